Background: an optimization exercise with open tools, aiming at small area. Do not read the settings as production practice. RTL that was checked went through simulation tests only; none was proved equivalent to the original. Runs are listed by start time; runs that overlapped did not see each other's results, and the first one shown may already differ from the original design. Not every run is shown, and edits may drop behaviour that the tests do not exercise. The RTL of runs 8 to 14 was laid out without a check of its function. Power figures rest on the tool's default switching activity, not on a simulated workload.

===== flow/run.sh =====
#!/bin/bash
# synth_recipe.tcl (not shown) runs the flow's synth.tcl, then flattens the netlist and writes it again
# the make line also repeats each setting of config.mk as NAME=value (left out here)
make -C /OpenROAD-flow-scripts/flow DESIGN_CONFIG=/design/flow/config.mk WORK_HOME=/design/flow/orfs CLKGATE_MAP_FILE= SYNTH_SCRIPT=/design/flow/synth_recipe.tcl finish

===== flow/config.mk =====
export PLATFORM = sky130hd
export DESIGN_NAME = uart_top
export DESIGN_NICKNAME = uart_top
export VERILOG_FILES = /design/flow/design.v
export SDC_FILE = /design/flow/constraint.sdc
export NUM_CORES = 4
export LEC_CHECK = 0
export CAP_MARGIN = 20
export CORE_MARGIN = 2
export CORE_UTILIZATION = 40
export SLEW_MARGIN = 20

===== flow/constraint.sdc =====
create_clock -name core_clock -period 8.0 [get_ports {iClk}]
set_input_delay 1.6000 -clock core_clock [delete_from_list [all_inputs] [get_ports {iClk}]]
set_output_delay 1.6000 -clock core_clock [all_outputs]
set_load 0.01 [all_outputs]

===== flow/design.v =====
`timescale 1ns / 1ps
module uart_top (
    input  wire iClk,
    input  wire iRst,
    input  wire iRx,
    output wire oTx
  );
  localparam P_CMD  = 3'd0;
  localparam P_A    = 3'd1;
  localparam P_B    = 3'd2;
  localparam P_WAIT = 3'd3;
  localparam P_TXF  = 3'd4;    
  localparam P_TX   = 3'd5;
  localparam P_TXL  = 3'd6;    
  reg  [511:0] rRing;
  reg  [5:0]   rS;        
  reg  [5:0]   rK;        
  reg  [2:0]   rPh;
  reg          rBusy;     
  reg  [3:0]   rC;        
  reg  [3:0]   rB;        
  reg  [7:0]   rD;
  reg          rX7;
  reg          rReady;    
  reg          rSub;
  reg          rCout;
  reg          rPend;     
  reg          rTx;
  wire [7:0] wHead  = rRing[7:0];
  wire       wHit   = (rS == rK);
  wire       wRxPh  = (rPh == P_CMD) | (rPh == P_A) | (rPh == P_B);
  wire       wTxPh  = rPh[2];
  wire       wWr    = rReady & wHit & ((rPh == P_A) | (rPh == P_B));
  wire       wWrA   = wWr & (rPh == P_A);
  wire       wWrB   = wWr & (rPh == P_B);
  wire       wInv   = wWrB & rSub;
  wire [7:0] wOpR   = wWrA ? 8'd0 : wHead;
  wire [7:0] wOpX   = (wWr ? rD : 8'd0) ^ {8{wInv}};
  wire       wCin   = rPend | (wInv & (rK == 6'd0));
  wire [8:0] wSum   = {1'b0, wOpR} + {1'b0, wOpX} + {8'd0, wCin};
  wire       wTop   = (rS == 6'd63);
  wire       wSample = rBusy & wRxPh & (((rB == 4'd1) & (rC == 4'd15)) |
                                        ((rB >= 4'd2) & (rB <= 4'd8) & (rC == 4'd0)));
  wire       wRxEnd  = rBusy & wRxPh & (rB == 4'd8) & (rC == 4'd15);
  wire       wBitEnd = (rC == 4'd15);
  wire       wLdWin  = (rB >= 4'd7) | ((rB == 4'd6) & wBitEnd) | ((rB == 4'd0) & ~wBitEnd);
  wire       wLoad   = wTxPh & wLdWin & wHit;
  wire       wFrEnd  = (rB == 4'd9) & wBitEnd;
  wire       wKDec   = ((rPh == P_TX) | (rPh == P_TXL)) & (rB == 4'd0) & wBitEnd;
  wire       wTxGo   = (rPh == P_WAIT) & ~rPend & rB[3] & rB[2];
  always @(posedge iClk) begin
    rRing <= {wSum[7:0], rRing[511:8]};
  end
  always @(posedge iClk) begin
    if (wSample) rD <= {iRx, rD[7:1]};
    else if (wLoad) rD[6:0] <= wHead[6:0];
    if (wKDec) rD[7] <= rX7;
    if (wLoad) rX7 <= wHead[7];
  end
  always @(posedge iClk) begin
    if (iRst) begin
      rS     <= 6'd0;
      rK     <= 6'd63;
      rPh    <= P_CMD;
      rBusy  <= 1'b0;
      rC     <= 4'd0;
      rB     <= 4'd0;
      rReady <= 1'b0;
      rSub   <= 1'b0;
      rCout  <= 1'b0;
      rPend  <= 1'b0;
      rTx    <= 1'b1;
    end else begin
      rS    <= rS + 6'd1;
      rPend <= wSum[8] & ~wTop;
      if (wSum[8] & wTop) rCout <= 1'b1;
      if (rBusy) begin
        rC <= rC + 4'd1;
        if (wBitEnd) rB <= rB + 4'd1;
      end
      if (wRxPh) begin
        if (!rBusy) begin
          if (!iRx) begin
            rBusy <= 1'b1;
            rC    <= 4'd1;
            rB    <= 4'd0;
          end
        end else if (wRxEnd) begin
          rBusy <= 1'b0;
        end
        if (wSample && rB == 4'd8) rReady <= 1'b1;
        if (rPh == P_CMD) begin
          if (rReady) begin
            rReady <= 1'b0;
            rSub   <= rD[0];
            rCout  <= 1'b0;
            rPh    <= P_A;
          end
        end else if (wWr) begin
          rReady <= 1'b0;
          rK     <= rK - 6'd1;
          if (rK == 6'd0) begin
            rPh <= (rPh == P_A) ? P_B : P_WAIT;
            if (rPh == P_B) rBusy <= 1'b1;
          end
        end
      end
      if (wTxGo) begin
        rPh   <= P_TXF;
        rBusy <= 1'b1;
        rC    <= 4'd0;
        rB    <= 4'd0;
      end
      if (wKDec) rK <= rK - 6'd1;
      if ((rPh == P_TXL) && (rB == 4'd9) && (rC == 4'd14)) begin
        rPh   <= P_CMD;
        rBusy <= 1'b0;
      end
      if (wTxPh && wFrEnd) begin
        rB <= 4'd0;
        if (rPh == P_TXF) begin
          rPh <= P_TX;
        end else if (rK == 6'd0) begin
          rPh <= P_TXL;
        end
      end
      if (wTxGo)
        rTx <= 1'b0;
      else if (wTxPh && wBitEnd) begin
        case (rB)
          4'd0:    rTx <= (rPh == P_TXF) ? (rCout & ~rSub) : rD[0];
          4'd1:    rTx <= (rPh == P_TXF) ? 1'b0 : rD[1];
          4'd2:    rTx <= (rPh == P_TXF) ? 1'b0 : rD[2];
          4'd3:    rTx <= (rPh == P_TXF) ? 1'b0 : rD[3];
          4'd4:    rTx <= (rPh == P_TXF) ? 1'b0 : rD[4];
          4'd5:    rTx <= (rPh == P_TXF) ? 1'b0 : rD[5];
          4'd6:    rTx <= (rPh == P_TXF) ? 1'b0 : rD[6];
          4'd7:    rTx <= (rPh == P_TXF) ? 1'b0 : rD[7];
          4'd8:    rTx <= 1'b1;
          default: rTx <= (rPh == P_TXL) ? 1'b1 : 1'b0;
        endcase
      end
    end
  end
  assign oTx = rTx;
endmodule

==> results of run 1 <==
## power groups by stage
stage / clock (mW) / combinational (mW) / sequential (mW)
after detailed placement: 0 / 0.0127 / 2.81
after floorplan: 0 / 0.00976 / 2.81
after CTS: 2.43 / 0.0128 / 2.75
after global routing: 2.54 / 0.0145 / 2.75
after global placement: 0 / 0.0126 / 2.81
final: 2.35 / 0.0125 / 2.75
## how the worst max path moves through the flow
stage | end | slack (ns) | depth (start not counted)
after floorplan | rCout$_SDFF_PP0_ | 4.92 | 12
after global placement | rCout$_SDFF_PP0_ | 4.64 | 11
after detailed placement | rCout$_SDFF_PP0_ | 4.56 | 12
after CTS | rCout$_SDFF_PP0_ | 4.57 | 12
after global routing | rCout$_SDFF_PP0_ | 4.16 | 12
final | rRing[510]$_DFF_P_ | 4.56 | 12
## synth_stat cells, drive strengths merged, types with 4 or more instances
library cell  instances  area (um^2)
nand4                 5        37.53
o21ai                13        65.06
xor2                 15        131.4
a21o                  4        30.03
buf                   7        52.54
dfxtp               541        10830
nand3                13        65.06
a21oi                17        96.35
xnor2                15        131.4
nor2b                 5        31.28
and3                  6        37.54
nor4                  7        50.05
nor3                  6        35.03
nor2                 25        96.35
and2b                 7        52.55
edfxtp                9        270.3
ha                   16        200.2
nand2b                5        38.78
nand2                22        85.09
mux2                  8        90.09
inv                  12        45.04
a31oi                 4        25.02
## registers in the layout, summed over array words and instances, names as in the netlist
name	count
rRing	512
rReady	1
rPh	3
rBusy	1
rTx	1
rK	6
rS	6
rD	8
rPend	1
rC	4
rX7	1
rCout	1
rB	4
rSub	1
## routing by layer
| metal | part of all wire, % | global-route usage (%) |
|---|---|---|
| met1 | 55 | 14.04 |
| met2 | 38 | 12.44 |
| met5 | 0 | 0 |
| met4 | 2.6 | 4.544 |
| met3 | 4.9 | 2.899 |
## cell type report
cell class | instances | area, um^2
well taps | 402 | 503.0
clock inverters | 24 | 284.0
fillers | 2689 | 16630
inverters | 12 | 45.04
repair buffers | 3 | 30.03
flip-flops and latches | 550 | 11100
clock buffers | 64 | 1394
multi-input cells | 232 | 1650
## cell families after synthesis
kind of cell / synth area share [%]
adder cells (fa/ha/maj): 1.869
XOR/XNOR: 2.044
AO/OA/AOI/OAI: 2.988
buffers and inverters: 0.8174
AND/OR/NAND/NOR: 5.080
flip-flops: 86.35
multiplexers: 0.8565
## critical path, delay by kind of cell (launching register included)
kind,cells,cell delay (ns)
fa+ha+maj,2,0.85
compound gates,4,0.70
simple gates,3,0.65
flops,1,0.62
xor+xnor,3,0.56
==> impl_metrics.ini, run 1 <==
[critical_path]
cp.arrival_ns = 3.91
cp-start-kind = flop
critPathLaunch = rPh[1]$_SDFF_PP0_
critPathRequiredTime_ns = 8.48
crit_path_end_kind = flop
crit_type = reg -> reg
ff2ff_path_depth = 12
cpPeakStageDelay_ns = 0.62
timing.rr.end = rRing[510]$_DFF_P_
cpMaxStageDelayCell = dfxtp_1
path_max_fanout = 14
crit_chain = xor2_1, nand4_1, nor2_2, nand2_1, xor2_1, fa_1, fa_1, a21o_1, a21oi_1, o21bai_1, a21oi_1, xnor2_1
reg2reg_from = rPh[1]$_SDFF_PP0_
ff2ff_setup_slack_ns = 4.56

[power_and_ir_drop]
p_sw_share_pct = 18.79
intPower_mw = 4.150
ir_drop_uv = 205.9
pwr-share-comb_pct = 0.2
clockPowerShare_pct = 45.9
p_leak_nw = 6.024
total_power_mw = 5.110
power_switching_mw = 0.9603
p_seq_share_pct = 53.8
p_per_area_nw_per_um2 = 340.5

[cts]
cts.sinks = 550
cts_resized = 0
clock_path_buffers = 3
htreeDepth = 2
clk_latency_ns = 0.55
cts_tree = built
cts_made_buffers = 49
clkTransAtPathRegs_ns = 0.06
cts_hold_buf = 0
cts-root-buf = clkbuf_16
postCtsSetupRepairBufs = 0

[grt]
grt_pass1_wl_um = 25870
antenna_found_initial = 0
grt_usage_pct = 9.480
grt_pass1_vias = 5215
grt.overflow.total = 0
grt_max_degree = 17

[timing]
worstMarginPinSlew_ns = 0.7006
fin_skew_ns = 0.02447
tns_ns = 0
rsz0062_at_grt = false
fin_crit_ns = 3.436
setup_viol = 0
finalCritPeriodShare_pct = 42.95
timing.hold.ws_ns = 0.3149
worst_slack_ns = 4.564
fmax_mhz = 291.0
slew_headroom_pct = 52.98
hold_violations = 0
drv_slew = 0

[floorplanning]
die_h_um = 183.3
dieArea_um2 = 33590
die_w_um = 183.3
start_util_pct = 40.64
core_um2 = 31640
num_rows = 65
num_io_pins = 4

[layout]
diodes = 0
fin_area_um2 = 15010
final_common_cell = dfxtp_1
final_nets = 869
drive_gt1_share_pct = 10.96
final_cell_mix = 541 x dfxtp_1, 50 x clkbuf_16, 24 x nor2_1
fin_util_pct = 47.44
final_cells = 1287
area_growth_pct = 16.73

[synthesis]
async_reset_ff_share_pct = 0
seq_area_frac_synth_pct = 86.35
synth_nets = 824
syn_inst = 803
synth_edf_count = 9
synthesis.area_um2 = 12860
ys_ff_latch = 550
ys_types = 63
syn_avg_cell_area_um2 = 16.01
ys_warn_count = 1
synth_ff_type = dfxtp_1

[placement]
hpwl_um = 8060
port_buffers = 3
place_inst = 1199
gp_congestion = 0.8090
post-place-ws_ns = 4.556
placed_area_um2 = 13330

[route]
ant_nets = 0
drt_first_iter_violations = 267
dr.pass1.iters = 5
num_vias = 5317
drcViolationCount = 0
wire_per_inst_um = 11.76
drt_wl_total_um = 15130
vias_per_cell = 4.131

[hold_path]
hold_path_class = reg -> reg
hold_depth = 0
holdPathEnd = rRing[467]$_DFF_P_
hold_path_startpoint = rRing[475]$_DFF_P_

[outcome]
status = complete, no violations

[flow_run]
cap_violations = 0
==> inputs of run 2 (changes only) <==
--- a/flow/config.mk
+++ b/flow/config.mk
@@ -5,7 +5,9 @@
 export SDC_FILE = /design/flow/constraint.sdc
 export NUM_CORES = 4
 export LEC_CHECK = 0
+export ABC_AREA = 1
 export CAP_MARGIN = 20
 export CORE_MARGIN = 2
 export CORE_UTILIZATION = 40
+export CTS_BUF_LIST = sky130_fd_sc_hd__clkbuf_4
 export SLEW_MARGIN = 20
==> impl_metrics.ini, run 2 <==
[timing]
rsz0062_at_grt = false
slew_headroom_pct = 29.18
finalCritPeriodShare_pct = 40.93
drv_slew = 0
fin_crit_ns = 3.274
setup_viol = 0
tns_ns = 0
worst_slack_ns = 4.726
fin_skew_ns = 0.03590
fmax_mhz = 305.4
hold_violations = 0
worstMarginPinSlew_ns = 1.051

[power_and_ir_drop]
p_per_area_nw_per_um2 = 326.3
p_sw_share_pct = 19.68
pwr-share-comb_pct = 0.3
p_seq_share_pct = 55.0
clockPowerShare_pct = 44.7
power_switching_mw = 0.9839
ir_drop_uv = 121.1
intPower_mw = 4.016
p_leak_nw = 6.406

[cts]
clock_path_buffers = 3
clkTransAtPathRegs_ns = 0.06
postCtsSetupRepairBufs = 0
cts.sinks = 550
cts-root-buf = clkbuf_4
cts_tree = built
clk_latency_ns = 0.74
htreeDepth = 4
cts_resized = 0
cts_hold_buf = 0
cts_made_buffers = 130

[critical_path]
critPathLaunch = rTx$_SDFFE_PP1P_
cp.arrival_ns = 1.67
reg2reg_from = rS[0]$_SDFF_PP0_
critical_path_cell_count = 1
critPathRequiredTime_ns = 6.40
cpPeakStageDelay_ns = 0.57
cp-start-kind = flop
crit_chain = clkdlybuf4s50_1
crit_path_end_kind = output pin
path_buf_inv = 1
path_max_fanout = 2
ff2ff_path_depth = 17
path_delay_family = buffers and inverters
crit_type = reg -> out
cpMaxStageDelayCell = clkdlybuf4s50_1

[synthesis]
synth_edf_count = 9
ys_ff_latch = 550
synth_top_family_by_area = simple AND/OR/NAND/NOR gates
syn_avg_cell_area_um2 = 14.26
yosysMostFrequentCell = dfxtp_1
async_reset_ff_share_pct = 0
synth_nets = 936
ys_types = 37
synth_fa_ha_area_share_pct = 1.841
synth-compound-area-share_pct = 2.494
synthesis.area_um2 = 13050
synth_top_area_share_pct = 83.02
synth_top_area_cell = dfxtp_1
synth-simple-area-share_pct = 6.857
ys_warn_count = 1
synth_ff_type = dfxtp_1
synthXorXnorAreaFrac_pct = 1.544
seq_area_frac_synth_pct = 85.09
synthTopCellsByArea = dfxtp_1 83%, nand2_1 2.3%, edfxtp_1 2.1%
synthTopCellsByCount = 541 x dfxtp_1, 81 x nand2_1, 62 x inv_1, 60 x nor2_1, 21 x a21oi_1
muxShareOfSynthArea_pct = 0
syn_inst = 915

[route]
num_vias = 6179
ant_nets = 0
dr.pass1.iters = 4
vias_per_cell = 3.901
wire_per_inst_um = 10.24
drt_first_iter_violations = 220
drt_wl_total_um = 16220
drcViolationCount = 0

[floorplanning]
start_util_pct = 40.41
num_io_pins = 4
dieArea_um2 = 34080
core_um2 = 32290
die_w_um = 184.6
die_h_um = 184.6
num_rows = 66

[placement]
port_buffers = 3
post-place-ws_ns = 4.852
hpwl_um = 8659
gp_congestion = 0.7913
placed_area_um2 = 13600
place_inst = 1355

[layout]
drive_gt1_share_pct = 20.86
final_nets = 1066
fin_area_um2 = 15320
final_cells = 1584
final_common_cell = dfxtp_1
area_growth_pct = 17.45
final_cell_mix = 541 x dfxtp_1, 199 x clkbuf_4, 81 x nand2_1
regMostFlops = rRing
largestRegisters = rRing (512), rD (8)
largest_reg_flops = 512

[hold_path]
hold_depth = 0
hold_path_startpoint = rRing[39]$_DFF_P_
hold_path_class = reg -> reg

[grt]
antenna_found_initial = 1
grt_pass1_vias = 6334
grt_usage_pct = 10.42
grt_pass1_wl_um = 28480
grt_max_degree = 18
grt.overflow.total = 0

[flow_run]
cap_violations = 0

[outcome]
status = complete, no violations
run 2: cell count changes after synthesis, moves of 6 or more:
| cell | before | now |
|---|---|---|
| o21ai_0 | 11 | 19 |
| nand2_1 | 21 | 81 |
| inv_1 | 12 | 62 |
| nor4_1 | 6 | 0 |
| inv_2 | 0 | 6 |
| nor2_1 | 24 | 60 |
| and2b_1 | 7 | 0 |
| mux2_2 | 7 | 0 |
run 2: path summary, 6_finish.rpt:
path                        end  slack, ns
max                         oTx       4.73
min           rRing[31]$_DFF_P_       0.30
max reg2reg  rRing[510]$_DFF_P_       4.82
min reg2reg   rRing[31]$_DFF_P_       0.30
run 2: metrics by stage:
step	util (%)	power (mW)	hold WS [ns]
finish	47.46	5.000	0.2991
global route	47.46	5.260	0.2972
CTS	47.45	5.104	0.2964
detailed placement	42.12	2.827	0.3121
global placement	42.12	2.827	0.3100
floorplan	-	2.822	0.3096
run 2: logic make-up (layout without fill, tap and decap cells):
kind of cell / after synthesis / count (layout)
AO/OA/AOI/OAI: 58 / 58
XOR/XNOR: 23 / 23
adder cells (fa/ha/maj): 18 / 18
buffers and inverters: 73 / 299
flip-flops: 550 / 550
other: 0 / 1
AND/OR/NAND/NOR: 193 / 193
run 2: layout make-up:
| cell class | count | area [um^2] |
|---|---|---|
| Fill cell | 2854 | 16970 |
| Clock inverter | 29 | 226.5 |
| Tap cell | 442 | 553.0 |
| Multi-Input combinational cell | 292 | 1662 |
| Timing Repair Buffer | 3 | 30.03 |
| Antenna cell | 1 | 2.502 |
| Inverter | 68 | 255.2 |
| Clock buffer | 199 | 1494 |
| Sequential cell | 550 | 11100 |
run 2: power by group through the flow:
stage / clock [mW] / combinational, mW / sequential, mW
after floorplan: 0 / 0.0122 / 2.81
after global placement: 0 / 0.0160 / 2.81
after detailed placement: 0 / 0.0165 / 2.81
after CTS: 2.34 / 0.0164 / 2.75
after global routing: 2.49 / 0.0191 / 2.75
final: 2.23 / 0.0163 / 2.75
run 2: per-layer routing:
layer  part of all wire, %  track usage, %  wire length [um]  vias up
li1                      -               -                 -     3212
met1                    53           13.82              8576     2807
met2                    40           13.65              6424      123
met3                   5.2           4.782               837       37
met4                   2.3           6.400               380        0
met5                     0               0                 0        -
==> inputs of run 3 (changes only) <==
--- a/flow/design.v
+++ b/flow/design.v
@@ -33,11 +33,9 @@
   wire       wWr    = rReady & wHit & ((rPh == P_A) | (rPh == P_B));
   wire       wWrA   = wWr & (rPh == P_A);
   wire       wWrB   = wWr & (rPh == P_B);
-  wire       wInv   = wWrB & rSub;
   wire [7:0] wOpR   = wWrA ? 8'd0 : wHead;
-  wire [7:0] wOpX   = (wWr ? rD : 8'd0) ^ {8{wInv}};
-  wire       wCin   = rPend | (wInv & (rK == 6'd0));
-  wire [8:0] wSum   = {1'b0, wOpR} + {1'b0, wOpX} + {8'd0, wCin};
+  wire [7:0] wOpX   = wWr ? rD : 8'd0;
+  wire [8:0] wSum   = {1'b0, wOpR} + {1'b0, wOpX} + {8'd0, rPend};
   wire       wTop   = (rS == 6'd63);
   wire       wSample = rBusy & wRxPh & (((rB == 4'd1) & (rC == 4'd15)) |
                                         ((rB >= 4'd2) & (rB <= 4'd8) & (rC == 4'd0)));
@@ -52,7 +50,7 @@
     rRing <= {wSum[7:0], rRing[511:8]};
   end
   always @(posedge iClk) begin
-    if (wSample) rD <= {iRx, rD[7:1]};
+    if (wSample) rD <= {iRx ^ (rSub & (rPh == P_A)), rD[7:1]};
     else if (wLoad) rD[6:0] <= wHead[6:0];
     if (wKDec) rD[7] <= rX7;
     if (wLoad) rX7 <= wHead[7];
@@ -63,17 +61,13 @@
       rK     <= 6'd63;
       rPh    <= P_CMD;
       rBusy  <= 1'b0;
-      rC     <= 4'd0;
-      rB     <= 4'd0;
       rReady <= 1'b0;
-      rSub   <= 1'b0;
-      rCout  <= 1'b0;
       rPend  <= 1'b0;
       rTx    <= 1'b1;
     end else begin
       rS    <= rS + 6'd1;
       rPend <= wSum[8] & ~wTop;
-      if (wSum[8] & wTop) rCout <= 1'b1;
+      if (wSum[8] & wTop & ~rSub) rCout <= 1'b1;
       if (rBusy) begin
         rC <= rC + 4'd1;
         if (wBitEnd) rB <= rB + 4'd1;
@@ -128,14 +122,14 @@
         rTx <= 1'b0;
       else if (wTxPh && wBitEnd) begin
         case (rB)
-          4'd0:    rTx <= (rPh == P_TXF) ? (rCout & ~rSub) : rD[0];
-          4'd1:    rTx <= (rPh == P_TXF) ? 1'b0 : rD[1];
-          4'd2:    rTx <= (rPh == P_TXF) ? 1'b0 : rD[2];
-          4'd3:    rTx <= (rPh == P_TXF) ? 1'b0 : rD[3];
-          4'd4:    rTx <= (rPh == P_TXF) ? 1'b0 : rD[4];
-          4'd5:    rTx <= (rPh == P_TXF) ? 1'b0 : rD[5];
-          4'd6:    rTx <= (rPh == P_TXF) ? 1'b0 : rD[6];
-          4'd7:    rTx <= (rPh == P_TXF) ? 1'b0 : rD[7];
+          4'd0:    rTx <= (rPh == P_TXF) ? rCout : rD[0] ^ rSub;
+          4'd1:    rTx <= (rPh == P_TXF) ? 1'b0 : rD[1] ^ rSub;
+          4'd2:    rTx <= (rPh == P_TXF) ? 1'b0 : rD[2] ^ rSub;
+          4'd3:    rTx <= (rPh == P_TXF) ? 1'b0 : rD[3] ^ rSub;
+          4'd4:    rTx <= (rPh == P_TXF) ? 1'b0 : rD[4] ^ rSub;
+          4'd5:    rTx <= (rPh == P_TXF) ? 1'b0 : rD[5] ^ rSub;
+          4'd6:    rTx <= (rPh == P_TXF) ? 1'b0 : rD[6] ^ rSub;
+          4'd7:    rTx <= (rPh == P_TXF) ? 1'b0 : rD[7] ^ rSub;
           4'd8:    rTx <= 1'b1;
           default: rTx <= (rPh == P_TXL) ? 1'b1 : 1'b0;
         endcase
==> flow/config.mk (replaced) <==
export PLATFORM = sky130hd
export DESIGN_NAME = uart_top
export DESIGN_NICKNAME = uart_top
export VERILOG_FILES = /design/flow/design.v
export SDC_FILE = /design/flow/constraint.sdc
export NUM_CORES = 4
export LEC_CHECK = 0
export CAP_MARGIN = 20
export CORE_MARGIN = 2
export CORE_UTILIZATION = 65
export CTS_BUF_LIST = sky130_fd_sc_hd__clkbuf_8
export CTS_CLUSTER_DIAMETER = 50
export CTS_CLUSTER_SIZE = 16
export SLEW_MARGIN = 20
==> impl_metrics.ini, run 3 <==
[outcome]
status = complete, no violations

[timing]
slew_headroom_pct = 39.13
hold_violations = 0
rsz0062_at_grt = false
drv_slew = 0
finalCritPeriodShare_pct = 45.20
fmax_mhz = 276.6
worstMarginPinSlew_ns = 0.9081
fin_skew_ns = 0.02470
tns_ns = 0
setup_viol = 0
fin_crit_ns = 3.616

[synthesis]
synth_edf_count = 19
synth_top_area_cell = dfxtp_1
synth_top_area_share_pct = 81.68
synthesis.area_um2 = 13010
synth_ff_type = dfxtp_1
ys_types = 56
syn_inst = 831
synthTopCellsByCount = 531 x dfxtp_1, 46 x nor2_1, 21 x nand2_1, 19 x edfxtp_1, 18 x xnor2_1
ys_ff_latch = 550
synthTopCellsByArea = dfxtp_1 82%, edfxtp_1 4.4%, ha_1 1.5%
seq_area_frac_synth_pct = 86.06
syn_avg_cell_area_um2 = 15.66
async_reset_ff_share_pct = 0
synth_nets = 852
yosysMostFrequentCell = dfxtp_1
ys_warn_count = 1

[floorplanning]
num_io_pins = 4
num_rows = 51
die_h_um = 145.5
dieArea_um2 = 21170
die_w_um = 145.5
core_um2 = 19530
start_util_pct = 66.65

[layout]
diodes = 0
largest_reg_flops = 512
final_cells = 1139
largestRegisters = rRing (512), rD (8)
regMostFlops = rRing
fillerInstances = 1262
drive_gt1_share_pct = 6.865
area_growth_pct = 7.528
final_common_cell = dfxtp_1
final_cell_mix = 531 x dfxtp_1, 46 x nor2_1, 43 x clkbuf_8
fin_util_pct = 71.67
final_nets = 887

[cts]
cts_made_buffers = 41
postCtsSetupRepairBufs = 0
clk_latency_ns = 0.56
cts_resized = 0
htreeDepth = 2
cts.sinks = 550
clock_path_buffers = 3
clkTransAtPathRegs_ns = 0.10
cts-root-buf = clkbuf_8
cts_tree = built
cts_hold_buf = 0

[grt]
grt_max_degree = 25
grt_pass1_vias = 5470
grt_usage_pct = 15.53
grt_pass1_wl_um = 26780
grt.overflow.total = 0
antenna_found_initial = 0

[placement]
hpwl_um = 9150
port_buffers = 3
place_inst = 1088
gp_congestion = 0.7904

[power_and_ir_drop]
total_power_mw = 4.111
p_per_area_nw_per_um2 = 293.7
ir_drop_uv = 204.2
p_leak_nw = 5.549

[route]
ant_nets = 0
num_vias = 5421
drcViolationCount = 0
drt_first_iter_violations = 275
dr.pass1.iters = 4
vias_per_cell = 4.759
wire_per_inst_um = 13.76
drt_wl_total_um = 15670

[critical_path]
cp-start-kind = flop
critPathRequiredTime_ns = 8.44
crit_type = reg -> reg
crit_path_end_kind = flop
path_max_fanout = 13
cp.arrival_ns = 4.06

[flow_run]
cap_violations = 0

[hold_path]
hold_path_class = reg -> reg
run 3: final timing paths:
path | cells past startpoint | end | slack [ns] | from
setup / recovery | 11 | rPend$_SDFF_PP0_ | 4.38 | rPh[1]$_SDFF_PP0_
hold / removal | 0 | rRing[499]$_DFF_P_ | 0.31 | rRing[507]$_DFF_P_
setup reg to reg | 11 | rPend$_SDFF_PP0_ | 4.38 | rPh[1]$_SDFF_PP0_
hold reg to reg | 0 | rRing[499]$_DFF_P_ | 0.31 | rRing[507]$_DFF_P_
run 3: cell type report:
| cell class | instances | area, um^2 | area share (%) |
|---|---|---|---|
| Inverter | 18 | 67.56 | 0.4828 |
| Tap cell | 265 | 331.6 | 2.369 |
| Clock inverter | 8 | 82.58 | 0.5901 |
| Multi-Input combinational cell | 252 | 1690 | 12.08 |
| Sequential cell | 550 | 11200 | 80.04 |
| Clock buffer | 43 | 591.8 | 4.229 |
| Timing Repair Buffer | 3 | 30.03 | 0.2146 |
run 3: power breakdown:
part           internal [mW]  leakage, nW  switching [mW]
registers               2.76         4.46          0.0154
logic                 0.0200        0.735          0.0238
clock network          0.529        0.355           0.763
run 3: kinds of logic after synthesis:
kind of cell | count (synthesis) | share of synthesized area, %
AOI/OAI and AO/OA | 45 | 2.375
xor gates and xnor gates | 25 | 1.682
adders and majority gates | 18 | 1.846
buffers and inverters | 29 | 0.9517
DFF | 550 | 86.06
muxes | 14 | 1.144
and+or+nand+nor | 150 | 5.941
run 3: critical path, stage by stage, from the launching register on:
cell and delay (ns):
dfxtp_1 0.56, xor2_1 0.22, nand3b_1 0.19, nor3_2 0.73, nand2_1 0.16, fa_1 0.43
fa_1 0.41, nor2b_1 0.12, o21ai_0 0.11, a21oi_1 0.21, o41ai_1 0.11, a311oi_1 0.24
run 3: per-stage QoR:
stage / instance area, um^2 / worst slack, ns / hold WS (ns)
6_report: 13990 / 4.384 / 0.3130
5_1_grt: 13990 / 4.093 / 0.3081
4_1_cts: 13990 / 4.360 / 0.3011
3_5_place_dp: 13320 / 3.877 / 0.3121
3_3_place_gp: 13320 / 4.061 / 0.3113
2_1_floorplan: 13020 / 5.192 / 0.3096
run 3: layer usage:
metal  part of all wire, %  routed length [um]  global-route usage, %  vias to the layer above
met1                    52                8201                  22.73                     2531
met5                     0                   0                      0                        -
li1                      -                   -                      -                     2759
met4                   2.9                 450                  6.716                        0
met2                    41                6446                  22.37                       93
met3                   3.7                 574                  3.699                       38
==> inputs of run 4 (changes only) <==
--- a/flow/config.mk
+++ b/flow/config.mk
@@ -8,7 +8,7 @@
 export CAP_MARGIN = 20
 export CORE_MARGIN = 2
 export CORE_UTILIZATION = 65
-export CTS_BUF_LIST = sky130_fd_sc_hd__clkbuf_8
-export CTS_CLUSTER_DIAMETER = 50
-export CTS_CLUSTER_SIZE = 16
+export CTS_BUF_LIST = sky130_fd_sc_hd__clkbuf_4 sky130_fd_sc_hd__clkbuf_8
+export CTS_CLUSTER_DIAMETER = 30
+export CTS_CLUSTER_SIZE = 10
 export SLEW_MARGIN = 20
==> impl_metrics.ini, run 4 <==
[grt]
grt_pass1_vias = 6073
use_met1_pct = 24.04
grt.busiest_layer = met2
antenna_found_initial = 0
grt_pass1_wl_um = 29680
grt_usage_pct = 17.36
gr-usage-met3_pct = 4.451
met2_usage_pct = 26.26
grt_max_degree = 25
grt.overflow.total = 0

[floorplanning]
start_util_pct = 66.65
die_h_um = 145.5
dieArea_um2 = 21170
core_um2 = 19530
num_io_pins = 4
num_rows = 51
die_w_um = 145.5

[outcome]
status = complete, no violations

[timing]
hold_violations = 0
finalCritPeriodShare_pct = 44.98
fin_crit_ns = 3.598
fin_skew_ns = 0.02872
worstMarginPinSlew_ns = 0.9135
tns_ns = 0
drv_slew = 0
fmax_mhz = 277.9
rsz0062_at_grt = false
setup_viol = 0
slew_headroom_pct = 38.77

[synthesis]
synth_fa_ha_area_share_pct = 1.846
synth_edf_count = 19
syn_avg_cell_area_um2 = 15.66
ys_warn_count = 1
yosysMostFrequentCell = dfxtp_1
synthXorXnorAreaFrac_pct = 1.682
synth_top_area_share_pct = 81.68
synthTopCellsByArea = dfxtp_1 82%, edfxtp_1 4.4%, ha_1 1.5%
synth_ff_type = dfxtp_1
synthesis.area_um2 = 13010
synth_nets = 852
seq_area_frac_synth_pct = 86.06
synth-compound-area-share_pct = 2.375
synthTopCellsByCount = 531 x dfxtp_1, 46 x nor2_1, 21 x nand2_1, 19 x edfxtp_1, 18 x xnor2_1
synth_top_family_by_area = simple AND/OR/NAND/NOR gates
muxShareOfSynthArea_pct = 1.144
synth-simple-area-share_pct = 5.941
ys_ff_latch = 550
ys_types = 56
syn_inst = 831
synth_top_area_cell = dfxtp_1
async_reset_ff_share_pct = 0

[layout]
final_nets = 919
diodes = 0
regMostFlops = rRing
final_common_cell = dfxtp_1
area_growth_pct = 12.78
final_cell_mix = 531 x dfxtp_1, 79 x clkbuf_8, 46 x nor2_1
fin_area_um2 = 14680
largestRegisters = rRing (512), rD (8)
largest_reg_flops = 512
drive_gt1_share_pct = 12.41

[cts]
htreeDepth = 3
cts_resized = 0
clkTransAtPathRegs_ns = 0.07
cts.sinks = 550
clk_latency_ns = 0.57
postCtsSetupRepairBufs = 0
cts_made_buffers = 73
clock_path_buffers = 3
cts-root-buf = clkbuf_8
cts_hold_buf = 0
cts_tree = built

[placement]
port_buffers = 3
placed_area_um2 = 13320
gp_congestion = 0.7904
hpwl_um = 9150

[route]
num_vias = 5628
drcViolationCount = 0
dr.pass1.iters = 4
wire_per_inst_um = 14.36
ant_nets = 0
drt_first_iter_violations = 316
drt_wl_total_um = 17120
vias_per_cell = 4.721

[critical_path]
timing.rr.end = rPend$_SDFF_PP0_
path_buf_inv = 0
cpMaxStageDelayCell = nor3_2
crit_type = reg -> reg
critPathRequiredTime_ns = 8.46
cp.arrival_ns = 4.05
crit_chain = xor2_1, nand3b_1, nor3_2, nand2_1, fa_1, fa_1, nor2b_1, o21ai_0, a21oi_1, o41ai_1, a311oi_1
reg2reg_from = rPh[0]$_SDFF_PP0_
cp_common_cell = fa_1
path_delay_family = simple AND/OR/NAND/NOR gates
path_max_fanout = 13
ff2ff_setup_slack_ns = 4.40
cp-start-kind = flop
cpPeakStageDelay_ns = 0.73
crit_path_end_kind = flop
ff2ff_path_depth = 11

[power_and_ir_drop]
ir_drop_uv = 250.0
p_per_area_nw_per_um2 = 326.2
p_leak_nw = 5.879

[hold_path]
hold_depth = 0
hold_path_class = reg -> reg
holdPathEnd = rRing[14]$_DFF_P_
hold_path_startpoint = rRing[22]$_DFF_P_

[flow_run]
cap_violations = 0
run 4: cell counts after synthesis:
No cell type changed its count.
run 4: area by class of cell:
cell class | instances | area, um^2
Tap cell | 265 | 331.6
Sequential cell | 550 | 11200
Multi-Input combinational cell | 252 | 1690
Fill cell | 1138 | 4848
Inverter | 18 | 67.56
Clock inverter | 18 | 217.7
Clock buffer | 86 | 1140
Timing Repair Buffer | 3 | 30.03
run 4: layer usage:
| layer | part of all wire (%) | wire, um |
|---|---|---|
| met1 | 49 | 8382 |
| met2 | 45 | 7719 |
| met3 | 4.0 | 680 |
| met4 | 1.9 | 333 |
| met5 | 0 | 0 |
run 4: worst max-delay path by stage:
stage | to | cells past startpoint | start | slack, ns
floorplan | rPend$_SDFF_PP0_ | 12 | rS[4]$_SDFF_PP0_ | 5.19
global placement | rK[3]$_SDFFE_PP1P_ | 5 | iRst | 4.06
detailed placement | rK[4]$_SDFFE_PP1P_ | 5 | iRst | 3.88
CTS | rPend$_SDFF_PP0_ | 11 | rPh[0]$_SDFF_PP0_ | 4.38
global route | rCout$_DFFE_PN_ | 11 | rPh[0]$_SDFF_PP0_ | 4.11
finish | rPend$_SDFF_PP0_ | 11 | rPh[0]$_SDFF_PP0_ | 4.40
run 4: logic make-up after synthesis:
family	Yosys count
flip-flops	550
multiplexers	14
AO/OA/AOI/OAI	45
XOR/XNOR	25
AND/OR/NAND/NOR	150
buffers and inverters	29
adder cells (fa/ha/maj)	18
run 4: power by group:
part | total (mW) | internal (mW) | switching [mW] | leakage [nW]
Clock | 1.96 | 1.04 | 0.923 | 0.685
Combinational | 0.0440 | 0.0201 | 0.0239 | 0.735
Sequential | 2.78 | 2.76 | 0.0155 | 4.46
Total | 4.79 | 3.82 | 0.962 | 5.88
run 4: stage by stage:
step | cells | setup slack [ns] | util (%) | total power [mW] | hold slack, ns
after floorplan | 831 | 5.192 | - | 2.870 | 0.3096
after global placement | 1088 | 4.061 | 68.22 | 2.880 | 0.3113
after detailed placement | 1088 | 3.877 | 68.22 | 2.883 | 0.3121
after CTS | 1192 | 4.377 | 75.17 | 4.850 | 0.3121
after global routing | 1192 | 4.108 | 75.17 | 4.971 | 0.3202
final | 1192 | 4.402 | 75.17 | 4.787 | 0.3106
==> inputs of run 5 (changes only) <==
==> flow/flow/run.sh (new file) <==
#!/bin/bash
# Standard layout, with clock tree synthesis told to use clkbuf_8 sink
# buffers in larger clusters and to add no dummy loads.
set -euo pipefail
export CTS_ARGS="-sink_clustering_enable -repair_clock_nets -dont_use_dummy_load -buf_list sky130_fd_sc_hd__clkbuf_8 -sink_clustering_size 20 -sink_clustering_max_diameter 60"
bash standard.sh > standard.log 2>&1
==> flow/standard.sh (new file) <==
#!/bin/bash
# synth_recipe.tcl (not shown) runs the flow's synth.tcl, then flattens the netlist and writes it again
# the make line also repeats each setting of config.mk as NAME=value (left out here)
make -C /OpenROAD-flow-scripts/flow DESIGN_CONFIG=/design/flow/config.mk WORK_HOME=/design/flow/orfs CLKGATE_MAP_FILE= SYNTH_SCRIPT=/design/flow/synth_recipe.tcl "${@:-finish}"
--- a/flow/config.mk
+++ b/flow/config.mk
@@ -8,7 +8,4 @@
 export CAP_MARGIN = 20
 export CORE_MARGIN = 2
 export CORE_UTILIZATION = 65
-export CTS_BUF_LIST = sky130_fd_sc_hd__clkbuf_4 sky130_fd_sc_hd__clkbuf_8
-export CTS_CLUSTER_DIAMETER = 30
-export CTS_CLUSTER_SIZE = 10
 export SLEW_MARGIN = 20
removed: flow/run.sh
==> impl_metrics.ini, run 5 <==
[synthesis]
syn_inst = 831
synth_nets = 852
synthTopCellsByArea = dfxtp_1 82%, edfxtp_1 4.4%, ha_1 1.5%
synth_top_area_cell = dfxtp_1
syn_avg_cell_area_um2 = 15.66
synthesis.area_um2 = 13010
yosysMostFrequentCell = dfxtp_1
synthTopCellsByCount = 531 x dfxtp_1, 46 x nor2_1, 21 x nand2_1, 19 x edfxtp_1, 18 x xnor2_1
ys_ff_latch = 550
async_reset_ff_share_pct = 0
synth_top_area_share_pct = 81.68
synth_edf_count = 19
synth_ff_type = dfxtp_1
seq_area_frac_synth_pct = 86.06
ys_types = 56
ys_warn_count = 1

[timing]
fin_skew_ns = 0.07890
drv_slew = 0
slew_headroom_pct = 39.05
hold_violations = 0
fmax_mhz = 277.4
worst_slack_ns = 4.395
tns_ns = 0
fin_crit_ns = 3.605
worstMarginPinSlew_ns = 0.9093
timing.hold.ws_ns = 0.3041
finalCritPeriodShare_pct = 45.06
rsz0062_at_grt = false
setup_viol = 0

[route]
dr.pass1.iters = 5
drcViolationCount = 0
num_vias = 5379
vias_per_cell = 4.794
wire_per_inst_um = 13.94
drt_first_iter_violations = 247
drt_wl_total_um = 15640
ant_nets = 0

[layout]
drive_gt1_share_pct = 5.251
final_cell_mix = 531 x dfxtp_1, 46 x nor2_1, 34 x clkbuf_8
largestRegisters = rRing (512), rD (8)
largest_reg_flops = 512
fin_util_pct = 70.61
regMostFlops = rRing
final_common_cell = dfxtp_1
regArea_um2 = 11200
fin_area_um2 = 13790
diodes = 0
final_nets = 880
area_growth_pct = 5.941
fillerInstances = 1266
final_cells = 1122
multiInputGateArea_um2 = 1690

[hold_path]
holdPathEnd = rRing[47]$_DFF_P_
hold_path_class = reg -> reg
hold_path_startpoint = rRing[55]$_DFF_P_
hold_depth = 0

[grt]
antenna_found_initial = 0
grt_pass1_vias = 5399
grt_usage_pct = 15.44
grt.overflow.total = 0
grt_pass1_wl_um = 26570
grt_max_degree = 25

[cts]
cts_resized = 0
htreeDepth = 2
clkTransAtPathRegs_ns = 0.11
cts_hold_buf = 0
cts-root-buf = clkbuf_8
cts.sinks = 550
cts_tree = built
clock_path_buffers = 3
cts_made_buffers = 34
clk_latency_ns = 0.56
postCtsSetupRepairBufs = 0

[critical_path]
ff2ff_path_depth = 11
cp-start-kind = input pin
critPathLaunch = iRst
critPathRequiredTime_ns = 8.40
reg2reg_from = rS[4]$_SDFF_PP0_
cp.arrival_ns = 4.01
ff2ff_setup_slack_ns = 4.47
crit_path_end_kind = flop
path_max_fanout = 24
timing.rr.end = rPend$_SDFF_PP0_
crit_type = in -> reg

[power_and_ir_drop]
p_leak_nw = 5.439
p_sw_share_pct = 19.18
p_seq_share_pct = 70.8
power_switching_mw = 0.7520
clockPowerShare_pct = 28.0
total_power_mw = 3.920
intPower_mw = 3.168
p_per_area_nw_per_um2 = 284.3
pwr-share-comb_pct = 1.1
ir_drop_uv = 232.7

[placement]
gp_congestion = 0.7904
hpwl_um = 9150
placed_area_um2 = 13320
post-place-ws_ns = 3.877
place_inst = 1088
port_buffers = 3

[floorplanning]
start_util_pct = 66.65
die_w_um = 145.5
num_io_pins = 4
die_h_um = 145.5
num_rows = 51
dieArea_um2 = 21170
core_um2 = 19530

[flow_run]
cap_violations = 0

[outcome]
status = complete, no violations
[run 5: worst max path at each step]
stage / end / slack, ns / cells past startpoint
after detailed placement: rK[4]$_SDFFE_PP1P_ / 3.88 / 5
final: rK[5]$_SDFFE_PP1P_ / 4.40 / 5
after CTS: rPend$_SDFF_PP0_ / 4.39 / 11
after floorplan: rPend$_SDFF_PP0_ / 5.19 / 12
after global placement: rK[3]$_SDFFE_PP1P_ / 4.06 / 5
after global routing: rPend$_SDFF_PP0_ / 4.16 / 11
[run 5: logic make-up (layout without fill, tap and decap cells)]
family          count (synthesis)  count (layout)  synth area share [%]
flops                         550             550                 86.06
xor+xnor                       25              25                 1.682
compound gates                 45              45                 2.375
mux                            14              14                 1.144
simple gates                  150             150                 5.941
buf+inv                        29              55                0.9517
fa+ha+maj                      18              18                 1.846
[run 5: power groups by stage]
stage	registers (mW)	logic [mW]	clock network [mW]
floorplan	2.83	0.0369	0
global placement	2.84	0.0411	0
detailed placement	2.84	0.0435	0
CTS	2.78	0.0438	1.15
global route	2.78	0.0493	1.24
finish	2.78	0.0438	1.10
[run 5: critical path, stage by stage]
cell and delay [ns]:
clkdlybuf4s50_1 1.03, clkinv_1 0.72, nand4_1 0.33, mux2i_1 0.11
nor3_1 0.21
[run 5: layer usage]
layer / track usage, % / wire length, um / up-vias / share of wire [%]
li1: - / - / 2726 / -
met1: 22.77 / 7994 / 2508 / 51
met2: 22.49 / 6509 / 108 / 42
met3: 3.699 / 762 / 37 / 4.9
met4: 5.735 / 377 / 0 / 2.4
met5: 0 / 0 / - / 0
[run 5: area by class of cell]
cell class,instances,area share [%]
clock buffer,34,3.394
timing repair buffer,3,0.2178
multi-input combinational,252,12.26
sequential,550,81.23
tap,265,2.405
inverter,18,0.4900
==> inputs of run 6 (changes only) <==
==> flow/flow/run.sh (replaced) <==
#!/bin/bash
# Layout flow: the standard flow (standard.sh) with two changes.
#  1. After the standard synthesis, the combinational logic is mapped again
#     for area (flow/remap.tcl with flow/area.abc). Flip-flop instances keep
#     their names and cell types.
#  2. Clock tree synthesis builds the tree from clkbuf_8 cells in clusters of
#     at most 20 sinks and adds no dummy loads.
# Each tool's output goes to a log file in the work folder.
set -euo pipefail
WORK=$(pwd)
RES=$WORK/orfs/results/$FLOW_PLATFORM/uart_top/base

bash standard.sh synth > standard_synth.log 2>&1

cp $RES/1_2_yosys.v $WORK/1_2_yosys_standard.v
export REMAP_IN=$WORK/1_2_yosys_standard.v
export REMAP_OUT=$WORK/1_2_yosys_remap.v
export REMAP_ABC=$WORK/flow/area.abc
export LIB_FILE=$FLOW_HOME/platforms/$FLOW_PLATFORM/lib/sky130_fd_sc_hd__tt_025C_1v80.lib
export DONT_USE_CELLS="$(sed -n '/^export DONT_USE_CELLS/,/^$/p' $FLOW_HOME/platforms/$FLOW_PLATFORM/config.mk | grep -o 'sky130_fd_sc_hd__[a-z0-9_]*' | tr '\n' ' ')"
yosys -c $WORK/flow/remap.tcl > remap.log 2>&1
cp $REMAP_OUT $RES/1_2_yosys.v
touch $RES/1_2_yosys.v

export CTS_ARGS="-sink_clustering_enable -repair_clock_nets -dont_use_dummy_load -buf_list sky130_fd_sc_hd__clkbuf_8 -sink_clustering_size 20 -sink_clustering_max_diameter 60"
bash standard.sh > standard.log 2>&1
==> flow/flow/area.abc (new file) <==
strash
dc2
dch -f
amap
topo
==> flow/flow/remap.tcl (new file) <==
# Re-map the combinational logic of a synthesized netlist for area; flip-flop
# instances (names and cell types) are kept as they are.
# env: REMAP_IN REMAP_OUT LIB_FILE REMAP_ABC DONT_USE_CELLS
set lib $::env(LIB_FILE)
set du {}
foreach c $::env(DONT_USE_CELLS) { lappend du -dont_use $c }
yosys read_verilog -defer $::env(REMAP_IN)
yosys read_liberty -ignore_miss_func -overwrite $lib
yosys hierarchy -top uart_top
# keep every sequential cell as an opaque instance
yosys blackbox {*}[regexp -all -inline {sky130_fd_sc_hd__\w*df\w*} [exec grep -o {sky130_fd_sc_hd__[a-z0-9_]*df[a-z0-9_]*} $::env(REMAP_IN)]]
yosys flatten
yosys opt -purge
yosys abc -script $::env(REMAP_ABC) -liberty $lib {*}$du
yosys opt_clean -purge
yosys hilomap -singleton -hicell sky130_fd_sc_hd__conb_1 HI -locell sky130_fd_sc_hd__conb_1 LO
yosys splitnets
yosys opt_clean -purge
yosys insbuf -buf sky130_fd_sc_hd__buf_4 A X
yosys tee -o $::env(REMAP_OUT).stat stat -liberty $lib
yosys write_verilog -noattr -nohex -nodec $::env(REMAP_OUT)
==> impl_metrics.ini, run 6 <==
[outcome]
status = complete, no violations

[route]
drcViolationCount = 0
drt_first_iter_violations = 313
num_vias = 5285
dr.pass1.iters = 6
ant_nets = 0
vias_per_cell = 4.894
wire_per_inst_um = 15.36
drt_wl_total_um = 16590

[floorplanning]
num_rows = 50
dieArea_um2 = 20310
die_h_um = 142.5
die_w_um = 142.5
start_util_pct = 66.44
core_um2 = 18770
num_io_pins = 4

[timing]
slew_headroom_pct = 47.53
finalCritPeriodShare_pct = 61.26
fmax_mhz = 204.0
drv_slew = 0
hold_violations = 0
tns_ns = 0
fin_crit_ns = 4.901
rsz0062_at_grt = false
worst_slack_ns = 3.099
worstMarginPinSlew_ns = 0.7828
setup_viol = 0
fin_skew_ns = 0.04745

[critical_path]
crit_path_end_kind = flop
cp-start-kind = flop
crit_chain = clkinv_1, a222oi_1, o21ai_0, nor3_1, o211ai_1, nor3_1, clkinv_1, nor4_1, nor2_1, a21o_1, o22ai_1, o21ai_0, and2_0, o311a_1, nor2_1, clkinv_1, a31oi_1, nor2_1
ff2ff_setup_slack_ns = 3.10
crit_type = reg -> reg
critPathRequiredTime_ns = 8.26
cp.arrival_ns = 5.16
cpPeakStageDelay_ns = 0.55
path_max_fanout = 11
cpMaxStageDelayCell = nor3_1

[layout]
fin_area_um2 = 13270
drive_gt1_share_pct = 4.255
area_growth_pct = 6.442
largestRegisters = rRing (512), rD (8)
diodes = 0
largest_reg_flops = 512
final_nets = 851
final_cells = 1080
final_common_cell = dfxtp_1
final_cell_mix = 531 x dfxtp_1, 66 x nor2_1, 47 x clkinv_1
multiInputGateArea_um2 = 1097
regMostFlops = rRing
fillerInstances = 1123
regArea_um2 = 11200

[cts]
cts_tree = built
clock_path_buffers = 3
htreeDepth = 2
postCtsSetupRepairBufs = 0
clk_latency_ns = 0.54
cts_hold_buf = 0
cts_resized = 0
clkTransAtPathRegs_ns = 0.11
cts_made_buffers = 34
cts-root-buf = clkbuf_8
cts.sinks = 550

[power_and_ir_drop]
p_per_area_nw_per_um2 = 293.0
p_leak_nw = 5.115
ir_drop_uv = 218.4

[placement]
port_buffers = 3
place_inst = 1046
hpwl_um = 10280
placed_area_um2 = 12800
post-place-ws_ns = 3.237
gp_congestion = 0.7798

[grt]
grt_pass1_vias = 5404
grt_max_degree = 21
grt_pass1_wl_um = 27700
grt.overflow.total = 0
grt_usage_pct = 17.52
antenna_found_initial = 0

[synthesis]
ys_warn_count = 1
syn_avg_cell_area_um2 = 15.43
synthesis.area_um2 = 12470
synth_nets = 811
syn_inst = 808

[flow_run]
cap_violations = 0

[hold_path]
hold_path_class = reg -> reg
[run 6: cell count changes in the layout (fill, tap and decap cells not counted), sizes merged, moves of 10 or more]
cell,before,now
a21oi,8,18
and2,12,1
clkinv,1,47
ha,16,0
inv,17,0
nand4,10,0
nor2,46,66
nor2b,12,2
o22ai,1,15
xnor2,18,0
[run 6: worst max-delay path: cells and delay by family, from the launching register on]
kind	cells	cell delay, ns
AOI/OAI and AO/OA	8	1.86
buffers and inverters	3	0.63
and+or+nand+nor	7	1.76
DFF	1	0.38
[run 6: through the flow]
stage / total power [mW] / hold slack (ns) / utilization, %
3_5_place_dp: 2.853 / 0.3121 / 68.23
4_1_cts: 3.930 / 0.3074 / 70.72
3_3_place_gp: 2.852 / 0.3105 / 68.20
2_1_floorplan: 2.842 / 0.3096 / -
6_report: 3.889 / 0.3079 / 70.72
5_1_grt: 4.023 / 0.3225 / 70.72
[run 6: area by class of cell]
class / instances / area share [%]
Clock buffer: 34 / 3.526
Inverter: 47 / 1.329
Multi-Input combinational cell: 211 / 8.267
Sequential cell: 550 / 84.39
Tap cell: 234 / 2.206
Timing Repair Buffer: 4 / 0.2828
[run 6: per-layer routing]
metal,wire length [um],track usage [%],vias to the layer above
met5,0,0,-
met3,670,3.869,39
met4,397,5.836,0
met1,8261,25.28,2487
li1,-,-,2682
met2,7256,26.70,77
[run 6: worst paths after layout]
kind	from	end	cells after the start
setup / recovery	rS[0]$_SDFF_PP0_	rCout$_DFFE_PN_	18
hold / removal	rRing[511]$_DFF_P_	rRing[503]$_DFF_P_	0
setup reg to reg	rS[0]$_SDFF_PP0_	rCout$_DFFE_PN_	18
hold reg to reg	rRing[511]$_DFF_P_	rRing[503]$_DFF_P_	0
[run 6: report_power, final]
| group | switching, mW | internal, mW | leakage, nW | total, mW |
|---|---|---|---|---|
| clock network | 0.712 | 0.387 | 0.244 | 1.10 |
| registers | 0.00641 | 2.76 | 4.47 | 2.76 |
| logic | 0.0175 | 0.00900 | 0.396 | 0.0265 |
==> inputs of run 7 (changes only) <==
--- a/flow/flow/run.sh
+++ b/flow/flow/run.sh
@@ -22,5 +22,5 @@
 cp $REMAP_OUT $RES/1_2_yosys.v
 touch $RES/1_2_yosys.v
 
-export CTS_ARGS="-sink_clustering_enable -repair_clock_nets -dont_use_dummy_load -buf_list sky130_fd_sc_hd__clkbuf_8 -sink_clustering_size 20 -sink_clustering_max_diameter 60"
+export CTS_ARGS="-sink_clustering_enable -repair_clock_nets -dont_use_dummy_load -buf_list sky130_fd_sc_hd__clkbuf_4 -sink_clustering_size 10 -sink_clustering_max_diameter 40"
 bash standard.sh > standard.log 2>&1
==> impl_metrics.ini, run 7 <==
[outcome]
status = complete, no violations

[timing]
fin_skew_ns = 0.04868
worstMarginPinSlew_ns = 0.7889
fmax_mhz = 203.3
setup_viol = 0
tns_ns = 0
timing.hold.ws_ns = 0.2902
worst_slack_ns = 3.082
finalCritPeriodShare_pct = 61.48
drv_slew = 0
fin_crit_ns = 4.918
rsz0062_at_grt = false
hold_violations = 0
slew_headroom_pct = 47.12

[hold_path]
hold_path_class = reg -> reg
hold_path_startpoint = rRing[8]$_DFF_P_
hold_depth = 0

[critical_path]
crit_type = reg -> reg
cp-start-kind = flop
crit_path_end_kind = flop
path_max_fanout = 11
reg2reg_from = rS[0]$_SDFF_PP0_
ff2ff_path_depth = 18
cp.arrival_ns = 5.32
critPathRequiredTime_ns = 8.40
critPathLaunch = rS[0]$_SDFF_PP0_

[power_and_ir_drop]
pwr-share-comb_pct = 0.7
total_power_mw = 3.932
power_switching_mw = 0.7779
p_seq_share_pct = 70.3
p_leak_nw = 5.178
intPower_mw = 3.154
clockPowerShare_pct = 29.1
p_sw_share_pct = 19.78
p_per_area_nw_per_um2 = 295.4
ir_drop_uv = 201.9

[floorplanning]
dieArea_um2 = 20310
start_util_pct = 66.44
core_um2 = 18770
num_rows = 50
die_h_um = 142.5
num_io_pins = 4
die_w_um = 142.5

[cts]
clkTransAtPathRegs_ns = 0.10
clock_path_buffers = 3
cts_made_buffers = 67
clk_latency_ns = 0.66
cts-root-buf = clkbuf_4
cts_resized = 0
cts_tree = built
cts.sinks = 550
postCtsSetupRepairBufs = 0
cts_hold_buf = 0
htreeDepth = 3

[layout]
final_common_cell = dfxtp_1
area_growth_pct = 6.743
final_nets = 884
fin_util_pct = 70.92
drive_gt1_share_pct = 7.850
largestRegisters = rRing (512), rD (8)
fin_area_um2 = 13310
final_cell_mix = 531 x dfxtp_1, 67 x clkbuf_4, 66 x nor2_1
largest_reg_flops = 512
final_cells = 1114
regMostFlops = rRing

[synthesis]
synth_nets = 811
syn_avg_cell_area_um2 = 15.43
syn_inst = 808
synthesis.area_um2 = 12470
ys_warn_count = 1

[route]
drt_wl_total_um = 17230
ant_nets = 0
dr.pass1.iters = 5
wire_per_inst_um = 15.46
drt_first_iter_violations = 302
num_vias = 5446
drcViolationCount = 0
vias_per_cell = 4.889

[placement]
placed_area_um2 = 12800
port_buffers = 3
gp_congestion = 0.7798
place_inst = 1046
hpwl_um = 10280
post-place-ws_ns = 3.237

[grt]
grt_pass1_wl_um = 29000
grt_usage_pct = 18.47
grt_pass1_vias = 5765
grt.overflow.total = 0
grt_max_degree = 17
antenna_found_initial = 1

[flow_run]
cap_violations = 0
## run 7: cell count changes in the layout (fill, tap and decap cells not counted), sizes merged
cell and delta:
clkbuf +33, diode +1
## run 7: path summary, 6_finish.rpt
path / endpoint / slack (ns)
min reg2reg: rRing[0]$_DFF_P_ / 0.29
min: rRing[0]$_DFF_P_ / 0.29
max: rCout$_DFFE_PN_ / 3.08
max reg2reg: rCout$_DFFE_PN_ / 3.08
## run 7: final cells by class
| type | count | area [um^2] |
|---|---|---|
| sequential | 550 | 11200 |
| timing repair buffer | 4 | 37.54 |
| inverter | 47 | 176.4 |
| multi-input combinational | 211 | 1097 |
| tap | 234 | 292.8 |
| fill | 1162 | 5458 |
| antenna | 1 | 2.502 |
| clock buffer | 67 | 503.0 |
## run 7: critical path: stages, from the launching register on
cell and delay [ns]:
dfxtp_1 0.38, clkinv_1 0.12, a222oi_1 0.41, o21ai_0 0.21
nor3_1 0.19, o211ai_1 0.17, nor3_1 0.56, clkinv_1 0.44
nor4_1 0.43, nor2_1 0.15, a21o_1 0.21, o22ai_1 0.22
o21ai_0 0.18, and2_0 0.23, o311a_1 0.33, nor2_1 0.16
clkinv_1 0.08, a31oi_1 0.16, nor2_1 0.05
## run 7: per-layer routing
metal / vias to the layer above / GRT usage (%) / part of all wire (%)
li1: 2761 / - / -
met1: 2529 / 25.81 / 49
met2: 116 / 27.40 / 44
met3: 40 / 5.148 / 4.4
met4: 0 / 7.973 / 2.3
met5: - / 0 / 0
## run 7: power by group through the flow
| stage | Sequential [mW] | Combinational [mW] | Clock [mW] |
|---|---|---|---|
| 6_report | 2.76 | 0.0264 | 1.14 |
| 5_1_grt | 2.77 | 0.0300 | 1.29 |
| 2_1_floorplan | 2.82 | 0.0178 | 0 |
| 3_5_place_dp | 2.83 | 0.0261 | 0 |
| 3_3_place_gp | 2.83 | 0.0254 | 0 |
| 4_1_cts | 2.76 | 0.0264 | 1.19 |
==> inputs of run 8 (changes only) <==
==> flow/design.v (replaced) <==
`timescale 1ns / 1ps
module uart_top (
    input  wire iClk,
    input  wire iRst,
    input  wire iRx,
    output wire oTx
  );
  localparam S_BOT  = 6'b000000;    
  localparam S_TOP  = 6'b100000;    
  localparam C_0    = 4'd0;         
  localparam C_1    = 4'd1;
  localparam C_15   = 4'd8;         
  localparam P_CMD  = 3'd0;
  localparam P_A    = 3'd1;
  localparam P_B    = 3'd2;
  localparam P_WAIT = 3'd3;
  localparam P_TXF  = 3'd4;    
  localparam P_TX   = 3'd5;
  localparam P_TXL  = 3'd6;    
  reg  [511:0] rRing;
  reg  [5:0]   rS;        
  reg  [5:0]   rK;        
  reg  [2:0]   rPh;
  reg          rBusy;     
  reg  [3:0]   rC;        
  reg  [3:0]   rB;        
  reg  [7:0]   rD;
  reg          rX7;
  reg          rReady;    
  reg          rSub;
  reg          rCout;
  reg          rPend;     
  reg          rTx;
  wire [7:0] wHead  = rRing[7:0];
  wire       wHit   = (rS == rK);
  wire       wTop   = (rS == S_TOP);
  wire       wBot   = (rS == S_BOT);
  wire [5:0] wSNext = {rS[4:0], rS[5] ^ rS[4] ^ ~|rS[4:0]};    
  wire [5:0] wKPrev = {rK[0] ^ rK[5] ^ ~|rK[5:1], rK[5:1]};    
  wire [3:0] wCNext = {rC[2:0], rC[3] ^ rC[2] ^ ~|rC[2:0]};
  wire       wBitEnd = (rC == C_15);
  wire       wBitBeg = (rC == C_0);
  wire       wPhA   = (rPh == P_A);
  wire       wRxPh  = ~rPh[2] & ~(rPh[1] & rPh[0]);
  wire       wTxPh  = rPh[2];
  wire       wWr    = rReady & wHit & (wPhA | (rPh == P_B));
  wire       wWrA   = wWr & wPhA;
  wire [7:0] wOpR   = wWrA ? 8'd0 : wHead;
  wire [7:0] wOpX   = wWr ? rD : 8'd0;
  wire [8:0] wSum   = {1'b0, wOpR} + {1'b0, wOpX} + {8'd0, rPend};
  wire       wStart  = wRxPh & ~rBusy & ~iRx;
  wire       wSample = rBusy & wRxPh & (((rB == 4'd0) & wBitEnd) |
                                        ((rB >= 4'd1) & (rB <= 4'd7) & wBitBeg));
  wire       wLdWin  = rB[3] | (rB[2] & rB[1]);
  wire       wLoad   = wTxPh & wLdWin & wHit;
  wire       wKDec   = ((rPh == P_TX) | (rPh == P_TXL)) & (rB == 4'd0) & wBitBeg;
  wire       wTxGo   = (rPh == P_WAIT) & ~rPend & rB[3] & rB[2];
  wire       wFrEnd  = (rB == 4'd8) & wBitEnd;
  wire       wTxBit  = (rPh == P_TXF) ? (rCout & (rB[2:0] == 3'd0)) : (rD[rB[2:0]] ^ rSub);
  always @(posedge iClk) begin
    rRing <= {wSum[7:0], rRing[511:8]};
  end
  always @(posedge iClk) begin
    if (wSample) rD <= {iRx ^ (rSub & wPhA), rD[7:1]};
    else if (wLoad) rD[6:0] <= wHead[6:0];
    if (wKDec) rD[7] <= rX7;
    if (wLoad) rX7 <= wHead[7];
  end
  always @(posedge iClk) begin
    if (wStart | wTxGo) begin
      rC <= C_1;
      rB <= 4'd15;
    end else begin
      rC <= wCNext;
      if (wBitEnd) rB <= (wTxPh & (rB == 4'd8)) ? 4'd15 : rB + 4'd1;
    end
  end
  always @(posedge iClk) begin
    if (iRst) begin
      rS     <= S_BOT;
      rK     <= S_TOP;
      rPh    <= P_CMD;
      rBusy  <= 1'b0;
      rReady <= 1'b0;
      rPend  <= 1'b0;
      rTx    <= 1'b1;
    end else begin
      rS    <= wSNext;
      rPend <= wSum[8] & ~wTop;
      if (wSum[8] & wTop & ~rSub) rCout <= 1'b1;
      if (wStart) rBusy <= 1'b1;
      else if ((rB == 4'd7) & wBitEnd) rBusy <= 1'b0;
      if (wSample && rB == 4'd7) rReady <= 1'b1;
      if (rPh == P_CMD) begin
        if (rReady) begin
          rReady <= 1'b0;
          rSub   <= rD[0];
          rCout  <= 1'b0;
          rPh    <= P_A;
        end
      end else if (wWr) begin
        rReady <= 1'b0;
        rK     <= wKPrev;
        if (wBot) rPh <= wPhA ? P_B : P_WAIT;
      end
      if (wTxGo) rPh <= P_TXF;
      if (wKDec) rK <= wKPrev;
      if (wTxPh && wFrEnd) begin
        if (rPh == P_TXL)
          rPh <= P_CMD;
        else if (rPh == P_TXF)
          rPh <= P_TX;
        else if (rK == S_BOT)
          rPh <= P_TXL;
      end
      if (wTxGo)
        rTx <= 1'b0;
      else if (wTxPh && wBitBeg)
        rTx <= rB[3] ? ~rB[0] : wTxBit;
    end
  end
  assign oTx = rTx;
endmodule
--- a/flow/flow/run.sh
+++ b/flow/flow/run.sh
@@ -22,5 +22,5 @@
 cp $REMAP_OUT $RES/1_2_yosys.v
 touch $RES/1_2_yosys.v
 
-export CTS_ARGS="-sink_clustering_enable -repair_clock_nets -dont_use_dummy_load -buf_list sky130_fd_sc_hd__clkbuf_4 -sink_clustering_size 10 -sink_clustering_max_diameter 40"
+export CTS_ARGS="-sink_clustering_enable -repair_clock_nets -dont_use_dummy_load -buf_list sky130_fd_sc_hd__clkbuf_8 -sink_clustering_size 20 -sink_clustering_max_diameter 60"
 bash standard.sh > standard.log 2>&1
==> impl_metrics.ini, run 8 <==
[route]
vias_per_cell = 4.750
wire_per_inst_um = 14.30
drt_wl_total_um = 15210
drcViolationCount = 0
dr.pass1.iters = 4
drt_first_iter_violations = 199
num_vias = 5054
ant_nets = 0

[timing]
fin_skew_ns = 0.07992
setup_viol = 0
rsz0062_at_grt = false
finalCritPeriodShare_pct = 60.09
tns_ns = 0
hold_violations = 0
timing.hold.ws_ns = 0.2903
worstMarginPinSlew_ns = 0.9445
slew_headroom_pct = 36.55
drv_slew = 0
fmax_mhz = 208.0
fin_crit_ns = 4.807

[power_and_ir_drop]
p_leak_nw = 5.100
p_per_area_nw_per_um2 = 295.0
ir_drop_uv = 222.9

[layout]
largest_reg_flops = 512
area_growth_pct = 6.143
fillerInstances = 1206
fin_area_um2 = 13060
final_cell_mix = 539 x dfxtp_1, 70 x nor2_1, 48 x clkinv_1
regMostFlops = rRing
fin_util_pct = 70.05
diodes = 0
final_nets = 835
largestRegisters = rRing (512), rD (8)
final_common_cell = dfxtp_1
drive_gt1_share_pct = 3.855

[cts]
htreeDepth = 1
cts.sinks = 550
clkTransAtPathRegs_ns = 0.12
cts-root-buf = clkbuf_8
clock_path_buffers = 3
clk_latency_ns = 0.62
cts_hold_buf = 0
cts_made_buffers = 31
cts_resized = 0
cts_tree = built
postCtsSetupRepairBufs = 0

[grt]
grt_pass1_vias = 4981
grt_pass1_wl_um = 25170
grt.overflow.total = 0
antenna_found_initial = 0
grt_usage_pct = 15.79
grt_max_degree = 21

[critical_path]
crit_path_end_kind = flop
cp-start-kind = flop
crit_type = reg -> reg
critPathLaunch = rK[5]$_SDFFE_PP1P_
cp.arrival_ns = 5.19
cpMaxStageDelayCell = nor3_1
ff2ff_path_depth = 18
reg2reg_from = rK[5]$_SDFFE_PP1P_
cpPeakStageDelay_ns = 0.74
critPathRequiredTime_ns = 8.39
path_max_fanout = 9
crit_chain = o22ai_1, a221oi_1, o2111ai_1, nand2b_1, nor3_1, clkinv_1, nor4_1, nor2_1, a21o_1, a21o_1, a21o_1, or2_0, a21oi_1, nor3_1, nor2_1, clkinv_1, a31oi_1, nor2_1

[floorplanning]
num_rows = 50
die_h_um = 141.6
start_util_pct = 65.99
dieArea_um2 = 20040
die_w_um = 141.6
num_io_pins = 4
core_um2 = 18640

[synthesis]
ys_warn_count = 1
synth_nets = 799
synthesis.area_um2 = 12300
syn_avg_cell_area_um2 = 15.46
syn_inst = 796

[placement]
gp_congestion = 0.7568
hpwl_um = 9208
port_buffers = 3
placed_area_um2 = 12630

[flow_run]
cap_violations = 0

[hold_path]
hold_depth = 0
hold_path_class = reg -> reg
hold_path_startpoint = rRing[187]$_DFF_P_

[outcome]
status = complete, no violations
## run 8: final cells by class
class	count	area, um^2	share of cell area (%)
Timing Repair Buffer	3	30.03	0.2300
Tap cell	234	292.8	2.242
Sequential cell	550	11120	85.16
Inverter	48	180.2	1.380
Multi-Input combinational cell	198	1008	7.723
Clock buffer	31	426.7	3.267
## run 8: through the flow
stage | total power, mW | setup WS, ns | instances
after global placement | 2.860 | 3.500 | 1033
after global routing | 3.987 | 2.781 | 1064
final | 3.852 | 3.193 | 1064
after floorplan | 2.849 | 4.059 | 796
after CTS | 3.894 | 3.163 | 1064
after detailed placement | 2.861 | 3.189 | 1033
## run 8: power breakdown
group | internal [mW] | switching (mW)
sequential | 2.76 | 0.00879
combinational | 0.0118 | 0.0218
clock | 0.348 | 0.706
## run 8: worst max-delay path, delay by kind of cell (launching register included)
family,cells,cell delay (ns)
compound gates,8,1.54
simple gates,8,2.03
flops,1,0.46
buf+inv,2,0.57
## run 8: metal layers
| metal | vias up | part of all wire (%) | routed length, um | global-route usage, % |
|---|---|---|---|---|
| li1 | 2602 | - | - | - |
| met1 | 2338 | 53 | 8087 | 24.55 |
| met2 | 75 | 41 | 6210 | 22.89 |
| met3 | 39 | 3.3 | 501 | 3.004 |
| met4 | 0 | 2.7 | 413 | 4.526 |
| met5 | - | 0 | 0 | 0 |
## run 8: worst paths after layout
| kind | slack [ns] | to |
|---|---|---|
| max reg2reg | 3.19 | rCout$_DFFE_PN_ |
| min reg2reg | 0.29 | rRing[179]$_DFF_P_ |
| min | 0.29 | rRing[179]$_DFF_P_ |
| max | 3.19 | rCout$_DFFE_PN_ |
==> inputs of run 9 (changes only) <==
--- a/flow/design.v
+++ b/flow/design.v
@@ -16,10 +16,11 @@
   localparam P_WAIT = 3'd3;
   localparam P_TXF  = 3'd4;    
   localparam P_TX   = 3'd5;
+  localparam P_TX0  = 3'd7;    
   localparam P_TXL  = 3'd6;    
   reg  [511:0] rRing;
   reg  [5:0]   rS;        
-  reg  [5:0]   rK;        
+  reg  [5:0]   rDist;     
   reg  [2:0]   rPh;
   reg          rBusy;     
   reg  [3:0]   rC;        
@@ -32,11 +33,10 @@
   reg          rPend;     
   reg          rTx;
   wire [7:0] wHead  = rRing[7:0];
-  wire       wHit   = (rS == rK);
+  wire       wHit   = (rDist == 6'd0);
   wire       wTop   = (rS == S_TOP);
   wire       wBot   = (rS == S_BOT);
   wire [5:0] wSNext = {rS[4:0], rS[5] ^ rS[4] ^ ~|rS[4:0]};    
-  wire [5:0] wKPrev = {rK[0] ^ rK[5] ^ ~|rK[5:1], rK[5:1]};    
   wire [3:0] wCNext = {rC[2:0], rC[3] ^ rC[2] ^ ~|rC[2:0]};
   wire       wBitEnd = (rC == C_15);
   wire       wBitBeg = (rC == C_0);
@@ -53,7 +53,7 @@
                                         ((rB >= 4'd1) & (rB <= 4'd7) & wBitBeg));
   wire       wLdWin  = rB[3] | (rB[2] & rB[1]);
   wire       wLoad   = wTxPh & wLdWin & wHit;
-  wire       wKDec   = ((rPh == P_TX) | (rPh == P_TXL)) & (rB == 4'd0) & wBitBeg;
+  wire       wKDec   = wTxPh & (rPh != P_TXF) & (rB == 4'd0) & wBitBeg;
   wire       wTxGo   = (rPh == P_WAIT) & ~rPend & rB[3] & rB[2];
   wire       wFrEnd  = (rB == 4'd8) & wBitEnd;
   wire       wTxBit  = (rPh == P_TXF) ? (rCout & (rB[2:0] == 3'd0)) : (rD[rB[2:0]] ^ rSub);
@@ -78,7 +78,7 @@
   always @(posedge iClk) begin
     if (iRst) begin
       rS     <= S_BOT;
-      rK     <= S_TOP;
+      rDist  <= 6'd63;
       rPh    <= P_CMD;
       rBusy  <= 1'b0;
       rReady <= 1'b0;
@@ -86,6 +86,7 @@
       rTx    <= 1'b1;
     end else begin
       rS    <= wSNext;
+      rDist <= rDist - 6'd1 - {5'd0, wWr | wKDec};
       rPend <= wSum[8] & ~wTop;
       if (wSum[8] & wTop & ~rSub) rCout <= 1'b1;
       if (wStart) rBusy <= 1'b1;
@@ -100,17 +101,16 @@
         end
       end else if (wWr) begin
         rReady <= 1'b0;
-        rK     <= wKPrev;
         if (wBot) rPh <= wPhA ? P_B : P_WAIT;
       end
       if (wTxGo) rPh <= P_TXF;
-      if (wKDec) rK <= wKPrev;
+      if (wLoad & wBot & (rPh == P_TX)) rPh <= (rB[3] & rB[0]) ? P_TXL : P_TX0;
       if (wTxPh && wFrEnd) begin
         if (rPh == P_TXL)
           rPh <= P_CMD;
         else if (rPh == P_TXF)
           rPh <= P_TX;
-        else if (rK == S_BOT)
+        else if (rPh == P_TX0)
           rPh <= P_TXL;
       end
       if (wTxGo)
--- a/flow/config.mk
+++ b/flow/config.mk
@@ -7,5 +7,5 @@
 export LEC_CHECK = 0
 export CAP_MARGIN = 20
 export CORE_MARGIN = 2
-export CORE_UTILIZATION = 65
+export CORE_UTILIZATION = 80
 export SLEW_MARGIN = 20
==> impl_metrics.ini, run 9 <==
[outcome]
lastStage = detailed placement (3_5_place_dp)
firstError = [ERROR DPL-0033] detailed placement checks failed during check placement.
status = stopped before the end

[floorplanning]
die_h_um = 127.7
die_w_um = 127.7
num_io_pins = 4
start_util_pct = 81.12
num_rows = 45

[placement]
hpwl_um = 14290
gp_congestion = 0.8423
port_buffers = 3

[synthesis]
synthesis.area_um2 = 12240
syn_inst = 786
synth_nets = 789
syn_avg_cell_area_um2 = 15.57
ys_warn_count = 1
==> run 9: power by group through the flow <==
stage / registers, mW / logic, mW / clock network (mW)
after global placement: 2.83 / 0.0338 / 0
after floorplan: 2.82 / 0.0261 / 0
==> run 9: worst max-delay path by stage <==
stage,cells after the start,to,startpoint
2_1_floorplan,17,rCout$_DFFE_PN_,rDist[2]$_SDFF_PP1_
3_3_place_gp,19,rCout$_DFFE_PN_,rPh[2]$_SDFF_PP0_
==> inputs of run 10 (changes only) <==
--- a/flow/design.v
+++ b/flow/design.v
@@ -47,7 +47,17 @@
   wire       wWrA   = wWr & wPhA;
   wire [7:0] wOpR   = wWrA ? 8'd0 : wHead;
   wire [7:0] wOpX   = wWr ? rD : 8'd0;
-  wire [8:0] wSum   = {1'b0, wOpR} + {1'b0, wOpX} + {8'd0, rPend};
+  wire [8:0] wCy;
+  wire [8:0] wSum;
+  assign wCy[0] = rPend;
+  genvar gi;
+  generate
+    for (gi = 0; gi < 8; gi = gi + 1) begin : g_add
+      assign wSum[gi]  = wOpR[gi] ^ wOpX[gi] ^ wCy[gi];
+      assign wCy[gi+1] = (wOpR[gi] & wOpX[gi]) | (wOpR[gi] & wCy[gi]) | (wOpX[gi] & wCy[gi]);
+    end
+  endgenerate
+  assign wSum[8] = wCy[8];
   wire       wStart  = wRxPh & ~rBusy & ~iRx;
   wire       wSample = rBusy & wRxPh & (((rB == 4'd0) & wBitEnd) |
                                         ((rB >= 4'd1) & (rB <= 4'd7) & wBitBeg));
--- a/flow/flow/run.sh
+++ b/flow/flow/run.sh
@@ -1,8 +1,8 @@
 #!/bin/bash
 # Layout flow: the standard flow (standard.sh) with two changes.
 #  1. After the standard synthesis, the combinational logic is mapped again
-#     for area (flow/remap.tcl with flow/area.abc). Flip-flop instances keep
-#     their names and cell types.
+#     for area (flow/remap.tcl with flow/area.abc). Flip-flop and full-adder
+#     instances keep their names and cell types.
 #  2. Clock tree synthesis builds the tree from clkbuf_8 cells in clusters of
 #     at most 20 sinks and adds no dummy loads.
 # Each tool's output goes to a log file in the work folder.
--- a/flow/flow/remap.tcl
+++ b/flow/flow/remap.tcl
@@ -7,8 +7,8 @@
 yosys read_verilog -defer $::env(REMAP_IN)
 yosys read_liberty -ignore_miss_func -overwrite $lib
 yosys hierarchy -top uart_top
-# keep every sequential cell as an opaque instance
-yosys blackbox {*}[regexp -all -inline {sky130_fd_sc_hd__\w*df\w*} [exec grep -o {sky130_fd_sc_hd__[a-z0-9_]*df[a-z0-9_]*} $::env(REMAP_IN)]]
+# keep every sequential cell, and the full-adder cells, as opaque instances
+yosys blackbox {*}[lsort -unique [regexp -all -inline {sky130_fd_sc_hd__(?:\w*df\w*|fa_\d)} [exec cat $::env(REMAP_IN)]]]
 yosys flatten
 yosys opt -purge
 yosys abc -script $::env(REMAP_ABC) -liberty $lib {*}$du
--- a/flow/config.mk
+++ b/flow/config.mk
@@ -7,5 +7,6 @@
 export LEC_CHECK = 0
 export CAP_MARGIN = 20
 export CORE_MARGIN = 2
-export CORE_UTILIZATION = 80
+export CORE_UTILIZATION = 65
+export PLACE_DENSITY = 0.8
 export SLEW_MARGIN = 20
==> impl_metrics.ini, run 10 <==
[timing]
drv_slew = 0
setup_viol = 0
tns_ns = 0
finalCritPeriodShare_pct = 56.23
fmax_mhz = 222.3
fin_skew_ns = 0.05778
timing.hold.ws_ns = 0.3059
slew_headroom_pct = 50.19
hold_violations = 0
worstMarginPinSlew_ns = 0.7422
fin_crit_ns = 4.498
rsz0062_at_grt = false

[cts]
cts-root-buf = clkbuf_8
htreeDepth = 2
postCtsSetupRepairBufs = 0
cts_resized = 0
clock_path_buffers = 3
cts_tree = built
cts_hold_buf = 0
cts.sinks = 550
cts_made_buffers = 34
clkTransAtPathRegs_ns = 0.11
clk_latency_ns = 0.54

[grt]
grt.overflow.total = 0
grt_max_degree = 21
grt_pass1_wl_um = 25560
antenna_found_initial = 0
grt_usage_pct = 16.33
grt_pass1_vias = 4963

[power_and_ir_drop]
pwr-share-comb_pct = 0.9
intPower_mw = 3.154
power_switching_mw = 0.7561
p_leak_nw = 5.072
p_per_area_nw_per_um2 = 300.9
ir_drop_uv = 225.3
total_power_mw = 3.910
clockPowerShare_pct = 28.4
p_seq_share_pct = 70.7
p_sw_share_pct = 19.34

[route]
dr.pass1.iters = 4
num_vias = 4794
vias_per_cell = 4.668
drt_wl_total_um = 15160
drt_first_iter_violations = 223
ant_nets = 0
drcViolationCount = 0
wire_per_inst_um = 14.76

[floorplanning]
start_util_pct = 65.64
die_w_um = 141.0
dieArea_um2 = 19880
core_um2 = 18580
num_io_pins = 4
num_rows = 50
die_h_um = 141.0

[flow_run]
cap_violations = 0

[critical_path]
cp-start-kind = flop
crit_type = reg -> reg
critPathRequiredTime_ns = 8.29
path_max_fanout = 4
crit_path_end_kind = flop
cp.arrival_ns = 4.79

[synthesis]
synth_nets = 766
synthesis.area_um2 = 12200
ys_warn_count = 1
syn_avg_cell_area_um2 = 16.15
syn_inst = 755

[layout]
area_growth_pct = 6.545
final_cell_mix = 539 x dfxtp_1, 55 x nor2_1, 45 x clkinv_1
final_common_cell = dfxtp_1
final_cells = 1027
regMostFlops = rRing
fin_area_um2 = 13000
largestRegisters = rRing (512), rD (8)
diodes = 0
largest_reg_flops = 512
final_nets = 806
fillerInstances = 1169
drive_gt1_share_pct = 4.414

[placement]
gp_congestion = 0.8120
placed_area_um2 = 12530
hpwl_um = 8724
place_inst = 993
port_buffers = 3

[hold_path]
hold_path_class = reg -> reg

[outcome]
status = complete, no violations
run 10: critical path, cell delays in order, from the launching register on:
cell      delay [ns]
dfxtp_1         0.35
nor3_1          0.27
nand4_1         0.23
o21ai_0         0.29
fa_1            0.25
fa_1            0.18
clkinv_1        0.08
fa_1            0.38
fa_1            0.40
fa_1            0.40
fa_1            0.39
fa_1            0.39
fa_1            0.37
clkinv_1        0.06
nor2_1          0.04
a21oi_1         0.14
nor2_1          0.05
run 10: layout make-up:
cell class	instances	area (um^2)	share of cell area [%]
clock buffer	34	467.9	3.601
inverter	45	168.9	1.300
multi-input combinational	160	907.1	6.981
sequential	550	11120	85.58
tap	234	292.8	2.253
timing repair buffer	4	37.54	0.2888
run 10: path summary, 6_finish.rpt:
path / depth (start not counted) / slack, ns / end / from
max: 16 / 3.50 / rCout$_DFFE_PN_ / rDist[3]$_SDFF_PP1_
min: 0 / 0.31 / rRing[429]$_DFF_P_ / rRing[437]$_DFF_P_
max reg2reg: 16 / 3.50 / rCout$_DFFE_PN_ / rDist[3]$_SDFF_PP1_
min reg2reg: 0 / 0.31 / rRing[429]$_DFF_P_ / rRing[437]$_DFF_P_
run 10: power groups by stage:
stage	Sequential, mW	Clock, mW	Combinational (mW)
4_1_cts	2.76	1.15	0.0364
3_3_place_gp	2.83	0	0.0344
2_1_floorplan	2.82	0	0.0265
3_5_place_dp	2.83	0	0.0364
6_report	2.76	1.11	0.0368
5_1_grt	2.77	1.24	0.0420
run 10: routing by layer:
layer | GRT usage, % | wire length, um | vias to the layer above | share of wire (%)
li1 | - | - | 2427 | -
met1 | 24.05 | 7611 | 2256 | 50
met2 | 24.62 | 6525 | 80 | 43
met3 | 3.804 | 634 | 31 | 4.2
met4 | 4.895 | 382 | 0 | 2.5
met5 | 0 | 0 | - | 0
run 10: metrics by stage:
step / worst slack, ns / utilization (%)
final: 3.502 / 69.94
after global routing: 3.187 / 69.94
after CTS: 3.507 / 69.94
after detailed placement: 3.539 / 67.42
after global placement: 3.613 / 67.42
after floorplan: 3.845 / -
==> inputs of run 11 (changes only) <==
--- a/flow/flow/run.sh
+++ b/flow/flow/run.sh
@@ -22,5 +22,5 @@
 cp $REMAP_OUT $RES/1_2_yosys.v
 touch $RES/1_2_yosys.v
 
-export CTS_ARGS="-sink_clustering_enable -repair_clock_nets -dont_use_dummy_load -buf_list sky130_fd_sc_hd__clkbuf_8 -sink_clustering_size 20 -sink_clustering_max_diameter 60"
+export CTS_ARGS="-sink_clustering_enable -repair_clock_nets -dont_use_dummy_load -buf_list sky130_fd_sc_hd__clkbuf_8 -sink_clustering_size 22 -sink_clustering_max_diameter 40"
 bash standard.sh > standard.log 2>&1
==> impl_metrics.ini, run 11 <==
[outcome]
status = complete, no violations

[critical_path]
crit_path_end_kind = flop
path_max_fanout = 4
cp.arrival_ns = 4.75
ff2ff_setup_slack_ns = 3.49
reg2reg_from = rDist[3]$_SDFF_PP1_
critPathRequiredTime_ns = 8.25
timing.rr.end = rCout$_DFFE_PN_
ff2ff_path_depth = 16
cp-start-kind = flop
crit_type = reg -> reg

[cts]
clk_latency_ns = 0.58
clock_path_buffers = 3
cts_resized = 0
htreeDepth = 2
cts.sinks = 550
cts_made_buffers = 39
cts_hold_buf = 0
cts-root-buf = clkbuf_8
clkTransAtPathRegs_ns = 0.11
cts_tree = built
postCtsSetupRepairBufs = 0

[layout]
regMostFlops = rRing
drive_gt1_share_pct = 5.013
final_nets = 811
fin_area_um2 = 13060
final_cell_mix = 539 x dfxtp_1, 55 x nor2_1, 45 x clkinv_1
fillerInstances = 1149
largestRegisters = rRing (512), rD (8)
largest_reg_flops = 512
diodes = 0
multiInputGateArea_um2 = 907.1
final_common_cell = dfxtp_1
regArea_um2 = 11120
final_cells = 1032
area_growth_pct = 7.109

[timing]
slew_headroom_pct = 53.03
worst_slack_ns = 3.495
setup_viol = 0
finalCritPeriodShare_pct = 56.31
fin_crit_ns = 4.505
drv_slew = 0
hold_violations = 0
fmax_mhz = 222.0
rsz0062_at_grt = false
worstMarginPinSlew_ns = 0.6998
fin_skew_ns = 0.1021
tns_ns = 0

[route]
dr.pass1.iters = 5
wire_per_inst_um = 14.58
drcViolationCount = 0
drt_first_iter_violations = 256
num_vias = 4806
drt_wl_total_um = 15050
vias_per_cell = 4.657
ant_nets = 0

[hold_path]
hold_path_startpoint = rRing[502]$_DFF_P_
hold_path_class = reg -> reg
holdPathEnd = rRing[494]$_DFF_P_
hold_depth = 0

[placement]
post-place-ws_ns = 3.539
placed_area_um2 = 12530
gp_congestion = 0.8120
place_inst = 993
port_buffers = 3
hpwl_um = 8724

[floorplanning]
start_util_pct = 65.64
num_io_pins = 4
core_um2 = 18580
die_h_um = 141.0
die_w_um = 141.0
dieArea_um2 = 19880
num_rows = 50

[grt]
grt.overflow.total = 0
grt_pass1_vias = 5046
grt_pass1_wl_um = 25540
grt_max_degree = 23
grt_usage_pct = 16.37
antenna_found_initial = 0

[power_and_ir_drop]
ir_drop_uv = 261.3
p_per_area_nw_per_um2 = 303.9
p_leak_nw = 5.108

[synthesis]
ys_warn_count = 1
syn_inst = 755
synth_nets = 766
synthesis.area_um2 = 12200
syn_avg_cell_area_um2 = 16.15

[flow_run]
cap_violations = 0
[run 11: worst max-delay path, stage by stage, from the launching register on]
cell and delay (ns):
dfxtp_1 0.34, nor3_1 0.28, nand4_1 0.23, o21ai_0 0.29, fa_1 0.25, fa_1 0.18
clkinv_1 0.08, fa_1 0.38, fa_1 0.40, fa_1 0.40, fa_1 0.40, fa_1 0.39
fa_1 0.37, clkinv_1 0.06, nor2_1 0.04, a21oi_1 0.14, nor2_1 0.05
[run 11: per-stage QoR]
step / power [mW] / hold WS [ns] / utilization [%]
after floorplan: 2.850 / 0.3096 / -
after global placement: 2.861 / 0.3126 / 67.42
after detailed placement: 2.863 / 0.3121 / 67.42
after CTS: 4.007 / 0.2507 / 70.31
after global routing: 4.109 / 0.2633 / 70.31
final: 3.970 / 0.2641 / 70.31
[run 11: area by class of cell]
cell class | count | area share [%]
clock buffers | 39 | 4.109
repair buffers | 4 | 0.2873
flip-flops and latches | 550 | 85.13
multi-input cells | 160 | 6.944
well taps | 234 | 2.241
inverters | 45 | 1.293
[run 11: worst max path at each step]
| stage | startpoint | end | cells after the start |
|---|---|---|---|
| final | rDist[3]$_SDFF_PP1_ | rCout$_DFFE_PN_ | 16 |
| after global routing | rDist[5]$_SDFF_PP1_ | rCout$_DFFE_PN_ | 16 |
| after CTS | rDist[5]$_SDFF_PP1_ | rCout$_DFFE_PN_ | 16 |
| after detailed placement | rDist[3]$_SDFF_PP1_ | rCout$_DFFE_PN_ | 16 |
| after global placement | rDist[3]$_SDFF_PP1_ | rCout$_DFFE_PN_ | 16 |
| after floorplan | rDist[3]$_SDFF_PP1_ | rCout$_DFFE_PN_ | 16 |
[run 11: routing by layer]
| layer | global-route usage [%] | vias up | share of wire [%] |
|---|---|---|---|
| met5 | 0 | - | 0 |
| met4 | 6.263 | 0 | 2.4 |
| met3 | 3.601 | 32 | 3.7 |
| met2 | 24.52 | 82 | 43 |
| met1 | 23.78 | 2250 | 50 |
| li1 | - | 2442 | - |
[run 11: where the power goes]
part           switching [mW]  internal [mW]
Combinational          0.0239         0.0129
Sequential            0.00878           2.75
Clock                   0.730          0.440
==> inputs of run 12 (changes only) <==
--- a/flow/flow/run.sh
+++ b/flow/flow/run.sh
@@ -22,5 +22,5 @@
 cp $REMAP_OUT $RES/1_2_yosys.v
 touch $RES/1_2_yosys.v
 
-export CTS_ARGS="-sink_clustering_enable -repair_clock_nets -dont_use_dummy_load -buf_list sky130_fd_sc_hd__clkbuf_8 -sink_clustering_size 22 -sink_clustering_max_diameter 40"
+export CTS_ARGS="-sink_clustering_enable -repair_clock_nets -dont_use_dummy_load -buf_list sky130_fd_sc_hd__clkbuf_8 -sink_clustering_size 20 -sink_clustering_max_diameter 100"
 bash standard.sh > standard.log 2>&1
==> impl_metrics.ini, run 12 <==
[outcome]
status = complete, no violations

[cts]
cts-root-buf = clkbuf_8
clkTransAtPathRegs_ns = 0.11
postCtsSetupRepairBufs = 0
clock_path_buffers = 3
cts_made_buffers = 31
htreeDepth = 1
clk_latency_ns = 0.56
cts.sinks = 550
cts_tree = built
cts_resized = 0
cts_hold_buf = 0

[critical_path]
crit_type = reg -> reg
critPathLaunch = rDist[3]$_SDFF_PP1_
crit_path_end_kind = flop
reg2reg_from = rDist[3]$_SDFF_PP1_
path_max_fanout = 4
cp.arrival_ns = 4.85
cp-start-kind = flop
critPathRequiredTime_ns = 8.34

[grt]
grt_max_degree = 21
grt.overflow.total = 0
antenna_found_initial = 0
grt_pass1_wl_um = 25210
grt_usage_pct = 15.89
grt_pass1_vias = 4983

[synthesis]
synthesis.area_um2 = 12200
synth_nets = 766
ys_warn_count = 1
syn_avg_cell_area_um2 = 16.15
syn_inst = 755

[layout]
largestRegisters = rRing (512), rD (8)
largest_reg_flops = 512
diodes = 0
regMostFlops = rRing
final_cells = 1024
final_nets = 803
final_common_cell = dfxtp_1
area_growth_pct = 6.207
drive_gt1_share_pct = 4.051
fillerInstances = 1173
final_cell_mix = 539 x dfxtp_1, 55 x nor2_1, 45 x clkinv_1

[timing]
worstMarginPinSlew_ns = 0.6822
setup_viol = 0
fmax_mhz = 221.9
fin_crit_ns = 4.507
fin_skew_ns = 0.03291
finalCritPeriodShare_pct = 56.33
drv_slew = 0
hold_violations = 0
rsz0062_at_grt = false
worst_slack_ns = 3.493
slew_headroom_pct = 54.21
tns_ns = 0

[placement]
gp_congestion = 0.8120
hpwl_um = 8724
port_buffers = 3
place_inst = 993
post-place-ws_ns = 3.539

[hold_path]
hold_path_class = reg -> reg
hold_path_startpoint = rRing[207]$_DFF_P_

[route]
drcViolationCount = 0
routed.top_layer = met4
drt_wl_total_um = 14760
num_vias = 4799
wl_met3_um = 570
dr.pass1.iters = 4
ant_nets = 0
drt_first_iter_violations = 275
drt-met1-wl_um = 7458
wire_per_inst_um = 14.41
wl_met2_um = 6409
vias_per_cell = 4.687

[power_and_ir_drop]
p_seq_share_pct = 71.7
p_sw_share_pct = 19.12
pwr-share-comb_pct = 1.0
p_per_area_nw_per_um2 = 297.5
ir_drop_uv = 206.0
power_switching_mw = 0.7367
p_leak_nw = 5.050
clockPowerShare_pct = 27.3
intPower_mw = 3.116

[floorplanning]
core_um2 = 18580
die_w_um = 141.0
dieArea_um2 = 19880
start_util_pct = 65.64
die_h_um = 141.0
num_rows = 50
num_io_pins = 4

[flow_run]
cap_violations = 0
run 12: stage by stage:
stage	power (mW)	hold slack, ns	util, %	instance area [um^2]
final	3.853	0.2892	69.72	12950
after global routing	3.995	0.2862	69.72	12950
after CTS	3.893	0.2931	69.72	12950
after detailed placement	2.863	0.3121	67.42	12530
after global placement	2.861	0.3126	67.42	12530
after floorplan	2.850	0.3096	-	12200
run 12: path summary, 6_finish.rpt:
kind / endpoint / slack (ns) / cells after the start
hold reg to reg: rRing[199]$_DFF_P_ / 0.29 / 0
setup / recovery: rCout$_DFFE_PN_ / 3.49 / 16
hold / removal: rRing[199]$_DFF_P_ / 0.29 / 0
setup reg to reg: rCout$_DFFE_PN_ / 3.49 / 16
run 12: critical path, cell delays in order, from the launching register on:
cell and delay (ns):
dfxtp_1 0.35, nor3_1 0.28, nand4_1 0.23, o21ai_0 0.29, fa_1 0.25, fa_1 0.18, clkinv_1 0.08, fa_1 0.38
fa_1 0.40, fa_1 0.40, fa_1 0.40, fa_1 0.39, fa_1 0.37, clkinv_1 0.06, nor2_1 0.04, a21oi_1 0.14
nor2_1 0.05
run 12: power by group through the flow:
| stage | Clock (mW) | Sequential, mW | Combinational, mW |
|---|---|---|---|
| after floorplan | 0 | 2.82 | 0.0265 |
| after global placement | 0 | 2.83 | 0.0344 |
| after detailed placement | 0 | 2.83 | 0.0364 |
| after CTS | 1.09 | 2.76 | 0.0364 |
| after global routing | 1.19 | 2.77 | 0.0420 |
| final | 1.05 | 2.76 | 0.0368 |
run 12: per-layer routing:
metal | GRT usage [%] | up-vias
li1 | - | 2424
met1 | 23.65 | 2262
met2 | 24.18 | 82
met3 | 3.227 | 31
met4 | 4.421 | 0
met5 | 0 | -
run 12: final cells by class:
| class | instances | area, um^2 | area share (%) |
|---|---|---|---|
| Timing Repair Buffer | 4 | 37.54 | 0.2898 |
| Tap cell | 234 | 292.8 | 2.260 |
| Sequential cell | 550 | 11120 | 85.85 |
| Clock buffer | 31 | 426.7 | 3.294 |
| Inverter | 45 | 168.9 | 1.304 |
| Multi-Input combinational cell | 160 | 907.1 | 7.003 |
==> inputs of run 13 (changes only) <==
--- a/flow/flow/run.sh
+++ b/flow/flow/run.sh
@@ -22,5 +22,5 @@
 cp $REMAP_OUT $RES/1_2_yosys.v
 touch $RES/1_2_yosys.v
 
-export CTS_ARGS="-sink_clustering_enable -repair_clock_nets -dont_use_dummy_load -buf_list sky130_fd_sc_hd__clkbuf_8 -sink_clustering_size 20 -sink_clustering_max_diameter 100"
+export CTS_ARGS="-sink_clustering_enable -repair_clock_nets -dont_use_dummy_load -buf_list sky130_fd_sc_hd__clkbuf_16 -sink_clustering_size 28 -sink_clustering_max_diameter 60"
 bash standard.sh > standard.log 2>&1
==> impl_metrics.ini, run 13 <==
[outcome]
status = complete, no violations

[timing]
fmax_mhz = 222.1
finalCritPeriodShare_pct = 56.28
worstMarginPinSlew_ns = 0.7352
slew_headroom_pct = 50.66
tns_ns = 0
drv_slew = 0
fin_skew_ns = 0.05856
rsz0062_at_grt = false
hold_violations = 0
worst_slack_ns = 3.497
setup_viol = 0
fin_crit_ns = 4.503

[floorplanning]
num_rows = 50
dieArea_um2 = 19880
core_um2 = 18580
start_util_pct = 65.64
num_io_pins = 4
die_w_um = 141.0
die_h_um = 141.0

[cts]
cts.sinks = 550
htreeDepth = 1
cts_hold_buf = 0
cts_resized = 0
cts-root-buf = clkbuf_16
postCtsSetupRepairBufs = 0
cts_made_buffers = 26
clkTransAtPathRegs_ns = 0.08
cts_tree = built
clock_path_buffers = 3
clk_latency_ns = 0.54

[grt]
grt_pass1_wl_um = 26170
grt_usage_pct = 16.65
grt.overflow.total = 0
grt_pass1_vias = 4957
grt_max_degree = 29
antenna_found_initial = 0

[placement]
post-place-ws_ns = 3.539
gp_congestion = 0.8120
hpwl_um = 8724
port_buffers = 3

[route]
ant_nets = 0
dr.pass1.iters = 4
drt_first_iter_violations = 280
drcViolationCount = 0
wire_per_inst_um = 15.33
drt_wl_total_um = 15620
vias_per_cell = 4.691
num_vias = 4780

[layout]
final_cell_mix = 539 x dfxtp_1, 55 x nor2_1, 45 x clkinv_1
multiInputGateArea_um2 = 907.1
final_nets = 798
final_common_cell = dfxtp_1
largest_reg_flops = 512
regArea_um2 = 11120
regMostFlops = rRing
fillerInstances = 1151
drive_gt1_share_pct = 3.439
diodes = 0
largestRegisters = rRing (512), rD (8)
area_growth_pct = 8.042

[critical_path]
ff2ff_setup_slack_ns = 3.50
path_delay_family = adder cells
crit_type = reg -> reg
crit_chain = nor3_1, nand4_1, o21ai_0, fa_1, fa_1, clkinv_1, fa_1, fa_1, fa_1, fa_1, fa_1, fa_1, clkinv_1, nor2_1, a21oi_1, nor2_1
cp-start-kind = flop
cpPeakStageDelay_ns = 0.40
cpMaxStageDelayCell = fa_1
path_max_fanout = 4
path_buf_inv = 2
crit_path_end_kind = flop
cp_common_cell = fa_1
cp.arrival_ns = 4.78
critPathRequiredTime_ns = 8.28

[power_and_ir_drop]
ir_drop_uv = 229.4
p_leak_nw = 5.148
p_per_area_nw_per_um2 = 313.3

[synthesis]
syn_avg_cell_area_um2 = 16.15
synthesis.area_um2 = 12200
ys_warn_count = 1
synth_nets = 766
syn_inst = 755

[flow_run]
cap_violations = 0

[hold_path]
hold_path_class = reg -> reg
-- run 13: layout make-up --
type                            instances  area share [%]
Tap cell                              234           2.222
Multi-Input combinational cell        160           6.884
Timing Repair Buffer                    4          0.2848
Clock buffer                           26           4.937
Sequential cell                       550           84.39
Inverter                               45           1.282
-- run 13: path summary, 6_finish.rpt --
kind | startpoint | to | depth (start not counted)
worst max-delay path | rDist[3]$_SDFF_PP1_ | rCout$_DFFE_PN_ | 16
worst min-delay path | rRing[499]$_DFF_P_ | rRing[491]$_DFF_P_ | 0
worst max register to register | rDist[3]$_SDFF_PP1_ | rCout$_DFFE_PN_ | 16
worst min register to register | rRing[499]$_DFF_P_ | rRing[491]$_DFF_P_ | 0
-- run 13: layer usage --
metal	routed length, um	track usage (%)	vias up
met3	500	2.582	28
met1	7850	24.55	2255
met2	6925	26.06	74
li1	-	-	2423
met4	345	4.895	0
met5	0	0	-
-- run 13: through the flow --
step	std cells	hold WS [ns]	power [mW]	utilization [%]	instance area (um^2)
CTS	1019	0.2775	4.161	70.92	13180
finish	1019	0.2839	4.129	70.92	13180
detailed placement	993	0.3121	2.863	67.42	12530
global placement	993	0.3126	2.861	67.42	12530
global route	1019	0.2718	4.259	70.92	13180
floorplan	755	0.3096	2.850	-	12200
-- run 13: worst register-to-register path, cell delays in order (launching register included) --
cell and delay [ns]:
dfxtp_1 0.34, nor3_1 0.28, nand4_1 0.23, o21ai_0 0.29, fa_1 0.25, fa_1 0.18, clkinv_1 0.08, fa_1 0.38
fa_1 0.40, fa_1 0.40, fa_1 0.40, fa_1 0.39, fa_1 0.37, clkinv_1 0.06, nor2_1 0.04, a21oi_1 0.14
nor2_1 0.05
-- run 13: power by group --
| part | internal, mW | switching [mW] |
|---|---|---|
| sequential | 2.75 | 0.00883 |
| combinational | 0.0129 | 0.0239 |
| clock | 0.580 | 0.749 |
| total | 3.35 | 0.781 |
==> inputs of run 14 (changes only) <==
--- a/flow/design.v
+++ b/flow/design.v
@@ -26,7 +26,6 @@
   reg  [3:0]   rC;        
   reg  [3:0]   rB;        
   reg  [7:0]   rD;
-  reg          rX7;
   reg          rReady;    
   reg          rSub;
   reg          rCout;
@@ -63,6 +62,7 @@
                                         ((rB >= 4'd1) & (rB <= 4'd7) & wBitBeg));
   wire       wLdWin  = rB[3] | (rB[2] & rB[1]);
   wire       wLoad   = wTxPh & wLdWin & wHit;
+  wire       wLoad7  = wTxPh & (rDist == 6'd63) & ~rB[3] & ~(rB[2] & rB[1] & rB[0]);
   wire       wKDec   = wTxPh & (rPh != P_TXF) & (rB == 4'd0) & wBitBeg;
   wire       wTxGo   = (rPh == P_WAIT) & ~rPend & rB[3] & rB[2];
   wire       wFrEnd  = (rB == 4'd8) & wBitEnd;
@@ -72,9 +72,10 @@
   end
   always @(posedge iClk) begin
     if (wSample) rD <= {iRx ^ (rSub & wPhA), rD[7:1]};
-    else if (wLoad) rD[6:0] <= wHead[6:0];
-    if (wKDec) rD[7] <= rX7;
-    if (wLoad) rX7 <= wHead[7];
+    else begin
+      if (wLoad) rD[6:0] <= wHead[6:0];
+      if (wLoad7) rD[7] <= wHead[7];
+    end
   end
   always @(posedge iClk) begin
     if (wStart | wTxGo) begin
--- a/flow/flow/run.sh
+++ b/flow/flow/run.sh
@@ -22,5 +22,5 @@
 cp $REMAP_OUT $RES/1_2_yosys.v
 touch $RES/1_2_yosys.v
 
-export CTS_ARGS="-sink_clustering_enable -repair_clock_nets -dont_use_dummy_load -buf_list sky130_fd_sc_hd__clkbuf_16 -sink_clustering_size 28 -sink_clustering_max_diameter 60"
+export CTS_ARGS="-sink_clustering_enable -repair_clock_nets -dont_use_dummy_load -buf_list sky130_fd_sc_hd__clkbuf_4 -sink_clustering_size 12 -sink_clustering_max_diameter 40"
 bash standard.sh > standard.log 2>&1
==> impl_metrics.ini, run 14 <==
[synthesis]
ys_warn_count = 1
synth_nets = 769
synthesis.area_um2 = 12180
syn_avg_cell_area_um2 = 16.07
syn_inst = 758

[outcome]
status = complete, no violations

[timing]
worstMarginPinSlew_ns = 0.7144
setup_viol = 0
fin_crit_ns = 4.707
finalCritPeriodShare_pct = 58.84
slew_headroom_pct = 52.23
rsz0062_at_grt = false
hold_violations = 0
drv_slew = 0
fin_skew_ns = 0.1007
fmax_mhz = 212.4
tns_ns = 0

[route]
num_vias = 4948
drt_first_iter_violations = 243
drt_wl_total_um = 15660
ant_nets = 0
vias_per_cell = 4.708
wire_per_inst_um = 14.90
drcViolationCount = 0
dr.pass1.iters = 4

[grt]
grt_max_degree = 19
grt_pass1_vias = 5212
grt_usage_pct = 16.95
antenna_found_initial = 1
grt.overflow.total = 0
grt_pass1_wl_um = 26340

[cts]
htreeDepth = 2
postCtsSetupRepairBufs = 0
cts_tree = built
clkTransAtPathRegs_ns = 0.11
cts.sinks = 549
cts_made_buffers = 53
clock_path_buffers = 3
cts-root-buf = clkbuf_4
clk_latency_ns = 0.70
cts_resized = 0
cts_hold_buf = 0

[layout]
fillerInstances = 1194
regMostFlops = rRing
largestRegisters = rRing (512), rD (8)
drive_gt1_share_pct = 6.626
final_cell_mix = 539 x dfxtp_1, 59 x nor2_1, 53 x clkinv_1, 53 x clkbuf_4
final_nets = 828
final_common_cell = dfxtp_1
largest_reg_flops = 512
area_growth_pct = 6.019

[placement]
port_buffers = 3
gp_congestion = 0.7844
hpwl_um = 9144

[critical_path]
critPathRequiredTime_ns = 8.42
crit_path_end_kind = flop
crit_type = reg -> reg
cp.arrival_ns = 5.13
cp_common_cell = fa_1
crit_chain = nor3_1, nand4_1, or2_0, o21ai_0, fa_1, fa_1, clkinv_1, fa_1, fa_1, fa_1, fa_1, fa_1, fa_1, clkinv_1, nor2_1, a31oi_1, nor2_1
cpPeakStageDelay_ns = 0.40
cp-start-kind = flop
cpMaxStageDelayCell = fa_1
path_max_fanout = 4

[floorplanning]
num_rows = 50
core_um2 = 18520
start_util_pct = 65.78
die_w_um = 140.9
die_h_um = 140.9
num_io_pins = 4
dieArea_um2 = 19850

[power_and_ir_drop]
ir_drop_uv = 165.4
total_power_mw = 3.830
p_per_area_nw_per_um2 = 296.5
p_leak_nw = 5.030

[flow_run]
cap_violations = 0

[hold_path]
hold_path_class = reg -> reg
## run 14: layout make-up
type	instances	area, um^2	area share [%]
Timing Repair Buffer	4	37.54	0.2906
Clock buffer	53	397.9	3.081
Inverter	53	198.9	1.540
Antenna cell	2	5.005	0.03875
Tap cell	234	292.8	2.267
Multi-Input combinational cell	156	892.1	6.908
Sequential cell	549	11090	85.87
## run 14: report_power, final
group	switching [mW]	total (mW)	internal [mW]
sequential	0.00930	2.76	2.75
clock	0.723	1.03	0.306
combinational	0.0283	0.0415	0.0132
total	0.760	3.83	3.07
## run 14: layer usage
| layer | share of wire [%] | track usage (%) | wire [um] |
|---|---|---|---|
| met2 | 44 | 25.37 | 6950 |
| met1 | 48 | 24.04 | 7490 |
| met3 | 5.2 | 4.280 | 813 |
| met5 | 0 | 0 | 0 |
| met4 | 2.6 | 6.947 | 410 |
## run 14: worst paths after layout
check	to	from	cells past startpoint	slack, ns
max	rCout$_DFFE_PN_	rDist[4]$_SDFF_PP1_	17	3.29
min	rRing[498]$_DFF_P_	rRing[506]$_DFF_P_	0	0.27
max reg2reg	rCout$_DFFE_PN_	rDist[4]$_SDFF_PP1_	17	3.29
min reg2reg	rRing[498]$_DFF_P_	rRing[506]$_DFF_P_	0	0.27
## run 14: per-stage QoR
step | instance area, um^2 | hold WS [ns] | util, % | setup WS, ns | std cells
floorplan | 12180 | 0.3096 | - | 3.654 | 758
global placement | 12510 | 0.3117 | 67.57 | 3.355 | 996
detailed placement | 12510 | 0.3121 | 67.57 | 3.308 | 996
CTS | 12910 | 0.2493 | 69.72 | 3.281 | 1049
global route | 12910 | 0.2368 | 69.74 | 3.003 | 1051
finish | 12910 | 0.2678 | 69.74 | 3.293 | 1051
## run 14: worst max-delay path, delay by kind of cell (launching register included)
| kind | cells | cell delay (ns) |
|---|---|---|
| AO/OA/AOI/OAI | 2 | 0.42 |
| AND/OR/NAND/NOR | 5 | 0.79 |
| buffers and inverters | 2 | 0.15 |
| adder cells (fa/ha/maj) | 8 | 2.75 |
| flip-flops | 1 | 0.37 |
==> inputs of run 15 (changes only) <==
--- a/flow/design.v
+++ b/flow/design.v
@@ -115,7 +115,7 @@
         if (wBot) rPh <= wPhA ? P_B : P_WAIT;
       end
       if (wTxGo) rPh <= P_TXF;
-      if (wLoad & wBot & (rPh == P_TX)) rPh <= (rB[3] & rB[0]) ? P_TXL : P_TX0;
+      if (wLoad & wBot & (rPh == P_TX)) rPh <= ((rB[3] & rB[0]) | wFrEnd) ? P_TXL : P_TX0;
       if (wTxPh && wFrEnd) begin
         if (rPh == P_TXL)
           rPh <= P_CMD;
--- a/flow/flow/run.sh
+++ b/flow/flow/run.sh
@@ -3,8 +3,8 @@
 #  1. After the standard synthesis, the combinational logic is mapped again
 #     for area (flow/remap.tcl with flow/area.abc). Flip-flop and full-adder
 #     instances keep their names and cell types.
-#  2. Clock tree synthesis builds the tree from clkbuf_8 cells in clusters of
-#     at most 20 sinks and adds no dummy loads.
+#  2. Clock tree synthesis builds the tree from clkbuf_4 cells in clusters of
+#     at most 12 sinks and adds no dummy loads.
 # Each tool's output goes to a log file in the work folder.
 set -euo pipefail
 WORK=$(pwd)
==> impl_metrics.ini, run 15 <==
[critical_path]
path_max_fanout = 7
crit_chain = nor3_1, nand3_1, or2_0, nor2_1, clkinv_1, nand2_1, fa_1, fa_1, clkinv_1, fa_1, fa_1, fa_1, fa_1, fa_1, fa_1, clkinv_1, nor4_1, o21a_1
cp.arrival_ns = 5.41
critPathRequiredTime_ns = 8.42
cpMaxStageDelayCell = nor2_1
cp_common_cell = fa_1
crit_type = reg -> reg
crit_path_end_kind = flop
path_delay_family = adder cells
cp-start-kind = flop
cpPeakStageDelay_ns = 0.40
path_buf_inv = 3

[floorplanning]
die_h_um = 140.9
start_util_pct = 65.76
dieArea_um2 = 19850
die_w_um = 140.9
core_um2 = 18520
num_io_pins = 4
num_rows = 50

[cts]
postCtsSetupRepairBufs = 0
cts-root-buf = clkbuf_4
cts_hold_buf = 0
cts_made_buffers = 52
htreeDepth = 2
clk_latency_ns = 0.67
clock_path_buffers = 3
cts.sinks = 549
cts_resized = 0
cts_tree = built
clkTransAtPathRegs_ns = 0.11

[power_and_ir_drop]
ir_drop_uv = 193.1
p_per_area_nw_per_um2 = 295.4
total_power_mw = 3.811
p_leak_nw = 5.027

[layout]
largestRegisters = rRing (512), rD (8)
final_nets = 822
final_cell_mix = 539 x dfxtp_1, 52 x clkbuf_4, 48 x nor2_1
fillerInstances = 1225
drive_gt1_share_pct = 6.551
regMostFlops = rRing
fin_util_pct = 69.67
largest_reg_flops = 512
fin_area_um2 = 12900
final_common_cell = dfxtp_1
area_growth_pct = 5.938

[flow_run]
cap_violations = 0

[route]
num_vias = 4919
drcViolationCount = 0
drt_first_iter_violations = 206
ant_nets = 0
vias_per_cell = 4.712
drt_wl_total_um = 15470
dr.pass1.iters = 4
wire_per_inst_um = 14.82

[timing]
rsz0062_at_grt = false
setup_viol = 0
slew_headroom_pct = 55.66
fmax_mhz = 200.6
finalCritPeriodShare_pct = 62.33
tns_ns = 0
drv_slew = 0
fin_skew_ns = 0.04514
worstMarginPinSlew_ns = 0.6606
hold_violations = 0
fin_crit_ns = 4.986

[placement]
gp_congestion = 0.7558
hpwl_um = 9510
placed_area_um2 = 12510
port_buffers = 3

[synthesis]
syn_avg_cell_area_um2 = 16.17
ys_warn_count = 1
synth_nets = 764
syn_inst = 753
synthesis.area_um2 = 12180

[grt]
grt_max_degree = 18
antenna_found_initial = 1
grt_usage_pct = 16.96
grt_pass1_wl_um = 26460
grt.overflow.total = 0
grt_pass1_vias = 5235

[hold_path]
hold_path_class = reg -> reg

[outcome]
status = complete, no violations
[run 15: cell count changes in the layout (fill, tap and decap cells not counted), sizes merged, moves of 3 or more]
cell,change
nor3,-4
nand2,+6
a21oi,+6
o2111ai,-3
nor2,-11
nor2b,+3
clkinv,-8
[run 15: final timing paths]
| kind | start | end | slack [ns] | depth (start not counted) |
|---|---|---|---|---|
| min | rRing[498]$_DFF_P_ | rRing[490]$_DFF_P_ | 0.29 | 0 |
| min reg2reg | rRing[498]$_DFF_P_ | rRing[490]$_DFF_P_ | 0.29 | 0 |
| max reg2reg | rDist[4]$_SDFF_PP1_ | rCout$_DFFE_PN_ | 3.01 | 18 |
| max | rDist[4]$_SDFF_PP1_ | rCout$_DFFE_PN_ | 3.01 | 18 |
[run 15: report_power, final]
| group | switching (mW) | leakage [nW] | internal [mW] |
|---|---|---|---|
| Clock | 0.714 | 0.239 | 0.300 |
| Sequential | 0.00809 | 4.47 | 2.75 |
| Combinational | 0.0258 | 0.320 | 0.0140 |
| Total | 0.748 | 5.03 | 3.06 |
[run 15: stage by stage]
step / worst slack, ns / instances / hold slack (ns)
floorplan: 3.478 / 753 / 0.3096
global route: 2.769 / 1044 / 0.2651
CTS: 3.012 / 1043 / 0.2759
detailed placement: 3.025 / 991 / 0.3121
global placement: 3.128 / 991 / 0.3107
finish: 3.014 / 1044 / 0.2946
[run 15: layout make-up]
cell class	count	area (um^2)	area share, %
multi-input cells	159	918.4	7.119
flip-flops and latches	549	11090	85.97
diodes	1	2.502	0.01940
inverters	45	168.9	1.309
repair buffers	4	37.54	0.2910
clock buffers	52	390.4	3.026
well taps	234	292.8	2.269
[run 15: per-layer routing]
| layer | GRT usage (%) | vias up | wire [um] | part of all wire [%] |
|---|---|---|---|---|
| li1 | - | 2491 | - | - |
| met1 | 23.28 | 2315 | 7446 | 48 |
| met2 | 26.57 | 76 | 7082 | 46 |
| met3 | 3.974 | 37 | 563 | 3.6 |
| met4 | 6.737 | 0 | 376 | 2.4 |
| met5 | 0 | - | 0 | 0 |
==> inputs of run 16 (changes only) <==
--- a/flow/flow/run.sh
+++ b/flow/flow/run.sh
@@ -22,5 +22,5 @@
 cp $REMAP_OUT $RES/1_2_yosys.v
 touch $RES/1_2_yosys.v
 
-export CTS_ARGS="-sink_clustering_enable -repair_clock_nets -dont_use_dummy_load -buf_list sky130_fd_sc_hd__clkbuf_4 -sink_clustering_size 12 -sink_clustering_max_diameter 40"
+export CTS_ARGS="-sink_clustering_enable -repair_clock_nets -dont_use_dummy_load -buf_list {sky130_fd_sc_hd__clkbuf_4 sky130_fd_sc_hd__clkbuf_8} -sink_clustering_buffer sky130_fd_sc_hd__clkbuf_4 -sink_clustering_size 12 -sink_clustering_max_diameter 40"
 bash standard.sh > standard.log 2>&1
==> impl_metrics.ini, run 16 <==
[outcome]
status = complete, no violations

[layout]
diodes = 0
regMostFlops = rRing
drive_gt1_share_pct = 6.551
final_cell_mix = 539 x dfxtp_1, 48 x nor2_1, 47 x clkbuf_4
largestRegisters = rRing (512), rD (8)
largest_reg_flops = 512
area_growth_pct = 6.175
final_common_cell = dfxtp_1
fin_util_pct = 69.82
fin_area_um2 = 12930
final_nets = 822

[power_and_ir_drop]
p_per_area_nw_per_um2 = 297.5
p_sw_share_pct = 19.54
power_switching_mw = 0.7515
pwr-share-comb_pct = 1.0
p_seq_share_pct = 71.7
ir_drop_uv = 193.4
intPower_mw = 3.095
p_leak_nw = 5.040
clockPowerShare_pct = 27.3

[critical_path]
cp-start-kind = flop
crit_type = reg -> reg
cp.arrival_ns = 5.28
critPathRequiredTime_ns = 8.31
path_max_fanout = 7
crit_path_end_kind = flop

[grt]
grt_max_degree = 18
grt_pass1_vias = 5235
grt_pass1_wl_um = 26470
grt_usage_pct = 16.97
grt.overflow.total = 0
antenna_found_initial = 0

[hold_path]
hold_path_class = reg -> reg

[placement]
hpwl_um = 9510
placed_area_um2 = 12510
port_buffers = 3
gp_congestion = 0.7558

[timing]
slew_headroom_pct = 55.01
fin_skew_ns = 0.04221
fmax_mhz = 201.0
hold_violations = 0
setup_viol = 0
fin_crit_ns = 4.976
rsz0062_at_grt = false
drv_slew = 0
worstMarginPinSlew_ns = 0.6703
tns_ns = 0
finalCritPeriodShare_pct = 62.19

[floorplanning]
num_io_pins = 4
num_rows = 50
die_h_um = 140.9
core_um2 = 18520
dieArea_um2 = 19850
start_util_pct = 65.76
die_w_um = 140.9

[cts]
clk_latency_ns = 0.54
htreeDepth = 2
cts_made_buffers = 52
cts_tree = built
cts_resized = 0
postCtsSetupRepairBufs = 0
clock_path_buffers = 3
cts_hold_buf = 0
cts-root-buf = clkbuf_8
cts.sinks = 549
clkTransAtPathRegs_ns = 0.11

[route]
ant_nets = 0
drcViolationCount = 0
vias_per_cell = 4.713
dr.pass1.iters = 4
wl_met2_um = 6974
drt_wl_total_um = 15480
num_vias = 4916
wl_met3_um = 583
drt_first_iter_violations = 231
wire_per_inst_um = 14.84
routed.top_layer = met4
drt-met1-wl_um = 7491

[synthesis]
ys_warn_count = 1
synth_nets = 764
syn_avg_cell_area_um2 = 16.17
synthesis.area_um2 = 12180
syn_inst = 753

[flow_run]
cap_violations = 0
[run 16: changes by cell type in the layout (fill, tap and decap cells not counted), sizes merged]
cell   delta
diode     -1
[run 16: worst max-delay path: stages (launching register included)]
cell and delay [ns]:
dfxtp_1 0.35, nor3_1 0.19, nand3_1 0.15, or2_0 0.24
nor2_1 0.40, clkinv_1 0.25, nand2_1 0.14, fa_1 0.19
fa_1 0.17, clkinv_1 0.07, fa_1 0.37, fa_1 0.40
fa_1 0.39, fa_1 0.39, fa_1 0.39, fa_1 0.37
clkinv_1 0.07, nor4_1 0.04, o21a_1 0.16
[run 16: path summary, 6_finish.rpt]
check	start	to	slack, ns	cells after the start
min reg2reg	rRing[498]$_DFF_P_	rRing[490]$_DFF_P_	0.30	0
min	rRing[498]$_DFF_P_	rRing[490]$_DFF_P_	0.30	0
max reg2reg	rDist[4]$_SDFF_PP1_	rCout$_DFFE_PN_	3.02	18
max	rDist[4]$_SDFF_PP1_	rCout$_DFFE_PN_	3.02	18
[run 16: layout make-up]
cell class	instances	area (um^2)
multi-input cells	159	918.4
inverters	45	168.9
clock buffers	52	421.7
flip-flops and latches	549	11090
fillers	1218	5588
repair buffers	4	37.54
well taps	234	292.8
[run 16: power by group through the flow]
stage          logic [mW]  registers [mW]  clock network [mW]
6_report           0.0399            2.76                1.05
5_1_grt            0.0463            2.76                1.19
4_1_cts            0.0406            2.76                1.09
3_5_place_dp       0.0403            2.82                   0
3_3_place_gp       0.0407            2.82                   0
2_1_floorplan      0.0291            2.82                   0
[run 16: per-stage QoR]
stage               instances  power (mW)  hold slack, ns  worst slack [ns]
global placement          991       2.860          0.3107             3.128
finish                   1043       3.846          0.3030             3.024
floorplan                 753       2.846          0.3096             3.478
global route             1043       4.001          0.3007             2.769
CTS                      1043       3.886          0.2940             3.012
detailed placement        991       2.860          0.3121             3.025
[run 16: per-layer routing]
layer	track usage, %	vias to the layer above
met5	0	-
met4	6.947	0
met3	3.906	43
met2	26.57	71
met1	23.28	2314
li1	-	2488
==> inputs of run 17 (changes only) <==
--- a/flow/design.v
+++ b/flow/design.v
@@ -58,11 +58,11 @@
   endgenerate
   assign wSum[8] = wCy[8];
   wire       wStart  = wRxPh & ~rBusy & ~iRx;
-  wire       wSample = rBusy & wRxPh & (((rB == 4'd0) & wBitEnd) |
-                                        ((rB >= 4'd1) & (rB <= 4'd7) & wBitBeg));
+  wire       wSample = rBusy & (((rB == 4'd0) & wBitEnd) |
+                                ((rB >= 4'd1) & (rB <= 4'd7) & wBitBeg));
   wire       wLdWin  = rB[3] | (rB[2] & rB[1]);
   wire       wLoad   = wTxPh & wLdWin & wHit;
-  wire       wLoad7  = wTxPh & (rDist == 6'd63) & ~rB[3] & ~(rB[2] & rB[1] & rB[0]);
+  wire       wLoad7  = wTxPh & (rDist == 6'd63);
   wire       wKDec   = wTxPh & (rPh != P_TXF) & (rB == 4'd0) & wBitBeg;
   wire       wTxGo   = (rPh == P_WAIT) & ~rPend & rB[3] & rB[2];
   wire       wFrEnd  = (rB == 4'd8) & wBitEnd;
--- a/flow/flow/run.sh
+++ b/flow/flow/run.sh
@@ -22,5 +22,5 @@
 cp $REMAP_OUT $RES/1_2_yosys.v
 touch $RES/1_2_yosys.v
 
-export CTS_ARGS="-sink_clustering_enable -repair_clock_nets -dont_use_dummy_load -buf_list {sky130_fd_sc_hd__clkbuf_4 sky130_fd_sc_hd__clkbuf_8} -sink_clustering_buffer sky130_fd_sc_hd__clkbuf_4 -sink_clustering_size 12 -sink_clustering_max_diameter 40"
+export CTS_ARGS="-sink_clustering_enable -repair_clock_nets -dont_use_dummy_load -buf_list sky130_fd_sc_hd__clkbuf_4 -sink_clustering_size 12 -sink_clustering_max_diameter 40"
 bash standard.sh > standard.log 2>&1
==> impl_metrics.ini, run 17 <==
[outcome]
status = complete, no violations

[layout]
area_growth_pct = 6.002
final_nets = 818
fin_util_pct = 69.68
final_common_cell = dfxtp_1
fillerInstances = 1204
largestRegisters = rRing (512), rD (8)
regMostFlops = rRing
largest_reg_flops = 512
final_cell_mix = 539 x dfxtp_1, 54 x clkbuf_4, 50 x nor2_1
drive_gt1_share_pct = 6.708
fin_area_um2 = 12900
final_cells = 1040

[timing]
hold_violations = 0
finalCritPeriodShare_pct = 67.51
worst_slack_ns = 2.599
rsz0062_at_grt = false
worstMarginPinSlew_ns = 0.7703
timing.hold.ws_ns = 0.2696
tns_ns = 0
setup_viol = 0
drv_slew = 0
fin_skew_ns = 0.07729
fin_crit_ns = 5.401
slew_headroom_pct = 48.30
fmax_mhz = 185.1

[cts]
cts_tree = built
cts-root-buf = clkbuf_4
clk_latency_ns = 0.68
clock_path_buffers = 3
cts_made_buffers = 53
cts_hold_buf = 0
clkTransAtPathRegs_ns = 0.11
cts.sinks = 549
htreeDepth = 2
postCtsSetupRepairBufs = 0
cts_resized = 0

[placement]
gp_congestion = 0.8340
post-place-ws_ns = 2.696
placed_area_um2 = 12500
hpwl_um = 8890
port_buffers = 3
place_inst = 985

[route]
drt_first_iter_violations = 163
ant_nets = 0
dr.pass1.iters = 4
vias_per_cell = 4.709
drcViolationCount = 0
drt_wl_total_um = 15140
num_vias = 4897
wire_per_inst_um = 14.55

[power_and_ir_drop]
total_power_mw = 3.819
p_per_area_nw_per_um2 = 296.0
ir_drop_uv = 163.9
p_leak_nw = 5.006

[floorplanning]
die_h_um = 140.9
die_w_um = 140.9
dieArea_um2 = 19840
start_util_pct = 65.74
core_um2 = 18520
num_rows = 50
num_io_pins = 4

[grt]
grt_pass1_wl_um = 25600
grt.overflow.total = 0
grt_max_degree = 19
antenna_found_initial = 1
grt_usage_pct = 16.31
grt_pass1_vias = 5245

[critical_path]
cp.arrival_ns = 5.76
crit_path_end_kind = flop
critPathRequiredTime_ns = 8.36
cp-start-kind = flop
path_max_fanout = 5
crit_type = reg -> reg

[synthesis]
synth_nets = 759
synthesis.area_um2 = 12170
syn_inst = 748
syn_avg_cell_area_um2 = 16.27
ys_warn_count = 1

[flow_run]
cap_violations = 0

[hold_path]
hold_path_class = reg -> reg
## run 17: path summary, 6_finish.rpt
check,cells past startpoint,slack (ns),from,end
worst max-delay path,17,2.60,rDist[2]$_SDFF_PP1_,rCout$_DFFE_PN_
worst max register to register,17,2.60,rDist[2]$_SDFF_PP1_,rCout$_DFFE_PN_
worst min-delay path,0,0.27,rRing[507]$_DFF_P_,rRing[499]$_DFF_P_
worst min register to register,0,0.27,rRing[507]$_DFF_P_,rRing[499]$_DFF_P_
## run 17: layout make-up
type,instances,area [um^2],area share (%)
flip-flops and latches,549,11090,85.95
inverters,47,176.4,1.367
clock buffers,53,397.9,3.083
well taps,234,292.8,2.269
diodes,1,2.502,0.01939
repair buffers,4,37.54,0.2909
multi-input cells,152,905.9,7.020
## run 17: layer usage
layer	GRT usage, %	vias up	wire length, um
met5	0	-	0
met4	7.263	0	408
met3	4.620	44	654
met2	24.11	101	6620
met1	22.81	2274	7453
li1	-	2478	-
## run 17: critical path, cell delays in order, from the launching register on
cell and delay (ns):
dfxtp_1 0.37, or3_1 0.39, or4_1 0.48, or3_1 0.41, o21ai_0 0.28, fa_1 0.23
fa_1 0.17, clkinv_1 0.08, fa_1 0.38, fa_1 0.42, fa_1 0.42, fa_1 0.40
fa_1 0.39, fa_1 0.38, clkinv_1 0.07, nor2_1 0.03, a21oi_1 0.14, nor2_1 0.05
## run 17: report_power, final
part	leakage, nW	switching [mW]	internal (mW)
Sequential	4.47	0.00972	2.75
Clock	0.244	0.718	0.306
Combinational	0.297	0.0221	0.0134
Total	5.01	0.750	3.07
==> inputs of run 18 (changes only) <==
--- a/flow/flow/run.sh
+++ b/flow/flow/run.sh
@@ -22,5 +22,6 @@
 cp $REMAP_OUT $RES/1_2_yosys.v
 touch $RES/1_2_yosys.v
 
+export BUFFER_PORTS_ARGS="-buffer_cell sky130_fd_sc_hd__buf_1"
 export CTS_ARGS="-sink_clustering_enable -repair_clock_nets -dont_use_dummy_load -buf_list sky130_fd_sc_hd__clkbuf_4 -sink_clustering_size 12 -sink_clustering_max_diameter 40"
 bash standard.sh > standard.log 2>&1
==> impl_metrics.ini, run 18 <==
[outcome]
status = complete, no violations

[power_and_ir_drop]
p_leak_nw = 5.004
p_per_area_nw_per_um2 = 296.1
ir_drop_uv = 167.5

[grt]
grt_pass1_vias = 5163
grt.overflow.total = 0
antenna_found_initial = 1
grt_max_degree = 19
grt_usage_pct = 16.20
grt_pass1_wl_um = 25450

[layout]
final_common_cell = dfxtp_1
regMostFlops = rRing
largestRegisters = rRing (512), rD (8)
largest_reg_flops = 512
drive_gt1_share_pct = 6.824
final_nets = 819
fillerInstances = 1191
fin_util_pct = 69.61
area_growth_pct = 5.890
final_cell_mix = 539 x dfxtp_1, 53 x clkbuf_4, 50 x nor2_1

[timing]
fmax_mhz = 185.9
setup_viol = 0
finalCritPeriodShare_pct = 67.24
worstMarginPinSlew_ns = 0.8212
fin_skew_ns = 0.07509
drv_slew = 0
hold_violations = 0
fin_crit_ns = 5.379
timing.hold.ws_ns = 0.2964
tns_ns = 0
slew_headroom_pct = 45.25
rsz0062_at_grt = false

[floorplanning]
start_util_pct = 65.74
dieArea_um2 = 19840
num_rows = 50
core_um2 = 18520
die_h_um = 140.9
num_io_pins = 4
die_w_um = 140.9

[route]
drt_wl_total_um = 15090
num_vias = 4888
wire_per_inst_um = 14.50
ant_nets = 0
dr.pass1.iters = 7
vias_per_cell = 4.695
drcViolationCount = 0
drt_first_iter_violations = 174

[cts]
cts.sinks = 549
postCtsSetupRepairBufs = 0
cts_resized = 0
cts_hold_buf = 0
htreeDepth = 2
cts_made_buffers = 53
clkTransAtPathRegs_ns = 0.11
cts-root-buf = clkbuf_4
cts_tree = built
clk_latency_ns = 0.66
clock_path_buffers = 3

[critical_path]
path_buf_inv = 2
ff2ff_path_depth = 17
timing.rr.end = rCout$_DFFE_PN_
crit_chain = or3_1, or4_1, or3_1, o21ai_0, fa_1, fa_1, clkinv_1, fa_1, fa_1, fa_1, fa_1, fa_1, fa_1, clkinv_1, nor2_1, a21oi_1, nor2_1
cp-start-kind = flop
cp_common_cell = fa_1
crit_type = reg -> reg
path_delay_family = adder cells
cpMaxStageDelayCell = or4_1
reg2reg_from = rDist[2]$_SDFF_PP1_
cpPeakStageDelay_ns = 0.48
crit_path_end_kind = flop
path_max_fanout = 5
critPathLaunch = rDist[2]$_SDFF_PP1_
cp.arrival_ns = 5.75
ff2ff_setup_slack_ns = 2.62
critPathRequiredTime_ns = 8.37

[placement]
gp_congestion = 0.7874
port_buffers = 3
hpwl_um = 8948

[flow_run]
cap_violations = 0

[synthesis]
synth_nets = 759
ys_warn_count = 1
syn_avg_cell_area_um2 = 16.27
syn_inst = 748
synthesis.area_um2 = 12170

[hold_path]
hold_path_startpoint = rRing[480]$_DFF_P_
hold_depth = 0
holdPathEnd = rRing[472]$_DFF_P_
hold_path_class = reg -> reg
==> run 18: worst max path at each step <==
stage / depth (start not counted) / endpoint / slack, ns
CTS: 17 / rCout$_DFFE_PN_ / 2.60
global route: 17 / rCout$_DFFE_PN_ / 2.30
detailed placement: 17 / rCout$_DFFE_PN_ / 2.72
finish: 17 / rCout$_DFFE_PN_ / 2.62
floorplan: 17 / rCout$_DFFE_PN_ / 3.08
global placement: 17 / rCout$_DFFE_PN_ / 2.87
==> run 18: through the flow <==
stage	area, um^2	instances	worst slack, ns	power [mW]
final	12890	1041	2.621	3.817
after floorplan	12170	748	3.077	2.845
after global routing	12890	1041	2.303	3.964
after global placement	12480	985	2.870	2.855
after CTS	12880	1039	2.598	3.862
after detailed placement	12480	986	2.717	2.858
==> run 18: per-layer routing <==
layer	share of wire [%]	global-route usage [%]	vias up
met4	2.6	7.421	0
li1	-	-	2478
met1	50	23.57	2286
met3	4.1	3.635	38
met5	0	0	-
met2	44	23.59	86
==> run 18: worst reg2reg max path, cell delays in order, from the launching register on <==
cell	delay (ns)
dfxtp_1	0.36
or3_1	0.41
or4_1	0.48
or3_1	0.41
o21ai_0	0.29
fa_1	0.25
fa_1	0.17
clkinv_1	0.07
fa_1	0.38
fa_1	0.39
fa_1	0.39
fa_1	0.39
fa_1	0.39
fa_1	0.38
clkinv_1	0.07
nor2_1	0.04
a21oi_1	0.15
nor2_1	0.06
==> run 18: final cells by class <==
cell class	count	area, um^2	share of cell area, %
sequential	549	11090	86.04
multi-input combinational	152	905.9	7.028
clock buffer	53	397.9	3.087
tap	234	292.8	2.271
inverter	47	176.4	1.369
timing repair buffer	5	23.77	0.1844
antenna	1	2.502	0.01941
==> run 18: power by group <==
| part | total, mW | internal (mW) | switching [mW] |
|---|---|---|---|
| clock | 1.02 | 0.306 | 0.716 |
| combinational | 0.0355 | 0.0128 | 0.0228 |
| sequential | 2.76 | 2.75 | 0.0102 |
| total | 3.82 | 3.07 | 0.749 |
==> inputs of run 19 (changes only) <==
--- a/flow/flow/run.sh
+++ b/flow/flow/run.sh
@@ -22,6 +22,6 @@
 cp $REMAP_OUT $RES/1_2_yosys.v
 touch $RES/1_2_yosys.v
 
-export BUFFER_PORTS_ARGS="-buffer_cell sky130_fd_sc_hd__buf_1"
+export BUFFER_PORTS_ARGS="-buffer_cell sky130_fd_sc_hd__buf_2"
 export CTS_ARGS="-sink_clustering_enable -repair_clock_nets -dont_use_dummy_load -buf_list sky130_fd_sc_hd__clkbuf_4 -sink_clustering_size 12 -sink_clustering_max_diameter 40"
 bash standard.sh > standard.log 2>&1
==> impl_metrics.ini, run 19 <==
[layout]
largestRegisters = rRing (512), rD (8)
fin_area_um2 = 12900
area_growth_pct = 5.982
drive_gt1_share_pct = 7.311
fillerInstances = 1193
final_common_cell = dfxtp_1
final_cell_mix = 539 x dfxtp_1, 54 x clkbuf_4, 50 x nor2_1
final_nets = 820
regMostFlops = rRing
largest_reg_flops = 512

[outcome]
status = complete, no violations

[floorplanning]
core_um2 = 18520
dieArea_um2 = 19840
die_w_um = 140.9
die_h_um = 140.9
start_util_pct = 65.74
num_io_pins = 4
num_rows = 50

[route]
drcViolationCount = 0
drt_wl_total_um = 14830
num_vias = 4911
wire_per_inst_um = 14.23
drt_first_iter_violations = 167
dr.pass1.iters = 7
ant_nets = 0
vias_per_cell = 4.713

[grt]
grt_pass1_vias = 5144
antenna_found_initial = 1
grt_max_degree = 19
grt_pass1_wl_um = 25460
grt_usage_pct = 16.28
grt.overflow.total = 0

[flow_run]
cap_violations = 0

[critical_path]
critPathRequiredTime_ns = 8.44
ff2ff_setup_slack_ns = 2.84
crit_type = reg -> reg
ff2ff_path_depth = 17
path_max_fanout = 5
cp-start-kind = flop
timing.rr.end = rCout$_DFFE_PN_
reg2reg_from = rDist[2]$_SDFF_PP1_
cp.arrival_ns = 5.61
crit_path_end_kind = flop

[timing]
tns_ns = 0
finalCritPeriodShare_pct = 64.52
slew_headroom_pct = 59.60
drv_slew = 0
hold_violations = 0
worst_slack_ns = 2.838
setup_viol = 0
fmax_mhz = 193.7
rsz0062_at_grt = false
fin_skew_ns = 0.06372
fin_crit_ns = 5.162
worstMarginPinSlew_ns = 0.6014

[synthesis]
syn_inst = 748
synthesis.area_um2 = 12170
ys_warn_count = 1
synth_nets = 759
syn_avg_cell_area_um2 = 16.27

[hold_path]
hold_path_startpoint = rRing[188]$_DFF_P_
holdPathEnd = rRing[180]$_DFF_P_
hold_path_class = reg -> reg
hold_depth = 0

[cts]
cts-root-buf = clkbuf_4
cts_hold_buf = 0
clock_path_buffers = 3
postCtsSetupRepairBufs = 0
clkTransAtPathRegs_ns = 0.11
cts_resized = 0
cts_made_buffers = 54
cts.sinks = 549
clk_latency_ns = 0.68
cts_tree = built
htreeDepth = 2

[placement]
post-place-ws_ns = 2.759
gp_congestion = 0.7918
port_buffers = 3
hpwl_um = 8634
placed_area_um2 = 12490

[power_and_ir_drop]
ir_drop_uv = 185.4
p_per_area_nw_per_um2 = 295.9
p_leak_nw = 5.015
-- run 19: layout make-up --
cell class,instances,area (um^2),share of cell area (%)
inverters,47,176.4,1.367
well taps,234,292.8,2.269
clock buffers,54,405.4,3.142
multi-input cells,152,905.9,7.022
diodes,1,2.502,0.01940
repair buffers,5,27.53,0.2134
flip-flops and latches,549,11090,85.97
-- run 19: per-stage QoR --
step	power (mW)	hold slack [ns]	cells	utilization [%]
global placement	2.856	0.3098	985	67.40
finish	3.818	0.2935	1042	69.67
global route	3.974	0.3014	1042	69.67
detailed placement	2.857	0.3121	986	67.43
CTS	3.862	0.3006	1040	69.61
floorplan	2.845	0.3096	748	-
-- run 19: worst max path at each step --
stage	startpoint	endpoint	cells after the start	slack, ns
finish	rDist[2]$_SDFF_PP1_	rCout$_DFFE_PN_	17	2.84
global route	rDist[4]$_SDFF_PP1_	rCout$_DFFE_PN_	17	2.57
CTS	rDist[2]$_SDFF_PP1_	rCout$_DFFE_PN_	17	2.82
detailed placement	rDist[2]$_SDFF_PP1_	rCout$_DFFE_PN_	17	2.76
global placement	rDist[2]$_SDFF_PP1_	rCout$_DFFE_PN_	17	2.88
floorplan	rDist[2]$_SDFF_PP1_	rCout$_DFFE_PN_	17	3.08
-- run 19: per-layer routing --
layer | part of all wire, % | up-vias | track usage [%]
met4 | 2.8 | 0 | 7.684
li1 | - | 2498 | -
met5 | 0 | - | 0
met2 | 43 | 103 | 24.08
met1 | 50 | 2275 | 23.23
met3 | 4.1 | 35 | 3.668
-- run 19: power breakdown --
part	switching, mW	internal, mW
clock	0.712	0.312
sequential	0.00981	2.75
combinational	0.0218	0.0129
total	0.744	3.07
-- run 19: critical path, cell delays in order, from the launching register on --
cell and delay, ns:
dfxtp_1 0.34, or3_1 0.40, or4_1 0.45, or3_1 0.41, o21ai_0 0.28, fa_1 0.24
fa_1 0.17, clkinv_1 0.08, fa_1 0.38, fa_1 0.40, fa_1 0.40, fa_1 0.40
fa_1 0.39, fa_1 0.37, clkinv_1 0.06, nor2_1 0.04, a21oi_1 0.14, nor2_1 0.05
==> inputs of run 20 (changes only) <==
--- a/flow/flow/run.sh
+++ b/flow/flow/run.sh
@@ -22,6 +22,5 @@
 cp $REMAP_OUT $RES/1_2_yosys.v
 touch $RES/1_2_yosys.v
 
-export BUFFER_PORTS_ARGS="-buffer_cell sky130_fd_sc_hd__buf_2"
 export CTS_ARGS="-sink_clustering_enable -repair_clock_nets -dont_use_dummy_load -buf_list sky130_fd_sc_hd__clkbuf_4 -sink_clustering_size 12 -sink_clustering_max_diameter 40"
 bash standard.sh > standard.log 2>&1
--- a/flow/config.mk
+++ b/flow/config.mk
@@ -5,8 +5,8 @@
 export SDC_FILE = /design/flow/constraint.sdc
 export NUM_CORES = 4
 export LEC_CHECK = 0
-export CAP_MARGIN = 20
+export CAP_MARGIN = 0
 export CORE_MARGIN = 2
 export CORE_UTILIZATION = 65
 export PLACE_DENSITY = 0.8
-export SLEW_MARGIN = 20
+export SLEW_MARGIN = 0
==> impl_metrics.ini, run 20 <==
[cts]
cts_resized = 0
htreeDepth = 2
cts_hold_buf = 0
postCtsSetupRepairBufs = 0
clk_latency_ns = 0.68
cts-root-buf = clkbuf_4
clkTransAtPathRegs_ns = 0.11
cts_made_buffers = 53
cts_tree = built
clock_path_buffers = 3
cts.sinks = 549

[layout]
final_cells = 1039
area_growth_pct = 5.941
largestRegisters = rRing (512), rD (8)
final_cell_mix = 539 x dfxtp_1, 53 x clkbuf_4, 50 x nor2_1
final_nets = 817
multiInputGateArea_um2 = 905.9
regArea_um2 = 11090
regMostFlops = rRing
final_common_cell = dfxtp_1
largest_reg_flops = 512
fillerInstances = 1204
drive_gt1_share_pct = 6.592
fin_util_pct = 69.64
fin_area_um2 = 12900

[placement]
hpwl_um = 8890
placed_area_um2 = 12500
gp_congestion = 0.8340
port_buffers = 3
place_inst = 985

[timing]
rsz0062_at_grt = false
fmax_mhz = 185.7
finalCritPeriodShare_pct = 67.32
fin_skew_ns = 0.07608
tns_ns = 0
setup_viol = 0
drv_slew = 0
worstMarginPinSlew_ns = 1.221
fin_crit_ns = 5.386
hold_violations = 0
slew_headroom_pct = 18.21

[synthesis]
ys_warn_count = 1
synthesis.area_um2 = 12170
syn_avg_cell_area_um2 = 16.27
syn_inst = 748
synth_nets = 759

[hold_path]
hold_path_class = reg -> reg

[grt]
grt.overflow.total = 0
grt_pass1_vias = 5245
grt_usage_pct = 16.31
antenna_found_initial = 1
grt_pass1_wl_um = 25600
grt_max_degree = 19

[floorplanning]
num_io_pins = 4
dieArea_um2 = 19840
die_h_um = 140.9
core_um2 = 18520
num_rows = 50
start_util_pct = 65.74
die_w_um = 140.9

[critical_path]
crit_type = reg -> reg
critPathRequiredTime_ns = 8.36
cp_common_cell = fa_1
crit_path_end_kind = flop
cp-start-kind = flop
crit_chain = or3_1, or4_1, or3_1, o21ai_0, fa_1, fa_1, clkinv_1, fa_1, fa_1, fa_1, fa_1, fa_1, fa_1, clkinv_1, nor2_1, a21oi_1, nor2_1
path_max_fanout = 5
cpMaxStageDelayCell = or4_1
cpPeakStageDelay_ns = 0.48
cp.arrival_ns = 5.75

[power_and_ir_drop]
p_leak_nw = 5.003
total_power_mw = 3.818
p_per_area_nw_per_um2 = 296.1
ir_drop_uv = 163.8

[route]
ant_nets = 0
wire_per_inst_um = 14.56
vias_per_cell = 4.699
dr.pass1.iters = 4
num_vias = 4882
drt_first_iter_violations = 162
drt_wl_total_um = 15130
drcViolationCount = 0

[outcome]
status = complete, no violations

[flow_run]
cap_violations = 0
-- run 20: cell count changes in the layout (fill, tap and decap cells not counted), sizes merged --
| cell | previous run | this run |
|---|---|---|
| clkbuf | 54 | 53 |
| buf | 5 | 0 |
| clkdlybuf4s50 | 0 | 3 |
-- run 20: metrics by stage --
stage                     hold WS, ns  worst slack, ns
after floorplan                0.3096            3.077
after global placement         0.3109            2.878
final                          0.2714            2.614
after global routing           0.2687            2.373
after CTS                      0.2601            2.585
after detailed placement       0.3121            2.696
-- run 20: cell type report --
type                    count  area share, %
diodes                      1        0.01940
clock buffers              53          3.085
repair buffers              3         0.2329
inverters                  47          1.368
flip-flops and latches    549          86.00
multi-input cells         152          7.024
well taps                 234          2.270
-- run 20: worst paths after layout --
path / start / end / slack [ns] / cells past startpoint
worst max-delay path: rDist[2]$_SDFF_PP1_ / rCout$_DFFE_PN_ / 2.61 / 17
worst min-delay path: rRing[507]$_DFF_P_ / rRing[499]$_DFF_P_ / 0.27 / 0
worst max register to register: rDist[2]$_SDFF_PP1_ / rCout$_DFFE_PN_ / 2.61 / 17
worst min register to register: rRing[507]$_DFF_P_ / rRing[499]$_DFF_P_ / 0.27 / 0
-- run 20: per-layer routing --
metal / GRT usage (%) / vias to the layer above / routed length [um]
li1: - / 2478 / -
met1: 22.81 / 2262 / 7383
met2: 24.11 / 98 / 6542
met3: 4.620 / 44 / 727
met4: 7.263 / 0 / 478
met5: 0 / - / 0
-- run 20: power by group --
part           switching, mW  internal, mW
clock network          0.718         0.306
registers            0.00971          2.75
logic                 0.0221        0.0133
total                  0.749          3.07
-- run 20: worst max-delay path: cells and delay by family, from the launching register on --
kind | cells | cell delay [ns]
DFF | 1 | 0.37
adders and majority gates | 8 | 2.78
and+or+nand+nor | 5 | 1.36
buffers and inverters | 2 | 0.15
AOI/OAI and AO/OA | 2 | 0.42
==> inputs of run 21 (changes only) <==
--- a/flow/flow/run.sh
+++ b/flow/flow/run.sh
@@ -22,5 +22,5 @@
 cp $REMAP_OUT $RES/1_2_yosys.v
 touch $RES/1_2_yosys.v
 
-export CTS_ARGS="-sink_clustering_enable -repair_clock_nets -dont_use_dummy_load -buf_list sky130_fd_sc_hd__clkbuf_4 -sink_clustering_size 12 -sink_clustering_max_diameter 40"
+export CTS_ARGS="-sink_clustering_enable -repair_clock_nets -dont_use_dummy_load -buf_list sky130_fd_sc_hd__clkbuf_4 -sink_clustering_size 12 -sink_clustering_max_diameter 50"
 bash standard.sh > standard.log 2>&1
--- a/flow/config.mk
+++ b/flow/config.mk
@@ -5,8 +5,8 @@
 export SDC_FILE = /design/flow/constraint.sdc
 export NUM_CORES = 4
 export LEC_CHECK = 0
-export CAP_MARGIN = 0
+export CAP_MARGIN = 20
 export CORE_MARGIN = 2
 export CORE_UTILIZATION = 65
 export PLACE_DENSITY = 0.8
-export SLEW_MARGIN = 0
+export SLEW_MARGIN = 20
==> impl_metrics.ini, run 21 <==
[route]
vias_per_cell = 4.676
drt_first_iter_violations = 166
drt_wl_total_um = 15010
ant_nets = 0
wire_per_inst_um = 14.44
dr.pass1.iters = 4
num_vias = 4858
drcViolationCount = 0

[floorplanning]
num_rows = 50
die_w_um = 140.9
num_io_pins = 4
die_h_um = 140.9
core_um2 = 18520
start_util_pct = 65.74
dieArea_um2 = 19840

[synthesis]
syn_avg_cell_area_um2 = 16.27
syn_inst = 748
synthesis.area_um2 = 12170
synth_nets = 759
ys_warn_count = 1

[timing]
finalCritPeriodShare_pct = 67.17
fmax_mhz = 186.1
rsz0062_at_grt = false
worstMarginPinSlew_ns = 0.7589
tns_ns = 0
fin_crit_ns = 5.373
slew_headroom_pct = 49.06
setup_viol = 0
fin_skew_ns = 0.05671
hold_violations = 0
drv_slew = 0

[layout]
area_growth_pct = 5.941
largest_reg_flops = 512
final_common_cell = dfxtp_1
regMostFlops = rRing
final_cells = 1039
final_nets = 817
largestRegisters = rRing (512), rD (8)
final_cell_mix = 539 x dfxtp_1, 53 x clkbuf_4, 50 x nor2_1
drive_gt1_share_pct = 6.592

[placement]
place_inst = 985
gp_congestion = 0.8340
port_buffers = 3
hpwl_um = 8890

[cts]
postCtsSetupRepairBufs = 0
clock_path_buffers = 3
cts_tree = built
cts_hold_buf = 0
cts_made_buffers = 52
clk_latency_ns = 0.67
cts.sinks = 549
cts-root-buf = clkbuf_4
htreeDepth = 2
clkTransAtPathRegs_ns = 0.11
cts_resized = 0

[critical_path]
cp-start-kind = flop
ff2ff_setup_slack_ns = 2.63
timing.rr.end = rCout$_DFFE_PN_
cp.arrival_ns = 5.75
crit_path_end_kind = flop
crit_type = reg -> reg
reg2reg_from = rDist[2]$_SDFF_PP1_
critPathRequiredTime_ns = 8.38
path_max_fanout = 5
ff2ff_path_depth = 17

[grt]
grt_pass1_wl_um = 25480
grt_pass1_vias = 5222
grt_max_degree = 19
grt.overflow.total = 0
grt_usage_pct = 16.21
antenna_found_initial = 1

[power_and_ir_drop]
ir_drop_uv = 170.2
p_per_area_nw_per_um2 = 295.0
p_leak_nw = 5.002

[outcome]
status = complete, no violations

[hold_path]
hold_path_class = reg -> reg
hold_path_startpoint = rRing[508]$_DFF_P_
hold_depth = 0
holdPathEnd = rRing[500]$_DFF_P_

[flow_run]
cap_violations = 0
run 21: stage by stage:
| step | hold WS [ns] | utilization, % | instance area [um^2] | worst slack, ns | power [mW] |
|---|---|---|---|---|---|
| floorplan | 0.3096 | - | 12170 | 3.077 | 2.845 |
| global placement | 0.3109 | 67.48 | 12500 | 2.878 | 2.856 |
| detailed placement | 0.3121 | 67.48 | 12500 | 2.696 | 2.858 |
| CTS | 0.2726 | 69.59 | 12890 | 2.617 | 3.848 |
| global route | 0.2595 | 69.64 | 12900 | 2.383 | 3.954 |
| finish | 0.2818 | 69.64 | 12900 | 2.627 | 3.804 |
run 21: critical path, cell delays in order, from the launching register on:
cell,delay (ns)
dfxtp_1,0.37
or3_1,0.39
or4_1,0.48
or3_1,0.41
o21ai_0,0.28
fa_1,0.24
fa_1,0.17
clkinv_1,0.08
fa_1,0.38
fa_1,0.42
fa_1,0.41
fa_1,0.39
fa_1,0.39
fa_1,0.38
clkinv_1,0.07
nor2_1,0.03
a21oi_1,0.14
nor2_1,0.05
run 21: routing by layer:
metal / vias to the layer above / global-route usage [%] / wire length, um
li1: 2481 / - / -
met5: - / 0 / 0
met4: 0 / 7.211 / 373
met1: 2240 / 22.62 / 7447
met3: 37 / 4.484 / 629
met2: 100 / 24.11 / 6556
run 21: layout make-up:
class,instances,area [um^2]
clock buffers,52,390.4
fillers,1204,5622
flip-flops and latches,549,11090
well taps,234,292.8
diodes,1,2.502
repair buffers,4,37.54
multi-input cells,152,905.9
inverters,47,176.4
run 21: worst max path at each step:
stage | slack, ns | startpoint | depth (start not counted) | endpoint
2_1_floorplan | 3.08 | rDist[2]$_SDFF_PP1_ | 17 | rCout$_DFFE_PN_
3_3_place_gp | 2.88 | rDist[2]$_SDFF_PP1_ | 17 | rCout$_DFFE_PN_
3_5_place_dp | 2.70 | rDist[2]$_SDFF_PP1_ | 17 | rCout$_DFFE_PN_
4_1_cts | 2.62 | rDist[2]$_SDFF_PP1_ | 17 | rCout$_DFFE_PN_
5_1_grt | 2.38 | rDist[2]$_SDFF_PP1_ | 17 | rCout$_DFFE_PN_
6_report | 2.63 | rDist[2]$_SDFF_PP1_ | 17 | rCout$_DFFE_PN_
run 21: power breakdown:
part           total (mW)  switching (mW)  leakage, nW  internal [mW]
Clock                1.01           0.709        0.239          0.301
Sequential           2.76         0.00974         4.47           2.75
Combinational      0.0356          0.0222        0.297         0.0134

## static timing again, ports no longer ideal
The flow's constraints put no driver on any port. The routed layouts listed below were extracted and timed again, unchanged, in two steps.
Step 1, drivers: a clkbuf_16 drives iClk and a buf_2 each remaining input, both assumed.
Step 2, shift: input delay + t, output delay - t, t = (earliest + latest rising clock arrival at the registers) / 2. This alone moves slack from input paths to output paths.
Three values: ideal ports, drivers, drivers and shift; two values: the first two.
run	t (ns)	setup slack, ns	worst setup path after step 2	pins driven straight from the clock port
run 1	0.585	4.564 / 4.564 / 4.564	register to register	1
run 2	0.760	4.726 / 4.686 / 4.816	register to register	1
run 3	0.587	4.384 / 4.384 / 3.870	input to register	1
run 4	0.599	4.402 / 4.401 / 3.827	input to register	1
run 5	0.556	4.395 / 4.410 / 3.854	input to register	1
run 6	0.558	3.099 / 3.099 / 3.099	register to register	1
run 7	0.675	3.082 / 3.082 / 3.082	register to register	1
run 8	0.614	3.193 / 3.193 / 3.193	register to register	1
run 10	0.555	3.502 / 3.502 / 3.502	register to register	1
run 11	0.568	3.495 / 3.495 / 3.495	register to register	1
run 12	0.604	3.493 / 3.493 / 3.493	register to register	1
run 13	0.562	3.497 / 3.497 / 3.497	register to register	1
run 14	0.696	3.293 / 3.293 / 3.293	register to register	1
run 15	0.686	3.014 / 3.014 / 3.014	register to register	1
run 16	0.569	3.024 / 3.024 / 3.024	register to register	1
run 17	0.668	2.599 / 2.599 / 2.599	register to register	1
run 18	0.668	2.621 / 2.621 / 2.621	register to register	1
run 19	0.682	2.838 / 2.838 / 2.838	register to register	1
run 20	0.675	2.614 / 2.614 / 2.614	register to register	1
run 21	0.671	2.627 / 2.627 / 2.627	register to register	1
After both steps setup and hold are still met in every run listed. For run 4, which loses most, drivers alone change the setup slack by -0.001 ns; drivers and shift together by -0.575 ns.
